This is an optimization exercise on Yosys and OpenROAD, whose aim is small area and a short achievable clock period, not a production implementation. Where RTL was checked, it was by simulation tests only, not by an equivalence proof against the original. Runs are listed by start time; runs that overlapped did not see each other's results, and the first one shown may already differ from the original design. Not every run is shown, and edits may drop behaviour that the tests do not exercise. For runs 2 to 4, 8 to 11 and 13 to 19, only the layout was checked, not whether the RTL still works. No activity file was given, so power comes from the tool's default toggle rates.

[run.sh]
#!/bin/bash
# synth_recipe.tcl (not shown) runs the flow's synth.tcl, then flattens the netlist and writes it again
# the make line also repeats each setting of config.mk as NAME=value (left out here)
make -C /OpenROAD-flow-scripts/flow DESIGN_CONFIG=/design/flow/config.mk WORK_HOME=/design/flow/orfs CLKGATE_MAP_FILE= SYNTH_SCRIPT=/design/flow/synth_recipe.tcl finish
[config.mk]
export PLATFORM = sky130hd
export DESIGN_NAME = mod_reg
export DESIGN_NICKNAME = mod_reg
export VERILOG_FILES = /design/flow/design.v
export SDC_FILE = /design/flow/constraint.sdc
export NUM_CORES = 4
export LEC_CHECK = 0
export CAP_MARGIN = 20
export CORE_MARGIN = 2
export CORE_UTILIZATION = 40
export SLEW_MARGIN = 20
[constraint.sdc]
create_clock -name core_clock -period 28.0 [get_ports {clk}]
set_input_delay 5.6000 -clock core_clock [delete_from_list [all_inputs] [get_ports {clk}]]
set_output_delay 5.6000 -clock core_clock [all_outputs]
set_load 0.01 [all_outputs]
[design.v]
`timescale 1ns / 1ps
module divbyconstant(
    input [31:0] a,
    output [31:0] b
    );
assign b = a / 1234101;
endmodule
module integer_division_modulus(
    input [31:0] a,
    output [31:0] r
    );
wire [31:0] b;
divbyconstant D0 (.a(a), .b(b));
assign r = a - 1234101 * b;
endmodule
`timescale 1ns / 1ps
module mod_reg(
    input clk,
    input [31:0] a,
    output reg [31:0] r
    );
wire [31:0] r_comb;
integer_division_modulus M0 (.a(a), .r(r_comb));
always @(posedge clk)
    r <= r_comb;
endmodule
==> results of run 1 <==
cell usage after synthesis (12+ instances only):
library cell | number | area [µm²]
nand2_1 | 162 | 608
inv_1 | 282 | 1060
o31ai_1 | 22 | 165
and3_1 | 22 | 138
o211ai_1 | 40 | 300
o21ai_0 | 102 | 510
o21ai_1 | 18 | 90.1
nor2_1 | 191 | 717
a211o_1 | 20 | 175
xor2_1 | 46 | 403
ha_1 | 168 | 2100
dfxtp_1 | 32 | 641
buf_2 | 18 | 90.1
xnor2_1 | 201 | 1760
nand2b_1 | 12 | 75.1
fa_1 | 103 | 2060
mux2i_1 | 29 | 290
or2_2 | 20 | 125
nand3_1 | 84 | 420
o21a_1 | 17 | 128
clkbuf_1 | 54 | 203
mux2_2 | 13 | 146
o21bai_1 | 35 | 263
a21o_1 | 18 | 135
nor3_1 | 60 | 300
a21oi_1 | 151 | 756
nor4_1 | 19 | 119
a211oi_1 | 24 | 180
nand4_1 | 23 | 144
or3_1 | 22 | 138
inv_2 | 12 | 45.0
and2_1 | 22 | 138
a21boi_0 | 12 | 90.1
a31oi_1 | 33 | 206
worst max-delay path by stage:
stage	startpoint	endpoint
global route	a[20]	r[31]
CTS	a[14]	r[31]
floorplan	a[22]	r[31]
global placement	a[14]	r[31]
detailed placement	a[14]	r[31]
finish	a[20]	r[31]
metal layers:
metal  track usage  up-vias  part of all wire  wire length [µm]
met2         0.424      482              0.49             27700
li1              -     9086                 -                 -
met3        0.0161       72             0.039              2230
met4        0.0433        0             0.015               839
met1         0.324     8949              0.46             26000
met5             0        -                 0                 0
cell families (layout without fill, tap and decap cells):
logic type               after synthesis  in the layout  synth area share
XOR/XNOR                             256            256             0.132
buffers and inverters                391            678            0.0879
adder cells (fa/ha/maj)              275            275             0.239
multiplexers                          44             44            0.0268
flip-flops                            32             32            0.0365
AND/OR/NAND/NOR                      702            702             0.197
AO/OA/AOI/OAI                        687            687             0.281
repair_timing:
| action | in CTS | in global routing |
|---|---|---|
| buffers inserted | 0 | 54 |
| pin swaps | 0 | 79 |
| gates cloned | 0 | 2 |
| setup endpoints to repair | 3 | 14 |
| resized for setup | 15 | 200 |
per-stage QoR:
stage          std cells   util  setup WS [ns]  area, µm²  TNS (ns)
2_1_floorplan       2387      -          0.269      17600         0
3_3_place_gp        3195  0.473         0.0463      20400         0
3_5_place_dp        3195  0.473         -0.389      20400     -1.00
4_1_cts             3203  0.478         0.0274      20600         0
5_1_grt             3259  0.510         -0.334      22000    -0.969
6_report            3259  0.510          0.833      22000         0
cell type report:
class / instances / area (µm²)
repair buffers: 369 / 3010
multi-input cells: 1964 / 16300
clock buffers: 5 / 125
clock inverters: 3 / 18.8
flip-flops and latches: 32 / 641
fillers: 4324 / 21200
well taps: 585 / 732
inverters: 301 / 1140
critical path: cells and delay by family:
family,cells,cell delay [ns]
XOR/XNOR,4,0.81
buffers and inverters,18,2.81
adder cells (fa/ha/maj),9,2.91
AND/OR/NAND/NOR,19,5.18
AO/OA/AOI/OAI,52,9.67
multiplexers,2,0.35
==> results.tsv, run 1 <==
metric	value	unit
Avg Cell Area, Syn	7.35	µm²
number of I/O pins	65	
CP max FO	15	
FMAX	0.0368	GHz
asr flop ratio synth	0	
final WL	56800	µm
Pre-antenna DRT Iters	5	
fin. max-slew vios	0	
Starting DRT DRC Count	1316	
Syn Inst Count	2387	
status	timing/DRC/antenna clean	
Hold Crit Class	primary input to register	
critical path launch point type	primary input	
clock slew at the register clock pins of the worst setup and hold paths	0.06	ns
crit-path most repeated cell	a21oi_2	
DR vias/cell	5.70	
Tmin final	27.17	ns
vias	18600	
hold_buf cts	0	
Hold Crit Depth	3	
Slew headroom	0.370	
hold_ws	6.21	ns
Syn. warnings	1	
Crit Path Class	primary input to register	
hpwl dp	46700	µm
Global Route Usage Sum	0.240	
final setup fails	0	
die area	0.0456	mm²
Rows	76	
first-pass GRT wire length	90200	µm
DRC viols	0	
Port Buffers	64	
Arrival @ worst endpoint	27.38	ns
# H-tree levels	2	
antenna cells	0	
Die Y	213	µm
post-route ant nets	0	
vias in the first global route	17900	
max_cap viols	0	
DR WL/cell	17.4	µm
Biggest register	r	
post-synth cell types	122	
Yosys reg bits	32	
crit-path max cell delay	0.55	ns
Core ar.	0.0432	mm²
period utilisation layout	0.970	
CP max-delay cell	or4_4	
hold path start	a[2]	
routability congestion estimate from global placement	0.977	
layout cells sized above 1	0.213	
Final Hold Fails	0	
CTS buffer count	5	
CP endpoint kind	register	
Hold Path End	r[0]	
clock root cell	clkbuf_16	
commonest non-fill, non-tap cell in the layout	buf_4	
Clock Sinks	32	
WP data required	28.21	ns
most used cells in the layout excluding fill and tap cells	287 x buf_4, 280 x inv_1, 187 x xnor2_1	
actual slew at the worst max-slew pin	0.938	ns
post-synthesis sequential area ratio	0.0365	
largest net degree at the start of global routing	29	
nets	2977	
Die W	213	µm
total gr overflow	0	
Post-Syn Area	0.0176	mm²
max FFs per register	32	
initial core utilization	0.407	
CTS tree	built	
initial antenna violation count	0	
Main synth FF type	dfxtp_1	
synthesis-to-layout area growth	25.4	%
CTS Buffer Depth	2	
EDFF count, synth	0	
Regs by FF count	r x32	
Power of run 1 is not shown: default switching activity piles up to over one toggle a cycle in this logic, so the estimate is an artifact.
==> run 2: changes to the inputs <==
==> design.v (replaced) <==
module integer_division_modulus(input [31:0] a, output [22:0] s);
reg [19:0] t0;
always @* begin
  case (a[31:28])
    4'd0: t0 = 20'd0;
    4'd1: t0 = 20'd635539;
    4'd2: t0 = 20'd36977;
    4'd3: t0 = 20'd672516;
    4'd4: t0 = 20'd73954;
    4'd5: t0 = 20'd709493;
    4'd6: t0 = 20'd110931;
    4'd7: t0 = 20'd746470;
    4'd8: t0 = 20'd147908;
    4'd9: t0 = 20'd783447;
    4'd10: t0 = 20'd184885;
    4'd11: t0 = 20'd820424;
    4'd12: t0 = 20'd221862;
    4'd13: t0 = 20'd857401;
    4'd14: t0 = 20'd258839;
    4'd15: t0 = 20'd894378;
    default: t0 = 20'd0;
  endcase
end
reg [20:0] t1;
always @* begin
  case (a[27:24])
    4'd0: t1 = 21'd0;
    4'd1: t1 = 21'd733903;
    4'd2: t1 = 21'd233705;
    4'd3: t1 = 21'd967608;
    4'd4: t1 = 21'd467410;
    4'd5: t1 = 21'd1201313;
    4'd6: t1 = 21'd701115;
    4'd7: t1 = 21'd200917;
    4'd8: t1 = 21'd934820;
    4'd9: t1 = 21'd434622;
    4'd10: t1 = 21'd1168525;
    4'd11: t1 = 21'd668327;
    4'd12: t1 = 21'd168129;
    4'd13: t1 = 21'd902032;
    4'd14: t1 = 21'd401834;
    4'd15: t1 = 21'd1135737;
    default: t1 = 21'd0;
  endcase
end
reg [20:0] t2;
always @* begin
  case (a[23:20])
    4'd0: t2 = 21'd0;
    4'd1: t2 = 21'd1048576;
    4'd2: t2 = 21'd863051;
    4'd3: t2 = 21'd677526;
    4'd4: t2 = 21'd492001;
    4'd5: t2 = 21'd306476;
    4'd6: t2 = 21'd120951;
    4'd7: t2 = 21'd1169527;
    4'd8: t2 = 21'd984002;
    4'd9: t2 = 21'd798477;
    4'd10: t2 = 21'd612952;
    4'd11: t2 = 21'd427427;
    4'd12: t2 = 21'd241902;
    4'd13: t2 = 21'd56377;
    4'd14: t2 = 21'd1104953;
    4'd15: t2 = 21'd919428;
    default: t2 = 21'd0;
  endcase
end
assign s = a[19:0] + t0 + t1 + t2;
endmodule
module mod_final(input [22:0] s, output reg [20:0] r);
wire [23:0] d1 = {1'b0, s} - 24'd1234101;
wire [23:0] d2 = {1'b0, s} - 24'd2468202;
wire [23:0] d3 = {1'b0, s} - 24'd3702303;
always @* begin
  r = s[20:0];
  if (!d1[23]) r = d1[20:0];
  if (!d2[23]) r = d2[20:0];
  if (!d3[23]) r = d3[20:0];
end
endmodule
module mod_reg(
    input clk,
    input [31:0] a,
    output reg [31:0] r
    );
wire [22:0] s;
wire [20:0] rf;
integer_division_modulus M0 (.a(a), .s(s));
mod_final F0 (.s(s), .r(rf));
always @(posedge clk) r <= {11'd0, rf};
endmodule
==> results.tsv, run 2 <==
metric	value	unit
final instance area	0.00649	mm²
hpwl dp	13900	µm
fin. max-slew vios	0	
most frequent cells after synthesis	73 x nor2_1, 67 x a21oi_1, 65 x ha_1	
most used cells in the layout excluding fill and tap cells	73 x nor2_1, 67 x a21oi_1, 65 x ha_1	
dominant cells by area after synthesis	ha_1 14%, fa_1 7.5%, dfxtp_1 7.2%, a21oi_1 5.7%, xnor2_1 4.8%	
Final Worst Setup Slack	14.50	ns
first-pass GRT wire length	26900	µm
CTS buffer count	3	
vias in the first global route	5303	
Avg Cell Area, Syn	7.54	µm²
Biggest register	r	
setup TNS	0	ns
Regs by FF count	r x21	
DR vias/cell	5.93	
routability congestion estimate from global placement	0.918	
crit-path max cell delay	0.78	ns
Main synth FF type	dfxtp_1	
Yosys reg bits	21	
CP max FO	18	
CP endpoint kind	register	
Arrival @ worst endpoint	13.68	ns
asr flop ratio synth	0	
largest net degree at the start of global routing	29	
EDFF count, synth	0	
dpl cell area	0.00640	mm²
Starting DRT DRC Count	527	
die area	0.0156	mm²
layout cells sized above 1	0.0651	
nets	920	
vias	5831	
post-route ant nets	0	
post-synthesis sequential area ratio	0.0720	
final WL	16700	µm
Global Route Usage Sum	0.206	
total gr overflow	0	
Syn Inst Count	774	
WP data required	28.19	ns
clock root cell	clkbuf_16	
Post-CTS Setup Repair Bufs	0	
commonest non-fill, non-tap cell in the layout	nor2_1	
Rows	44	
number of I/O pins	65	
Hold Crit Class	register to output port	
max_cap viols	0	
CTS tree	built	
Die W	125	µm
post-synth cell types	95	
clock slew at the register clock pins of the worst setup and hold paths	0.05	ns
DRC viols	0	
Slew headroom	0.314	
synthesis-to-layout area growth	11.2	%
FMAX	0.0741	GHz
Clock Sinks	21	
Util after Layout	0.450	
CTS Buffer Depth	2	
Crit Path Class	primary input to register	
most common cell in the synthesized netlist	nor2_1	
final setup fails	0	
post-synth top area share	0.139	
Syn. warnings	3	
Filler cells	1513	
actual slew at the worst max-slew pin	1.03	ns
Port Buffers	53	
Hold Crit Depth	1	
status	timing/DRC/antenna clean	
area leader, netlist	ha_1	
RSZ-0062 raised after global routing	false	
DP Worst Slack	14.33	ns
DR WL/cell	17.0	µm
max FFs per register	21	
CTS-repair resized insts	0	
# H-tree levels	1	
crit-path most repeated cell	a21oi_1	
worst path bufs/invs	3	
delay-heaviest family, CP	compound AO/OA/AOI/OAI gates	
period utilisation layout	0.482	
initial core utilization	0.405	
Pre-antenna DRT Iters	5	
CP max-delay cell	o311a_1	
hold_buf cts	0	
Post-Syn Area	0.00584	mm²
hold path start	r[17]	
initial antenna violation count	0	
antenna cells	0	
critical path launch point type	primary input	
Tmin final	13.50	ns
Hold Path End	r[17]	
Core ar.	0.0144	mm²
Die Y	125	µm
Final Hold Fails	0	
[run 2: changes by cell type after synthesis, sizes merged, moves of 62 or more]
cell,before,now
xnor2,207,34
nand2,164,49
nor2,193,74
inv,294,59
nand3,84,22
ha,168,65
fa,103,22
a21oi,154,69
o21ai,122,51
[run 2: worst max path at each step]
stage,start,endpoint,slack [ns],depth (start not counted)
finish,a[28],r[9],14.50,31
global route,a[28],r[9],13.83,31
CTS,a[28],r[18],14.55,31
detailed placement,a[28],r[18],14.33,31
global placement,a[28],r[20],14.30,29
floorplan,a[30],r[3],16.04,29
[run 2: logic make-up (layout without fill, tap and decap cells)]
logic type      count (synthesis)  after routing  synth area share
compound gates                275            275             0.351
xor+xnor                       49             49            0.0761
fa+ha+maj                      87             87             0.215
buf+inv                       102            117            0.0791
flops                          21             21            0.0720
mux                             6              6            0.0105
other cells                     1             11          0.000642
simple gates                  233            233             0.196
[run 2: routing by layer]
metal / track usage / up-vias / share of wire
met5: 0 / - / 0
met4: 0.0791 / 0 / 0.033
met3: 0.0133 / 35 / 0.048
met2: 0.356 / 236 / 0.48
met1: 0.268 / 2699 / 0.44
li1: - / 2861 / -
[run 2: metrics by stage]
stage	std cells	hold WS [ns]
6_report	983	6.60
2_1_floorplan	784	5.90
3_3_place_gp	978	6.34
5_1_grt	983	6.62
3_5_place_dp	978	6.33
4_1_cts	982	6.58
[run 2: cell type report]
cell class                      count  area, µm²  area share
Sequential cell                    21        420      0.0648
Inverter                           59        221      0.0341
Tap cell                          184        230      0.0355
Timing Repair Buffer               54        538      0.0829
Clock buffer                        4       78.8      0.0121
Multi-Input combinational cell    661       5000       0.771
Power of run 2 is not shown: the default activity estimate is doubtful for this run.
==> run 3: changes to the inputs <==
--- a/design.v
+++ b/design.v
@@ -88,4 +88,6 @@
 integer_division_modulus M0 (.a(a), .s(s));
-mod_final F0 (.s(s), .r(rf));
-always @(posedge clk) r <= {11'd0, rf};
+reg [22:0] sr;
+always @(posedge clk) sr <= s;
+mod_final F0 (.s(sr), .r(rf));
+always @* r = {11'd0, rf};
 endmodule
==> results.tsv, run 3 <==
metric	value	unit
clock network power share	0.043	
asr flop ratio synth	0	
total gr overflow	0	
synthesis-to-layout area growth	11.9	%
Post-Synth Adder-Cell Area	0.232	
CP max FO	7	
final setup fails	0	
routability congestion estimate from global placement	0.903	
FMAX	0.0870	GHz
Net Sw Frac	0.492	
setup TNS	0	ns
Starting DRT DRC Count	446	
initial core utilization	0.407	
status	timing/DRC/antenna clean	
Crit Path Class	primary input to register	
dominant cells by area after synthesis	ha_1 15%, dfxtp_1 8.6%, fa_1 8.2%, xnor2_1 5.7%, a21oi_1 4.9%	
# H-tree levels	1	
Syn. warnings	3	
largest net degree at the start of global routing	31	
power per cell area	113	mW/mm²
area leader, netlist	ha_1	
dpl cell area	0.00590	mm²
Avg Cell Area, Syn	7.39	µm²
placed insts	917	
CTS-repair resized insts	0	
crit-path max cell delay	0.55	ns
post-route ant nets	0	
DP Worst Slack	16.19	ns
period utilisation layout	0.411	
post-synthesis sequential area ratio	0.0862	
Pint	0.343	mW
CTS buffer count	3	
CTS Buffer Depth	2	
Reg area	460	µm²
first-pass GRT wire length	22900	µm
Final Worst Setup Slack	16.50	ns
most common cell in the synthesized netlist	inv_1	
CTS tree	built	
post-synthesis compound-gate area fraction	0.288	
Reg power frac	0.142	
actual slew at the worst max-slew pin	1.05	ns
die area	0.0143	mm²
fraction of synthesized cell area in xor and xnor cells	0.0885	
Tmin final	11.50	ns
vias in the first global route	4870	
commonest non-fill, non-tap cell in the layout	inv_1	
hpwl dp	11600	µm
Port Buffers	53	
Final Hold Fails	0	
CP endpoint kind	register	
hold_buf cts	0	
most used cells in the layout excluding fill and tap cells	65 x inv_1, 64 x ha_1, 62 x nor2_1	
largest family of logic cells by synthesized area	compound AO/OA/AOI/OAI gates	
nets	865	
most frequent cells after synthesis	65 x inv_1, 64 x ha_1, 62 x nor2_1	
Die Y	120	µm
Regs by FF count	sr x23	
Main synth FF type	dfxtp_1	
Biggest register	sr	
leakage power figure	2.59	nW
Filler cells	1387	
max_cap viols	0	
Global Route Usage Sum	0.192	
DR vias/cell	5.55	
max FFs per register	23	
initial antenna violation count	0	
CP max-delay cell	o311ai_1	
final std cells w/o fill	921	
critical path launch point type	primary input	
layout cells sized above 1	0.0336	
Rows	42	
delay-heaviest family, CP	compound AO/OA/AOI/OAI gates	
post-synth cell types	74	
Multi-input gate area	0.00445	mm²
P_sw	0.333	mW
worst-path cell chain	clkdlybuf4s50_1 -> inv_1 -> ha_1 -> nand2b_1 -> nor3_1 -> a311oi_1 -> ha_1 -> nor2b_1 -> o21a_1 -> o21ai_0 -> a211oi_1 -> o21a_1 -> o21a_1 -> or2_2 -> fa_1 -> inv_1 -> ha_1 -> a21oi_1 -> nand2_1 -> a211o_1 -> o311ai_1 -> o211ai_1 -> a31oi_1 -> xnor2_1	
Yosys reg bits	23	
final instance area	0.00598	mm²
final WL	13900	µm
Core ar.	0.0131	mm²
mux contribution to synthesized area	0.0133	
Arrival @ worst endpoint	11.68	ns
WP data required	28.18	ns
Post-CTS Setup Repair Bufs	0	
Pre-antenna DRT Iters	5	
RSZ-0062 raised after global routing	false	
Hold Crit Class	primary input to register	
Slew headroom	0.299	
clock root cell	clkbuf_16	
hold_ws	6.24	ns
clock slew at the register clock pins of the worst setup and hold paths	0.05	ns
fin. max-slew vios	0	
Syn Inst Count	723	
DR WL/cell	15.1	µm
post-synth top area share	0.150	
EDFF count, synth	0	
DRC viols	0	
Post-Syn Area	0.00534	mm²
number of I/O pins	65	
antenna cells	0	
VDD IR max	0.0310	mV
Synth Area in Simple Gates	0.203	
worst path bufs/invs	3	
vias	5116	
Comb pwr share	0.816	
Clock Sinks	23	
Die W	120	µm
-- run 3: cell types whose count changed after synthesis, moves of 6 or more --
cell,change
inv_1,+6
a21oi_1,-15
and3_1,-6
o21a_1,+10
o21ai_0,+11
o211ai_1,-8
o21ai_1,-8
nor2_1,-11
nand2b_1,+13
-- run 3: final cells by class --
cell class	count	area share
Sequential cell	23	0.0770
Multi-Input combinational cell	600	0.744
Clock buffer	4	0.0132
Timing Repair Buffer	53	0.0887
Inverter	65	0.0408
Tap cell	176	0.0368
-- run 3: path summary, 6_finish.rpt --
kind	cells past startpoint	from	to
min	3	a[0]	sr[0]
max	24	a[28]	sr[20]
-- run 3: metrics by stage --
step | total power [mW] | utilization
after global routing | 0.740 | 0.455
after detailed placement | 0.644 | 0.449
after CTS | 0.675 | 0.455
final | 0.676 | 0.455
after global placement | 0.636 | 0.449
after floorplan | 0.464 | -
-- run 3: cells by family (layout without fill, tap and decap cells) --
group / after synthesis / after routing
AO/OA/AOI/OAI: 227 / 227
AND/OR/NAND/NOR: 215 / 215
buffers and inverters: 110 / 122
adder cells (fa/ha/maj): 86 / 86
XOR/XNOR: 54 / 54
flip-flops: 23 / 23
multiplexers: 7 / 7
other: 1 / 11
-- run 3: worst min-delay path, delay by kind of cell --
family / cells / cell delay, ns
buf+inv: 1 / 0.46
fa+ha+maj: 2 / 0.38
-- run 3: routing by layer --
metal  share of wire  up-vias  global-route usage  routed length (µm)
met1            0.46     2320               0.245                6340
met4           0.020        0              0.0581                 281
met3           0.039       22             0.00523                 547
met2            0.48      176               0.352                6730
met5               0        -                   0                   0
li1                -     2598                   -                   -
-- run 3: power groups by stage --
stage | combinational [mW] | clock (mW) | sequential, mW
3_5_place_dp | 0.548 | 0 | 0.0960
3_3_place_gp | 0.541 | 0 | 0.0957
5_1_grt | 0.609 | 0.0310 | 0.100
6_report | 0.552 | 0.0290 | 0.0958
4_1_cts | 0.551 | 0.0298 | 0.0949
2_1_floorplan | 0.402 | 0 | 0.0621
==> run 4: changes to the inputs <==
==> flow/run.sh (new file) <==
#!/bin/bash
# Standard layout; keeps the full tool output in standard.log.
bash standard.sh > standard.log 2>&1
==> standard.sh (new file) <==
#!/bin/bash
# synth_recipe.tcl (not shown) runs the flow's synth.tcl, then flattens the netlist and writes it again
# the make line also repeats each setting of config.mk as NAME=value (left out here)
make -C /OpenROAD-flow-scripts/flow DESIGN_CONFIG=/design/flow/config.mk WORK_HOME=/design/flow/orfs CLKGATE_MAP_FILE= SYNTH_SCRIPT=/design/flow/synth_recipe.tcl "${@:-finish}"
removed: run.sh
==> results.tsv, run 4 <==
metric	value	unit
antenna cells	0	
P_sw	0.333	mW
setup TNS	0	ns
Pint	0.343	mW
power per cell area	113	mW/mm²
most used cells in the layout excluding fill and tap cells	65 x inv_1, 64 x ha_1, 62 x nor2_1	
Avg Cell Area, Syn	7.39	µm²
max FFs per register	23	
DR WL/cell	15.1	µm
area leader, netlist	ha_1	
initial core utilization	0.407	
Reg power frac	0.142	
layout cells sized above 1	0.0336	
CP max-delay cell	o311ai_1	
Main synth FF type	dfxtp_1	
worst path bufs/invs	3	
critical path launch point type	primary input	
Tmin final	11.50	ns
Net Sw Frac	0.492	
die area	0.0143	mm²
Syn Inst Count	723	
vias	5116	
vias in the first global route	4870	
fin. max-slew vios	0	
CP max FO	7	
Comb pwr share	0.816	
actual slew at the worst max-slew pin	1.05	ns
post-synth cell types	74	
CTS Buffer Depth	2	
Hold Path End	sr[0]	
post-synth top area share	0.150	
synthesis-to-layout area growth	11.9	%
leakage power figure	2.59	nW
Rows	42	
total gr overflow	0	
nets	865	
EDFF count, synth	0	
most frequent cells after synthesis	65 x inv_1, 64 x ha_1, 62 x nor2_1	
crit-path max cell delay	0.55	ns
CP endpoint kind	register	
VDD IR max	0.0310	mV
Clock Sinks	23	
clock network power share	0.043	
post-synthesis sequential area ratio	0.0862	
Util after Layout	0.455	
Yosys reg bits	23	
Die W	120	µm
routability congestion estimate from global placement	0.903	
commonest non-fill, non-tap cell in the layout	inv_1	
post-route ant nets	0	
DRC viols	0	
clock slew at the register clock pins of the worst setup and hold paths	0.05	ns
RSZ-0062 raised after global routing	false	
Biggest register	sr	
hold_buf cts	0	
Regs by FF count	sr x23	
DR vias/cell	5.55	
hold path start	a[0]	
Hold Crit Class	primary input to register	
Global Route Usage Sum	0.192	
final WL	13900	µm
Crit Path Class	primary input to register	
asr flop ratio synth	0	
clock root cell	clkbuf_16	
Pre-antenna DRT Iters	5	
Slew headroom	0.299	
status	timing/DRC/antenna clean	
largest net degree at the start of global routing	31	
worst-path cell chain	clkdlybuf4s50_1 -> inv_1 -> ha_1 -> nand2b_1 -> nor3_1 -> a311oi_1 -> ha_1 -> nor2b_1 -> o21a_1 -> o21ai_0 -> a211oi_1 -> o21a_1 -> o21a_1 -> or2_2 -> fa_1 -> inv_1 -> ha_1 -> a21oi_1 -> nand2_1 -> a211o_1 -> o311ai_1 -> o211ai_1 -> a31oi_1 -> xnor2_1	
Core ar.	0.0131	mm²
most common cell in the synthesized netlist	inv_1	
Die Y	120	µm
# H-tree levels	1	
Final Hold Fails	0	
Arrival @ worst endpoint	11.68	ns
delay-heaviest family, CP	compound AO/OA/AOI/OAI gates	
CTS buffer count	3	
Post-CTS Setup Repair Bufs	0	
FMAX	0.0870	GHz
CTS tree	built	
Port Buffers	53	
final setup fails	0	
Post-Syn Area	0.00534	mm²
hpwl dp	11600	µm
first-pass GRT wire length	22900	µm
CTS-repair resized insts	0	
number of I/O pins	65	
dominant cells by area after synthesis	ha_1 15%, dfxtp_1 8.6%, fa_1 8.2%, xnor2_1 5.7%, a21oi_1 4.9%	
Starting DRT DRC Count	446	
Syn. warnings	3	
period utilisation layout	0.411	
Hold Crit Depth	3	
initial antenna violation count	0	
WP data required	28.18	ns
max_cap viols	0	
## run 4: per-layer routing
layer | share of wire | vias up | GRT usage | wire length [µm]
li1 | - | 2598 | - | -
met1 | 0.46 | 2320 | 0.245 | 6340
met2 | 0.48 | 176 | 0.352 | 6730
met3 | 0.039 | 22 | 0.00523 | 547
met4 | 0.020 | 0 | 0.0581 | 281
met5 | 0 | - | 0 | 0
## run 4: worst max-delay path by stage
stage                     endpoint  startpoint  slack, ns  cells after the start
final                       sr[20]       a[28]      16.50                     24
after global routing        sr[20]       a[28]      16.05                     24
after CTS                   sr[20]       a[28]      16.45                     24
after detailed placement    sr[20]       a[28]      16.19                     24
after global placement      sr[20]       a[28]      16.43                     24
after floorplan             sr[20]       a[31]      17.54                     23
## run 4: power groups by stage
stage	clock network [mW]	logic [mW]	registers, mW
floorplan	0	0.402	0.0621
global placement	0	0.541	0.0957
detailed placement	0	0.548	0.0960
CTS	0.0298	0.551	0.0949
global route	0.0310	0.609	0.100
finish	0.0290	0.552	0.0958
## run 4: metrics by stage
step / std cells / area, µm² / power, mW / setup WS (ns) / hold WS (ns)
final: 921 / 5980 / 0.676 / 16.50 / 6.24
after global routing: 921 / 5980 / 0.740 / 16.05 / 6.25
after CTS: 921 / 5980 / 0.675 / 16.45 / 6.24
after detailed placement: 917 / 5900 / 0.644 / 16.19 / 6.49
after global placement: 917 / 5900 / 0.636 / 16.43 / 6.50
after floorplan: 733 / 5380 / 0.464 / 17.54 / 5.91
## run 4: cells by family after synthesis
family | count (synthesis) | share of synthesized area
mux | 7 | 0.0133
fa+ha+maj | 86 | 0.232
flops | 23 | 0.0862
simple gates | 215 | 0.203
buf+inv | 110 | 0.0885
compound gates | 227 | 0.288
other cells | 1 | 0.000702
xor+xnor | 54 | 0.0885
## run 4: final cells by class
type / count / area, µm²
Sequential cell: 23 / 460
Clock buffer: 4 / 78.8
Multi-Input combinational cell: 600 / 4450
Fill cell: 1387 / 7160
Timing Repair Buffer: 53 / 531
Tap cell: 176 / 220
Inverter: 65 / 244
## run 4: worst min-delay path, cell delays in order
cell	delay (ns)
clkdlybuf4s50_1	0.46
ha_1	0.19
fa_1	0.19
==> run 5: changes to the inputs <==
==> design.v (replaced) <==
module mod_fold(input [31:0] a, output [22:0] s);
wire [3:0] t0_sel = a[31:28];
wire [19:0] t0 =
    ({20{t0_sel == 4'd1}} & 20'd635539) |
    ({20{t0_sel == 4'd2}} & 20'd36977) |
    ({20{t0_sel == 4'd3}} & 20'd672516) |
    ({20{t0_sel == 4'd4}} & 20'd73954) |
    ({20{t0_sel == 4'd5}} & 20'd709493) |
    ({20{t0_sel == 4'd6}} & 20'd110931) |
    ({20{t0_sel == 4'd7}} & 20'd746470) |
    ({20{t0_sel == 4'd8}} & 20'd147908) |
    ({20{t0_sel == 4'd9}} & 20'd783447) |
    ({20{t0_sel == 4'd10}} & 20'd184885) |
    ({20{t0_sel == 4'd11}} & 20'd820424) |
    ({20{t0_sel == 4'd12}} & 20'd221862) |
    ({20{t0_sel == 4'd13}} & 20'd857401) |
    ({20{t0_sel == 4'd14}} & 20'd258839) |
    ({20{t0_sel == 4'd15}} & 20'd894378);
wire [3:0] t1_sel = a[27:24];
wire [20:0] t1 =
    ({21{t1_sel == 4'd1}} & 21'd733903) |
    ({21{t1_sel == 4'd2}} & 21'd233705) |
    ({21{t1_sel == 4'd3}} & 21'd967608) |
    ({21{t1_sel == 4'd4}} & 21'd467410) |
    ({21{t1_sel == 4'd5}} & 21'd1201313) |
    ({21{t1_sel == 4'd6}} & 21'd701115) |
    ({21{t1_sel == 4'd7}} & 21'd200917) |
    ({21{t1_sel == 4'd8}} & 21'd934820) |
    ({21{t1_sel == 4'd9}} & 21'd434622) |
    ({21{t1_sel == 4'd10}} & 21'd1168525) |
    ({21{t1_sel == 4'd11}} & 21'd668327) |
    ({21{t1_sel == 4'd12}} & 21'd168129) |
    ({21{t1_sel == 4'd13}} & 21'd902032) |
    ({21{t1_sel == 4'd14}} & 21'd401834) |
    ({21{t1_sel == 4'd15}} & 21'd1135737);
wire [3:0] t2_sel = a[23:20];
wire [20:0] t2 =
    ({21{t2_sel == 4'd1}} & 21'd1048576) |
    ({21{t2_sel == 4'd2}} & 21'd863051) |
    ({21{t2_sel == 4'd3}} & 21'd677526) |
    ({21{t2_sel == 4'd4}} & 21'd492001) |
    ({21{t2_sel == 4'd5}} & 21'd306476) |
    ({21{t2_sel == 4'd6}} & 21'd120951) |
    ({21{t2_sel == 4'd7}} & 21'd1169527) |
    ({21{t2_sel == 4'd8}} & 21'd984002) |
    ({21{t2_sel == 4'd9}} & 21'd798477) |
    ({21{t2_sel == 4'd10}} & 21'd612952) |
    ({21{t2_sel == 4'd11}} & 21'd427427) |
    ({21{t2_sel == 4'd12}} & 21'd241902) |
    ({21{t2_sel == 4'd13}} & 21'd56377) |
    ({21{t2_sel == 4'd14}} & 21'd1104953) |
    ({21{t2_sel == 4'd15}} & 21'd919428);
assign s = a[19:0] + t0 + t1 + t2;
endmodule
module mod_top(input [22:0] s, output [21:0] x);
wire [2:0] k_sel = s[22:20];
wire [20:0] k =
    ({21{k_sel == 3'd1}} & 21'd1048576) |
    ({21{k_sel == 3'd2}} & 21'd863051) |
    ({21{k_sel == 3'd3}} & 21'd677526) |
    ({21{k_sel == 3'd4}} & 21'd492001) |
    ({21{k_sel == 3'd5}} & 21'd306476) |
    ({21{k_sel == 3'd6}} & 21'd120951) |
    ({21{k_sel == 3'd7}} & 21'd1169527);
assign x = s[19:0] + k;
endmodule
module mod_final(input [21:0] x, output [20:0] r);
wire [22:0] d = {1'b0, x} - 23'd1234101;
assign r = d[22] ? x[20:0] : d[20:0];
endmodule
module integer_division_modulus(input [31:0] a, output [20:0] r);
wire [22:0] s;
wire [21:0] x;
mod_fold A0 (.a(a), .s(s));
mod_top B0 (.s(s), .x(x));
mod_final C0 (.x(x), .r(r));
endmodule
module mod_reg(
    input clk,
    input [31:0] a,
    output reg [31:0] r
    );
wire [22:0] s;
wire [21:0] x;
wire [20:0] rc;
mod_fold A0 (.a(a), .s(s));
reg [22:0] q;
always @(posedge clk) q <= s;
mod_top B0 (.s(q), .x(x));
mod_final C0 (.x(x), .r(rc));
always @* r = {11'd0, rc};
endmodule
==> run.sh (new file) <==
#!/bin/bash
# synth_recipe.tcl (not shown) runs the flow's synth.tcl, then flattens the netlist and writes it again
# the make line also repeats each setting of config.mk as NAME=value (left out here)
make -C /OpenROAD-flow-scripts/flow DESIGN_CONFIG=/design/flow/config.mk WORK_HOME=/design/flow/orfs CLKGATE_MAP_FILE= SYNTH_SCRIPT=/design/flow/synth_recipe.tcl finish
removed: flow/run.sh
removed: standard.sh
==> results.tsv, run 5 <==
metric	value	unit
status	timing/DRC/antenna clean	
hpwl dp	11000	µm
max FFs per register	23	
layout cells sized above 1	0.0566	
# H-tree levels	1	
most common cell in the synthesized netlist	inv_1	
Slew headroom	0.401	
actual slew at the worst max-slew pin	0.898	ns
vias	4734	
Final Hold Fails	0	
CP max-delay cell	o2111a_1	
Arrival @ worst endpoint	5.35	ns
FMAX	0.0913	GHz
Post-Syn Area	0.00537	mm²
CTS buffer count	3	
dominant cells by area after synthesis	fa_1 15%, ha_1 11%, dfxtp_1 8.6%, inv_1 6.2%, xnor2_1 6.2%	
Hold Crit Class	primary input to register	
Regs by FF count	q x23	
final setup fails	0	
post-synth top area share	0.149	
most frequent cells after synthesis	89 x inv_1, 61 x nor2_1, 47 x ha_1, 47 x nand2_1, 44 x a21oi_1	
Syn Inst Count	699	
asr flop ratio synth	0	
initial antenna violation count	0	
Clock Sinks	23	
initial core utilization	0.407	
DRC viols	0	
Syn. warnings	1	
synthesis-to-layout area growth	11.7	%
Starting DRT DRC Count	200	
die area	0.0144	mm²
WP data required	22.40	ns
first-pass GRT wire length	21100	µm
post-route ant nets	0	
hold_buf cts	0	
Pre-antenna DRT Iters	5	
Core ar.	0.0132	mm²
DR WL/cell	14.0	µm
CTS Buffer Depth	2	
CP endpoint kind	output port	
clock slew at the register clock pins of the worst setup and hold paths	0.05	ns
EDFF count, synth	0	
setup TNS	0	ns
antenna cells	0	
Global Route Usage Sum	0.178	
fin. max-slew vios	0	
clock root cell	clkbuf_16	
Post-CTS Setup Repair Bufs	0	
worst-path cell chain	nand2_1 -> o21ai_0 -> ha_1 -> nand2_1 -> o21ai_0 -> or3_1 -> o31ai_1 -> o211ai_1 -> a21oi_1 -> xor2_1 -> o2111a_1 -> nor2_1 -> mux2i_1 -> clkdlybuf4s50_1	
Yosys reg bits	23	
CTS-repair resized insts	0	
Biggest register	q	
Avg Cell Area, Syn	7.68	µm²
Filler cells	1331	
nets	845	
commonest non-fill, non-tap cell in the layout	inv_1	
most used cells in the layout excluding fill and tap cells	89 x inv_1, 61 x nor2_1, 53 x clkdlybuf4s50_1	
total gr overflow	0	
largest net degree at the start of global routing	27	
hold_ws	6.32	ns
crit-path max cell delay	0.81	ns
max_cap viols	0	
Tmin final	10.95	ns
post-synth cell types	79	
Crit Path Class	register to output port	
final WL	12600	µm
period utilisation layout	0.391	
Port Buffers	53	
WP depth	14	
Multi-input gate area	0.00437	mm²
RSZ-0062 raised after global routing	false	
area leader, netlist	fa_1	
Main synth FF type	dfxtp_1	
delay-heaviest family, CP	compound AO/OA/AOI/OAI gates	
Rows	42	
Hold Crit Depth	5	
Reg area	460	µm²
number of I/O pins	65	
post-synthesis sequential area ratio	0.0858	
DR vias/cell	5.26	
Die W	120	µm
vias in the first global route	4492	
CP max FO	18	
CTS tree	built	
Die Y	120	µm
critical path launch point type	register	
worst path bufs/invs	1	
routability congestion estimate from global placement	0.838	
==> run 5: cell types whose count changed in the layout (fill, tap and decap cells not counted), moves of 6 or more <==
cell | previous run | this run
inv_1 | 65 | 89
fa_1 | 22 | 40
ha_1 | 64 | 47
o21ai_0 | 50 | 34
nand2b_1 | 22 | 10
a31oi_1 | 18 | 8
o21a_1 | 16 | 7
a21oi_1 | 52 | 44
nor3_2 | 1 | 9
o211ai_1 | 5 | 12
and2_1 | 2 | 8
and3_1 | 6 | 0
nor4_1 | 7 | 1
==> run 5: cell type report <==
type                            instances  share of cell area
Inverter                               89              0.0557
Sequential cell                        23              0.0768
Clock inverter                          1            0.000835
Tap cell                              176              0.0367
Timing Repair Buffer                   53              0.0885
Multi-Input combinational cell        555               0.729
Clock buffer                            3              0.0125
==> run 5: worst min-delay path, delay by kind of cell <==
family                   cells  cell delay [ns]
buffers and inverters        3             0.52
adder cells (fa/ha/maj)      2             0.42
==> run 5: per-layer routing <==
metal | vias to the layer above | share of wire | GRT usage
li1 | 2410 | - | -
met1 | 2196 | 0.45 | 0.226
met2 | 114 | 0.50 | 0.330
met3 | 14 | 0.037 | 0.0119
met4 | 0 | 0.016 | 0.0397
met5 | - | 0 | 0
==> run 5: final timing paths <==
kind / start / endpoint / slack, ns
setup / recovery: q[21] / r[1] / 17.05
hold / removal: a[0] / q[0] / 6.32
==> run 5: per-stage QoR <==
stage | instances | setup slack (ns) | util | cell area [µm²]
after CTS | 900 | 17.00 | 0.455 | 6000
after floorplan | 709 | 18.34 | - | 5410
after global routing | 900 | 16.66 | 0.455 | 6000
after detailed placement | 896 | 17.26 | 0.448 | 5920
final | 900 | 17.05 | 0.455 | 6000
after global placement | 896 | 17.33 | 0.448 | 5920
==> run 5: logic make-up after synthesis <==
kind of cell	share of synthesized area
other	0.000699
and+or+nand+nor	0.200
DFF	0.0858
adders and majority gates	0.259
AOI/OAI and AO/OA	0.239
buffers and inverters	0.107
xor gates and xnor gates	0.101
muxes	0.00746
Power of run 5 is not shown: the default activity estimate is doubtful for this run.
==> run 6: changes to the inputs <==
==> flow/run.sh (new file) <==
#!/bin/bash
# The standard layout (standard.sh) with three changes:
#  - synthesis maps with flow/abc.script (flow/synth.tcl wraps synth_recipe.tcl's steps);
#  - ports are buffered with buf_1 instead of the flow's default pick;
#  - smaller clock buffers for the small clock tree.
set -euo pipefail
W=$PWD
sed -e "s#SYNTH_SCRIPT=[^ ]*#SYNTH_SCRIPT=$W/flow/synth.tcl#" standard.sh > my_standard.sh
export MY_ABC_SCRIPT=$W/flow/abc.script
bash my_standard.sh \
  "BUFFER_PORTS_ARGS=-buffer_cell sky130_fd_sc_hd__buf_1" \
  finish > flow.log 2>&1
==> flow/abc.script (new file) <==
strash
&get -n
&fraig -x
&put
scorr
dc2
dretime
strash
&get -n
&dch -f
&nf {D}
&put
buffer
upsize {D}
dnsize {D}
stime -p
==> flow/synth.tcl (new file) <==
# synth_recipe.tcl with one change: abc maps with flow/abc.script (area-recovering
# mapping) instead of ORFS's speed script. Everything else is the standard synthesis.
proc synth {args} { yosys synth -nofsm -noshare {*}$args }
proc abc {args} {
  set i [lsearch -exact $args -script]
  if {$i >= 0} { lset args [expr {$i + 1}] $::env(MY_ABC_SCRIPT) }
  set i [lsearch -exact $args -D]
  if {$i >= 0} { set args [lreplace $args $i [expr {$i + 1}]] }
  if {[info exists ::env(MY_ABC_D)]} { lappend args -D $::env(MY_ABC_D) }
  yosys abc {*}$args
}
source $::env(SCRIPTS_DIR)/synth.tcl
# left out here: clear keep_hierarchy, flatten, clean up, hide names made inside functions, write 1_2_yosys.v
==> standard.sh (new file) <==
#!/bin/bash
# synth_recipe.tcl (not shown) runs the flow's synth.tcl, then flattens the netlist and writes it again
# the make line also repeats each setting of config.mk as NAME=value (left out here)
make -C /OpenROAD-flow-scripts/flow DESIGN_CONFIG=/design/flow/config.mk WORK_HOME=/design/flow/orfs CLKGATE_MAP_FILE= SYNTH_SCRIPT=/design/flow/synth_recipe.tcl "${@:-finish}"
removed: run.sh
==> results.tsv, run 6 <==
metric	value	unit
status	timing/DRC/antenna clean	
max_cap viols	0	
post-synthesis sequential area ratio	0.103	
Syn Inst Count	584	
fin. max-slew vios	0	
synthesis-to-layout area growth	7.38	%
asr flop ratio synth	0	
most common cell in the synthesized netlist	inv_1	
DR vias/cell	5.08	
worst-path cell chain	a21oi_1 -> a21oi_1 -> ha_1 -> inv_1 -> fa_1 -> nor2b_1 -> o21ai_1 -> a21boi_1 -> o21ai_1 -> a21boi_0 -> o21ai_1 -> a21o_1 -> a21boi_0 -> o21ai_1 -> a211oi_1 -> a2111oi_2 -> o21ai_1 -> xnor2_1 -> inv_1 -> o31ai_4 -> nand2_1 -> mux2i_1 -> buf_1	
die area	0.0120	mm²
DRC viols	0	
Crit Path Class	register to output port	
area leader, netlist	fa_1	
final instance area	0.00479	mm²
post-route ant nets	0	
vias	3905	
first-pass GRT wire length	17600	µm
Yosys reg bits	23	
# H-tree levels	1	
hold path start	a[0]	
RSZ-0062 raised after global routing	false	
Rows	38	
Hold Path End	q[0]	
initial core utilization	0.411	
Main synth FF type	dfxtp_1	
hpwl dp	9610	µm
Syn. warnings	1	
critical path launch point type	register	
Core ar.	0.0108	mm²
vias in the first global route	3899	
antenna cells	0	
Pre-antenna DRT Iters	4	
DR WL/cell	13.9	µm
CTS-repair resized insts	0	
Avg Cell Area, Syn	7.63	µm²
hold_buf cts	0	
crit-path max cell delay	0.63	ns
WP data required	22.40	ns
Final Hold Fails	0	
Hold Crit Class	primary input to register	
initial antenna violation count	0	
crit-path most repeated cell	o21ai_1	
Regs by FF count	q x23	
EDFF count, synth	0	
FMAX	0.0901	GHz
Clock Sinks	23	
Hold Crit Depth	5	
Arrival @ worst endpoint	5.50	ns
CTS Buffer Depth	2	
most frequent cells after synthesis	91 x inv_1, 51 x nand2_1, 49 x a21oi_1	
max FFs per register	23	
post-synth cell types	46	
layout cells sized above 1	0.0254	
Tmin final	11.10	ns
Biggest register	q	
Port Buffers	53	
final setup fails	0	
commonest non-fill, non-tap cell in the layout	inv_1	
Die W	110	µm
dominant cells by area after synthesis	fa_1 18%, ha_1 13%, dfxtp_1 10%, inv_1 7.7%, a21oi_1 5.5%	
dpl cell area	0.00474	mm²
setup TNS	0	ns
nets	750	
final WL	10700	µm
period utilisation layout	0.396	
post-synth top area share	0.180	
most used cells in the layout excluding fill and tap cells	91 x inv_1, 53 x buf_1, 51 x nand2_1	
CP max FO	19	
Slew headroom	0.508	
actual slew at the worst max-slew pin	0.730	ns
CP endpoint kind	output port	
CP max-delay cell	o31ai_4	
CTS buffer count	3	
Post-CTS Setup Repair Bufs	0	
Global Route Usage Sum	0.185	
CTS tree	built	
clock root cell	clkbuf_8	
total gr overflow	0	
clock slew at the register clock pins of the worst setup and hold paths	0.07	ns
number of I/O pins	65	
Post-Syn Area	0.00446	mm²
Die Y	110	µm
Starting DRT DRC Count	229	
routability congestion estimate from global placement	0.885	
largest net degree at the start of global routing	21	
## run 6: cell types whose count changed after synthesis, sizes merged, moves of 8 or more
cell | previous run | this run
a21oi | 46 | 55
and2 | 10 | 2
buf | 23 | 13
clkbuf | 19 | 10
nor2 | 61 | 41
nor3 | 28 | 9
o211ai | 14 | 0
o21bai | 1 | 9
xnor2 | 39 | 28
## run 6: final cells by class
type                       count  area [µm²]
clock buffer                   3        41.3
timing repair buffer          54         206
fill                        1122        6050
inverter                      92         345
sequential                    23         460
clock inverter                 1        5.00
multi-input combinational    456        3550
tap                          140         175
## run 6: worst max path at each step
stage | start | end | cells past startpoint
after floorplan | a[23] | q[21] | 25
after global placement | a[20] | q[21] | 25
after detailed placement | a[20] | q[21] | 25
after CTS | q[22] | r[1] | 23
after global routing | q[22] | r[0] | 23
final | q[22] | r[1] | 23
## run 6: logic make-up after synthesis
group,count (synthesis),share of synthesized area
multiplexers,1,0.00225
adder cells (fa/ha/maj),87,0.312
buffers and inverters,115,0.108
AND/OR/NAND/NOR,148,0.151
other,1,0.000841
flip-flops,23,0.103
AO/OA/AOI/OAI,154,0.215
XOR/XNOR,55,0.108
## run 6: worst max-delay path, delay by kind of cell (launching register included)
| family | cells | cell delay, ns |
|---|---|---|
| and+or+nand+nor | 2 | 0.40 |
| muxes | 1 | 0.20 |
| DFF | 1 | 0.57 |
| buffers and inverters | 3 | 0.35 |
| AOI/OAI and AO/OA | 14 | 2.91 |
| xor gates and xnor gates | 1 | 0.20 |
| adders and majority gates | 2 | 0.63 |
## run 6: stage by stage
| stage | cells | utilization | hold slack (ns) | setup slack (ns) |
|---|---|---|---|---|
| after CTS | 769 | 0.442 | 5.99 | 16.85 |
| after floorplan | 594 | - | 5.95 | 17.67 |
| after detailed placement | 765 | 0.437 | 6.26 | 16.70 |
| after global routing | 769 | 0.442 | 6.01 | 16.34 |
| final | 769 | 0.442 | 5.98 | 16.90 |
| after global placement | 765 | 0.437 | 6.25 | 16.70 |
## run 6: routing by layer
metal,vias to the layer above,part of all wire,GRT usage
li1,1995,-,-
met5,-,0,0
met1,1764,0.43,0.223
met2,129,0.50,0.351
met4,0,0.028,0.0633
met3,17,0.045,0.00711
Power of run 6 is not shown: the default activity estimate is doubtful for this run.
==> run 7: changes to the inputs <==
--- a/flow/run.sh
+++ b/flow/run.sh
@@ -11,2 +11,2 @@
   "BUFFER_PORTS_ARGS=-buffer_cell sky130_fd_sc_hd__buf_1" \
-  finish > flow.log 2>&1
+  SETUP_SLACK_MARGIN=17.5 finish > flow.log 2>&1
==> results.tsv, run 7 <==
metric	value	unit
Main synth FF type	dfxtp_1	
Arrival @ worst endpoint	10.43	ns
actual slew at the worst max-slew pin	0.605	ns
post-route ant nets	0	
setup TNS	0	ns
EDFF count, synth	0	
Tmin final	10.29	ns
DR vias/cell	5.11	
die area	0.0120	mm²
layout cells sized above 1	0.141	
period utilisation layout	0.368	
Die Y	110	µm
hpwl dp	9610	µm
vias	4009	
first-pass GRT wire length	18000	µm
fin. max-slew vios	0	
Pre-antenna DRT Iters	4	
Crit Path Class	primary input to register	
FMAX	0.0972	GHz
Port Buffers	53	
Die W	110	µm
# H-tree levels	1	
largest net degree at the start of global routing	21	
RSZ-0062 raised after global routing	true	
Starting DRT DRC Count	239	
Global Route Usage Sum	0.189	
synthesis-to-layout area growth	16.4	%
Hold Crit Class	primary input to register	
WP data required	28.14	ns
status	timing/DRC/antenna clean	
CP max-delay cell	fa_1	
vias in the first global route	3970	
most used cells in the layout excluding fill and tap cells	88 x inv_1, 50 x nand2_1, 46 x ha_1	
final WL	11400	µm
post-synth top area share	0.180	
CTS Buffer Depth	2	
post-synth cell types	46	
Final Hold Fails	0	
total gr overflow	0	
antenna cells	0	
crit-path max cell delay	0.56	ns
nets	766	
Regs by FF count	q x23	
Yosys reg bits	23	
commonest non-fill, non-tap cell in the layout	inv_1	
most common cell in the synthesized netlist	inv_1	
final setup fails	0	
DRC viols	0	
CP max FO	11	
max FFs per register	23	
most frequent cells after synthesis	91 x inv_1, 51 x nand2_1, 49 x a21oi_1	
initial antenna violation count	0	
dominant cells by area after synthesis	fa_1 18%, ha_1 13%, dfxtp_1 10%, inv_1 7.7%, a21oi_1 5.5%	
delay-heaviest family, CP	compound AO/OA/AOI/OAI gates	
DR WL/cell	14.5	µm
routability congestion estimate from global placement	0.885	
Avg Cell Area, Syn	7.63	µm²
Syn Inst Count	584	
max_cap viols	0	
CTS tree	built	
area leader, netlist	fa_1	
worst path bufs/invs	2	
Rows	38	
Syn. warnings	1	
critical path launch point type	primary input	
number of I/O pins	65	
Clock Sinks	23	
Biggest register	q	
clock root cell	clkbuf_8	
asr flop ratio synth	0	
CP endpoint kind	register	
Post-Syn Area	0.00446	mm²
initial core utilization	0.411	
CTS buffer count	3	
post-synthesis sequential area ratio	0.103	
Slew headroom	0.592	
Core ar.	0.0108	mm²
hold_buf cts	0	
clock slew at the register clock pins of the worst setup and hold paths	0.08	ns
[run 7: changes by cell type in the layout (fill, tap and decap cells not counted), moves of 4 or more]
| cell | previous run | this run |
|---|---|---|
| inv_2 | 0 | 4 |
| o21ai_0 | 32 | 26 |
| buf_1 | 53 | 41 |
| buf_2 | 0 | 5 |
| a21oi_1 | 49 | 39 |
| a21boi_0 | 6 | 1 |
| nor3_1 | 9 | 5 |
| o21ai_1 | 9 | 13 |
| a21oi_2 | 6 | 13 |
| xnor2_2 | 0 | 4 |
| xnor2_1 | 28 | 24 |
| buf_4 | 1 | 15 |
| clkbuf_2 | 0 | 6 |
[run 7: layout make-up]
class                   instances  area [µm²]
repair buffers                 70         352
fillers                      1081        5650
clock buffers                   3        41.3
inverters                      92         345
flip-flops and latches         23         467
clock inverters                 1        5.00
well taps                     140         175
multi-input cells             456        3800
[run 7: kinds of logic (layout without fill, tap and decap cells)]
family / after synthesis / count (layout) / synth area share
buf+inv: 115 / 166 / 0.108
mux: 1 / 1 / 0.00225
other cells: 1 / 11 / 0.000841
xor+xnor: 55 / 55 / 0.108
fa+ha+maj: 87 / 87 / 0.312
compound gates: 154 / 154 / 0.215
flops: 23 / 23 / 0.103
simple gates: 148 / 148 / 0.151
[run 7: through the flow]
stage	utilization	instances	hold slack (ns)	setup slack [ns]	instance area [µm²]
after floorplan	-	594	5.95	17.67	4500
after global placement	0.437	765	6.25	16.70	4740
after detailed placement	0.437	765	6.26	16.70	4740
after CTS	0.452	773	5.99	17.50	4900
after global routing	0.479	785	6.01	17.34	5190
final	0.479	785	5.98	17.71	5190
[run 7: worst min-delay path, delay by kind of cell]
kind / cells / cell delay, ns
adders and majority gates: 2 / 0.42
buffers and inverters: 3 / 0.18
[run 7: worst paths after layout]
path                 to  depth (start not counted)  startpoint
hold / removal     q[0]                          5        a[0]
setup / recovery  q[21]                         25       a[23]
[run 7: layer usage]
layer	track usage	vias to the layer above	routed length (µm)
li1	-	2026	-
met1	0.223	1851	4900
met2	0.363	112	5700
met3	0.00593	20	381
met4	0.0678	0	364
met5	0	-	0
[run 7: what timing repair did]
action / CTS / global route
gates resized for setup: 27 / 57
setup buffers: 4 / 11
pin swaps: 6 / 20
setup endpoints to repair: 27 / 25
gates cloned: 0 / 1
Power of run 7 is not shown: the default activity estimate is doubtful for this run.
==> run 8: changes to the inputs <==
==> design.v (replaced) <==
module mod_fold(input [31:0] a, output [22:0] s);
wire [3:0] t0_sel = a[31:28];
wire [22:0] t0 =
    ({23{t0_sel == 4'd1}} & 23'd635539) |
    ({23{t0_sel == 4'd2}} & 23'd36977) |
    ({23{t0_sel == 4'd3}} & 23'd672516) |
    ({23{t0_sel == 4'd4}} & 23'd73954) |
    ({23{t0_sel == 4'd5}} & 23'd709493) |
    ({23{t0_sel == 4'd6}} & 23'd110931) |
    ({23{t0_sel == 4'd7}} & 23'd746470) |
    ({23{t0_sel == 4'd8}} & 23'd147908) |
    ({23{t0_sel == 4'd9}} & 23'd783447) |
    ({23{t0_sel == 4'd10}} & 23'd184885) |
    ({23{t0_sel == 4'd11}} & 23'd820424) |
    ({23{t0_sel == 4'd12}} & 23'd221862) |
    ({23{t0_sel == 4'd13}} & 23'd857401) |
    ({23{t0_sel == 4'd14}} & 23'd258839) |
    ({23{t0_sel == 4'd15}} & 23'd894378);
wire [3:0] t1_sel = a[27:24];
wire [22:0] t1 =
    ({23{t1_sel == 4'd1}} & 23'd733903) |
    ({23{t1_sel == 4'd2}} & 23'd233705) |
    ({23{t1_sel == 4'd3}} & 23'd967608) |
    ({23{t1_sel == 4'd4}} & 23'd467410) |
    ({23{t1_sel == 4'd5}} & 23'd1201313) |
    ({23{t1_sel == 4'd6}} & 23'd701115) |
    ({23{t1_sel == 4'd7}} & 23'd200917) |
    ({23{t1_sel == 4'd8}} & 23'd934820) |
    ({23{t1_sel == 4'd9}} & 23'd434622) |
    ({23{t1_sel == 4'd10}} & 23'd1168525) |
    ({23{t1_sel == 4'd11}} & 23'd668327) |
    ({23{t1_sel == 4'd12}} & 23'd168129) |
    ({23{t1_sel == 4'd13}} & 23'd902032) |
    ({23{t1_sel == 4'd14}} & 23'd401834) |
    ({23{t1_sel == 4'd15}} & 23'd1135737);
wire [3:0] t2_sel = a[23:20];
wire [22:0] t2 =
    ({23{t2_sel == 4'd1}} & 23'd1048576) |
    ({23{t2_sel == 4'd2}} & 23'd863051) |
    ({23{t2_sel == 4'd3}} & 23'd677526) |
    ({23{t2_sel == 4'd4}} & 23'd492001) |
    ({23{t2_sel == 4'd5}} & 23'd306476) |
    ({23{t2_sel == 4'd6}} & 23'd120951) |
    ({23{t2_sel == 4'd7}} & 23'd1169527) |
    ({23{t2_sel == 4'd8}} & 23'd984002) |
    ({23{t2_sel == 4'd9}} & 23'd798477) |
    ({23{t2_sel == 4'd10}} & 23'd612952) |
    ({23{t2_sel == 4'd11}} & 23'd427427) |
    ({23{t2_sel == 4'd12}} & 23'd241902) |
    ({23{t2_sel == 4'd13}} & 23'd56377) |
    ({23{t2_sel == 4'd14}} & 23'd1104953) |
    ({23{t2_sel == 4'd15}} & 23'd919428);
wire [22:0] cs1 = {1'b0, 1'b0, 1'b0, a[19], a[18], a[17], a[16], a[15], a[14], a[13], a[12], a[11], a[10], a[9], a[8], a[7], a[6], a[5], a[4], a[3], a[2], a[1], a[0]} ^ {t0[22], t0[21], t0[20], t0[19], t0[18], t0[17], t0[16], t0[15], t0[14], t0[13], t0[12], t0[11], t0[10], t0[9], t0[8], t0[7], t0[6], t0[5], t0[4], t0[3], t0[2], t0[1], t0[0]} ^ {t1[22], t1[21], t1[20], t1[19], t1[18], t1[17], t1[16], t1[15], t1[14], t1[13], t1[12], t1[11], t1[10], t1[9], t1[8], t1[7], t1[6], t1[5], t1[4], t1[3], t1[2], t1[1], t1[0]};
wire [22:0] cc2 = ({1'b0, 1'b0, 1'b0, a[19], a[18], a[17], a[16], a[15], a[14], a[13], a[12], a[11], a[10], a[9], a[8], a[7], a[6], a[5], a[4], a[3], a[2], a[1], a[0]} & {t0[22], t0[21], t0[20], t0[19], t0[18], t0[17], t0[16], t0[15], t0[14], t0[13], t0[12], t0[11], t0[10], t0[9], t0[8], t0[7], t0[6], t0[5], t0[4], t0[3], t0[2], t0[1], t0[0]}) | ({1'b0, 1'b0, 1'b0, a[19], a[18], a[17], a[16], a[15], a[14], a[13], a[12], a[11], a[10], a[9], a[8], a[7], a[6], a[5], a[4], a[3], a[2], a[1], a[0]} & {t1[22], t1[21], t1[20], t1[19], t1[18], t1[17], t1[16], t1[15], t1[14], t1[13], t1[12], t1[11], t1[10], t1[9], t1[8], t1[7], t1[6], t1[5], t1[4], t1[3], t1[2], t1[1], t1[0]}) | ({t0[22], t0[21], t0[20], t0[19], t0[18], t0[17], t0[16], t0[15], t0[14], t0[13], t0[12], t0[11], t0[10], t0[9], t0[8], t0[7], t0[6], t0[5], t0[4], t0[3], t0[2], t0[1], t0[0]} & {t1[22], t1[21], t1[20], t1[19], t1[18], t1[17], t1[16], t1[15], t1[14], t1[13], t1[12], t1[11], t1[10], t1[9], t1[8], t1[7], t1[6], t1[5], t1[4], t1[3], t1[2], t1[1], t1[0]});
wire [22:0] cs3 = {t2[22], t2[21], t2[20], t2[19], t2[18], t2[17], t2[16], t2[15], t2[14], t2[13], t2[12], t2[11], t2[10], t2[9], t2[8], t2[7], t2[6], t2[5], t2[4], t2[3], t2[2], t2[1], t2[0]} ^ {cs1[22], cs1[21], cs1[20], cs1[19], cs1[18], cs1[17], cs1[16], cs1[15], cs1[14], cs1[13], cs1[12], cs1[11], cs1[10], cs1[9], cs1[8], cs1[7], cs1[6], cs1[5], cs1[4], cs1[3], cs1[2], cs1[1], cs1[0]} ^ {cc2[21], cc2[20], cc2[19], cc2[18], cc2[17], cc2[16], cc2[15], cc2[14], cc2[13], cc2[12], cc2[11], cc2[10], cc2[9], cc2[8], cc2[7], cc2[6], cc2[5], cc2[4], cc2[3], cc2[2], cc2[1], cc2[0], 1'b0};
wire [22:0] cc4 = ({t2[22], t2[21], t2[20], t2[19], t2[18], t2[17], t2[16], t2[15], t2[14], t2[13], t2[12], t2[11], t2[10], t2[9], t2[8], t2[7], t2[6], t2[5], t2[4], t2[3], t2[2], t2[1], t2[0]} & {cs1[22], cs1[21], cs1[20], cs1[19], cs1[18], cs1[17], cs1[16], cs1[15], cs1[14], cs1[13], cs1[12], cs1[11], cs1[10], cs1[9], cs1[8], cs1[7], cs1[6], cs1[5], cs1[4], cs1[3], cs1[2], cs1[1], cs1[0]}) | ({t2[22], t2[21], t2[20], t2[19], t2[18], t2[17], t2[16], t2[15], t2[14], t2[13], t2[12], t2[11], t2[10], t2[9], t2[8], t2[7], t2[6], t2[5], t2[4], t2[3], t2[2], t2[1], t2[0]} & {cc2[21], cc2[20], cc2[19], cc2[18], cc2[17], cc2[16], cc2[15], cc2[14], cc2[13], cc2[12], cc2[11], cc2[10], cc2[9], cc2[8], cc2[7], cc2[6], cc2[5], cc2[4], cc2[3], cc2[2], cc2[1], cc2[0], 1'b0}) | ({cs1[22], cs1[21], cs1[20], cs1[19], cs1[18], cs1[17], cs1[16], cs1[15], cs1[14], cs1[13], cs1[12], cs1[11], cs1[10], cs1[9], cs1[8], cs1[7], cs1[6], cs1[5], cs1[4], cs1[3], cs1[2], cs1[1], cs1[0]} & {cc2[21], cc2[20], cc2[19], cc2[18], cc2[17], cc2[16], cc2[15], cc2[14], cc2[13], cc2[12], cc2[11], cc2[10], cc2[9], cc2[8], cc2[7], cc2[6], cc2[5], cc2[4], cc2[3], cc2[2], cc2[1], cc2[0], 1'b0});
wire g5 = cs3[0] & 1'b0;
wire p6 = cs3[0] ^ 1'b0;
wire g7 = cs3[1] & cc4[0];
wire p8 = cs3[1] ^ cc4[0];
wire g9 = cs3[2] & cc4[1];
wire p10 = cs3[2] ^ cc4[1];
wire g11 = cs3[3] & cc4[2];
wire p12 = cs3[3] ^ cc4[2];
wire g13 = cs3[4] & cc4[3];
wire p14 = cs3[4] ^ cc4[3];
wire g15 = cs3[5] & cc4[4];
wire p16 = cs3[5] ^ cc4[4];
wire g17 = cs3[6] & cc4[5];
wire p18 = cs3[6] ^ cc4[5];
wire g19 = cs3[7] & cc4[6];
wire p20 = cs3[7] ^ cc4[6];
wire g21 = cs3[8] & cc4[7];
wire p22 = cs3[8] ^ cc4[7];
wire g23 = cs3[9] & cc4[8];
wire p24 = cs3[9] ^ cc4[8];
wire g25 = cs3[10] & cc4[9];
wire p26 = cs3[10] ^ cc4[9];
wire g27 = cs3[11] & cc4[10];
wire p28 = cs3[11] ^ cc4[10];
wire g29 = cs3[12] & cc4[11];
wire p30 = cs3[12] ^ cc4[11];
wire g31 = cs3[13] & cc4[12];
wire p32 = cs3[13] ^ cc4[12];
wire g33 = cs3[14] & cc4[13];
wire p34 = cs3[14] ^ cc4[13];
wire g35 = cs3[15] & cc4[14];
wire p36 = cs3[15] ^ cc4[14];
wire g37 = cs3[16] & cc4[15];
wire p38 = cs3[16] ^ cc4[15];
wire g39 = cs3[17] & cc4[16];
wire p40 = cs3[17] ^ cc4[16];
wire g41 = cs3[18] & cc4[17];
wire p42 = cs3[18] ^ cc4[17];
wire g43 = cs3[19] & cc4[18];
wire p44 = cs3[19] ^ cc4[18];
wire g45 = cs3[20] & cc4[19];
wire p46 = cs3[20] ^ cc4[19];
wire g47 = cs3[21] & cc4[20];
wire p48 = cs3[21] ^ cc4[20];
wire g49 = cs3[22] & cc4[21];
wire p50 = cs3[22] ^ cc4[21];
wire g51 = g7 | (p8 & g5);
wire p52 = p8 & p6;
wire g53 = g11 | (p12 & g9);
wire p54 = p12 & p10;
wire g55 = g15 | (p16 & g13);
wire p56 = p16 & p14;
wire g57 = g19 | (p20 & g17);
wire p58 = p20 & p18;
wire g59 = g23 | (p24 & g21);
wire p60 = p24 & p22;
wire g61 = g27 | (p28 & g25);
wire p62 = p28 & p26;
wire g63 = g31 | (p32 & g29);
wire p64 = p32 & p30;
wire g65 = g35 | (p36 & g33);
wire p66 = p36 & p34;
wire g67 = g39 | (p40 & g37);
wire p68 = p40 & p38;
wire g69 = g43 | (p44 & g41);
wire p70 = p44 & p42;
wire g71 = g47 | (p48 & g45);
wire p72 = p48 & p46;
wire g73 = g9 | (p10 & g51);
wire p74 = p10 & p52;
wire g75 = g53 | (p54 & g51);
wire p76 = p54 & p52;
wire g77 = g17 | (p18 & g55);
wire p78 = p18 & p56;
wire g79 = g57 | (p58 & g55);
wire p80 = p58 & p56;
wire g81 = g25 | (p26 & g59);
wire p82 = p26 & p60;
wire g83 = g61 | (p62 & g59);
wire p84 = p62 & p60;
wire g85 = g33 | (p34 & g63);
wire p86 = p34 & p64;
wire g87 = g65 | (p66 & g63);
wire p88 = p66 & p64;
wire g89 = g41 | (p42 & g67);
wire p90 = p42 & p68;
wire g91 = g69 | (p70 & g67);
wire p92 = p70 & p68;
wire g93 = g49 | (p50 & g71);
wire p94 = p50 & p72;
wire g95 = g13 | (p14 & g75);
wire p96 = p14 & p76;
wire g97 = g55 | (p56 & g75);
wire p98 = p56 & p76;
wire g99 = g77 | (p78 & g75);
wire p100 = p78 & p76;
wire g101 = g79 | (p80 & g75);
wire p102 = p80 & p76;
wire g103 = g29 | (p30 & g83);
wire p104 = p30 & p84;
wire g105 = g63 | (p64 & g83);
wire p106 = p64 & p84;
wire g107 = g85 | (p86 & g83);
wire p108 = p86 & p84;
wire g109 = g87 | (p88 & g83);
wire p110 = p88 & p84;
wire g111 = g45 | (p46 & g91);
wire p112 = p46 & p92;
wire g113 = g71 | (p72 & g91);
wire p114 = p72 & p92;
wire g115 = g93 | (p94 & g91);
wire p116 = p94 & p92;
wire g117 = g21 | (p22 & g101);
wire p118 = p22 & p102;
wire g119 = g59 | (p60 & g101);
wire p120 = p60 & p102;
wire g121 = g81 | (p82 & g101);
wire p122 = p82 & p102;
wire g123 = g83 | (p84 & g101);
wire p124 = p84 & p102;
wire g125 = g103 | (p104 & g101);
wire p126 = p104 & p102;
wire g127 = g105 | (p106 & g101);
wire p128 = p106 & p102;
wire g129 = g107 | (p108 & g101);
wire p130 = p108 & p102;
wire g131 = g109 | (p110 & g101);
wire p132 = p110 & p102;
wire g133 = g37 | (p38 & g131);
wire p134 = p38 & p132;
wire g135 = g67 | (p68 & g131);
wire p136 = p68 & p132;
wire g137 = g89 | (p90 & g131);
wire p138 = p90 & p132;
wire g139 = g91 | (p92 & g131);
wire p140 = p92 & p132;
wire g141 = g111 | (p112 & g131);
wire p142 = p112 & p132;
wire g143 = g113 | (p114 & g131);
wire p144 = p114 & p132;
wire g145 = g115 | (p116 & g131);
wire p146 = p116 & p132;
wire [23:0] sum;
assign sum[0] = p6;
assign sum[1] = p8 ^ g5;
assign sum[2] = p10 ^ g51;
assign sum[3] = p12 ^ g73;
assign sum[4] = p14 ^ g75;
assign sum[5] = p16 ^ g95;
assign sum[6] = p18 ^ g97;
assign sum[7] = p20 ^ g99;
assign sum[8] = p22 ^ g101;
assign sum[9] = p24 ^ g117;
assign sum[10] = p26 ^ g119;
assign sum[11] = p28 ^ g121;
assign sum[12] = p30 ^ g123;
assign sum[13] = p32 ^ g125;
assign sum[14] = p34 ^ g127;
assign sum[15] = p36 ^ g129;
assign sum[16] = p38 ^ g131;
assign sum[17] = p40 ^ g133;
assign sum[18] = p42 ^ g135;
assign sum[19] = p44 ^ g137;
assign sum[20] = p46 ^ g139;
assign sum[21] = p48 ^ g141;
assign sum[22] = p50 ^ g143;
assign sum[23] = g145;
assign s = sum[22:0];
endmodule
module mod_final(input [22:0] s, output [20:0] r);
wire [2:0] k_sel = s[22:20];
wire [20:0] k =
    ({21{k_sel == 3'd1}} & 21'd1048576) |
    ({21{k_sel == 3'd2}} & 21'd863051) |
    ({21{k_sel == 3'd3}} & 21'd677526) |
    ({21{k_sel == 3'd4}} & 21'd492001) |
    ({21{k_sel == 3'd5}} & 21'd306476) |
    ({21{k_sel == 3'd6}} & 21'd120951) |
    ({21{k_sel == 3'd7}} & 21'd1169527);
wire g147 = s[0] & k[0];
wire p148 = s[0] ^ k[0];
wire g149 = s[1] & k[1];
wire p150 = s[1] ^ k[1];
wire g151 = s[2] & k[2];
wire p152 = s[2] ^ k[2];
wire g153 = s[3] & k[3];
wire p154 = s[3] ^ k[3];
wire g155 = s[4] & k[4];
wire p156 = s[4] ^ k[4];
wire g157 = s[5] & k[5];
wire p158 = s[5] ^ k[5];
wire g159 = s[6] & k[6];
wire p160 = s[6] ^ k[6];
wire g161 = s[7] & k[7];
wire p162 = s[7] ^ k[7];
wire g163 = s[8] & k[8];
wire p164 = s[8] ^ k[8];
wire g165 = s[9] & k[9];
wire p166 = s[9] ^ k[9];
wire g167 = s[10] & k[10];
wire p168 = s[10] ^ k[10];
wire g169 = s[11] & k[11];
wire p170 = s[11] ^ k[11];
wire g171 = s[12] & k[12];
wire p172 = s[12] ^ k[12];
wire g173 = s[13] & k[13];
wire p174 = s[13] ^ k[13];
wire g175 = s[14] & k[14];
wire p176 = s[14] ^ k[14];
wire g177 = s[15] & k[15];
wire p178 = s[15] ^ k[15];
wire g179 = s[16] & k[16];
wire p180 = s[16] ^ k[16];
wire g181 = s[17] & k[17];
wire p182 = s[17] ^ k[17];
wire g183 = s[18] & k[18];
wire p184 = s[18] ^ k[18];
wire g185 = s[19] & k[19];
wire p186 = s[19] ^ k[19];
wire g187 = 1'b0 & k[20];
wire p188 = 1'b0 ^ k[20];
wire g189 = g149 | (p150 & g147);
wire p190 = p150 & p148;
wire g191 = g153 | (p154 & g151);
wire p192 = p154 & p152;
wire g193 = g157 | (p158 & g155);
wire p194 = p158 & p156;
wire g195 = g161 | (p162 & g159);
wire p196 = p162 & p160;
wire g197 = g165 | (p166 & g163);
wire p198 = p166 & p164;
wire g199 = g169 | (p170 & g167);
wire p200 = p170 & p168;
wire g201 = g173 | (p174 & g171);
wire p202 = p174 & p172;
wire g203 = g177 | (p178 & g175);
wire p204 = p178 & p176;
wire g205 = g181 | (p182 & g179);
wire p206 = p182 & p180;
wire g207 = g185 | (p186 & g183);
wire p208 = p186 & p184;
wire g209 = g151 | (p152 & g189);
wire p210 = p152 & p190;
wire g211 = g191 | (p192 & g189);
wire p212 = p192 & p190;
wire g213 = g159 | (p160 & g193);
wire p214 = p160 & p194;
wire g215 = g195 | (p196 & g193);
wire p216 = p196 & p194;
wire g217 = g167 | (p168 & g197);
wire p218 = p168 & p198;
wire g219 = g199 | (p200 & g197);
wire p220 = p200 & p198;
wire g221 = g175 | (p176 & g201);
wire p222 = p176 & p202;
wire g223 = g203 | (p204 & g201);
wire p224 = p204 & p202;
wire g225 = g183 | (p184 & g205);
wire p226 = p184 & p206;
wire g227 = g207 | (p208 & g205);
wire p228 = p208 & p206;
wire g229 = g155 | (p156 & g211);
wire p230 = p156 & p212;
wire g231 = g193 | (p194 & g211);
wire p232 = p194 & p212;
wire g233 = g213 | (p214 & g211);
wire p234 = p214 & p212;
wire g235 = g215 | (p216 & g211);
wire p236 = p216 & p212;
wire g237 = g171 | (p172 & g219);
wire p238 = p172 & p220;
wire g239 = g201 | (p202 & g219);
wire p240 = p202 & p220;
wire g241 = g221 | (p222 & g219);
wire p242 = p222 & p220;
wire g243 = g223 | (p224 & g219);
wire p244 = p224 & p220;
wire g245 = g187 | (p188 & g227);
wire p246 = p188 & p228;
wire g247 = g163 | (p164 & g235);
wire p248 = p164 & p236;
wire g249 = g197 | (p198 & g235);
wire p250 = p198 & p236;
wire g251 = g217 | (p218 & g235);
wire p252 = p218 & p236;
wire g253 = g219 | (p220 & g235);
wire p254 = p220 & p236;
wire g255 = g237 | (p238 & g235);
wire p256 = p238 & p236;
wire g257 = g239 | (p240 & g235);
wire p258 = p240 & p236;
wire g259 = g241 | (p242 & g235);
wire p260 = p242 & p236;
wire g261 = g243 | (p244 & g235);
wire p262 = p244 & p236;
wire g263 = g179 | (p180 & g261);
wire p264 = p180 & p262;
wire g265 = g205 | (p206 & g261);
wire p266 = p206 & p262;
wire g267 = g225 | (p226 & g261);
wire p268 = p226 & p262;
wire g269 = g227 | (p228 & g261);
wire p270 = p228 & p262;
wire g271 = g245 | (p246 & g261);
wire p272 = p246 & p262;
wire [21:0] x0;
assign x0[0] = p148;
assign x0[1] = p150 ^ g147;
assign x0[2] = p152 ^ g189;
assign x0[3] = p154 ^ g209;
assign x0[4] = p156 ^ g211;
assign x0[5] = p158 ^ g229;
assign x0[6] = p160 ^ g231;
assign x0[7] = p162 ^ g233;
assign x0[8] = p164 ^ g235;
assign x0[9] = p166 ^ g247;
assign x0[10] = p168 ^ g249;
assign x0[11] = p170 ^ g251;
assign x0[12] = p172 ^ g253;
assign x0[13] = p174 ^ g255;
assign x0[14] = p176 ^ g257;
assign x0[15] = p178 ^ g259;
assign x0[16] = p180 ^ g261;
assign x0[17] = p182 ^ g263;
assign x0[18] = p184 ^ g265;
assign x0[19] = p186 ^ g267;
assign x0[20] = p188 ^ g269;
assign x0[21] = g271;
wire g273 = x0[0] & 1'b1;
wire p274 = x0[0] ^ 1'b1;
wire g275 = x0[1] & 1'b1;
wire p276 = x0[1] ^ 1'b1;
wire g277 = x0[2] & 1'b0;
wire p278 = x0[2] ^ 1'b0;
wire g279 = x0[3] & 1'b1;
wire p280 = x0[3] ^ 1'b1;
wire g281 = x0[4] & 1'b0;
wire p282 = x0[4] ^ 1'b0;
wire g283 = x0[5] & 1'b0;
wire p284 = x0[5] ^ 1'b0;
wire g285 = x0[6] & 1'b1;
wire p286 = x0[6] ^ 1'b1;
wire g287 = x0[7] & 1'b0;
wire p288 = x0[7] ^ 1'b0;
wire g289 = x0[8] & 1'b1;
wire p290 = x0[8] ^ 1'b1;
wire g291 = x0[9] & 1'b1;
wire p292 = x0[9] ^ 1'b1;
wire g293 = x0[10] & 1'b0;
wire p294 = x0[10] ^ 1'b0;
wire g295 = x0[11] & 1'b1;
wire p296 = x0[11] ^ 1'b1;
wire g297 = x0[12] & 1'b0;
wire p298 = x0[12] ^ 1'b0;
wire g299 = x0[13] & 1'b1;
wire p300 = x0[13] ^ 1'b1;
wire g301 = x0[14] & 1'b0;
wire p302 = x0[14] ^ 1'b0;
wire g303 = x0[15] & 1'b0;
wire p304 = x0[15] ^ 1'b0;
wire g305 = x0[16] & 1'b1;
wire p306 = x0[16] ^ 1'b1;
wire g307 = x0[17] & 1'b0;
wire p308 = x0[17] ^ 1'b0;
wire g309 = x0[18] & 1'b1;
wire p310 = x0[18] ^ 1'b1;
wire g311 = x0[19] & 1'b1;
wire p312 = x0[19] ^ 1'b1;
wire g313 = x0[20] & 1'b0;
wire p314 = x0[20] ^ 1'b0;
wire g315 = x0[21] & 1'b1;
wire p316 = x0[21] ^ 1'b1;
wire g317 = g275 | (p276 & g273);
wire p318 = p276 & p274;
wire g319 = g279 | (p280 & g277);
wire p320 = p280 & p278;
wire g321 = g283 | (p284 & g281);
wire p322 = p284 & p282;
wire g323 = g287 | (p288 & g285);
wire p324 = p288 & p286;
wire g325 = g291 | (p292 & g289);
wire p326 = p292 & p290;
wire g327 = g295 | (p296 & g293);
wire p328 = p296 & p294;
wire g329 = g299 | (p300 & g297);
wire p330 = p300 & p298;
wire g331 = g303 | (p304 & g301);
wire p332 = p304 & p302;
wire g333 = g307 | (p308 & g305);
wire p334 = p308 & p306;
wire g335 = g311 | (p312 & g309);
wire p336 = p312 & p310;
wire g337 = g315 | (p316 & g313);
wire p338 = p316 & p314;
wire g339 = g277 | (p278 & g317);
wire p340 = p278 & p318;
wire g341 = g319 | (p320 & g317);
wire p342 = p320 & p318;
wire g343 = g285 | (p286 & g321);
wire p344 = p286 & p322;
wire g345 = g323 | (p324 & g321);
wire p346 = p324 & p322;
wire g347 = g293 | (p294 & g325);
wire p348 = p294 & p326;
wire g349 = g327 | (p328 & g325);
wire p350 = p328 & p326;
wire g351 = g301 | (p302 & g329);
wire p352 = p302 & p330;
wire g353 = g331 | (p332 & g329);
wire p354 = p332 & p330;
wire g355 = g309 | (p310 & g333);
wire p356 = p310 & p334;
wire g357 = g335 | (p336 & g333);
wire p358 = p336 & p334;
wire g359 = g281 | (p282 & g341);
wire p360 = p282 & p342;
wire g361 = g321 | (p322 & g341);
wire p362 = p322 & p342;
wire g363 = g343 | (p344 & g341);
wire p364 = p344 & p342;
wire g365 = g345 | (p346 & g341);
wire p366 = p346 & p342;
wire g367 = g297 | (p298 & g349);
wire p368 = p298 & p350;
wire g369 = g329 | (p330 & g349);
wire p370 = p330 & p350;
wire g371 = g351 | (p352 & g349);
wire p372 = p352 & p350;
wire g373 = g353 | (p354 & g349);
wire p374 = p354 & p350;
wire g375 = g313 | (p314 & g357);
wire p376 = p314 & p358;
wire g377 = g337 | (p338 & g357);
wire p378 = p338 & p358;
wire g379 = g289 | (p290 & g365);
wire p380 = p290 & p366;
wire g381 = g325 | (p326 & g365);
wire p382 = p326 & p366;
wire g383 = g347 | (p348 & g365);
wire p384 = p348 & p366;
wire g385 = g349 | (p350 & g365);
wire p386 = p350 & p366;
wire g387 = g367 | (p368 & g365);
wire p388 = p368 & p366;
wire g389 = g369 | (p370 & g365);
wire p390 = p370 & p366;
wire g391 = g371 | (p372 & g365);
wire p392 = p372 & p366;
wire g393 = g373 | (p374 & g365);
wire p394 = p374 & p366;
wire g395 = g305 | (p306 & g393);
wire p396 = p306 & p394;
wire g397 = g333 | (p334 & g393);
wire p398 = p334 & p394;
wire g399 = g355 | (p356 & g393);
wire p400 = p356 & p394;
wire g401 = g357 | (p358 & g393);
wire p402 = p358 & p394;
wire g403 = g375 | (p376 & g393);
wire p404 = p376 & p394;
wire g405 = g377 | (p378 & g393);
wire p406 = p378 & p394;
wire [22:0] x1;
assign x1[0] = p274;
assign x1[1] = p276 ^ g273;
assign x1[2] = p278 ^ g317;
assign x1[3] = p280 ^ g339;
assign x1[4] = p282 ^ g341;
assign x1[5] = p284 ^ g359;
assign x1[6] = p286 ^ g361;
assign x1[7] = p288 ^ g363;
assign x1[8] = p290 ^ g365;
assign x1[9] = p292 ^ g379;
assign x1[10] = p294 ^ g381;
assign x1[11] = p296 ^ g383;
assign x1[12] = p298 ^ g385;
assign x1[13] = p300 ^ g387;
assign x1[14] = p302 ^ g389;
assign x1[15] = p304 ^ g391;
assign x1[16] = p306 ^ g393;
assign x1[17] = p308 ^ g395;
assign x1[18] = p310 ^ g397;
assign x1[19] = p312 ^ g399;
assign x1[20] = p314 ^ g401;
assign x1[21] = p316 ^ g403;
assign x1[22] = g405;
assign r = x1[22] ? x1[20:0] : x0[20:0];
endmodule
module integer_division_modulus(input [31:0] a, output [20:0] r);
wire [22:0] s;
mod_fold A0 (.a(a), .s(s));
mod_final C0 (.s(s), .r(r));
endmodule
module mod_reg(
    input clk,
    input [31:0] a,
    output [31:0] r
    );
wire [22:0] s;
reg [22:0] q;
wire [20:0] rc;
mod_fold A0 (.a(a), .s(s));
always @(posedge clk) q <= s;
mod_final C0 (.s(q), .r(rc));
assign r = {11'd0, rc};
endmodule
==> flow/run.sh (replaced) <==
#!/bin/bash
# The standard layout (standard.sh, the ORFS flow) with these changes:
#  - synthesis maps with flow/abc.script (flow/synth.tcl is synth_recipe.tcl with abc's script swapped);
#  - ports are buffered with buf_1 instead of the flow's default pick;
#  - any extra ORFS make variables listed in flow/knobs.txt (one per line).
# The make output goes to flow.log; each ORFS step keeps its own log under orfs/logs/.
set -euo pipefail
W=$PWD
sed -e "s#SYNTH_SCRIPT=[^ ]*#SYNTH_SCRIPT=$W/flow/synth.tcl#" standard.sh > my_standard.sh
export MY_ABC_SCRIPT=$W/flow/abc.script
EXTRA=()
if [[ -f flow/knobs.txt ]]; then
  while IFS= read -r line; do [[ -n "$line" ]] && EXTRA+=("$line"); done < flow/knobs.txt
fi
bash my_standard.sh "BUFFER_PORTS_ARGS=-buffer_cell sky130_fd_sc_hd__buf_1" "${EXTRA[@]}" finish > flow.log 2>&1
==> flow/abc.script (replaced) <==
strash
&get -n
&st
&dch
&nf
&put
buffer -c
upsize -c
dnsize -c
stime -p
==> results.tsv, run 8 <==
metric	value	unit
area leader, netlist	fa_1	
most used cells in the layout excluding fill and tap cells	77 x inv_1, 57 x nand2_1, 53 x buf_1	
max_cap viols	0	
routability congestion estimate from global placement	0.909	
Syn. warnings	1	
WP data required	22.40	ns
CTS-repair resized insts	0	
post-synth top area share	0.201	
first-pass GRT wire length	18500	µm
post-synthesis sequential area ratio	0.0986	
Final Hold Fails	0	
Biggest register	q	
Arrival @ worst endpoint	4.87	ns
Post-CTS Setup Repair Bufs	0	
placed insts	753	
Slew headroom	0.529	
DRC viols	0	
DR WL/cell	14.4	µm
critical path launch point type	register	
hold_buf cts	0	
layout cells sized above 1	0.0440	
Multi-input gate area	0.00379	mm²
Starting DRT DRC Count	262	
dominant cells by area after synthesis	fa_1 20%, ha_1 12%, dfxtp_1 9.9%, inv_1 6.2%, nand2_1 4.6%	
number of I/O pins	65	
Die Y	112	µm
post-synth cell types	59	
RSZ-0062 raised after global routing	false	
period utilisation layout	0.374	
total gr overflow	0	
actual slew at the worst max-slew pin	0.705	ns
Crit Path Class	register to output port	
initial core utilization	0.409	
Die W	112	µm
synthesis-to-layout area growth	7.23	%
CP endpoint kind	output port	
fin. max-slew vios	0	
most common cell in the synthesized netlist	inv_1	
nets	741	
Main synth FF type	dfxtp_1	
clock root cell	clkbuf_16	
FMAX	0.0955	GHz
hpwl dp	9720	µm
vias	3919	
largest net degree at the start of global routing	20	
vias in the first global route	3908	
final instance area	0.00501	mm²
Post-Syn Area	0.00467	mm²
final setup fails	0	
CTS Buffer Depth	2	
Reg area	460	µm²
EDFF count, synth	0	
final WL	10900	µm
Avg Cell Area, Syn	8.14	µm²
initial antenna violation count	0	
# H-tree levels	1	
clock slew at the register clock pins of the worst setup and hold paths	0.05	ns
post-route ant nets	0	
asr flop ratio synth	0	
Filler cells	1173	
Pre-antenna DRT Iters	4	
status	timing/DRC/antenna clean	
Port Buffers	53	
antenna cells	0	
CP max FO	19	
final std cells w/o fill	757	
CTS buffer count	3	
Yosys reg bits	23	
Clock Sinks	23	
dpl cell area	0.00493	mm²
CTS tree	built	
commonest non-fill, non-tap cell in the layout	inv_1	
most frequent cells after synthesis	77 x inv_1, 57 x nand2_1, 47 x fa_1	
Syn Inst Count	574	
Global Route Usage Sum	0.179	
Regs by FF count	q x23	
Tmin final	10.47	ns
DR vias/cell	5.18	
Core ar.	0.0114	mm²
Hold Crit Class	primary input to register	
die area	0.0126	mm²
max FFs per register	23	
Rows	39	
setup TNS	0	ns
==> run 8: metal layers <==
metal | track usage | routed length [µm] | vias to the layer above
li1 | - | - | 1986
met1 | 0.229 | 4820 | 1791
met2 | 0.328 | 5480 | 124
met3 | 0.00702 | 379 | 18
met4 | 0.0504 | 203 | 0
met5 | 0 | 0 | -
==> run 8: final timing paths <==
check	cells after the start	slack, ns	end	start
worst max-delay path	20	17.53	r[2]	q[21]
worst min-delay path	3	5.80	q[0]	a[0]
==> run 8: cell families after synthesis <==
logic type | count (synthesis) | share of synthesized area
compound gates | 114 | 0.173
xor+xnor | 44 | 0.0825
fa+ha+maj | 93 | 0.325
buf+inv | 105 | 0.0986
flops | 23 | 0.0986
mux | 18 | 0.0429
other cells | 1 | 0.000803
simple gates | 176 | 0.179
==> run 8: per-stage QoR <==
stage | hold WS (ns) | util | setup WS (ns)
floorplan | 5.88 | - | 18.38
global placement | 6.07 | 0.432 | 17.73
detailed placement | 6.07 | 0.432 | 17.67
CTS | 5.81 | 0.439 | 17.55
global route | 5.82 | 0.439 | 17.22
finish | 5.80 | 0.439 | 17.53
==> run 8: final cells by class <==
class / count / share of cell area
clock buffers: 3 / 0.0150
clock inverters: 1 / 0.000999
inverters: 77 / 0.0577
multi-input cells: 456 / 0.757
flip-flops and latches: 23 / 0.0919
well taps: 143 / 0.0357
repair buffers: 54 / 0.0412
==> run 8: critical path: stages, from the launching register on <==
cell and delay, ns:
dfxtp_1 0.41, inv_1 0.14, nand2_1 0.12, nand2_1 0.06, nand2_1 0.21, ha_1 0.18, inv_1 0.05, fa_1 0.40
nand3b_2 0.27, a211oi_2 0.33, nor2_1 0.14, inv_1 0.13, fa_1 0.24, xor2_1 0.31, a2111oi_2 0.11, o21ai_2 0.35
a31oi_4 0.18, a31oi_2 0.21, buf_4 0.33, mux2_4 0.33, buf_1 0.13
Power of run 8 is not shown: the default activity estimate is doubtful for this run.
==> run 9: changes to the inputs <==
==> design.v (replaced) <==
module mod_fold(input [31:0] a, output [22:0] s);
wire [3:0] t0_sel = a[31:28];
wire [19:0] t0 =
    ({20{t0_sel == 4'd1}} & 20'd635539) |
    ({20{t0_sel == 4'd2}} & 20'd36977) |
    ({20{t0_sel == 4'd3}} & 20'd672516) |
    ({20{t0_sel == 4'd4}} & 20'd73954) |
    ({20{t0_sel == 4'd5}} & 20'd709493) |
    ({20{t0_sel == 4'd6}} & 20'd110931) |
    ({20{t0_sel == 4'd7}} & 20'd746470) |
    ({20{t0_sel == 4'd8}} & 20'd147908) |
    ({20{t0_sel == 4'd9}} & 20'd783447) |
    ({20{t0_sel == 4'd10}} & 20'd184885) |
    ({20{t0_sel == 4'd11}} & 20'd820424) |
    ({20{t0_sel == 4'd12}} & 20'd221862) |
    ({20{t0_sel == 4'd13}} & 20'd857401) |
    ({20{t0_sel == 4'd14}} & 20'd258839) |
    ({20{t0_sel == 4'd15}} & 20'd894378);
wire [3:0] t1_sel = a[27:24];
wire [20:0] t1 =
    ({21{t1_sel == 4'd1}} & 21'd733903) |
    ({21{t1_sel == 4'd2}} & 21'd233705) |
    ({21{t1_sel == 4'd3}} & 21'd967608) |
    ({21{t1_sel == 4'd4}} & 21'd467410) |
    ({21{t1_sel == 4'd5}} & 21'd1201313) |
    ({21{t1_sel == 4'd6}} & 21'd701115) |
    ({21{t1_sel == 4'd7}} & 21'd200917) |
    ({21{t1_sel == 4'd8}} & 21'd934820) |
    ({21{t1_sel == 4'd9}} & 21'd434622) |
    ({21{t1_sel == 4'd10}} & 21'd1168525) |
    ({21{t1_sel == 4'd11}} & 21'd668327) |
    ({21{t1_sel == 4'd12}} & 21'd168129) |
    ({21{t1_sel == 4'd13}} & 21'd902032) |
    ({21{t1_sel == 4'd14}} & 21'd401834) |
    ({21{t1_sel == 4'd15}} & 21'd1135737);
wire [2:0] t2_sel = a[23:21];
wire [20:0] t2 =
    ({21{t2_sel == 3'd1}} & 21'd863051) |
    ({21{t2_sel == 3'd2}} & 21'd492001) |
    ({21{t2_sel == 3'd3}} & 21'd120951) |
    ({21{t2_sel == 3'd4}} & 21'd984002) |
    ({21{t2_sel == 3'd5}} & 21'd612952) |
    ({21{t2_sel == 3'd6}} & 21'd241902) |
    ({21{t2_sel == 3'd7}} & 21'd1104953);
assign s = a[20:0] + t0 + t1 + t2;
endmodule
module mod_top(input [22:0] s, output [21:0] x);
wire [2:0] k_sel = s[22:20];
wire [20:0] k =
    ({21{k_sel == 3'd1}} & 21'd1048576) |
    ({21{k_sel == 3'd2}} & 21'd863051) |
    ({21{k_sel == 3'd3}} & 21'd677526) |
    ({21{k_sel == 3'd4}} & 21'd492001) |
    ({21{k_sel == 3'd5}} & 21'd306476) |
    ({21{k_sel == 3'd6}} & 21'd120951) |
    ({21{k_sel == 3'd7}} & 21'd1169527);
assign x = s[19:0] + k;
endmodule
module mod_final(input [21:0] x, output [20:0] r);
wire [22:0] d = {1'b0, x} - 23'd1234101;
assign r = d[22] ? x[20:0] : d[20:0];
endmodule
module integer_division_modulus(input [31:0] a, output [20:0] r);
wire [22:0] s;
wire [21:0] x;
mod_fold A0 (.a(a), .s(s));
mod_top B0 (.s(s), .x(x));
mod_final C0 (.x(x), .r(r));
endmodule
module mod_reg(
    input clk,
    input [31:0] a,
    output reg [31:0] r
    );
wire [22:0] s;
wire [21:0] x;
wire [20:0] rc;
mod_fold A0 (.a(a), .s(s));
reg [22:0] q;
always @(posedge clk) q <= s;
mod_top B0 (.s(q), .x(x));
mod_final C0 (.x(x), .r(rc));
always @* r = {11'd0, rc};
endmodule
==> flow/abc.script (replaced) <==
strash
&get -n
&fraig -x
&put
scorr
dc2
dretime
strash
&get -n
&dch -f
&nf {D}
&put
buffer
upsize {D}
dnsize {D}
stime -p
==> results.tsv, run 9 <==
metric	value	unit
post-synthesis compound-gate area fraction	0.191	
Avg Cell Area, Syn	7.86	µm²
Regs by FF count	q x23	
CP max-delay cell	fa_1	
largest family of logic cells by synthesized area	adder cells	
DP Worst Slack	16.30	ns
Pre-antenna DRT Iters	4	
Core ar.	0.0102	mm²
Slew headroom	0.570	
first-pass GRT wire length	15100	µm
mux contribution to synthesized area	0.00270	
initial antenna violation count	0	
Die W	106	µm
routability congestion estimate from global placement	0.922	
Arrival @ worst endpoint	11.63	ns
CP endpoint kind	register	
Rows	37	
EDFF count, synth	0	
final instance area	0.00449	mm²
CTS buffer count	3	
number of I/O pins	65	
CP max FO	14	
most used cells in the layout excluding fill and tap cells	79 x inv_1, 53 x buf_1, 52 x nor2_1	
asr flop ratio synth	0	
Hold Crit Class	primary input to register	
WP data required	28.19	ns
vias	3427	
period utilisation layout	0.409	
CTS Buffer Depth	2	
Util after Layout	0.438	
Post-Syn Area	0.00417	mm²
Filler cells	1072	
Tmin final	11.45	ns
largest net degree at the start of global routing	23	
Final Hold Fails	0	
crit-path most repeated cell	o21ai_0	
most frequent cells after synthesis	79 x inv_1, 52 x nor2_1, 46 x ha_1	
DR vias/cell	4.83	
clock slew at the register clock pins of the worst setup and hold paths	0.07	ns
actual slew at the worst max-slew pin	0.641	ns
Syn Inst Count	530	
Main synth FF type	dfxtp_1	
initial core utilization	0.407	
Global Route Usage Sum	0.165	
CTS tree	built	
Port Buffers	53	
Biggest register	q	
setup TNS	0	ns
antenna cells	0	
Syn. warnings	1	
max_cap viols	0	
clock root cell	clkbuf_8	
post-synth cell types	37	
area leader, netlist	fa_1	
Starting DRT DRC Count	151	
Post-Synth Adder-Cell Area	0.330	
fraction of synthesized cell area in xor and xnor cells	0.116	
vias in the first global route	3357	
commonest non-fill, non-tap cell in the layout	inv_1	
post-synth top area share	0.192	
die area	0.0113	mm²
worst path bufs/invs	1	
critical path launch point type	primary input	
DRC viols	0	
RSZ-0062 raised after global routing	false	
hpwl dp	8060	µm
FMAX	0.0873	GHz
most common cell in the synthesized netlist	inv_1	
CTS-repair resized insts	0	
Yosys reg bits	23	
dpl cell area	0.00444	mm²
post-synthesis sequential area ratio	0.110	
nets	694	
fin. max-slew vios	0	
DR WL/cell	12.7	µm
Final Worst Setup Slack	16.55	ns
hold_buf cts	0	
dominant cells by area after synthesis	fa_1 19%, ha_1 14%, dfxtp_1 11%, inv_1 7.1%, xnor2_1 6.9%	
Post-CTS Setup Repair Bufs	0	
final setup fails	0	
Synth Area in Simple Gates	0.146	
layout cells sized above 1	0.0209	
post-route ant nets	0	
Clock Sinks	23	
# H-tree levels	1	
final WL	8990	µm
max FFs per register	23	
crit-path max cell delay	0.49	ns
total gr overflow	0	
Die Y	106	µm
synthesis-to-layout area growth	7.63	%
delay-heaviest family, CP	compound AO/OA/AOI/OAI gates	
status	timing/DRC/antenna clean	
Crit Path Class	primary input to register	
==> run 9: changes by cell type in the layout (fill, tap and decap cells not counted), moves of 6 or more <==
| cell | previous run | this run |
|---|---|---|
| nor2_1 | 42 | 52 |
| o21ai_0 | 18 | 29 |
| nand2b_1 | 13 | 6 |
| nand2_1 | 57 | 40 |
| xnor2_1 | 22 | 33 |
| o211ai_1 | 10 | 0 |
| fa_1 | 47 | 40 |
| o21bai_1 | 1 | 12 |
| nand4_1 | 6 | 0 |
| mux2i_1 | 14 | 0 |
==> run 9: worst paths after layout <==
check | start | end | slack (ns) | cells after the start
setup / recovery | a[25] | q[21] | 16.55 | 29
hold / removal | a[20] | q[21] | 5.97 | 4
==> run 9: area by class of cell <==
| cell class | instances | area [µm²] | share of cell area |
|---|---|---|---|
| multi-input cells | 415 | 3310 | 0.739 |
| flip-flops and latches | 23 | 460 | 0.103 |
| inverters | 79 | 297 | 0.0661 |
| repair buffers | 53 | 199 | 0.0444 |
| well taps | 136 | 170 | 0.0379 |
| clock buffers | 3 | 41.3 | 0.00921 |
| clock inverters | 1 | 5.00 | 0.00112 |
==> run 9: cell families after synthesis <==
family                   count (synthesis)
other                                    1
XOR/XNOR                                55
AND/OR/NAND/NOR                        138
AO/OA/AOI/OAI                          124
multiplexers                             1
adder cells (fa/ha/maj)                 86
flip-flops                              23
buffers and inverters                  102
==> run 9: per-layer routing <==
| metal | global-route usage | part of all wire | up-vias |
|---|---|---|---|
| met5 | 0 | 0 | - |
| met4 | 0.0404 | 0.017 | 0 |
| met3 | 0.00858 | 0.038 | 8 |
| met2 | 0.304 | 0.47 | 104 |
| met1 | 0.212 | 0.48 | 1524 |
| li1 | - | - | 1791 |
==> run 9: stage by stage <==
stage               cells  hold WS (ns)
global route          710          6.02
CTS                   710          5.97
detailed placement    706          6.23
global placement      706          6.22
floorplan             540          5.96
finish                710          5.97
Power of run 9 is left out: the tool's default activity adds up to more than one toggle a clock period on the data nets, which glitch-free logic cannot reach.
==> run 10: changes to the inputs <==
--- a/design.v
+++ b/design.v
@@ -35,28 +35,30 @@
     ({21{t1_sel == 4'd15}} & 21'd1135737);
-wire [2:0] t2_sel = a[23:21];
+wire [3:0] t2_sel = a[23:20];
 wire [20:0] t2 =
-    ({21{t2_sel == 3'd1}} & 21'd863051) |
-    ({21{t2_sel == 3'd2}} & 21'd492001) |
-    ({21{t2_sel == 3'd3}} & 21'd120951) |
-    ({21{t2_sel == 3'd4}} & 21'd984002) |
-    ({21{t2_sel == 3'd5}} & 21'd612952) |
-    ({21{t2_sel == 3'd6}} & 21'd241902) |
-    ({21{t2_sel == 3'd7}} & 21'd1104953);
-assign s = a[20:0] + t0 + t1 + t2;
+    ({21{t2_sel == 4'd1}} & 21'd1048576) |
+    ({21{t2_sel == 4'd2}} & 21'd863051) |
+    ({21{t2_sel == 4'd3}} & 21'd677526) |
+    ({21{t2_sel == 4'd4}} & 21'd492001) |
+    ({21{t2_sel == 4'd5}} & 21'd306476) |
+    ({21{t2_sel == 4'd6}} & 21'd120951) |
+    ({21{t2_sel == 4'd7}} & 21'd1169527) |
+    ({21{t2_sel == 4'd8}} & 21'd984002) |
+    ({21{t2_sel == 4'd9}} & 21'd798477) |
+    ({21{t2_sel == 4'd10}} & 21'd612952) |
+    ({21{t2_sel == 4'd11}} & 21'd427427) |
+    ({21{t2_sel == 4'd12}} & 21'd241902) |
+    ({21{t2_sel == 4'd13}} & 21'd56377) |
+    ({21{t2_sel == 4'd14}} & 21'd1104953) |
+    ({21{t2_sel == 4'd15}} & 21'd919428);
+assign s = a[19:0] + t0 + t1 + t2;
 endmodule
-module mod_top(input [22:0] s, output [21:0] x);
-wire [2:0] k_sel = s[22:20];
-wire [20:0] k =
-    ({21{k_sel == 3'd1}} & 21'd1048576) |
-    ({21{k_sel == 3'd2}} & 21'd863051) |
-    ({21{k_sel == 3'd3}} & 21'd677526) |
-    ({21{k_sel == 3'd4}} & 21'd492001) |
-    ({21{k_sel == 3'd5}} & 21'd306476) |
-    ({21{k_sel == 3'd6}} & 21'd120951) |
-    ({21{k_sel == 3'd7}} & 21'd1169527);
-assign x = s[19:0] + k;
+module mod_top(input [22:0] s, output [22:0] x);
+assign x = s;
 endmodule
-module mod_final(input [21:0] x, output [20:0] r);
-wire [22:0] d = {1'b0, x} - 23'd1234101;
-assign r = d[22] ? x[20:0] : d[20:0];
+module mod_final(input [22:0] x, output [20:0] r);
+wire [23:0] d1 = {1'b0, x} - 24'd2468202;
+wire [21:0] y1 = d1[23] ? x[21:0] : d1[21:0];
+wire [22:0] d0 = {1'b0, y1} - 23'd1234101;
+wire [20:0] y0 = d0[22] ? y1[20:0] : d0[20:0];
+assign r = y0[20:0];
 endmodule
@@ -64,3 +66,3 @@
 wire [22:0] s;
-wire [21:0] x;
+wire [22:0] x;
 mod_fold A0 (.a(a), .s(s));
@@ -75,3 +77,3 @@
 wire [22:0] s;
-wire [21:0] x;
+wire [22:0] x;
 wire [20:0] rc;
==> results.tsv, run 10 <==
metric	value	unit
final WL	9710	µm
max_cap viols	0	
Biggest register	q	
Regs by FF count	q x23	
clock root cell	clkbuf_8	
Clock Sinks	23	
nets	695	
Syn. warnings	1	
antenna cells	0	
commonest non-fill, non-tap cell in the layout	inv_1	
Post-CTS Setup Repair Bufs	0	
DR vias/cell	5.00	
max FFs per register	23	
total gr overflow	0	
period utilisation layout	0.394	
post-route ant nets	0	
Rows	37	
Arrival @ worst endpoint	11.21	ns
Global Route Usage Sum	0.177	
Pre-antenna DRT Iters	4	
DR WL/cell	13.3	µm
crit path from	a[24]	
synthesis-to-layout area growth	7.11	%
post-synth top area share	0.183	
post-synthesis sequential area ratio	0.108	
initial antenna violation count	0	
most used cells in the layout excluding fill and tap cells	82 x inv_1, 53 x buf_1, 45 x nand2_1	
fin. max-slew vios	0	
Port Buffers	53	
Tmin final	11.02	ns
Die W	107	µm
Syn Inst Count	553	
number of I/O pins	65	
Die Y	107	µm
Hold Crit Class	primary input to register	
post-synth cell types	53	
vias in the first global route	3542	
hold path start	a[11]	
final setup fails	0	
FMAX	0.0907	GHz
vias	3649	
Crit Path Class	primary input to register	
hold_buf cts	0	
critical path launch point type	primary input	
Main synth FF type	dfxtp_1	
Core ar.	0.0103	mm²
Filler cells	1069	
status	timing/DRC/antenna clean	
die area	0.0115	mm²
hpwl dp	8630	µm
layout cells sized above 1	0.0438	
CP max FO	19	
Starting DRT DRC Count	195	
crit-path most repeated cell	o21ai_0	
routability congestion estimate from global placement	0.867	
Yosys reg bits	23	
Avg Cell Area, Syn	7.70	µm²
clock slew at the register clock pins of the worst setup and hold paths	0.07	ns
largest net degree at the start of global routing	21	
Final Hold Fails	0	
CP endpoint kind	register	
# H-tree levels	1	
initial core utilization	0.412	
RSZ-0062 raised after global routing	false	
actual slew at the worst max-slew pin	0.924	ns
CP max-delay cell	nor4_1	
EDFF count, synth	0	
Post-Syn Area	0.00426	mm²
CTS-repair resized insts	0	
CTS Buffer Depth	2	
area leader, netlist	fa_1	
first-pass GRT wire length	16400	µm
dominant cells by area after synthesis	fa_1 18%, dfxtp_1 11%, ha_1 8.2%, xnor2_1 7.6%, inv_1 7.2%	
setup TNS	0	ns
WP data required	28.19	ns
most frequent cells after synthesis	82 x inv_1, 45 x nand2_1, 44 x nor2_1	
most common cell in the synthesized netlist	inv_1	
asr flop ratio synth	0	
Slew headroom	0.384	
DRC viols	0	
CTS buffer count	3	
CTS tree	built	
crit-path max cell delay	0.62	ns
run 10: cell types whose count changed after synthesis, moves of 6 or more:
| cell | previous run | this run |
|---|---|---|
| ha_1 | 46 | 28 |
| o21ai_1 | 3 | 12 |
| nor2_1 | 52 | 44 |
| a21o_1 | 15 | 9 |
| o22ai_1 | 0 | 6 |
run 10: layout make-up:
| cell class | count | area [µm²] | area share |
|---|---|---|---|
| clock buffer | 3 | 41.3 | 0.00906 |
| clock inverter | 1 | 5.00 | 0.00110 |
| inverter | 82 | 308 | 0.0675 |
| multi-input combinational | 431 | 3370 | 0.739 |
| sequential | 23 | 460 | 0.101 |
| tap | 136 | 170 | 0.0373 |
| timing repair buffer | 54 | 206 | 0.0453 |
run 10: logic make-up (layout without fill, tap and decap cells):
group	Yosys count	after routing	synth area share
xor gates and xnor gates	64	64	0.132
AOI/OAI and AO/OA	136	136	0.213
muxes	1	1	0.00235
buffers and inverters	109	140	0.109
and+or+nand+nor	152	152	0.168
DFF	23	23	0.108
adders and majority gates	67	67	0.266
other	1	11	0.000881
run 10: worst max-delay path, delay by kind of cell:
kind	cells	cell delay, ns
AO/OA/AOI/OAI	12	1.98
AND/OR/NAND/NOR	7	1.49
buffers and inverters	3	0.61
adder cells (fa/ha/maj)	4	1.39
XOR/XNOR	1	0.14
run 10: layer usage:
layer / vias to the layer above / GRT usage / wire [µm] / part of all wire
li1: 1880 / - / - / -
met1: 1623 / 0.232 / 4460 / 0.46
met2: 126 / 0.299 / 4440 / 0.46
met3: 20 / 0.00729 / 406 / 0.042
met4: 0 / 0.0826 / 397 / 0.041
met5: - / 0 / 0 / 0
run 10: path summary, 6_finish.rpt:
kind / end / slack (ns) / depth (start not counted)
setup / recovery: q[21] / 16.98 / 27
hold / removal: q[11] / 6.01 / 5
run 10: stage by stage:
stage                     instances  hold WS (ns)  instance area, µm²  utilization  worst slack, ns
after floorplan                 563          6.02                4290            -            17.52
after global routing            730          6.04                4560        0.442            16.36
after global placement          726          6.15                4510        0.437            16.91
after CTS                       730          5.99                4560        0.442            16.96
final                           730          6.01                4560        0.442            16.98
after detailed placement        726          6.15                4510        0.437            16.70
Power of run 10 is not shown: the default activity estimate is doubtful for this run.
==> run 11: changes to the inputs <==
==> design.v: back to that of run 8 <==
==> results.tsv, run 11 <==
metric	value	unit
Port Buffers	53	
final instance area	0.00454	mm²
commonest non-fill, non-tap cell in the layout	inv_1	
actual slew at the worst max-slew pin	0.821	ns
Yosys reg bits	23	
clock root cell	clkbuf_8	
first-pass GRT wire length	16400	µm
largest net degree at the start of global routing	16	
post-route ant nets	0	
Rows	37	
vias in the first global route	3462	
Regs by FF count	q x23	
Main synth FF type	dfxtp_1	
Tmin final	11.68	ns
delay-heaviest family, CP	compound AO/OA/AOI/OAI gates	
initial core utilization	0.411	
hold_buf cts	0	
number of I/O pins	65	
most used cells in the layout excluding fill and tap cells	85 x inv_1, 53 x buf_1, 47 x fa_1	
hpwl dp	8690	µm
DR WL/cell	14.0	µm
area leader, netlist	fa_1	
post-synth top area share	0.223	
Pre-antenna DRT Iters	4	
status	timing/DRC/antenna clean	
synthesis-to-layout area growth	7.46	%
Slew headroom	0.451	
FMAX	0.0856	GHz
Clock Sinks	23	
CP endpoint kind	output port	
hold_ws	5.78	ns
Post-CTS Setup Repair Bufs	0	
CP max-delay cell	dfxtp_1	
Final Hold Fails	0	
Biggest register	q	
initial antenna violation count	0	
Core ar.	0.0103	mm²
vias	3387	
crit-path max cell delay	0.55	ns
CTS tree	built	
Starting DRT DRC Count	112	
routability congestion estimate from global placement	0.908	
Global Route Usage Sum	0.177	
CTS Buffer Depth	2	
max FFs per register	23	
Arrival @ worst endpoint	6.08	ns
setup TNS	0	ns
DRC viols	0	
WP data required	22.40	ns
Filler cells	1071	
RSZ-0062 raised after global routing	false	
Post-Syn Area	0.00422	mm²
CP max FO	14	
final setup fails	0	
die area	0.0114	mm²
crit-path most repeated cell	o21a_1	
final WL	9610	µm
Crit Path Class	register to output port	
fin. max-slew vios	0	
clock slew at the register clock pins of the worst setup and hold paths	0.07	ns
period utilisation layout	0.417	
Syn. warnings	1	
nets	677	
Syn Inst Count	508	
most frequent cells after synthesis	85 x inv_1, 47 x fa_1, 46 x ha_1	
total gr overflow	0	
worst path bufs/invs	2	
Hold Crit Class	primary input to register	
Die Y	107	µm
dominant cells by area after synthesis	fa_1 22%, ha_1 14%, dfxtp_1 11%, inv_1 7.6%, xnor2_1 3.7%	
most common cell in the synthesized netlist	inv_1	
CTS buffer count	3	
dpl cell area	0.00449	mm²
max_cap viols	0	
critical path launch point type	register	
DR vias/cell	4.94	
CTS-repair resized insts	0	
asr flop ratio synth	0	
Avg Cell Area, Syn	8.32	µm²
antenna cells	0	
# H-tree levels	1	
EDFF count, synth	0	
post-synthesis sequential area ratio	0.109	
layout cells sized above 1	0.0527	
post-synth cell types	55	
Die W	107	µm
[run 11: cell count changes in the layout (fill, tap and decap cells not counted), moves of 13 or more]
cell     delta
xnor2_1    -19
ha_1       +18
nand2_1    -13
xor2_1     -13
nor2_1     -13
[run 11: path summary, 6_finish.rpt]
| path | from | to | slack [ns] | cells past startpoint |
|---|---|---|---|---|
| max | q[22] | r[4] | 16.32 | 27 |
| min | a[0] | q[0] | 5.78 | 3 |
[run 11: logic make-up after synthesis]
logic type | count (synthesis) | synth area share
simple gates | 133 | 0.156
buf+inv | 111 | 0.110
compound gates | 110 | 0.185
fa+ha+maj | 93 | 0.359
xor+xnor | 32 | 0.0664
flops | 23 | 0.109
mux | 5 | 0.0142
other cells | 1 | 0.000888
[run 11: through the flow]
| step | std cells | utilization | setup WS (ns) |
|---|---|---|---|
| 6_report | 686 | 0.442 | 16.32 |
| 5_1_grt | 686 | 0.442 | 15.73 |
| 4_1_cts | 686 | 0.442 | 16.31 |
| 3_5_place_dp | 682 | 0.437 | 16.35 |
| 3_3_place_gp | 682 | 0.437 | 16.51 |
| 2_1_floorplan | 518 | - | 17.10 |
[run 11: area by class of cell]
cell class	instances	area [µm²]	share of cell area
multi-input cells	384	3340	0.735
flip-flops and latches	23	460	0.101
inverters	85	319	0.0703
repair buffers	54	206	0.0455
well taps	136	170	0.0375
clock buffers	3	41.3	0.00910
clock inverters	1	5.00	0.00110
[run 11: per-layer routing]
metal / track usage / up-vias / part of all wire
li1: - / 1739 / -
met1: 0.234 / 1543 / 0.45
met4: 0.0492 / 0 / 0.019
met2: 0.315 / 97 / 0.49
met5: 0 / - / 0
met3: 0.00790 / 8 / 0.037
Power of run 11 is not shown: the default activity estimate is doubtful for this run.
==> run 12: changes to the inputs <==
==> design.v (replaced) <==
module mod_fold(input [31:0] a, output [22:0] s);
wire [2:0] t0_sel = a[31:29];
wire [17:0] t0 =
    ({18{t0_sel == 3'd1}} & 18'd36977) |
    ({18{t0_sel == 3'd2}} & 18'd73954) |
    ({18{t0_sel == 3'd3}} & 18'd110931) |
    ({18{t0_sel == 3'd4}} & 18'd147908) |
    ({18{t0_sel == 3'd5}} & 18'd184885) |
    ({18{t0_sel == 3'd6}} & 18'd221862) |
    ({18{t0_sel == 3'd7}} & 18'd258839);
wire [3:0] t1_sel = a[28:25];
wire [20:0] t1 =
    ({21{t1_sel == 4'd1}} & 21'd233705) |
    ({21{t1_sel == 4'd2}} & 21'd467410) |
    ({21{t1_sel == 4'd3}} & 21'd701115) |
    ({21{t1_sel == 4'd4}} & 21'd934820) |
    ({21{t1_sel == 4'd5}} & 21'd1168525) |
    ({21{t1_sel == 4'd6}} & 21'd168129) |
    ({21{t1_sel == 4'd7}} & 21'd401834) |
    ({21{t1_sel == 4'd8}} & 21'd635539) |
    ({21{t1_sel == 4'd9}} & 21'd869244) |
    ({21{t1_sel == 4'd10}} & 21'd1102949) |
    ({21{t1_sel == 4'd11}} & 21'd102553) |
    ({21{t1_sel == 4'd12}} & 21'd336258) |
    ({21{t1_sel == 4'd13}} & 21'd569963) |
    ({21{t1_sel == 4'd14}} & 21'd803668) |
    ({21{t1_sel == 4'd15}} & 21'd1037373);
wire [3:0] t2_sel = a[24:21];
wire [20:0] t2 =
    ({21{t2_sel == 4'd1}} & 21'd863051) |
    ({21{t2_sel == 4'd2}} & 21'd492001) |
    ({21{t2_sel == 4'd3}} & 21'd120951) |
    ({21{t2_sel == 4'd4}} & 21'd984002) |
    ({21{t2_sel == 4'd5}} & 21'd612952) |
    ({21{t2_sel == 4'd6}} & 21'd241902) |
    ({21{t2_sel == 4'd7}} & 21'd1104953) |
    ({21{t2_sel == 4'd8}} & 21'd733903) |
    ({21{t2_sel == 4'd9}} & 21'd362853) |
    ({21{t2_sel == 4'd10}} & 21'd1225904) |
    ({21{t2_sel == 4'd11}} & 21'd854854) |
    ({21{t2_sel == 4'd12}} & 21'd483804) |
    ({21{t2_sel == 4'd13}} & 21'd112754) |
    ({21{t2_sel == 4'd14}} & 21'd975805) |
    ({21{t2_sel == 4'd15}} & 21'd604755);
assign s = a[20:0] + t0 + t1 + t2;
endmodule
module mod_top(input [22:0] s, output [22:0] x);
assign x = s;
endmodule
module mod_final(input [22:0] x, output [20:0] r);
wire [23:0] d1 = {1'b0, x} - 24'd2468202;
wire [21:0] y1 = d1[23] ? x[21:0] : d1[21:0];
wire [22:0] d0 = {1'b0, y1} - 23'd1234101;
wire [20:0] y0 = d0[22] ? y1[20:0] : d0[20:0];
assign r = y0[20:0];
endmodule
module integer_division_modulus(input [31:0] a, output [20:0] r);
wire [22:0] s;
wire [22:0] x;
mod_fold A0 (.a(a), .s(s));
mod_top B0 (.s(s), .x(x));
mod_final C0 (.x(x), .r(r));
endmodule
module mod_reg(
    input clk,
    input [31:0] a,
    output reg [31:0] r
    );
wire [22:0] s;
wire [22:0] x;
wire [20:0] rc;
mod_fold A0 (.a(a), .s(s));
reg [22:0] q;
always @(posedge clk) q <= s;
mod_top B0 (.s(q), .x(x));
mod_final C0 (.x(x), .r(rc));
always @* r = {11'd0, rc};
endmodule
==> results.tsv, run 12 <==
metric	value	unit
first-pass GRT wire length	14400	µm
layout cells sized above 1	0.0178	
dominant cells by area after synthesis	fa_1 18%, dfxtp_1 12%, ha_1 9.9%, xnor2_1 8.2%, inv_1 7.1%	
max FFs per register	23	
Filler cells	1067	
Tmin final	11.30	ns
mux contribution to synthesized area	0.00255	
actual slew at the worst max-slew pin	0.841	ns
critical path launch point type	primary input	
routability congestion estimate from global placement	0.953	
most frequent cells after synthesis	74 x inv_1, 61 x nor2_1, 49 x nand2_1	
DR WL/cell	12.5	µm
Synth Area in Simple Gates	0.204	
fraction of synthesized cell area in xor and xnor cells	0.129	
period utilisation layout	0.403	
fin. max-slew vios	0	
Hold Crit Class	primary input to register	
final setup fails	0	
crit-path most repeated cell	o21ai_0	
post-route ant nets	0	
synthesis-to-layout area growth	7.96	%
CTS buffer count	3	
DR vias/cell	4.78	
DRC viols	0	
area leader, netlist	fa_1	
most common cell in the synthesized netlist	inv_1	
WP data required	28.18	ns
CP max FO	10	
met2 usage	0.320	
hpwl dp	7830	µm
total gr overflow	0	
busiest layer in global routing	met2	
status	timing/DRC/antenna clean	
CP endpoint kind	register	
Syn Inst Count	520	
post-synth top area share	0.178	
Port Buffers	53	
clock slew at the register clock pins of the worst setup and hold paths	0.07	ns
die area	0.0106	mm²
Avg Cell Area, Syn	7.56	µm²
final WL	8730	µm
Post-Syn Area	0.00393	mm²
initial core utilization	0.408	
M3 GR Usage	0.0122	
CTS Buffer Depth	2	
max_cap viols	0	
FMAX	0.0885	GHz
largest net degree at the start of global routing	18	
EDFF count, synth	0	
Arrival @ worst endpoint	11.48	ns
Core ar.	0.00964	mm²
Biggest register	q	
number of I/O pins	65	
Starting DRT DRC Count	88	
antenna cells	0	
RSZ-0062 raised after global routing	false	
Post-Synth Adder-Cell Area	0.279	
Rows	36	
vias	3325	
Main synth FF type	dfxtp_1	
post-synthesis sequential area ratio	0.117	
hold_buf cts	0	
GRT met1 Usage	0.212	
nets	663	
crit-path max cell delay	0.53	ns
post-synth cell types	49	
Global Route Usage Sum	0.171	
Yosys reg bits	23	
Pre-antenna DRT Iters	5	
Die Y	103	µm
CP max-delay cell	fa_1	
# H-tree levels	1	
Slew headroom	0.435	
most used cells in the layout excluding fill and tap cells	74 x inv_1, 61 x nor2_1, 53 x buf_1	
Die W	103	µm
Crit Path Class	primary input to register	
Syn. warnings	1	
Final Hold Fails	0	
clock root cell	clkbuf_8	
Regs by FF count	q x23	
asr flop ratio synth	0	
CTS tree	built	
vias in the first global route	3141	
largest family of logic cells by synthesized area	adder cells	
CTS-repair resized insts	0	
initial antenna violation count	0	
post-synthesis compound-gate area fraction	0.162	
Clock Sinks	23	
setup TNS	0	ns
commonest non-fill, non-tap cell in the layout	inv_1	
Post-CTS Setup Repair Bufs	0	
## run 12: metal layers
layer	vias to the layer above	wire, µm
li1	1755	-
met1	1490	3930
met2	76	4330
met3	4	379
met4	0	89
met5	-	0
## run 12: final timing paths
path / start / end / slack, ns / cells past startpoint
worst max-delay path: a[25] / q[21] / 16.70 / 29
worst min-delay path: a[0] / q[0] / 5.79 / 3
## run 12: final cells by class
| class | count | area [µm²] | share of cell area |
|---|---|---|---|
| inverter | 74 | 278 | 0.0654 |
| sequential | 23 | 460 | 0.108 |
| multi-input combinational | 409 | 3100 | 0.729 |
| tap | 133 | 166 | 0.0392 |
| clock buffer | 4 | 45.0 | 0.0106 |
| timing repair buffer | 53 | 199 | 0.0469 |
## run 12: kinds of logic (layout without fill, tap and decap cells)
family                   after synthesis  count (layout)
flip-flops                            23              23
AO/OA/AOI/OAI                         99              99
buffers and inverters                 98             131
AND/OR/NAND/NOR                      173             173
other                                  1              11
multiplexers                           1               1
adder cells (fa/ha/maj)               67              67
XOR/XNOR                              58              58
## run 12: critical path, delay by kind of cell
family | cells | cell delay, ns
xor+xnor | 1 | 0.13
compound gates | 14 | 2.76
buf+inv | 5 | 0.61
simple gates | 5 | 0.92
fa+ha+maj | 4 | 1.44
## run 12: metrics by stage
stage	hold WS [ns]	std cells	util	setup slack, ns	cell area [µm²]
after CTS	5.79	696	0.440	16.76	4240
after detailed placement	6.06	692	0.436	16.49	4200
after global routing	5.80	696	0.440	16.21	4240
after floorplan	5.88	530	-	17.29	3970
after global placement	6.05	692	0.436	16.72	4200
final	5.79	696	0.440	16.70	4240
Power of run 12 is not shown: the default activity estimate is doubtful for this run.
==> run 13: changes to the inputs <==
==> design.v (replaced) <==
module mod_fold(input [31:0] a, output [22:0] s);
wire [3:0] t0_sel = a[31:28];
wire [19:0] t0 =
    ({20{t0_sel == 4'd1}} & 20'd635539) |
    ({20{t0_sel == 4'd2}} & 20'd36977) |
    ({20{t0_sel == 4'd3}} & 20'd672516) |
    ({20{t0_sel == 4'd4}} & 20'd73954) |
    ({20{t0_sel == 4'd5}} & 20'd709493) |
    ({20{t0_sel == 4'd6}} & 20'd110931) |
    ({20{t0_sel == 4'd7}} & 20'd746470) |
    ({20{t0_sel == 4'd8}} & 20'd147908) |
    ({20{t0_sel == 4'd9}} & 20'd783447) |
    ({20{t0_sel == 4'd10}} & 20'd184885) |
    ({20{t0_sel == 4'd11}} & 20'd820424) |
    ({20{t0_sel == 4'd12}} & 20'd221862) |
    ({20{t0_sel == 4'd13}} & 20'd857401) |
    ({20{t0_sel == 4'd14}} & 20'd258839) |
    ({20{t0_sel == 4'd15}} & 20'd894378);
wire [2:0] t1_sel = a[27:25];
wire [20:0] t1 =
    ({21{t1_sel == 3'd1}} & 21'd233705) |
    ({21{t1_sel == 3'd2}} & 21'd467410) |
    ({21{t1_sel == 3'd3}} & 21'd701115) |
    ({21{t1_sel == 3'd4}} & 21'd934820) |
    ({21{t1_sel == 3'd5}} & 21'd1168525) |
    ({21{t1_sel == 3'd6}} & 21'd168129) |
    ({21{t1_sel == 3'd7}} & 21'd401834);
wire [2:0] t2_sel = a[24:22];
wire [20:0] t2 =
    ({21{t2_sel == 3'd1}} & 21'd492001) |
    ({21{t2_sel == 3'd2}} & 21'd984002) |
    ({21{t2_sel == 3'd3}} & 21'd241902) |
    ({21{t2_sel == 3'd4}} & 21'd733903) |
    ({21{t2_sel == 3'd5}} & 21'd1225904) |
    ({21{t2_sel == 3'd6}} & 21'd483804) |
    ({21{t2_sel == 3'd7}} & 21'd975805);
assign s = a[21:0] + t0 + t1 + t2;
endmodule
module mod_top(input [22:0] s, output [21:0] x);
wire [2:0] k_sel = s[22:20];
wire [20:0] k =
    ({21{k_sel == 3'd1}} & 21'd1048576) |
    ({21{k_sel == 3'd2}} & 21'd863051) |
    ({21{k_sel == 3'd3}} & 21'd677526) |
    ({21{k_sel == 3'd4}} & 21'd492001) |
    ({21{k_sel == 3'd5}} & 21'd306476) |
    ({21{k_sel == 3'd6}} & 21'd120951) |
    ({21{k_sel == 3'd7}} & 21'd1169527);
assign x = s[19:0] + k;
endmodule
module mod_final(input [21:0] x, output [20:0] r);
wire [22:0] d = {1'b0, x} - 23'd1234101;
assign r = d[22] ? x[20:0] : d[20:0];
endmodule
module integer_division_modulus(input [31:0] a, output [20:0] r);
wire [22:0] s;
wire [21:0] x;
mod_fold A0 (.a(a), .s(s));
mod_top B0 (.s(s), .x(x));
mod_final C0 (.x(x), .r(r));
endmodule
module mod_reg(
    input clk,
    input [31:0] a,
    output reg [31:0] r
    );
wire [22:0] s;
wire [21:0] x;
wire [20:0] rc;
mod_fold A0 (.a(a), .s(s));
reg [22:0] q;
always @(posedge clk) q <= s;
mod_top B0 (.s(q), .x(x));
mod_final C0 (.x(x), .r(rc));
always @* r = {11'd0, rc};
endmodule
==> results.tsv, run 13 <==
metric	value	unit
status	timing/DRC/antenna clean	
CP max-delay cell	a21oi_2	
most used cells in the layout excluding fill and tap cells	86 x inv_1, 53 x buf_1, 47 x ha_1	
setup TNS	0	ns
largest family of logic cells by synthesized area	adder cells	
Multi-input gate area	0.00310	mm²
actual slew at the worst max-slew pin	0.838	ns
clock slew at the register clock pins of the worst setup and hold paths	0.07	ns
Reg area	460	µm²
Port Buffers	53	
routability congestion estimate from global placement	0.897	
Post-CTS Setup Repair Bufs	0	
FMAX	0.0895	GHz
Hold Path End	q[22]	
CTS tree	built	
most frequent cells after synthesis	86 x inv_1, 47 x ha_1, 46 x a21oi_1	
asr flop ratio synth	0	
Main synth FF type	dfxtp_1	
initial antenna violation count	0	
initial core utilization	0.410	
post-synthesis compound-gate area fraction	0.175	
Util after Layout	0.443	
Avg Cell Area, Syn	8.06	µm²
Syn. warnings	1	
hold path start	a[21]	
Clock Sinks	23	
WP data required	22.40	ns
DR vias/cell	4.60	
Biggest register	q	
post-synth cell types	35	
Starting DRT DRC Count	78	
DR WL/cell	12.4	µm
fin. max-slew vios	0	
Rows	36	
Hold Crit Depth	3	
Hold Crit Class	primary input to register	
Post-Syn Area	0.00397	mm²
commonest non-fill, non-tap cell in the layout	inv_1	
Post-Synth Adder-Cell Area	0.345	
max_cap viols	0	
CP endpoint kind	output port	
post-synth top area share	0.197	
RSZ-0062 raised after global routing	false	
vias	3092	
Filler cells	1020	
post-route ant nets	0	
Slew headroom	0.442	
Global Route Usage Sum	0.160	
vias in the first global route	3121	
Die Y	104	µm
number of I/O pins	65	
layout cells sized above 1	0.0223	
total gr overflow	0	
critical path launch point type	register	
CTS-repair resized insts	0	
clock root cell	clkbuf_8	
Synth Area in Simple Gates	0.115	
final WL	8340	µm
Final Hold Fails	0	
antenna cells	0	
Tmin final	11.18	ns
dpl cell area	0.00425	mm²
area leader, netlist	fa_1	
Arrival @ worst endpoint	5.58	ns
fraction of synthesized cell area in xor and xnor cells	0.132	
Pre-antenna DRT Iters	6	
crit-path max cell delay	0.68	ns
synthesis-to-layout area growth	8.07	%
final instance area	0.00429	mm²
crit-path most repeated cell	o21ai_0	
dominant cells by area after synthesis	fa_1 20%, ha_1 15%, dfxtp_1 12%, xnor2_1 8.2%, inv_1 8.1%	
Crit Path Class	register to output port	
period utilisation layout	0.399	
max FFs per register	23	
hold_buf cts	0	
DRC viols	0	
hpwl dp	7660	µm
CP max FO	20	
EDFF count, synth	0	
nets	659	
Die W	104	µm
post-synthesis sequential area ratio	0.116	
largest net degree at the start of global routing	21	
Regs by FF count	q x23	
mux contribution to synthesized area	0.00252	
Core ar.	0.00968	mm²
Yosys reg bits	23	
CTS buffer count	3	
CTS Buffer Depth	2	
final setup fails	0	
Syn Inst Count	493	
# H-tree levels	1	
first-pass GRT wire length	14300	µm
die area	0.0107	mm²
most common cell in the synthesized netlist	inv_1	
run 13: cell count changes after synthesis, sizes merged, moves of 10 or more:
cell	change
o21bai	+12
inv	+12
nor2	-17
nand3	-10
a21oi	+29
ha	+16
nand2	-23
run 13: cell families (layout without fill, tap and decap cells):
group | after synthesis | after routing
AO/OA/AOI/OAI | 113 | 113
buffers and inverters | 107 | 143
XOR/XNOR | 60 | 60
adder cells (fa/ha/maj) | 86 | 86
AND/OR/NAND/NOR | 102 | 102
other | 1 | 11
multiplexers | 1 | 1
flip-flops | 23 | 23
run 13: worst max-delay path by stage:
stage	start	to	slack, ns	cells after the start
after floorplan	a[25]	q[22]	17.54	28
after global placement	a[27]	q[22]	16.90	27
after detailed placement	a[25]	q[22]	16.75	29
after CTS	q[21]	r[17]	16.77	25
after global routing	q[21]	r[19]	16.25	24
final	q[21]	r[3]	16.82	25
run 13: area by class of cell:
type / count / share of cell area
sequential: 23 / 0.107
tap: 133 / 0.0388
multi-input combinational: 373 / 0.722
timing repair buffer: 53 / 0.0464
clock buffer: 4 / 0.0105
inverter: 86 / 0.0752
run 13: routing by layer:
layer,global-route usage,vias to the layer above,wire (µm)
li1,-,1644,-
met1,0.213,1358,3960
met2,0.282,78,3940
met3,0.00881,12,291
met4,0.0473,0,148
met5,0,-,0
run 13: per-stage QoR:
stage / setup slack, ns / std cells / hold slack [ns]
after floorplan: 17.54 / 503 / 5.85
after global placement: 16.90 / 668 / 5.95
after detailed placement: 16.75 / 668 / 5.99
after CTS: 16.77 / 672 / 5.72
after global routing: 16.25 / 672 / 5.73
final: 16.82 / 672 / 5.72
run 13: critical path: cells and delay by family (launching register included):
family                     cells  cell delay [ns]
buffers and inverters          3             0.43
and+or+nand+nor                6             0.67
DFF                            1             0.48
AOI/OAI and AO/OA             12             2.73
adders and majority gates      2             0.63
xor gates and xnor gates       2             0.37
Power of run 13 is left out: the tool's default activity adds up to more than one toggle a clock period on the data nets, which glitch-free logic cannot reach.
==> run 14: changes to the inputs <==
==> design.v (replaced) <==
module mod_fold(input [31:0] a, output [23:0] s);
wire [2:0] t0_sel = a[31:29];
wire [17:0] t0 =
    ({18{t0_sel == 3'd1}} & 18'd36977) |
    ({18{t0_sel == 3'd2}} & 18'd73954) |
    ({18{t0_sel == 3'd3}} & 18'd110931) |
    ({18{t0_sel == 3'd4}} & 18'd147908) |
    ({18{t0_sel == 3'd5}} & 18'd184885) |
    ({18{t0_sel == 3'd6}} & 18'd221862) |
    ({18{t0_sel == 3'd7}} & 18'd258839);
wire [2:0] t1_sel = a[28:26];
wire [20:0] t1 =
    ({21{t1_sel == 3'd1}} & 21'd467410) |
    ({21{t1_sel == 3'd2}} & 21'd934820) |
    ({21{t1_sel == 3'd3}} & 21'd168129) |
    ({21{t1_sel == 3'd4}} & 21'd635539) |
    ({21{t1_sel == 3'd5}} & 21'd1102949) |
    ({21{t1_sel == 3'd6}} & 21'd336258) |
    ({21{t1_sel == 3'd7}} & 21'd803668);
wire [2:0] t2_sel = a[25:23];
wire [20:0] t2 =
    ({21{t2_sel == 3'd1}} & 21'd984002) |
    ({21{t2_sel == 3'd2}} & 21'd733903) |
    ({21{t2_sel == 3'd3}} & 21'd483804) |
    ({21{t2_sel == 3'd4}} & 21'd233705) |
    ({21{t2_sel == 3'd5}} & 21'd1217707) |
    ({21{t2_sel == 3'd6}} & 21'd967608) |
    ({21{t2_sel == 3'd7}} & 21'd717509);
assign s = a[22:0] + t0 + t1 + t2;
endmodule
module mod_top(input [23:0] s, output [21:0] x);
wire [3:0] k_sel = s[23:20];
wire [20:0] k =
    ({21{k_sel == 4'd1}} & 21'd1048576) |
    ({21{k_sel == 4'd2}} & 21'd863051) |
    ({21{k_sel == 4'd3}} & 21'd677526) |
    ({21{k_sel == 4'd4}} & 21'd492001) |
    ({21{k_sel == 4'd5}} & 21'd306476) |
    ({21{k_sel == 4'd6}} & 21'd120951) |
    ({21{k_sel == 4'd7}} & 21'd1169527) |
    ({21{k_sel == 4'd8}} & 21'd984002) |
    ({21{k_sel == 4'd9}} & 21'd798477) |
    ({21{k_sel == 4'd10}} & 21'd612952) |
    ({21{k_sel == 4'd11}} & 21'd427427) |
    ({21{k_sel == 4'd12}} & 21'd241902) |
    ({21{k_sel == 4'd13}} & 21'd56377) |
    ({21{k_sel == 4'd14}} & 21'd1104953) |
    ({21{k_sel == 4'd15}} & 21'd919428);
assign x = s[19:0] + k;
endmodule
module mod_final(input [21:0] x, output [20:0] r);
wire [22:0] d = {1'b0, x} - 23'd1234101;
assign r = d[22] ? x[20:0] : d[20:0];
endmodule
module integer_division_modulus(input [31:0] a, output [20:0] r);
wire [23:0] s;
wire [21:0] x;
mod_fold A0 (.a(a), .s(s));
mod_top B0 (.s(s), .x(x));
mod_final C0 (.x(x), .r(r));
endmodule
module mod_reg(
    input clk,
    input [31:0] a,
    output reg [31:0] r
    );
wire [23:0] s;
wire [21:0] x;
wire [20:0] rc;
mod_fold A0 (.a(a), .s(s));
reg [23:0] q;
always @(posedge clk) q <= s;
mod_top B0 (.s(q), .x(x));
mod_final C0 (.x(x), .r(rc));
always @* r = {11'd0, rc};
endmodule
==> results.tsv, run 14 <==
metric	value	unit
DR vias/cell	4.67	
antenna cells	0	
critical path launch point type	register	
Clock Sinks	24	
layout cells sized above 1	0.0230	
final instance area	0.00438	mm²
Starting DRT DRC Count	73	
WL met2	4290	µm
Filler cells	1047	
routability congestion estimate from global placement	0.832	
most common cell in the synthesized netlist	inv_1	
post-synthesis sequential area ratio	0.119	
fin. max-slew vios	0	
crit-path max cell delay	0.55	ns
commonest non-fill, non-tap cell in the layout	inv_1	
Hold Crit Depth	3	
placed insts	695	
delay-heaviest family, CP	compound AO/OA/AOI/OAI gates	
Yosys reg bits	24	
EDFF count, synth	0	
dominant cells by area after synthesis	fa_1 17%, ha_1 16%, dfxtp_1 12%, xnor2_1 7.8%, inv_1 7.2%	
Rows	36	
DRC viols	0	
die area	0.0109	mm²
FMAX	0.0884	GHz
top sig layer	met4	
clock slew at the register clock pins of the worst setup and hold paths	0.07	ns
CTS tree	built	
Avg Cell Area, Syn	7.79	µm²
final setup fails	0	
worst path bufs/invs	2	
Hold Path End	q[23]	
routed metal-1 wire length	4240	µm
final WL	8920	µm
asr flop ratio synth	0	
Arrival @ worst endpoint	5.71	ns
number of I/O pins	65	
period utilisation layout	0.404	
Core ar.	0.00977	mm²
post-synth top area share	0.169	
Pre-antenna DRT Iters	5	
Die Y	104	µm
CTS buffer count	3	
CTS Buffer Depth	2	
Tmin final	11.31	ns
vias	3266	
synthesis-to-layout area growth	8.46	%
CTS-repair resized insts	0	
final std cells w/o fill	699	
Final Hold Fails	0	
DR WL/cell	12.8	µm
most frequent cells after synthesis	77 x inv_1, 55 x nor2_1, 53 x ha_1	
Syn Inst Count	518	
actual slew at the worst max-slew pin	0.702	ns
initial antenna violation count	0	
CP endpoint kind	output port	
Die W	104	µm
Post-Syn Area	0.00404	mm²
clock root cell	clkbuf_8	
CP max FO	14	
post-route ant nets	0	
Port Buffers	53	
Hold Crit Class	primary input to register	
Main synth FF type	dfxtp_1	
post-synth cell types	43	
vias in the first global route	3267	
Biggest register	q	
status	timing/DRC/antenna clean	
RSZ-0062 raised after global routing	false	
Regs by FF count	q x24	
first-pass GRT wire length	15000	µm
max FFs per register	24	
nets	687	
max_cap viols	0	
# H-tree levels	1	
WP data required	22.40	ns
hold_ws	5.67	ns
Reg area	480	µm²
Global Route Usage Sum	0.168	
Multi-input gate area	0.00319	mm²
largest net degree at the start of global routing	15	
WL met3	280	µm
hpwl dp	8140	µm
hold_buf cts	0	
total gr overflow	0	
setup TNS	0	ns
initial core utilization	0.413	
hold path start	a[22]	
CP max-delay cell	dfxtp_1	
most used cells in the layout excluding fill and tap cells	77 x inv_1, 55 x nor2_1, 53 x ha_1, 53 x buf_1, 50 x nand2_1	
Crit Path Class	register to output port	
Post-CTS Setup Repair Bufs	0	
area leader, netlist	fa_1	
Slew headroom	0.520	
Syn. warnings	1	
dpl cell area	0.00432	mm²
-- run 14: routing by layer --
metal  track usage  vias up
li1              -     1768
met1         0.218     1417
met2         0.312       75
met3       0.00627        6
met4        0.0299        0
met5             0        -
-- run 14: how the worst max path moves through the flow --
stage               start     to  slack (ns)  depth (start not counted)
global route        q[23]  r[13]       16.27                         26
detailed placement  a[28]  q[23]       16.83                         29
global placement    a[25]  q[23]       16.97                         30
CTS                 q[23]  r[19]       16.68                         26
floorplan           a[27]  q[23]       17.57                         28
finish              q[23]  r[19]       16.69                         26
-- run 14: cells by family after synthesis --
group | after synthesis | synth area share
and+or+nand+nor | 137 | 0.144
AOI/OAI and AO/OA | 119 | 0.185
xor gates and xnor gates | 54 | 0.117
DFF | 24 | 0.119
buffers and inverters | 96 | 0.100
adders and majority gates | 87 | 0.333
other | 1 | 0.000929
-- run 14: tightest hold or removal path: cells and delay by family --
| kind | cells | cell delay [ns] |
|---|---|---|
| AOI/OAI and AO/OA | 1 | 0.08 |
| adders and majority gates | 1 | 0.14 |
| buffers and inverters | 1 | 0.07 |
-- run 14: through the flow --
stage | setup slack (ns) | utilization
after floorplan | 17.57 | -
after detailed placement | 16.83 | 0.442
after global placement | 16.97 | 0.442
final | 16.69 | 0.448
after CTS | 16.68 | 0.448
after global routing | 16.27 | 0.448
-- run 14: cell type report --
cell class	count	area share
clock buffer	4	0.0126
inverter	77	0.0660
multi-input combinational	408	0.728
sequential	24	0.110
tap	133	0.0380
timing repair buffer	53	0.0454
Power of run 14 is left out for the same reason.
==> run 15: changes to the inputs <==
==> design.v (replaced) <==
module mod_fold(input [31:0] a, output [22:0] s);
wire [3:0] t0_sel = a[31:28];
wire [19:0] t0 =
    ({20{t0_sel == 4'd1}} & 20'd635539) |
    ({20{t0_sel == 4'd2}} & 20'd36977) |
    ({20{t0_sel == 4'd3}} & 20'd672516) |
    ({20{t0_sel == 4'd4}} & 20'd73954) |
    ({20{t0_sel == 4'd5}} & 20'd709493) |
    ({20{t0_sel == 4'd6}} & 20'd110931) |
    ({20{t0_sel == 4'd7}} & 20'd746470) |
    ({20{t0_sel == 4'd8}} & 20'd147908) |
    ({20{t0_sel == 4'd9}} & 20'd783447) |
    ({20{t0_sel == 4'd10}} & 20'd184885) |
    ({20{t0_sel == 4'd11}} & 20'd820424) |
    ({20{t0_sel == 4'd12}} & 20'd221862) |
    ({20{t0_sel == 4'd13}} & 20'd857401) |
    ({20{t0_sel == 4'd14}} & 20'd258839) |
    ({20{t0_sel == 4'd15}} & 20'd894378);
wire [2:0] t1_sel = a[27:25];
wire [20:0] t1 =
    ({21{t1_sel == 3'd1}} & 21'd233705) |
    ({21{t1_sel == 3'd2}} & 21'd467410) |
    ({21{t1_sel == 3'd3}} & 21'd701115) |
    ({21{t1_sel == 3'd4}} & 21'd934820) |
    ({21{t1_sel == 3'd5}} & 21'd1168525) |
    ({21{t1_sel == 3'd6}} & 21'd168129) |
    ({21{t1_sel == 3'd7}} & 21'd401834);
wire [3:0] t2_sel = a[24:21];
wire [20:0] t2 =
    ({21{t2_sel == 4'd1}} & 21'd863051) |
    ({21{t2_sel == 4'd2}} & 21'd492001) |
    ({21{t2_sel == 4'd3}} & 21'd120951) |
    ({21{t2_sel == 4'd4}} & 21'd984002) |
    ({21{t2_sel == 4'd5}} & 21'd612952) |
    ({21{t2_sel == 4'd6}} & 21'd241902) |
    ({21{t2_sel == 4'd7}} & 21'd1104953) |
    ({21{t2_sel == 4'd8}} & 21'd733903) |
    ({21{t2_sel == 4'd9}} & 21'd362853) |
    ({21{t2_sel == 4'd10}} & 21'd1225904) |
    ({21{t2_sel == 4'd11}} & 21'd854854) |
    ({21{t2_sel == 4'd12}} & 21'd483804) |
    ({21{t2_sel == 4'd13}} & 21'd112754) |
    ({21{t2_sel == 4'd14}} & 21'd975805) |
    ({21{t2_sel == 4'd15}} & 21'd604755);
assign s = a[20:0] + t0 + t1 + t2;
endmodule
module mod_top(input [22:0] s, output [21:0] x);
wire [2:0] k_sel = s[22:20];
wire [20:0] k =
    ({21{k_sel == 3'd1}} & 21'd1048576) |
    ({21{k_sel == 3'd2}} & 21'd863051) |
    ({21{k_sel == 3'd3}} & 21'd677526) |
    ({21{k_sel == 3'd4}} & 21'd492001) |
    ({21{k_sel == 3'd5}} & 21'd306476) |
    ({21{k_sel == 3'd6}} & 21'd120951) |
    ({21{k_sel == 3'd7}} & 21'd1169527);
assign x = s[19:0] + k;
endmodule
module mod_final(input [21:0] x, output [20:0] r);
wire [22:0] d = {1'b0, x} - 23'd1234101;
assign r = d[22] ? x[20:0] : d[20:0];
endmodule
module integer_division_modulus(input [31:0] a, output [20:0] r);
wire [22:0] s;
wire [21:0] x;
mod_fold A0 (.a(a), .s(s));
mod_top B0 (.s(s), .x(x));
mod_final C0 (.x(x), .r(r));
endmodule
module mod_reg(
    input clk,
    input [31:0] a,
    output reg [31:0] r
    );
wire [22:0] s;
wire [21:0] x;
wire [20:0] rc;
mod_fold A0 (.a(a), .s(s));
reg [22:0] q;
always @(posedge clk) q <= s;
mod_top B0 (.s(q), .x(x));
mod_final C0 (.x(x), .r(rc));
always @* r = {11'd0, rc};
endmodule
==> results.tsv, run 15 <==
metric	value	unit
commonest non-fill, non-tap cell in the layout	inv_1	
max_cap viols	0	
DRC viols	0	
Regs by FF count	q x23	
number of I/O pins	65	
Starting DRT DRC Count	134	
Filler cells	1089	
fin. max-slew vios	0	
most common cell in the synthesized netlist	inv_1	
Syn Inst Count	539	
FMAX	0.0872	GHz
Reg area	460	µm²
Clock Sinks	23	
clock slew at the register clock pins of the worst setup and hold paths	0.07	ns
total gr overflow	0	
routability congestion estimate from global placement	0.872	
antenna cells	0	
hpwl dp	7940	µm
most frequent cells after synthesis	97 x inv_1, 61 x nor2_1, 46 x ha_1	
WP data required	22.40	ns
nets	700	
RSZ-0062 raised after global routing	false	
Crit Path Class	register to output port	
CP endpoint kind	output port	
Rows	37	
critical path launch point type	register	
Core ar.	0.0102	mm²
status	timing/DRC/antenna clean	
Syn. warnings	1	
Post-CTS Setup Repair Bufs	0	
CTS-repair resized insts	0	
initial core utilization	0.408	
Yosys reg bits	23	
Port Buffers	53	
area leader, netlist	fa_1	
Post-Syn Area	0.00418	mm²
layout cells sized above 1	0.0207	
Main synth FF type	dfxtp_1	
Multi-input gate area	0.00323	mm²
vias	3388	
largest net degree at the start of global routing	22	
die area	0.0113	mm²
Pre-antenna DRT Iters	6	
Biggest register	q	
hold_ws	6.02	ns
DR vias/cell	4.73	
Slew headroom	0.395	
initial antenna violation count	0	
Hold Crit Class	primary input to register	
final setup fails	0	
post-route ant nets	0	
CTS tree	built	
# H-tree levels	1	
Final Hold Fails	0	
Die Y	106	µm
CP max FO	21	
first-pass GRT wire length	15100	µm
DR WL/cell	12.2	µm
period utilisation layout	0.410	
synthesis-to-layout area growth	7.13	%
setup TNS	0	ns
Die W	106	µm
post-synthesis sequential area ratio	0.110	
max FFs per register	23	
Avg Cell Area, Syn	7.75	µm²
clock root cell	clkbuf_8	
Arrival @ worst endpoint	5.87	ns
final WL	8760	µm
Global Route Usage Sum	0.162	
dominant cells by area after synthesis	fa_1 19%, ha_1 14%, dfxtp_1 11%, inv_1 8.7%, xnor2_1 6.7%	
actual slew at the worst max-slew pin	0.907	ns
vias in the first global route	3317	
CTS buffer count	3	
Tmin final	11.47	ns
post-synth top area share	0.192	
hold_buf cts	0	
post-synth cell types	42	
asr flop ratio synth	0	
most used cells in the layout excluding fill and tap cells	97 x inv_1, 61 x nor2_1, 53 x buf_1	
CTS Buffer Depth	2	
EDFF count, synth	0	
==> run 15: per-stage QoR <==
| step | setup slack (ns) | cells | instance area, µm² | util |
|---|---|---|---|---|
| floorplan | 17.44 | 549 | 4210 | - |
| global placement | 16.79 | 712 | 4430 | 0.433 |
| detailed placement | 16.56 | 712 | 4430 | 0.433 |
| CTS | 16.47 | 716 | 4470 | 0.437 |
| global route | 15.94 | 716 | 4470 | 0.437 |
| finish | 16.53 | 716 | 4470 | 0.437 |
==> run 15: per-layer routing <==
metal | global-route usage | up-vias | share of wire
met5 | 0 | - | 0
met1 | 0.216 | 1521 | 0.48
li1 | - | 1786 | -
met2 | 0.294 | 75 | 0.48
met4 | 0.0348 | 0 | 0.0090
met3 | 0.00552 | 6 | 0.034
==> run 15: worst paths after layout <==
path / start / endpoint / slack [ns] / depth (start not counted)
hold / removal: a[0] / q[0] / 6.02 / 5
setup / recovery: q[21] / r[13] / 16.53 / 26
==> run 15: critical path, cell delays in order (launching register included) <==
cell       delay (ns)
dfxtp_1          0.49
inv_1            0.19
a21oi_1          0.40
ha_1             0.25
inv_1            0.05
fa_1             0.40
nor2b_1          0.15
o21ai_2          0.07
a21boi_1         0.15
o21ai_1          0.09
a21boi_1         0.19
o21ai_1          0.10
nand2b_1         0.12
a21o_1           0.15
a21oi_2          0.07
o21bai_1         0.19
a21oi_2          0.11
nor3_1           0.32
a2111oi_4        0.10
xor2_1           0.26
o31ai_1          0.15
a21oi_1          0.15
a21bo_2          0.25
a21oi_2          0.72
nand2b_1         0.21
xnor2_1          0.12
buf_1            0.16
==> run 15: final cells by class <==
class | count | area share
tap | 136 | 0.0380
clock buffer | 4 | 0.0101
multi-input combinational | 403 | 0.723
sequential | 23 | 0.103
timing repair buffer | 53 | 0.0445
inverter | 97 | 0.0814
==> run 15: cell families (layout without fill, tap and decap cells) <==
logic type	count (synthesis)	in the layout	share of synthesized area
other	1	11	0.000898
AND/OR/NAND/NOR	130	130	0.136
XOR/XNOR	55	55	0.115
flip-flops	23	23	0.110
multiplexers	1	1	0.00240
AO/OA/AOI/OAI	120	120	0.181
buffers and inverters	123	154	0.124
adder cells (fa/ha/maj)	86	86	0.330
Power of run 15 is left out for the same reason.
==> run 16: changes to the inputs <==
--- a/design.v
+++ b/design.v
@@ -27,20 +27,12 @@
     ({21{t1_sel == 3'd7}} & 21'd401834);
-wire [3:0] t2_sel = a[24:21];
+wire [2:0] t2_sel = a[24:22];
 wire [20:0] t2 =
-    ({21{t2_sel == 4'd1}} & 21'd863051) |
-    ({21{t2_sel == 4'd2}} & 21'd492001) |
-    ({21{t2_sel == 4'd3}} & 21'd120951) |
-    ({21{t2_sel == 4'd4}} & 21'd984002) |
-    ({21{t2_sel == 4'd5}} & 21'd612952) |
-    ({21{t2_sel == 4'd6}} & 21'd241902) |
-    ({21{t2_sel == 4'd7}} & 21'd1104953) |
-    ({21{t2_sel == 4'd8}} & 21'd733903) |
-    ({21{t2_sel == 4'd9}} & 21'd362853) |
-    ({21{t2_sel == 4'd10}} & 21'd1225904) |
-    ({21{t2_sel == 4'd11}} & 21'd854854) |
-    ({21{t2_sel == 4'd12}} & 21'd483804) |
-    ({21{t2_sel == 4'd13}} & 21'd112754) |
-    ({21{t2_sel == 4'd14}} & 21'd975805) |
-    ({21{t2_sel == 4'd15}} & 21'd604755);
-assign s = a[20:0] + t0 + t1 + t2;
+    ({21{t2_sel == 3'd1}} & 21'd492001) |
+    ({21{t2_sel == 3'd2}} & 21'd984002) |
+    ({21{t2_sel == 3'd3}} & 21'd241902) |
+    ({21{t2_sel == 3'd4}} & 21'd733903) |
+    ({21{t2_sel == 3'd5}} & 21'd1225904) |
+    ({21{t2_sel == 3'd6}} & 21'd483804) |
+    ({21{t2_sel == 3'd7}} & 21'd975805);
+assign s = a[21:0] + t0 + t1 + t2;
 endmodule
==> flow/knobs.txt (new file) <==
CTS_BUF_LIST=sky130_fd_sc_hd__clkbuf_4
==> results.tsv, run 16 <==
metric	value	unit
Hold Crit Class	primary input to register	
Hold Crit Depth	3	
crit-path most repeated cell	o21ai_0	
FMAX	0.0890	GHz
asr flop ratio synth	0	
Tmin final	11.23	ns
Yosys reg bits	23	
fin. max-slew vios	0	
crit-path max cell delay	0.68	ns
die area	0.0107	mm²
Syn Inst Count	493	
DR WL/cell	12.4	µm
Post-CTS Setup Repair Bufs	0	
CTS buffer count	3	
critical path launch point type	register	
Hold Path End	q[22]	
clock slew at the register clock pins of the worst setup and hold paths	0.10	ns
Die Y	104	µm
Final Hold Fails	0	
area leader, netlist	fa_1	
dominant cells by area after synthesis	fa_1 20%, ha_1 15%, dfxtp_1 12%, xnor2_1 8.2%, inv_1 8.1%	
delay-heaviest family, CP	compound AO/OA/AOI/OAI gates	
clock root cell	clkbuf_4	
DRC viols	0	
post-route ant nets	0	
number of I/O pins	65	
total gr overflow	0	
CTS tree	built	
Pre-antenna DRT Iters	4	
Reg area	460	µm²
Port Buffers	53	
CP max-delay cell	a21oi_2	
setup TNS	0	ns
final setup fails	0	
largest net degree at the start of global routing	21	
post-synth cell types	35	
post-synthesis sequential area ratio	0.116	
Avg Cell Area, Syn	8.06	µm²
vias	3078	
period utilisation layout	0.401	
CTS Buffer Depth	2	
RSZ-0062 raised after global routing	false	
hold path start	a[21]	
first-pass GRT wire length	14300	µm
max FFs per register	23	
Arrival @ worst endpoint	5.63	ns
Global Route Usage Sum	0.161	
synthesis-to-layout area growth	7.75	%
EDFF count, synth	0	
Rows	36	
hpwl dp	7660	µm
# H-tree levels	1	
final WL	8350	µm
CP endpoint kind	output port	
Regs by FF count	q x23	
status	timing/DRC/antenna clean	
Clock Sinks	23	
layout cells sized above 1	0.0241	
Die W	104	µm
most common cell in the synthesized netlist	inv_1	
max_cap viols	0	
Starting DRT DRC Count	89	
vias in the first global route	3126	
most frequent cells after synthesis	86 x inv_1, 47 x ha_1, 46 x a21oi_1	
actual slew at the worst max-slew pin	0.836	ns
commonest non-fill, non-tap cell in the layout	inv_1	
Crit Path Class	register to output port	
Biggest register	q	
Filler cells	1018	
CP max FO	20	
Main synth FF type	dfxtp_1	
most used cells in the layout excluding fill and tap cells	86 x inv_1, 53 x buf_1, 47 x ha_1	
CTS-repair resized insts	0	
Multi-input gate area	0.00310	mm²
hold_buf cts	0	
post-synth top area share	0.197	
worst path bufs/invs	3	
initial antenna violation count	1	
Syn. warnings	1	
routability congestion estimate from global placement	0.897	
Post-Syn Area	0.00397	mm²
initial core utilization	0.410	
DR vias/cell	4.57	
WP data required	22.40	ns
Core ar.	0.00968	mm²
Slew headroom	0.443	
nets	659	
[run 16: changes by cell type after synthesis, moves of 5 or more]
cell,before,now
o21bai_1,7,14
clkbuf_1,13,8
inv_1,97,86
nor2_1,61,44
xnor2_1,32,37
a21oi_1,41,46
o21ai_0,22,15
nor3_1,16,8
[run 16: worst max path at each step]
stage | end | cells after the start | start
2_1_floorplan | q[22] | 28 | a[25]
3_3_place_gp | q[22] | 27 | a[27]
3_5_place_dp | q[22] | 29 | a[25]
4_1_cts | r[17] | 25 | q[21]
5_1_grt | r[19] | 24 | q[21]
6_report | r[3] | 25 | q[21]
[run 16: stage by stage]
stage | setup WS (ns) | cells | utilization | instance area [µm²] | hold WS, ns
after global placement | 16.90 | 668 | 0.439 | 4250 | 5.95
after global routing | 16.18 | 673 | 0.442 | 4280 | 5.67
after floorplan | 17.54 | 503 | - | 4010 | 5.85
after CTS | 16.70 | 672 | 0.442 | 4280 | 5.66
final | 16.77 | 673 | 0.442 | 4280 | 5.67
after detailed placement | 16.75 | 668 | 0.439 | 4250 | 5.99
[run 16: final cells by class]
type / instances / share of cell area
antenna: 1 / 0.000585
clock buffer: 4 / 0.00702
inverter: 86 / 0.0754
multi-input combinational: 373 / 0.724
sequential: 23 / 0.108
tap: 133 / 0.0389
timing repair buffer: 53 / 0.0465
[run 16: routing by layer]
| metal | global-route usage | share of wire | vias to the layer above |
|---|---|---|---|
| li1 | - | - | 1648 |
| met1 | 0.212 | 0.47 | 1344 |
| met2 | 0.282 | 0.48 | 78 |
| met3 | 0.00881 | 0.038 | 8 |
| met4 | 0.0502 | 0.016 | 0 |
| met5 | 0 | 0 | - |
[run 16: cell families after synthesis]
logic type	Yosys count	share of synthesized area
adders and majority gates	86	0.345
DFF	23	0.116
and+or+nand+nor	102	0.115
muxes	1	0.00252
AOI/OAI and AO/OA	113	0.175
xor gates and xnor gates	60	0.132
buffers and inverters	107	0.113
other	1	0.000944
Power of run 16 is left out for the same reason.
==> run 17: changes to the inputs <==
==> flow/abc.script (replaced) <==
strash
&get -n
&st
&dch
&nf
&put
buffer -c
upsize -c
dnsize -c
stime -p
removed: flow/knobs.txt
==> results.tsv, run 17 <==
metric	value	unit
hpwl dp	9300	µm
CP max FO	21	
commonest non-fill, non-tap cell in the layout	nand2_1	
Hold Path End	q[22]	
post-synth top area share	0.171	
first-pass GRT wire length	17800	µm
final setup fails	0	
Core ar.	0.0113	mm²
number of I/O pins	65	
worst-path cell chain	inv_1 -> a21oi_1 -> ha_1 -> inv_1 -> fa_1 -> nand3b_1 -> a2111oi_2 -> a211oi_2 -> xnor2_1 -> and2_1 -> nor2_1 -> a21boi_2 -> o221ai_2 -> o211ai_1 -> xnor2_1 -> buf_1	
DP Worst Slack	17.70	ns
Die Y	111	µm
asr flop ratio synth	0	
Yosys reg bits	23	
hold path start	a[21]	
Post-Syn Area	0.00457	mm²
Port Buffers	53	
hold_buf cts	0	
CTS tree	built	
Global Route Usage Sum	0.172	
WP data required	22.40	ns
total gr overflow	0	
WP depth	16	
Hold Crit Class	primary input to register	
DR WL/cell	13.6	µm
worst path bufs/invs	3	
crit-path max cell delay	0.73	ns
clock root cell	clkbuf_16	
RSZ-0062 raised after global routing	false	
Post-CTS Setup Repair Bufs	0	
die area	0.0123	mm²
Arrival @ worst endpoint	4.94	ns
Starting DRT DRC Count	197	
Syn. warnings	1	
delay-heaviest family, CP	compound AO/OA/AOI/OAI gates	
vias in the first global route	3935	
Final Worst Setup Slack	17.46	ns
most common cell in the synthesized netlist	nand2_1	
initial core utilization	0.406	
critical path launch point type	register	
Syn Inst Count	582	
max FFs per register	23	
Main synth FF type	dfxtp_1	
nets	744	
post-route ant nets	0	
Regs by FF count	q x23	
antenna cells	0	
Clock Sinks	23	
clock slew at the register clock pins of the worst setup and hold paths	0.05	ns
max_cap viols	0	
setup TNS	0	ns
largest net degree at the start of global routing	22	
CP endpoint kind	output port	
actual slew at the worst max-slew pin	0.913	ns
dominant cells by area after synthesis	fa_1 17%, ha_1 13%, dfxtp_1 10%, xnor2_1 7.5%, a21oi_1 6.0%	
Slew headroom	0.392	
vias	3877	
most frequent cells after synthesis	65 x nand2_1, 63 x inv_1, 55 x a21oi_1	
final WL	10500	µm
post-synth cell types	61	
fin. max-slew vios	0	
DR vias/cell	5.05	
CTS Buffer Depth	2	
Final Hold Fails	0	
# H-tree levels	1	
Avg Cell Area, Syn	7.86	µm²
layout cells sized above 1	0.0417	
Tmin final	10.54	ns
DRC viols	0	
status	timing/DRC/antenna clean	
CTS buffer count	3	
EDFF count, synth	0	
FMAX	0.0949	GHz
period utilisation layout	0.376	
most used cells in the layout excluding fill and tap cells	65 x nand2_1, 63 x inv_1, 55 x a21oi_1	
Rows	39	
Hold Crit Depth	3	
Die W	111	µm
initial antenna violation count	0	
Biggest register	q	
routability congestion estimate from global placement	0.873	
area leader, netlist	fa_1	
CP max-delay cell	o221ai_2	
Crit Path Class	register to output port	
Pre-antenna DRT Iters	5	
post-synthesis sequential area ratio	0.101	
synthesis-to-layout area growth	7.69	%
CTS-repair resized insts	0	
[run 17: changes by cell type after synthesis, sizes merged, moves of 4 or more]
cell	before	now
o211ai	0	4
nor2	44	48
o21bai	14	4
o21ai	19	30
nand3	0	7
nand2	26	65
inv	86	63
a211oi	0	6
nand4	0	8
[run 17: stage by stage]
step | hold slack [ns] | util | instances | instance area (µm²)
6_report | 5.74 | 0.437 | 767 | 4920
3_5_place_dp | 6.02 | 0.430 | 763 | 4840
5_1_grt | 5.79 | 0.437 | 767 | 4920
3_3_place_gp | 6.01 | 0.430 | 763 | 4840
2_1_floorplan | 5.85 | - | 592 | 4610
4_1_cts | 5.76 | 0.437 | 767 | 4920
[run 17: worst max path at each step]
stage                      from    end  slack (ns)
after floorplan           a[27]  q[21]       18.69
final                     q[21]  r[18]       17.46
after detailed placement  q[21]  r[18]       17.70
after CTS                 q[21]  r[18]       17.44
after global routing      q[21]  r[18]       17.07
after global placement    q[21]  r[20]       17.94
[run 17: worst min-delay path, cell delays in order]
cell     delay (ns)
buf_1          0.09
ha_1           0.16
xnor2_1        0.09
[run 17: area by class of cell]
cell class	instances	area, µm²
timing repair buffer	53	199
inverter	63	236
clock buffer	3	75.1
clock inverter	1	5.00
multi-input combinational	481	3770
sequential	23	460
fill	1200	6350
tap	143	179
[run 17: cells by family after synthesis]
kind of cell | count (synthesis) | share of synthesized area
AO/OA/AOI/OAI | 144 | 0.208
XOR/XNOR | 60 | 0.117
adder cells (fa/ha/maj) | 86 | 0.299
buffers and inverters | 88 | 0.0832
flip-flops | 23 | 0.101
multiplexers | 4 | 0.00958
other | 1 | 0.000820
AND/OR/NAND/NOR | 176 | 0.181
[run 17: routing by layer]
metal	up-vias	routed length (µm)	global-route usage
li1	2024	-	-
met4	0	152	0.0525
met3	11	404	0.0115
met1	1748	4640	0.209
met5	-	0	0
met2	94	5260	0.325
Power of run 17 is left out for the same reason.
==> run 18: changes to the inputs <==
==> flow/abc.script (replaced) <==
strash
&get -n
&fraig -x
&put
scorr
dc2
dretime
strash
&get -n
&dch -f
&nf {D}
&put
buffer
upsize {D}
dnsize {D}
stime -p
==> flow/knobs.txt (new file) <==
SETUP_SLACK_MARGIN=17.8
==> results.tsv, run 18 <==
metric	value	unit
EDFF count, synth	0	
period utilisation layout	0.364	
Hold Path End	q[22]	
post-synthesis sequential area ratio	0.116	
Hold Crit Class	primary input to register	
hold path start	a[21]	
layout cells sized above 1	0.291	
CP endpoint kind	output port	
antenna cells	0	
WP data required	22.40	ns
commonest non-fill, non-tap cell in the layout	inv_1	
Die W	104	µm
max FFs per register	23	
hpwl dp	7690	µm
final instance area	0.00514	mm²
routability congestion estimate from global placement	0.870	
Post-Syn Area	0.00397	mm²
Final Hold Fails	0	
post-synth cell types	35	
DR vias/cell	4.72	
Pre-antenna DRT Iters	4	
max_cap viols	0	
RSZ-0062 raised after global routing	true	
clock slew at the register clock pins of the worst setup and hold paths	0.07	ns
CTS tree	built	
CTS Buffer Depth	2	
most frequent cells after synthesis	86 x inv_1, 47 x ha_1, 46 x a21oi_1	
dominant cells by area after synthesis	fa_1 20%, ha_1 15%, dfxtp_1 12%, xnor2_1 8.2%, inv_1 8.1%	
synthesis-to-layout area growth	29.5	%
Regs by FF count	q x23	
setup TNS	0	ns
vias in the first global route	3391	
status	timing/DRC/antenna clean	
area leader, netlist	fa_1	
post-route ant nets	0	
fin. max-slew vios	0	
number of I/O pins	65	
DR WL/cell	13.3	µm
# H-tree levels	1	
Slew headroom	0.541	
die area	0.0107	mm²
dpl cell area	0.00429	mm²
total gr overflow	0	
vias	3423	
initial antenna violation count	0	
FMAX	0.0981	GHz
Core ar.	0.00968	mm²
initial core utilization	0.410	
first-pass GRT wire length	15300	µm
Clock Sinks	23	
final setup fails	0	
clock root cell	clkbuf_8	
Avg Cell Area, Syn	8.06	µm²
most common cell in the synthesized netlist	inv_1	
Hold Crit Depth	3	
final WL	9630	µm
most used cells in the layout excluding fill and tap cells	80 x inv_1, 49 x buf_4, 44 x ha_1	
asr flop ratio synth	0	
Main synth FF type	dfxtp_1	
Rows	36	
DRC viols	0	
Die Y	104	µm
Tmin final	10.19	ns
Starting DRT DRC Count	75	
Syn. warnings	1	
CP max FO	5	
Arrival @ worst endpoint	4.59	ns
Biggest register	q	
hold_buf cts	0	
Yosys reg bits	23	
Crit Path Class	register to output port	
Syn Inst Count	493	
CTS buffer count	3	
nets	712	
Global Route Usage Sum	0.173	
critical path launch point type	register	
largest net degree at the start of global routing	13	
Port Buffers	53	
post-synth top area share	0.197	
actual slew at the worst max-slew pin	0.686	ns
## run 18: changes by cell type after synthesis, sizes merged, moves of 4 or more
cell	before	now
o21ai	30	19
nand2	65	26
o211ai	4	0
nand3	7	0
nor2	48	44
o21bai	4	14
nand4	8	0
a211oi	6	0
inv	63	86
## run 18: what timing repair did
action | CTS | global route
setup buffers | 40 | 11
pin swaps | 39 | 54
setup endpoints to repair | 25 | 24
hold endpoints to repair | 0 | 0
gates resized for setup | 63 | 83
cloned | 2 | 0
## run 18: metrics by stage
| stage | instances | worst slack [ns] | util | hold slack [ns] |
|---|---|---|---|---|
| 2_1_floorplan | 503 | 17.81 | - | 5.85 |
| 6_report | 725 | 17.81 | 0.531 | 5.74 |
| 4_1_cts | 714 | 17.80 | 0.499 | 5.74 |
| 3_3_place_gp | 668 | 16.96 | 0.443 | 6.01 |
| 5_1_grt | 725 | 17.51 | 0.531 | 5.77 |
| 3_5_place_dp | 668 | 16.88 | 0.443 | 6.02 |
## run 18: cell type report
type                    count  area [µm²]
clock buffers               4        45.0
fillers                   924        4540
inverters                  86         328
multi-input cells         375        3490
flip-flops and latches     23         469
well taps                 133         166
repair buffers            104         647
## run 18: worst max path at each step
| stage | start | to | slack (ns) |
|---|---|---|---|
| after floorplan | a[25] | q[22] | 17.81 |
| after global placement | a[22] | q[22] | 16.96 |
| after detailed placement | a[22] | q[22] | 16.88 |
| after CTS | q[20] | r[13] | 17.80 |
| after global routing | q[21] | r[13] | 17.51 |
| final | q[20] | r[13] | 17.81 |
## run 18: layer usage
layer  track usage  part of all wire
met1         0.207              0.44
met3       0.00818             0.027
met4        0.0637             0.022
met5             0                 0
met2         0.326              0.51
## run 18: critical path, cell delays in order (launching register included)
cell,delay [ns]
dfxtp_4,0.40
inv_4,0.05
a21oi_4,0.15
a21oi_2,0.06
ha_2,0.17
a21o_1,0.16
a21oi_2,0.20
o21ai_2,0.08
a21oi_2,0.16
o21ai_1,0.08
a21oi_2,0.15
o21bai_1,0.12
a21oi_2,0.16
o21bai_1,0.09
a21oi_2,0.18
o21ai_2,0.07
a21oi_2,0.17
nor3_2,0.07
o21a_1,0.18
o21a_1,0.17
or3_4,0.34
a211o_4,0.40
a21oi_4,0.27
nand2b_4,0.20
xnor2_2,0.10
buf_2,0.14
## run 18: logic make-up after synthesis
family	synth area share
compound gates	0.175
xor+xnor	0.132
fa+ha+maj	0.345
buf+inv	0.113
flops	0.116
mux	0.00252
other cells	0.000944
simple gates	0.115
Power of run 18 is left out for the same reason.
==> run 19: changes to the inputs <==
==> flow/abc.script (replaced) <==
strash
&get -n
&st
&synch2
&if -g -K 6
&synch2
&nf
&put
stime -p
removed: flow/knobs.txt
==> results.tsv, run 19 <==
metric	value	unit
status	timing/DRC/antenna clean	
Avg Cell Area, Syn	7.69	µm²
most used cells in the layout excluding fill and tap cells	69 x clkinv_1, 69 x nand2_1, 58 x a21oi_1	
Multi-input gate area	0.00372	mm²
vias in the first global route	4083	
post-synth cell types	47	
initial core utilization	0.413	
post-synth top area share	0.174	
Global Route Usage Sum	0.185	
Starting DRT DRC Count	181	
post-synthesis sequential area ratio	0.102	
post-route ant nets	0	
final WL	10900	µm
Tmin final	10.94	ns
antenna cells	0	
Regs by FF count	q x23	
Reg area	460	µm²
largest net degree at the start of global routing	23	
# H-tree levels	1	
Hold Crit Class	primary input to register	
Die Y	110	µm
area leader, netlist	fa_1	
actual slew at the worst max-slew pin	0.725	ns
Post-Syn Area	0.00450	mm²
critical path launch point type	register	
max_cap viols	0	
Crit Path Class	register to output port	
Core ar.	0.0109	mm²
dominant cells by area after synthesis	fa_1 17%, ha_1 13%, dfxtp_1 10%, xnor2_1 7.8%, a21oi_1 6.5%	
FMAX	0.0914	GHz
Main synth FF type	dfxtp_1	
max FFs per register	23	
first-pass GRT wire length	18100	µm
Clock Sinks	23	
CP endpoint kind	output port	
crit path from	q[22]	
nets	758	
worst path bufs/invs	3	
Arrival @ worst endpoint	5.34	ns
die area	0.0121	mm²
CP endpoint	r[6]	
CTS tree	built	
Pre-antenna DRT Iters	4	
worst-path cell chain	clkinv_1 -> a21oi_1 -> ha_1 -> clkinv_1 -> fa_1 -> nand3b_1 -> a21oi_1 -> a31oi_1 -> o21bai_1 -> xor2_1 -> nand2_1 -> o31ai_1 -> a31o_1 -> o21ai_0 -> xnor2_1 -> buf_1	
DR WL/cell	14.0	µm
hpwl dp	9620	µm
clock slew at the register clock pins of the worst setup and hold paths	0.07	ns
CTS-repair resized insts	0	
CP max-delay cell	a31o_1	
initial antenna violation count	0	
routability congestion estimate from global placement	0.908	
hold_buf cts	0	
WP depth	16	
Syn. warnings	1	
delay-heaviest family, CP	compound AO/OA/AOI/OAI gates	
Filler cells	1110	
vias	4093	
CTS Buffer Depth	2	
Port Buffers	53	
Biggest register	q	
fin. max-slew vios	0	
synthesis-to-layout area growth	8.09	%
Die W	110	µm
Post-CTS Setup Repair Bufs	0	
crit-path max cell delay	0.71	ns
Rows	38	
Syn Inst Count	585	
layout cells sized above 1	0.00627	
Final Hold Fails	0	
DRC viols	0	
Slew headroom	0.517	
asr flop ratio synth	0	
DR vias/cell	5.26	
most frequent cells after synthesis	69 x clkinv_1, 69 x nand2_1, 58 x a21oi_1	
number of I/O pins	65	
CTS buffer count	3	
CP max FO	22	
RSZ-0062 raised after global routing	false	
clock root cell	clkbuf_8	
total gr overflow	0	
setup TNS	0	ns
period utilisation layout	0.391	
WP data required	22.40	ns
EDFF count, synth	0	
Yosys reg bits	23	
final setup fails	0	
-- run 19: worst min-delay path by stage --
stage / from / endpoint / slack (ns) / depth (start not counted)
after detailed placement: a[21] / q[22] / 6.02 / 3
after floorplan: a[21] / q[22] / 5.85 / 2
after global routing: a[21] / q[22] / 5.78 / 3
after global placement: a[21] / q[22] / 6.01 / 3
after CTS: a[21] / q[22] / 5.74 / 3
final: a[21] / q[22] / 5.75 / 3
-- run 19: logic make-up after synthesis --
family / after synthesis / share of synthesized area
other: 1 / 0.000833
multiplexers: 4 / 0.00890
adder cells (fa/ha/maj): 86 / 0.304
XOR/XNOR: 63 / 0.123
buffers and inverters: 83 / 0.0784
AO/OA/AOI/OAI: 157 / 0.211
AND/OR/NAND/NOR: 168 / 0.172
flip-flops: 23 / 0.102
-- run 19: routing by layer --
metal	routed length (µm)	share of wire	global-route usage
met1	4910	0.45	0.227
met2	5380	0.49	0.349
met3	367	0.034	0.00941
met4	213	0.020	0.0533
met5	0	0	0
-- run 19: layout make-up --
type	instances	share of cell area
multi-input cells	489	0.766
flip-flops and latches	23	0.0947
clock inverters	1	0.00103
well taps	140	0.0360
clock buffers	3	0.00849
inverters	69	0.0533
repair buffers	53	0.0409
-- run 19: worst min-delay path, cell delays in order --
cell and delay [ns]:
buf_1 0.10, ha_1 0.18, xnor2_1 0.08
-- run 19: stage by stage --
stage          hold slack [ns]  area, µm²  setup WS, ns   util  cells
4_1_cts                   5.74       4860         17.04  0.447    778
3_5_place_dp              6.02       4820         17.32  0.442    774
2_1_floorplan             5.85       4540         18.38      -    595
6_report                  5.75       4860         17.06  0.447    778
5_1_grt                   5.78       4860         16.60  0.447    778
3_3_place_gp              6.01       4820         17.48  0.442    774
Power of run 19 is left out for the same reason.

## re-timing with driven ports
No port has a modelled driver above. Below, the same layouts with a new extraction and two added sets of constraints.
Step 1: set_driving_cell puts a clkbuf_16 on clk and a buf_2 on each other input, an assumption about the parent block.
Step 2 also shifts input and output timing later by t, the mid clock arrival at the registers, as if the neighbouring blocks saw the same clock.
a / b / c = ideal ports / drivers / drivers and shift; a / b = the first two.
run	t (ns)	setup slack, ns	hold WS [ns]	latest minus earliest clock arrival (ns)
run 1	0.324	0.833 / 0.854 / 0.530	6.209 / 6.196 / 6.352	0.005 / 0.005
run 2	0.283	14.503 / 14.511 / 14.228	6.601 / 6.600 / 6.350	0.002 / 0.002
run 3	0.276	16.503 / 16.512 / 16.236	6.238 / 6.232 / 6.508	0.002 / 0.002
run 4	0.276	16.503 / 16.512 / 16.236	6.238 / 6.232 / 6.508	0.002 / 0.002
run 5	0.279	17.046 / 17.016 / 17.203	6.315 / 6.312 / 6.591	0.001 / 0.001
run 6	0.277	16.898 / 16.872 / 16.734	5.984 / 5.977 / 6.254	0.002 / 0.002
run 7	0.278	17.709 / 17.714 / 17.436	5.984 / 5.978 / 6.256	0.003 / 0.003
run 8	0.281	17.534 / 17.502 / 17.715	5.800 / 5.791 / 6.072	0.003 / 0.002
run 9	0.280	16.551 / 16.553 / 16.272	5.965 / 5.962 / 6.243	0.005 / 0.005
run 10	0.276	16.978 / 16.979 / 16.704	6.010 / 6.021 / 6.150	0.004 / 0.003
run 11	0.276	16.316 / 16.292 / 16.401	5.783 / 5.781 / 6.057	0.001 / 0.001
run 12	0.272	16.705 / 16.705 / 16.433	5.792 / 5.790 / 6.062	0.002 / 0.002
run 13	0.276	16.821 / 16.794 / 16.725	5.719 / 5.716 / 5.992	0.002 / 0.001
run 14	0.276	16.689 / 16.663 / 16.784	5.668 / 5.666 / 5.942	0.002 / 0.002
run 15	0.272	16.527 / 16.503 / 16.517	6.015 / 6.011 / 6.282	0.002 / 0.001
run 16	0.316	16.768 / 16.742 / 16.719	5.670 / 5.669 / 5.985	0.002 / 0.002
run 17	0.280	17.461 / 17.432 / 17.713	5.745 / 5.739 / 6.019	0.002 / 0.003
run 18	0.273	17.805 / 17.781 / 17.582	5.745 / 5.744 / 6.016	0.001 / 0.001
run 19	0.279	17.057 / 17.027 / 17.306	5.751 / 5.745 / 6.024	0.002 / 0.002
After both steps setup and hold are still met in every run listed. The setup slack of run 1, which loses most, moves by +0.021 ns with the drivers and by -0.303 ns with both steps.
